This design comes from an exercise in tuning for small area, a short achievable clock period and few clock cycles on the open sky130 flow, not from production work.
At most, simulation tests tie the RTL to the original design; equivalence was not proved.
The runs stand in the order in which they began. Some may have run side by side, so a run need not build on the results above it, and the first need not be the original design.
Some runs may be left out. An edit can pass the tests and still lose a function that they never use.
Function not checked in runs 7 and 8: the RTL went through the layout flow alone.
Power and IR drop assume default switching activity.

### flow/run.sh
#!/bin/bash
# synth_recipe.tcl (not shown) runs the flow's synth.tcl, then flattens the netlist and writes it again
# the make line also repeats each setting of config.mk as NAME=value (left out here)
make -C /OpenROAD-flow-scripts/flow DESIGN_CONFIG=/design/flow/config.mk WORK_HOME=/design/flow/orfs CLKGATE_MAP_FILE= SYNTH_SCRIPT=/design/flow/synth_recipe.tcl finish
### flow/config.mk
export PLATFORM = sky130hd
export DESIGN_NAME = mips_cpu
export DESIGN_NICKNAME = mips_cpu
export VERILOG_FILES = /design/flow/design.v
export SDC_FILE = /design/flow/constraint.sdc
export NUM_CORES = 4
export LEC_CHECK = 0
export CAP_MARGIN = 20
export CORE_MARGIN = 2
export CORE_UTILIZATION = 40
export SLEW_MARGIN = 20
### flow/constraint.sdc
create_clock -name core_clock -period 11.0 [get_ports {clk}]
set_input_delay 2.2000 -clock core_clock [delete_from_list [all_inputs] [get_ports {clk}]]
set_output_delay 2.2000 -clock core_clock [all_outputs]
set_load 0.01 [all_outputs]
### flow/design.v
localparam
	EXE_B_RT   = 0,
	EXE_B_IMM  = 1,
	EXE_B_LINK = 2;
localparam
	EXE_A_RS   = 0,
	EXE_A_PC  = 1;
localparam
	PC_NEXT = 0,
	PC_BRANCH = 2,
	PC_JUMP = 1,
	PC_JR = 3,
	PC_NOT_BRANCH = 4;
localparam
	EXE_ALU_ADD    = 0,
	EXE_ALU_SUB    = 1,
	EXE_ALU_SLT    = 2,
	EXE_ALU_LUI    = 3,
	EXE_ALU_AND    = 4,
	EXE_ALU_OR     = 5,
	EXE_ALU_XOR    = 6,
	EXE_ALU_NOR    = 7,
	EXE_ALU_SLL    = 8,
	EXE_ALU_SRL    = 9,   
	EXE_ALU_ROTR   = 10,
	EXE_ALU_SRA    = 11,
	EXE_ALU_SLLV   = 12,
	EXE_ALU_SRLV   = 13,   
	EXE_ALU_ROTRV  = 14,
	EXE_ALU_SRAV   = 15,
	EXE_ALU_SLTU   = 16,
	EXE_ALU_ADDU 	= 17,
	EXE_ALU_SUBU	= 18;
localparam
	WB_ADDR_RD    = 0,
	WB_ADDR_RT    = 1,
	WB_ADDR_LINK  = 2;
localparam
	WB_DATA_ALU   = 0,
	WB_DATA_MEM   = 1,
	WB_DATA_LINK  = 2,
	WB_DATA_REGA  = 3;
localparam
	PC_RESET  = 32'h0000_0000;
localparam   
	INST_R          = 6'b000000,   
	R_FUNC_SLL      = 6'b000000,
	R_FUNC_SRL      = 6'b000010,   
	R_FUNC_SRA      = 6'b000011,
	R_FUNC_SLLV     = 6'b000100,
	R_FUNC_SRLV     = 6'b000110,   
	R_FUNC_SRAV     = 6'b000111,
	R_FUNC_JR       = 6'b001000,
	R_FUNC_JALR     = 6'b001001,
	R_FUNC_MOVZ     = 6'b001010,
	R_FUNC_MOVN     = 6'b001011,
	R_FUNC_SYSCALL  = 6'b001100,
	R_FUNC_ADD      = 6'b100000,
	R_FUNC_ADDU     = 6'b100001,
	R_FUNC_SUB      = 6'b100010,
	R_FUNC_SUBU     = 6'b100011,
	R_FUNC_AND      = 6'b100100,
	R_FUNC_OR       = 6'b100101,
	R_FUNC_XOR      = 6'b100110,
	R_FUNC_NOR      = 6'b100111,
	R_FUNC_SLT      = 6'b101010,
	R_FUNC_SLTU     = 6'b101011,
	R_FUNC_TGE      = 6'b110000,
	R_FUNC_TGEU     = 6'b110001,
	R_FUNC_TLT      = 6'b110010,
	R_FUNC_TLTU     = 6'b110011,
	R_FUNC_TEQ      = 6'b110100,
	R_FUNC_TNE      = 6'b110110,
	INST_I          = 6'b000001,   
	I_FUNC_BLTZ     = 5'b00000,
	I_FUNC_BGEZ     = 5'b00001,
	I_FUNC_TGEI     = 5'b01000,
	I_FUNC_TGEIU    = 5'b01001,
	I_FUNC_TLTI     = 5'b01010,
	I_FUNC_TLTIU    = 5'b01011,
	I_FUNC_TEQI     = 5'b01100,
	I_FUNC_TNEI     = 5'b01110,
	I_FUNC_BLTZAL   = 5'b10000,
	I_FUNC_BGEZAL   = 5'b10001,
	INST_J          = 6'b000010,
	INST_JAL        = 6'b000011,
	INST_BEQ        = 6'b000100,
	INST_BNE        = 6'b000101,
	INST_BLEZ       = 6'b000110,
	INST_BGTZ       = 6'b000111,
	INST_ADDI       = 6'b001000,
	INST_ADDIU      = 6'b001001,
	INST_SLTI       = 6'b001010,
	INST_SLTIU      = 6'b001011,
	INST_ANDI       = 6'b001100,
	INST_ORI        = 6'b001101,
	INST_XORI       = 6'b001110,
	INST_LUI        = 6'b001111,
	INST_CP0        = 6'b010000,   
	CP_FUNC_MF     = 4'b0000,
	CP_FUNC_MT     = 4'b0100,
	CP0_CO_ERET     = 6'b011000,
	INST_LB         = 6'b100000,
	INST_LH         = 6'b100001,
	INST_LW         = 6'b100011,
	INST_LBU        = 6'b100100,
	INST_LHU        = 6'b100101,
	INST_SB         = 6'b101000,
	INST_SH         = 6'b101001,
	INST_SW         = 6'b101011;
localparam
	GPR_ZERO = 0,
	GPR_AT = 1,
	GPR_V0 = 2,
	GPR_V1 = 3,
	GPR_A0 = 4,
	GPR_A1 = 5,
	GPR_A2 = 6,
	GPR_A3 = 7,
	GPR_T0 = 8,
	GPR_T1 = 9,
	GPR_T2 = 10,
	GPR_T3 = 11,
	GPR_T4 = 12,
	GPR_T5 = 13,
	GPR_T6 = 14,
	GPR_T7 = 15,
	GPR_S0 = 16,
	GPR_S1 = 17,
	GPR_S2 = 18,
	GPR_S3 = 19,
	GPR_S4 = 20,
	GPR_S5 = 21,
	GPR_S6 = 22,
	GPR_S7 = 23,
	GPR_T8 = 24,
	GPR_T9 = 25,
	GPR_K0 = 26,
	GPR_K1 = 27,
	GPR_GP = 28,
	GPR_SP = 29,
	GPR_FP = 30,
	GPR_RA = 31;
`timescale 1ns / 1ps
module alu (
input wire[31:0] a, b,
input wire[4:0]sa,
input wire[4:0] oper,
output reg [31:0]result
);
localparam
	EXE_B_RT   = 0,
	EXE_B_IMM  = 1,
	EXE_B_LINK = 2;
localparam
	EXE_A_RS   = 0,
	EXE_A_PC  = 1;
localparam
	PC_NEXT = 0,
	PC_BRANCH = 2,
	PC_JUMP = 1,
	PC_JR = 3,
	PC_NOT_BRANCH = 4;
localparam
	EXE_ALU_ADD    = 0,
	EXE_ALU_SUB    = 1,
	EXE_ALU_SLT    = 2,
	EXE_ALU_LUI    = 3,
	EXE_ALU_AND    = 4,
	EXE_ALU_OR     = 5,
	EXE_ALU_XOR    = 6,
	EXE_ALU_NOR    = 7,
	EXE_ALU_SLL    = 8,
	EXE_ALU_SRL    = 9,   
	EXE_ALU_ROTR   = 10,
	EXE_ALU_SRA    = 11,
	EXE_ALU_SLLV   = 12,
	EXE_ALU_SRLV   = 13,   
	EXE_ALU_ROTRV  = 14,
	EXE_ALU_SRAV   = 15,
	EXE_ALU_SLTU   = 16,
	EXE_ALU_ADDU 	= 17,
	EXE_ALU_SUBU	= 18;
localparam
	WB_ADDR_RD    = 0,
	WB_ADDR_RT    = 1,
	WB_ADDR_LINK  = 2;
localparam
	WB_DATA_ALU   = 0,
	WB_DATA_MEM   = 1,
	WB_DATA_LINK  = 2,
	WB_DATA_REGA  = 3;
localparam
	PC_RESET  = 32'h0000_0000;
localparam   
	INST_R          = 6'b000000,   
	R_FUNC_SLL      = 6'b000000,
	R_FUNC_SRL      = 6'b000010,   
	R_FUNC_SRA      = 6'b000011,
	R_FUNC_SLLV     = 6'b000100,
	R_FUNC_SRLV     = 6'b000110,   
	R_FUNC_SRAV     = 6'b000111,
	R_FUNC_JR       = 6'b001000,
	R_FUNC_JALR     = 6'b001001,
	R_FUNC_MOVZ     = 6'b001010,
	R_FUNC_MOVN     = 6'b001011,
	R_FUNC_SYSCALL  = 6'b001100,
	R_FUNC_ADD      = 6'b100000,
	R_FUNC_ADDU     = 6'b100001,
	R_FUNC_SUB      = 6'b100010,
	R_FUNC_SUBU     = 6'b100011,
	R_FUNC_AND      = 6'b100100,
	R_FUNC_OR       = 6'b100101,
	R_FUNC_XOR      = 6'b100110,
	R_FUNC_NOR      = 6'b100111,
	R_FUNC_SLT      = 6'b101010,
	R_FUNC_SLTU     = 6'b101011,
	R_FUNC_TGE      = 6'b110000,
	R_FUNC_TGEU     = 6'b110001,
	R_FUNC_TLT      = 6'b110010,
	R_FUNC_TLTU     = 6'b110011,
	R_FUNC_TEQ      = 6'b110100,
	R_FUNC_TNE      = 6'b110110,
	INST_I          = 6'b000001,   
	I_FUNC_BLTZ     = 5'b00000,
	I_FUNC_BGEZ     = 5'b00001,
	I_FUNC_TGEI     = 5'b01000,
	I_FUNC_TGEIU    = 5'b01001,
	I_FUNC_TLTI     = 5'b01010,
	I_FUNC_TLTIU    = 5'b01011,
	I_FUNC_TEQI     = 5'b01100,
	I_FUNC_TNEI     = 5'b01110,
	I_FUNC_BLTZAL   = 5'b10000,
	I_FUNC_BGEZAL   = 5'b10001,
	INST_J          = 6'b000010,
	INST_JAL        = 6'b000011,
	INST_BEQ        = 6'b000100,
	INST_BNE        = 6'b000101,
	INST_BLEZ       = 6'b000110,
	INST_BGTZ       = 6'b000111,
	INST_ADDI       = 6'b001000,
	INST_ADDIU      = 6'b001001,
	INST_SLTI       = 6'b001010,
	INST_SLTIU      = 6'b001011,
	INST_ANDI       = 6'b001100,
	INST_ORI        = 6'b001101,
	INST_XORI       = 6'b001110,
	INST_LUI        = 6'b001111,
	INST_CP0        = 6'b010000,   
	CP_FUNC_MF     = 4'b0000,
	CP_FUNC_MT     = 4'b0100,
	CP0_CO_ERET     = 6'b011000,
	INST_LB         = 6'b100000,
	INST_LH         = 6'b100001,
	INST_LW         = 6'b100011,
	INST_LBU        = 6'b100100,
	INST_LHU        = 6'b100101,
	INST_SB         = 6'b101000,
	INST_SH         = 6'b101001,
	INST_SW         = 6'b101011;
localparam
	GPR_ZERO = 0,
	GPR_AT = 1,
	GPR_V0 = 2,
	GPR_V1 = 3,
	GPR_A0 = 4,
	GPR_A1 = 5,
	GPR_A2 = 6,
	GPR_A3 = 7,
	GPR_T0 = 8,
	GPR_T1 = 9,
	GPR_T2 = 10,
	GPR_T3 = 11,
	GPR_T4 = 12,
	GPR_T5 = 13,
	GPR_T6 = 14,
	GPR_T7 = 15,
	GPR_S0 = 16,
	GPR_S1 = 17,
	GPR_S2 = 18,
	GPR_S3 = 19,
	GPR_S4 = 20,
	GPR_S5 = 21,
	GPR_S6 = 22,
	GPR_S7 = 23,
	GPR_T8 = 24,
	GPR_T9 = 25,
	GPR_K0 = 26,
	GPR_K1 = 27,
	GPR_GP = 28,
	GPR_SP = 29,
	GPR_FP = 30,
	GPR_RA = 31;
	always @(*) begin
		result = 0;
		case (oper)
			EXE_ALU_ADD: begin
				result = a + b;
			end
			EXE_ALU_ADDU: begin
				result = a + b;
			end
			EXE_ALU_SUB: begin
				result = a - b;
			end
			EXE_ALU_SUBU: begin
				result = a - b;
			end
			EXE_ALU_AND: begin
				result = a & b;
			end
			EXE_ALU_OR: begin
				result = a | b;
			end
			EXE_ALU_XOR: begin
				result = a ^ b;
			end
			EXE_ALU_NOR: begin
				result = ~(a | b);
			end
			EXE_ALU_SLT: begin
				result = $signed(a) < $signed(b) ? 1 : 0;
			end
			EXE_ALU_SLTU: begin
				result = $unsigned(a) < $unsigned(b) ? 1 : 0;
			end
			EXE_ALU_SLL: begin
				result = $unsigned(b) << sa;				
			end
			EXE_ALU_SRL: begin
				result = $unsigned(b) >> sa;
			end
			EXE_ALU_SRA: begin
				result = $signed(b) >> sa;
			end
			EXE_ALU_SLLV: begin
				result = $unsigned(b) << a;
			end
			EXE_ALU_SRLV: begin
				result = $unsigned(b) >> a;
			end
			EXE_ALU_SRAV: begin
				result = $signed(b) >> a;
			end
			EXE_ALU_LUI: begin
				result = {b[15:0], 16'b0};
			end
		endcase
	end
endmodule
`timescale 1ns / 1ps
module regFile(
input wire clk,
input wire wreg,
input wire[4:0] n1,n2,
input wire[4:0] writeReg,
input wire[31:0] regData,
output wire[31:0] op1,op2
    );
reg[31:0] mem[31:1];
always @(posedge clk)
if(wreg & writeReg!=0) begin
   mem[writeReg] <= regData;
	end
assign op1 = (n1 == 0) ? 32'd0 : mem[n1];
assign op2 = (n2 == 0) ? 32'd0 : mem[n2];
endmodule
`timescale 1ns / 1ps
module pipeController (
	input wire clk,  
	input wire rst, 
	input wire [1:0] pc_src_id,
	input wire [1:0] pc_src_exe,
	input wire [31:0] instr,   
	input wire rs_rt_equal, 
	input wire is_load_exe, 
	input wire is_store_exe, 
	input wire [4:0] regw_addr_exe,  
	input wire wb_wen_exe,  
	input wire is_load_mem,  
	input wire is_store_mem,  
	input wire is_jump_exe,
	input wire is_branch_exe,
	input wire is_jump_mem,
	input wire is_branch_mem,
	input wire [4:0] addr_rt_mem,  
	input wire [4:0] regw_addr_mem,  
	input wire wb_wen_mem,  
	input wire [4:0] regw_addr_wb,  
	input wire wb_wen_wb,  
	output reg imm_ext,   
	output reg [1:0] exe_b_src,   
	output reg exe_a_src,
	output reg [4:0] exe_alu_oper,   
	output reg mem_ren,   
	output reg mem_wen,   
	output reg [1:0] wb_addr_src,   
	output reg wb_data_src,   
	output reg wb_wen,   
	output reg [1:0] pc_src,  
	output reg is_load,  
	output reg is_store,  
	output reg is_branch,
	output reg is_jump,
	output reg unrecognized,   
	output reg [2:0] fwd_a,
	output reg [2:0] fwd_b,
	output reg fwd_m,
	output reg if_rst, 
	output reg if_en,  
	input wire if_valid,  
	output reg id_rst,
	output reg id_en,
	input wire id_valid,
	output reg exe_rst,
	output reg exe_en,
	input wire exe_valid,
	output reg mem_rst,
	output reg mem_en,
	input wire mem_valid,
	output reg wb_rst,
	output reg wb_en,
	input wire wb_valid
	);
    reg reg_stall, control_stall;
    wire [4:0] addr_rs, addr_rt;
localparam
	EXE_B_RT   = 0,
	EXE_B_IMM  = 1,
	EXE_B_LINK = 2;
localparam
	EXE_A_RS   = 0,
	EXE_A_PC  = 1;
localparam
	PC_NEXT = 0,
	PC_BRANCH = 2,
	PC_JUMP = 1,
	PC_JR = 3,
	PC_NOT_BRANCH = 4;
localparam
	EXE_ALU_ADD    = 0,
	EXE_ALU_SUB    = 1,
	EXE_ALU_SLT    = 2,
	EXE_ALU_LUI    = 3,
	EXE_ALU_AND    = 4,
	EXE_ALU_OR     = 5,
	EXE_ALU_XOR    = 6,
	EXE_ALU_NOR    = 7,
	EXE_ALU_SLL    = 8,
	EXE_ALU_SRL    = 9,   
	EXE_ALU_ROTR   = 10,
	EXE_ALU_SRA    = 11,
	EXE_ALU_SLLV   = 12,
	EXE_ALU_SRLV   = 13,   
	EXE_ALU_ROTRV  = 14,
	EXE_ALU_SRAV   = 15,
	EXE_ALU_SLTU   = 16,
	EXE_ALU_ADDU 	= 17,
	EXE_ALU_SUBU	= 18;
localparam
	WB_ADDR_RD    = 0,
	WB_ADDR_RT    = 1,
	WB_ADDR_LINK  = 2;
localparam
	WB_DATA_ALU   = 0,
	WB_DATA_MEM   = 1,
	WB_DATA_LINK  = 2,
	WB_DATA_REGA  = 3;
localparam
	PC_RESET  = 32'h0000_0000;
localparam   
	INST_R          = 6'b000000,   
	R_FUNC_SLL      = 6'b000000,
	R_FUNC_SRL      = 6'b000010,   
	R_FUNC_SRA      = 6'b000011,
	R_FUNC_SLLV     = 6'b000100,
	R_FUNC_SRLV     = 6'b000110,   
	R_FUNC_SRAV     = 6'b000111,
	R_FUNC_JR       = 6'b001000,
	R_FUNC_JALR     = 6'b001001,
	R_FUNC_MOVZ     = 6'b001010,
	R_FUNC_MOVN     = 6'b001011,
	R_FUNC_SYSCALL  = 6'b001100,
	R_FUNC_ADD      = 6'b100000,
	R_FUNC_ADDU     = 6'b100001,
	R_FUNC_SUB      = 6'b100010,
	R_FUNC_SUBU     = 6'b100011,
	R_FUNC_AND      = 6'b100100,
	R_FUNC_OR       = 6'b100101,
	R_FUNC_XOR      = 6'b100110,
	R_FUNC_NOR      = 6'b100111,
	R_FUNC_SLT      = 6'b101010,
	R_FUNC_SLTU     = 6'b101011,
	R_FUNC_TGE      = 6'b110000,
	R_FUNC_TGEU     = 6'b110001,
	R_FUNC_TLT      = 6'b110010,
	R_FUNC_TLTU     = 6'b110011,
	R_FUNC_TEQ      = 6'b110100,
	R_FUNC_TNE      = 6'b110110,
	INST_I          = 6'b000001,   
	I_FUNC_BLTZ     = 5'b00000,
	I_FUNC_BGEZ     = 5'b00001,
	I_FUNC_TGEI     = 5'b01000,
	I_FUNC_TGEIU    = 5'b01001,
	I_FUNC_TLTI     = 5'b01010,
	I_FUNC_TLTIU    = 5'b01011,
	I_FUNC_TEQI     = 5'b01100,
	I_FUNC_TNEI     = 5'b01110,
	I_FUNC_BLTZAL   = 5'b10000,
	I_FUNC_BGEZAL   = 5'b10001,
	INST_J          = 6'b000010,
	INST_JAL        = 6'b000011,
	INST_BEQ        = 6'b000100,
	INST_BNE        = 6'b000101,
	INST_BLEZ       = 6'b000110,
	INST_BGTZ       = 6'b000111,
	INST_ADDI       = 6'b001000,
	INST_ADDIU      = 6'b001001,
	INST_SLTI       = 6'b001010,
	INST_SLTIU      = 6'b001011,
	INST_ANDI       = 6'b001100,
	INST_ORI        = 6'b001101,
	INST_XORI       = 6'b001110,
	INST_LUI        = 6'b001111,
	INST_CP0        = 6'b010000,   
	CP_FUNC_MF     = 4'b0000,
	CP_FUNC_MT     = 4'b0100,
	CP0_CO_ERET     = 6'b011000,
	INST_LB         = 6'b100000,
	INST_LH         = 6'b100001,
	INST_LW         = 6'b100011,
	INST_LBU        = 6'b100100,
	INST_LHU        = 6'b100101,
	INST_SB         = 6'b101000,
	INST_SH         = 6'b101001,
	INST_SW         = 6'b101011;
localparam
	GPR_ZERO = 0,
	GPR_AT = 1,
	GPR_V0 = 2,
	GPR_V1 = 3,
	GPR_A0 = 4,
	GPR_A1 = 5,
	GPR_A2 = 6,
	GPR_A3 = 7,
	GPR_T0 = 8,
	GPR_T1 = 9,
	GPR_T2 = 10,
	GPR_T3 = 11,
	GPR_T4 = 12,
	GPR_T5 = 13,
	GPR_T6 = 14,
	GPR_T7 = 15,
	GPR_S0 = 16,
	GPR_S1 = 17,
	GPR_S2 = 18,
	GPR_S3 = 19,
	GPR_S4 = 20,
	GPR_S5 = 21,
	GPR_S6 = 22,
	GPR_S7 = 23,
	GPR_T8 = 24,
	GPR_T9 = 25,
	GPR_K0 = 26,
	GPR_K1 = 27,
	GPR_GP = 28,
	GPR_SP = 29,
	GPR_FP = 30,
	GPR_RA = 31;
	reg rs_used,rt_used;
	always @(*) begin
		imm_ext = 0;
		exe_b_src = EXE_B_RT;
		exe_a_src = EXE_A_RS;
		exe_alu_oper = EXE_ALU_ADD;
		mem_ren = 0;
		mem_wen = 0;
		wb_addr_src = WB_ADDR_RD;
		wb_data_src = WB_DATA_ALU;
		wb_wen = 0;
		pc_src = 2'b00;
		rs_used = 0;
		rt_used = 0;
        is_load = 0;
        is_store = 0;
        is_branch = 0;
        is_jump = 0;
		unrecognized = 0;
		case (instr[31:26])
			INST_R: begin
				case (instr[5:0])
					R_FUNC_ADD: begin
						exe_alu_oper = EXE_ALU_ADD;
						wb_addr_src = WB_ADDR_RD;
						wb_data_src = WB_DATA_ALU;
						wb_wen = 1;
						rs_used = 1;
						rt_used = 1;
					end
					R_FUNC_ADDU: begin
						exe_alu_oper = EXE_ALU_ADDU;
						wb_addr_src = WB_ADDR_RD;
						wb_data_src = WB_DATA_ALU;
						wb_wen = 1;
						rs_used = 1;
						rt_used = 1;
					end
					R_FUNC_SUB: begin
						exe_alu_oper = EXE_ALU_SUB;
						wb_addr_src = WB_ADDR_RD;
						wb_data_src = WB_DATA_ALU;
						wb_wen = 1;
						rs_used = 1;
						rt_used = 1;
					end
					R_FUNC_SUBU: begin
						exe_alu_oper = EXE_ALU_SUBU;
						wb_addr_src = WB_ADDR_RD;
						wb_data_src = WB_DATA_ALU;
						wb_wen = 1;
						rs_used = 1;
						rt_used = 1;
					end
					R_FUNC_AND: begin
						exe_alu_oper = EXE_ALU_AND;
						wb_addr_src = WB_ADDR_RD;
						wb_data_src = WB_DATA_ALU;
						wb_wen = 1;
						rs_used = 1;
						rt_used = 1;
					end
					R_FUNC_OR: begin
						exe_alu_oper = EXE_ALU_OR;
						wb_addr_src = WB_ADDR_RD;
						wb_data_src = WB_DATA_ALU;
						wb_wen = 1;
						rs_used = 1;
						rt_used = 1;
					end
					R_FUNC_XOR: begin
						exe_alu_oper = EXE_ALU_XOR;
						wb_addr_src = WB_ADDR_RD;
						wb_data_src = WB_DATA_ALU;
						wb_wen = 1;
						rs_used = 1;
						rt_used = 1;
					end
					R_FUNC_NOR: begin
						exe_alu_oper = EXE_ALU_NOR;
						wb_addr_src = WB_ADDR_RD;
						wb_data_src = WB_DATA_ALU;
						wb_wen = 1;
						rs_used = 1;
						rt_used = 1;
					end
					R_FUNC_SLT: begin
						exe_alu_oper = EXE_ALU_SLT;
						wb_addr_src = WB_ADDR_RD;
						wb_data_src = WB_DATA_ALU;
						wb_wen = 1;
						rs_used = 1;
						rt_used = 1;
					end
					R_FUNC_SLTU: begin
						exe_alu_oper = EXE_ALU_SLTU;
						wb_addr_src = WB_ADDR_RD;
						wb_data_src = WB_DATA_ALU;
						wb_wen = 1;
						rs_used = 1;
						rt_used = 1;
					end
					R_FUNC_SLL: begin
						exe_alu_oper = EXE_ALU_SLL;
						wb_addr_src = WB_ADDR_RD;
						wb_data_src = WB_DATA_ALU;
						wb_wen = 1;
						rt_used = 1;
					end
					R_FUNC_SRL: begin
						exe_alu_oper = EXE_ALU_SRL;
						wb_addr_src = WB_ADDR_RD;
						wb_data_src = WB_DATA_ALU;
						wb_wen = 1;
						rt_used = 1;
					end
					R_FUNC_SRA: begin
						exe_alu_oper = EXE_ALU_SRA;
						wb_addr_src = WB_ADDR_RD;
						wb_data_src = WB_DATA_ALU;
						wb_wen = 1;
						rt_used = 1;
					end
					R_FUNC_SLLV: begin
						exe_alu_oper = EXE_ALU_SLLV;
						wb_addr_src = WB_ADDR_RD;
						wb_data_src = WB_DATA_ALU;
						wb_wen = 1;
						rs_used = 1;
						rt_used = 1;
					end
					R_FUNC_SRLV: begin
						exe_alu_oper = EXE_ALU_SRLV;
						wb_addr_src = WB_ADDR_RD;
						wb_data_src = WB_DATA_ALU;
						wb_wen = 1;
						rs_used = 1;
						rt_used = 1;
					end
					R_FUNC_SRAV: begin
						exe_alu_oper = EXE_ALU_SRAV;
						wb_addr_src = WB_ADDR_RD;
						wb_data_src = WB_DATA_ALU;
						wb_wen = 1;
						rs_used = 1;
						rt_used = 1;
					end
					R_FUNC_JR: begin
						rs_used = 1;
						pc_src = PC_JR;
						is_jump = 1;
					end
					default: begin
						unrecognized = 1;
					end
				endcase
			end
			INST_ADDI:begin
				imm_ext = 1;
				rs_used = 1;
				exe_b_src = EXE_B_IMM;
				exe_alu_oper = EXE_ALU_ADD;
				wb_addr_src = WB_ADDR_RT;
				wb_data_src = WB_DATA_ALU;
				wb_wen = 1;
			end
			INST_ADDIU:begin
				exe_alu_oper = EXE_ALU_ADDU;
				exe_b_src = EXE_B_IMM;
				imm_ext = 1;
				rs_used = 1;
				wb_addr_src = WB_ADDR_RT;
				wb_data_src = WB_DATA_ALU;
				wb_wen = 1;
			end
			INST_ANDI:begin
				exe_alu_oper = EXE_ALU_AND;
				exe_b_src = EXE_B_IMM;
				rs_used = 1;
				wb_addr_src = WB_ADDR_RT;
				wb_data_src = WB_DATA_ALU;
				wb_wen = 1;
			end
			INST_ORI:begin
				exe_alu_oper = EXE_ALU_OR;
				exe_b_src = EXE_B_IMM;
				rs_used = 1;
				wb_addr_src = WB_ADDR_RT;
				wb_data_src = WB_DATA_ALU;
				wb_wen = 1;
			end
			INST_XORI:begin
				exe_alu_oper = EXE_ALU_XOR;
				exe_b_src = EXE_B_IMM;
				rs_used = 1;
				wb_addr_src = WB_ADDR_RT;
				wb_data_src = WB_DATA_ALU;
				wb_wen = 1;
			end
			INST_LUI:begin
				exe_alu_oper = EXE_ALU_LUI;
				exe_b_src = EXE_B_IMM;
				wb_addr_src = WB_ADDR_RT;
				wb_data_src = WB_DATA_ALU;
				wb_wen = 1;
			end
			INST_SLTI:begin
				exe_alu_oper = EXE_ALU_SLT;
				exe_b_src = EXE_B_IMM;
				imm_ext = 1;
				wb_addr_src = WB_ADDR_RT;
				wb_data_src = WB_DATA_ALU;
				wb_wen = 1;
				rs_used = 1;
			end
			INST_SLTIU:begin
				exe_alu_oper = EXE_ALU_SLT;
				exe_b_src = EXE_B_IMM;
				wb_addr_src = WB_ADDR_RT;
				wb_data_src = WB_DATA_ALU;
				wb_wen = 1;
				rs_used = 1;
			end
			INST_BEQ: begin
				if (rs_rt_equal) begin
					pc_src = PC_BRANCH;
				end
				else begin
					pc_src = PC_NOT_BRANCH;
				end
				exe_b_src = EXE_B_IMM;
				imm_ext = 1;
				rs_used = 1;
				rt_used = 1;
				is_branch = 1;
			end
			INST_BNE: begin
				if (!rs_rt_equal) begin
					pc_src = PC_BRANCH;
				end
				else begin
					pc_src = PC_NOT_BRANCH;
				end
				exe_b_src = EXE_B_IMM;
				imm_ext = 1;
				rs_used = 1;
				rt_used = 1;
				is_branch = 1;
			end
			INST_J: begin
				pc_src = PC_JUMP;
				is_jump = 1;
			end
			INST_JAL: begin
				pc_src = PC_JUMP;
				wb_addr_src = WB_ADDR_LINK;
				wb_data_src = WB_DATA_ALU;
				exe_b_src = EXE_B_LINK;
				exe_a_src = EXE_A_PC;
				wb_wen = 1;
				is_jump = 1;
			end
			INST_LW: begin
				imm_ext = 1;
				exe_b_src = EXE_B_IMM;
				exe_alu_oper = EXE_ALU_ADD;
				mem_ren = 1;
				wb_addr_src = WB_ADDR_RT;
				wb_data_src = WB_DATA_MEM;
				wb_wen = 1;
				rs_used = 1;
				is_load = 1;
			end
			INST_SW: begin
				imm_ext = 1;
				exe_b_src = EXE_B_IMM;
				exe_alu_oper = EXE_ALU_ADD;
				mem_wen = 1;
				rs_used = 1;
				rt_used = 1;
				is_store = 1;
			end
			default: begin
				unrecognized = 1;
			end
		endcase
	end
	assign
        addr_rs = instr[25:21],
        addr_rt = instr[20:16];
	always @(*) begin
		reg_stall = 0;
		control_stall = 0;
		fwd_a = 0;
		fwd_b = 0;
		fwd_m = 0;
		if (rs_used && addr_rs!=0) begin
			if (regw_addr_exe == addr_rs && wb_wen_exe) begin
                if (is_load_exe) begin  
					reg_stall = 1;
                end 
				else begin
					fwd_a = 1;  
				end
			end
			else if (regw_addr_mem == addr_rs && wb_wen_mem) begin
                if (is_load_mem) begin
					fwd_a =3;
                end
				else begin
					fwd_a =2;			
				end
			end
            else if (regw_addr_wb == addr_rs && wb_wen_wb) begin
                fwd_a = 4;
            end
		end
		if (rt_used && addr_rt!=0) begin
			if (regw_addr_exe == addr_rt && wb_wen_exe) begin
                if (is_load_exe) begin
					reg_stall = 1;
                end
				else begin
					fwd_b = 1;
				end
			end
			else if (regw_addr_mem == addr_rt && wb_wen_mem) begin
				if (is_load_mem)
					fwd_b =3;
				else begin
					fwd_b =2;			
				end
			end
            else if (regw_addr_wb == addr_rt && wb_wen_wb) begin
                fwd_b = 4;
            end
		end
		if (is_branch_exe | is_jump_exe ) begin
			control_stall = 1;
		end
	end
	always @(*) begin
		if_rst = 0;
		if_en = 1;
		id_rst = 0;
		id_en = 1;
		exe_rst = 0;
		exe_en = 1;
		mem_rst = 0;
		mem_en = 1;
		wb_rst = 0;
		wb_en = 1;
		if (rst) begin
			if_rst = 1;
			id_rst = 1;
			exe_rst = 1;
			mem_rst = 1;
			wb_rst = 1;
		end
		else if (reg_stall) begin
			if_en = 0;
			id_en = 0;
			exe_rst = 1;
		end
		else if (control_stall) begin
			if_en = 0;
			id_en = 0;
			exe_rst = 1;
			if( pc_src_id == PC_BRANCH )begin
				id_rst = 1;
			end
		end
	end
endmodule
`timescale 1ns / 1ps
module stages(
	input wire clk,
	output reg [31:0] instr_data_ctrl,   
    output reg rs_rt_equal,
    output reg is_load_exe,
    output reg is_store_exe,
    output reg [4:0] regw_addr_exe,
    output reg wb_wen_exe,
    output reg is_load_mem,
    output reg is_store_mem,
    output reg is_jump_exe,
	output reg is_branch_exe,
	output reg is_jump_mem,
	output reg is_branch_mem,
    output reg [4:0] addr_rt_mem,
    output reg [4:0] regw_addr_mem,
    output reg wb_wen_mem,
    output reg [4:0] regw_addr_wb,
    output reg wb_wen_wb,
    input wire [1:0] pc_src_ctrl,
    output reg [1:0] pc_src_id,
    output reg [1:0] pc_src_exe,
	input wire imm_ext_ctrl,   
	input wire exe_a_src_ctrl,
	input wire [1:0] exe_b_src_ctrl,   
	input wire [4:0] exe_alu_oper_ctrl,   
	input wire mem_ren_ctrl,   
	input wire mem_wen_ctrl,   
	input wire [1:0] wb_addr_src_ctrl,   
	input wire wb_data_src_ctrl,   
	input wire wb_wen_ctrl,   
	input wire [2:0] fwd_a_ctrl,
	input wire [2:0] fwd_b_ctrl,
	input wire fwd_m_ctrl,
	input wire is_load_ctrl,
	input wire is_store_ctrl,
	input wire is_branch_ctrl,
	input wire is_jump_ctrl,
	input wire if_rst,   
	input wire if_en,   
	output reg if_valid,   
	output reg instr_ren,   
	output reg [31:0] instr_addr,   
	input wire [31:0] instr_data,   
	input wire id_rst,
	input wire id_en,
	output reg id_valid,
	input wire exe_rst,
	input wire exe_en,
	output reg exe_valid,
	output reg [31:0] instr_data_exe,
	input wire mem_rst,
	input wire mem_en,
	output reg mem_valid,
	output wire mem_ren,   
	output wire mem_wen,   
	output wire [31:0] mem_addr,   
	output wire [31:0] mem_dout,   
	input wire [31:0] mem_din,   
	output reg [31:0] instr_data_mem,
	input wire wb_rst,
	input wire wb_en,
	output reg [31:0] instr_data_wb,
	output reg wb_valid
    );
	reg [4:0] exe_alu_oper_exe;
	reg mem_ren_exe, mem_ren_mem;
	reg mem_wen_exe, mem_wen_mem;
	reg wb_data_src_exe, wb_data_src_mem;
	wire [31:0] instr_addr_next;
	reg [31:0] instr_addr_id;
	reg [31:0] instr_addr_next_id;
	reg [4:0] regw_addr_id;
	wire [4:0] addr_rs, addr_rt;
	wire [31:0] data_rs, data_rt, data_imm;
	reg AFromEXLW,BFromEXLW;	
	reg [31:0] instr_addr_exe;
	reg [31:0] instr_addr_next_exe;
	reg [31:0] data_rt_exe;
	wire [31:0] alu_a_exe, alu_b_exe;
	wire [31:0] alu_out_exe;
    reg [31:0] data_rs_fwd, data_rt_fwd;
    reg [4:0] addr_rs_exe, addr_rt_exe;
    reg [31:0] data_rs_exe, data_imm_exe;
    reg [1:0]exe_b_src_exe;
	reg exe_a_src_exe;
	reg [31:0] instr_addr_mem;
	reg [31:0] data_rt_mem;
	reg [31:0] alu_out_mem;
	reg [31:0] regw_data_mem;
	reg [31:0] regw_data_wb;
    reg [4:0] regw_addr_final;
    reg [31:0] regw_data_final;
    reg wb_wen_final;
localparam
	EXE_B_RT   = 0,
	EXE_B_IMM  = 1,
	EXE_B_LINK = 2;
localparam
	EXE_A_RS   = 0,
	EXE_A_PC  = 1;
localparam
	PC_NEXT = 0,
	PC_BRANCH = 2,
	PC_JUMP = 1,
	PC_JR = 3,
	PC_NOT_BRANCH = 4;
localparam
	EXE_ALU_ADD    = 0,
	EXE_ALU_SUB    = 1,
	EXE_ALU_SLT    = 2,
	EXE_ALU_LUI    = 3,
	EXE_ALU_AND    = 4,
	EXE_ALU_OR     = 5,
	EXE_ALU_XOR    = 6,
	EXE_ALU_NOR    = 7,
	EXE_ALU_SLL    = 8,
	EXE_ALU_SRL    = 9,   
	EXE_ALU_ROTR   = 10,
	EXE_ALU_SRA    = 11,
	EXE_ALU_SLLV   = 12,
	EXE_ALU_SRLV   = 13,   
	EXE_ALU_ROTRV  = 14,
	EXE_ALU_SRAV   = 15,
	EXE_ALU_SLTU   = 16,
	EXE_ALU_ADDU 	= 17,
	EXE_ALU_SUBU	= 18;
localparam
	WB_ADDR_RD    = 0,
	WB_ADDR_RT    = 1,
	WB_ADDR_LINK  = 2;
localparam
	WB_DATA_ALU   = 0,
	WB_DATA_MEM   = 1,
	WB_DATA_LINK  = 2,
	WB_DATA_REGA  = 3;
localparam
	PC_RESET  = 32'h0000_0000;
localparam   
	INST_R          = 6'b000000,   
	R_FUNC_SLL      = 6'b000000,
	R_FUNC_SRL      = 6'b000010,   
	R_FUNC_SRA      = 6'b000011,
	R_FUNC_SLLV     = 6'b000100,
	R_FUNC_SRLV     = 6'b000110,   
	R_FUNC_SRAV     = 6'b000111,
	R_FUNC_JR       = 6'b001000,
	R_FUNC_JALR     = 6'b001001,
	R_FUNC_MOVZ     = 6'b001010,
	R_FUNC_MOVN     = 6'b001011,
	R_FUNC_SYSCALL  = 6'b001100,
	R_FUNC_ADD      = 6'b100000,
	R_FUNC_ADDU     = 6'b100001,
	R_FUNC_SUB      = 6'b100010,
	R_FUNC_SUBU     = 6'b100011,
	R_FUNC_AND      = 6'b100100,
	R_FUNC_OR       = 6'b100101,
	R_FUNC_XOR      = 6'b100110,
	R_FUNC_NOR      = 6'b100111,
	R_FUNC_SLT      = 6'b101010,
	R_FUNC_SLTU     = 6'b101011,
	R_FUNC_TGE      = 6'b110000,
	R_FUNC_TGEU     = 6'b110001,
	R_FUNC_TLT      = 6'b110010,
	R_FUNC_TLTU     = 6'b110011,
	R_FUNC_TEQ      = 6'b110100,
	R_FUNC_TNE      = 6'b110110,
	INST_I          = 6'b000001,   
	I_FUNC_BLTZ     = 5'b00000,
	I_FUNC_BGEZ     = 5'b00001,
	I_FUNC_TGEI     = 5'b01000,
	I_FUNC_TGEIU    = 5'b01001,
	I_FUNC_TLTI     = 5'b01010,
	I_FUNC_TLTIU    = 5'b01011,
	I_FUNC_TEQI     = 5'b01100,
	I_FUNC_TNEI     = 5'b01110,
	I_FUNC_BLTZAL   = 5'b10000,
	I_FUNC_BGEZAL   = 5'b10001,
	INST_J          = 6'b000010,
	INST_JAL        = 6'b000011,
	INST_BEQ        = 6'b000100,
	INST_BNE        = 6'b000101,
	INST_BLEZ       = 6'b000110,
	INST_BGTZ       = 6'b000111,
	INST_ADDI       = 6'b001000,
	INST_ADDIU      = 6'b001001,
	INST_SLTI       = 6'b001010,
	INST_SLTIU      = 6'b001011,
	INST_ANDI       = 6'b001100,
	INST_ORI        = 6'b001101,
	INST_XORI       = 6'b001110,
	INST_LUI        = 6'b001111,
	INST_CP0        = 6'b010000,   
	CP_FUNC_MF     = 4'b0000,
	CP_FUNC_MT     = 4'b0100,
	CP0_CO_ERET     = 6'b011000,
	INST_LB         = 6'b100000,
	INST_LH         = 6'b100001,
	INST_LW         = 6'b100011,
	INST_LBU        = 6'b100100,
	INST_LHU        = 6'b100101,
	INST_SB         = 6'b101000,
	INST_SH         = 6'b101001,
	INST_SW         = 6'b101011;
localparam
	GPR_ZERO = 0,
	GPR_AT = 1,
	GPR_V0 = 2,
	GPR_V1 = 3,
	GPR_A0 = 4,
	GPR_A1 = 5,
	GPR_A2 = 6,
	GPR_A3 = 7,
	GPR_T0 = 8,
	GPR_T1 = 9,
	GPR_T2 = 10,
	GPR_T3 = 11,
	GPR_T4 = 12,
	GPR_T5 = 13,
	GPR_T6 = 14,
	GPR_T7 = 15,
	GPR_S0 = 16,
	GPR_S1 = 17,
	GPR_S2 = 18,
	GPR_S3 = 19,
	GPR_S4 = 20,
	GPR_S5 = 21,
	GPR_S6 = 22,
	GPR_S7 = 23,
	GPR_T8 = 24,
	GPR_T9 = 25,
	GPR_K0 = 26,
	GPR_K1 = 27,
	GPR_GP = 28,
	GPR_SP = 29,
	GPR_FP = 30,
	GPR_RA = 31;
	assign
		instr_addr_next = instr_addr + 1;
	always @(posedge clk) begin
		if (if_rst) begin
			if_valid <= 0;
			instr_ren <= 0;
			instr_addr <= 0;
		end
		else if (if_en) begin
			if_valid <= 1;
			instr_ren <= 1;
			case (pc_src_ctrl)
				PC_NEXT: instr_addr <= instr_addr_next;
				PC_JUMP: instr_addr <= instr_addr_id[31:26] + instr_data_ctrl[25:0];
				PC_BRANCH: instr_addr <= instr_addr_next_id + data_imm[31:0];
				PC_JR:instr_addr <= data_rs_fwd;
			endcase
		end
	end
	always @(posedge clk) begin
		if (id_rst) begin
			id_valid <= 0;
			instr_addr_id <= 0;
			instr_data_ctrl <= 0;
			instr_addr_next_id <= 0;
			pc_src_id <= 0;
		end
		else if (id_en) begin
			id_valid <= if_valid;
			instr_addr_id <= instr_addr;
			instr_data_ctrl <= instr_data;
			instr_addr_next_id <= instr_addr_next;
			pc_src_id <= pc_src_ctrl;
		end
	end
   assign
        addr_rs = instr_data_ctrl[25:21],
        addr_rt = instr_data_ctrl[20:16],
        data_imm = imm_ext_ctrl ? (instr_data_ctrl[15] == 1 ? {16'hffff, instr_data_ctrl[15:0]} : {16'h0, instr_data_ctrl[15:0]}) : {16'h0, instr_data_ctrl[15:0]};
	always @(*) begin
		regw_addr_id = instr_data_ctrl[15:11];
		case (wb_addr_src_ctrl)
			WB_ADDR_RD: regw_addr_id = instr_data_ctrl[15:11];
			WB_ADDR_RT: regw_addr_id = instr_data_ctrl[20:16];
			WB_ADDR_LINK: regw_addr_id = 5'd31;
		endcase
	end
	regFile REGFILE (
		.clk(clk),
		.n1(addr_rs),
		.op1(data_rs),
		.n2(addr_rt),
		.op2(data_rt),
		.wreg(wb_wen_wb),
		.writeReg(regw_addr_wb),
		.regData(regw_data_wb)
		);
	always @(*) begin 
		data_rs_fwd = data_rs;
		data_rt_fwd = data_rt;
		case (fwd_a_ctrl)
            0: data_rs_fwd = data_rs;
            1: data_rs_fwd = alu_out_exe;
            2: data_rs_fwd = alu_out_mem;
            3: data_rs_fwd = mem_din;
            4: data_rs_fwd = regw_data_wb;
		endcase
        case (fwd_b_ctrl)
            0: data_rt_fwd = data_rt;
            1: data_rt_fwd = alu_out_exe;
            2: data_rt_fwd = alu_out_mem;
            3: data_rt_fwd = mem_din;
            4: data_rt_fwd = regw_data_wb;
        endcase
        rs_rt_equal = (data_rs_fwd == data_rt_fwd);
	end
	always @(posedge clk) begin
		if (exe_rst) begin
			exe_valid <= 0;
			instr_addr_exe <= 0;
			instr_data_exe <= 0;
			regw_addr_exe <= 0;
			exe_a_src_exe <= 0;
			exe_b_src_exe <= 0;
			addr_rs_exe <= 0;
			addr_rt_exe <= 0;
			data_rs_exe <= 0;
			data_rt_exe <= 0;
			data_imm_exe <= 0;
			exe_alu_oper_exe <= 0;
			mem_ren_exe <= 0;
			mem_wen_exe <= 0;
			wb_data_src_exe <= 0;
			wb_wen_exe <= 0;
			is_load_exe <= 0;
			is_store_exe <= 0;
			is_jump_exe <= 0;
			is_branch_exe <= 0;
			instr_addr_next_exe <= 0;
			pc_src_exe <= 0;
		end
		else if (exe_en) begin
			exe_valid <= id_valid;
			instr_addr_exe <= instr_addr_id;
			instr_addr_next_exe <= instr_addr_next_id;
			instr_data_exe <= instr_data_ctrl;
			regw_addr_exe <= regw_addr_id;
			exe_a_src_exe <= exe_a_src_ctrl;
			exe_b_src_exe <= exe_b_src_ctrl;
			addr_rs_exe <= addr_rs;
			addr_rt_exe <= addr_rt;
			data_rs_exe <= data_rs_fwd;
			data_rt_exe <= data_rt_fwd;
			data_imm_exe <= data_imm;
			exe_alu_oper_exe <= exe_alu_oper_ctrl;
			mem_ren_exe <= mem_ren_ctrl;
			mem_wen_exe <= mem_wen_ctrl;
			wb_data_src_exe <= wb_data_src_ctrl;
			wb_wen_exe <= wb_wen_ctrl;
			is_load_exe <= is_load_ctrl;
			is_store_exe <= is_store_ctrl;
			is_jump_exe <= is_jump_ctrl;
			is_branch_exe <= is_branch_ctrl;
			pc_src_exe <= pc_src_id;
		end
	end
	assign alu_a_exe = exe_a_src_exe ? instr_addr_next_exe:data_rs_exe;
    assign alu_b_exe = exe_b_src_exe[1] ? 1 :(exe_b_src_exe[0] ? data_imm_exe : data_rt_exe);
	alu ALU (
		.sa(instr_data_exe[10:6]),
		.a(alu_a_exe),
		.b(alu_b_exe),
		.oper(exe_alu_oper_exe),
		.result(alu_out_exe)
		);
	always @(posedge clk) begin
		if (mem_rst) begin
			mem_valid <= 0;
			instr_addr_mem <= 0;
			instr_data_mem <= 0;
			regw_addr_mem <= 0;
			data_rt_mem <= 0;
			alu_out_mem <= 0;
			mem_ren_mem <= 0;
			mem_wen_mem <= 0;
			wb_data_src_mem <= 0;
			wb_wen_mem <= 0;
            is_load_mem <= 0;
            is_store_mem <= 0;
            is_jump_mem <= 0;
			is_branch_mem <= 0;
		end
		else if (mem_en) begin
			mem_valid <= exe_valid;
			instr_addr_mem <= instr_addr_exe;
			instr_data_mem <= instr_data_exe;
			regw_addr_mem <= regw_addr_exe;
			data_rt_mem <= data_rt_exe;
			alu_out_mem <= alu_out_exe;
			mem_ren_mem <= mem_ren_exe;
			mem_wen_mem <= mem_wen_exe;
			wb_data_src_mem <= wb_data_src_exe;
			wb_wen_mem <= wb_wen_exe;
            is_load_mem <= is_load_exe;
            is_store_mem <= is_store_exe;
            is_jump_mem <= is_jump_exe;
			is_branch_mem <= is_branch_exe;
		end
	end
	always @(*) begin
		regw_data_mem = alu_out_mem;
		case (wb_data_src_mem)
			WB_DATA_ALU: regw_data_mem = alu_out_mem;
			WB_DATA_MEM: regw_data_mem = mem_din;
		endcase
	end
	assign
		mem_ren = mem_ren_mem,
		mem_wen = mem_wen_mem,
		mem_addr = alu_out_mem,
		mem_dout = fwd_m_ctrl ? regw_data_wb : data_rt_mem; 
    always @(posedge clk) begin
        if (wb_rst) begin
            wb_valid <= 0;
            wb_wen_wb <= 0;
            regw_addr_wb <= 0;
            regw_data_wb <= 0;
            instr_data_wb <= 0;
        end
        else if (wb_en) begin
            wb_valid <= mem_valid;
            wb_wen_wb <= wb_wen_mem;
            regw_addr_wb <= regw_addr_mem;
            regw_data_wb <= regw_data_mem;
            instr_data_wb <= instr_data_mem;
        end
    end
endmodule
`timescale 1ns / 1ps
module mips_cpu (
	input  wire        clk,
	input  wire        rst,
	output wire [31:0] imem_addr,
	input  wire [31:0] imem_data,
	output wire        dmem_ren,
	output wire        dmem_wen,
	output wire [31:0] dmem_addr,
	output wire [31:0] dmem_wdata,
	input  wire [31:0] dmem_rdata
);
	wire instr_ren;
	wire [31:0] instr_data_ctrl, instr_data_exe, instr_data_mem, instr_data_wb;
	wire imm_ext_ctrl;
	wire [1:0] exe_b_src_ctrl;
	wire exe_a_src_ctrl;
	wire [4:0] exe_alu_oper_ctrl;
	wire mem_ren_ctrl;
	wire mem_wen_ctrl;
	wire [1:0] wb_addr_src_ctrl;
	wire wb_data_src_ctrl;
	wire wb_wen_ctrl;
	wire [1:0] pc_src_ctrl;
	wire if_rst, if_en, if_valid;
	wire id_rst, id_en, id_valid;
	wire exe_rst, exe_en, exe_valid;
	wire mem_rst, mem_en, mem_valid;
	wire wb_rst, wb_en, wb_valid;
	wire [2:0] fwd_a, fwd_b;
	wire fwd_m;
	wire is_load_ctrl, is_load_exe, is_load_mem;
	wire is_store_ctrl, is_store_exe, is_store_mem;
	wire rs_rt_equal;
	wire wb_wen_exe, wb_wen_mem, wb_wen_wb;
	wire [4:0] addr_rt_mem, regw_addr_exe, regw_addr_mem, regw_addr_wb;
	wire [1:0] pc_src_exe, pc_src_id;
	wire is_branch_exe, is_jump_exe, is_branch_ctrl, is_jump_ctrl, is_branch_mem, is_jump_mem;
	stages STAGES (
		.clk(clk),
		.instr_data_ctrl(instr_data_ctrl),
		.rs_rt_equal(rs_rt_equal),
		.is_load_exe(is_load_exe),
		.is_store_exe(is_store_exe),
		.regw_addr_exe(regw_addr_exe),
		.wb_wen_exe(wb_wen_exe),
		.is_load_mem(is_load_mem),
		.is_store_mem(is_store_mem),
		.is_jump_exe(is_jump_exe),
		.is_branch_exe(is_branch_exe),
		.is_jump_mem(is_jump_mem),
		.is_branch_mem(is_branch_mem),
		.addr_rt_mem(addr_rt_mem),
		.regw_addr_mem(regw_addr_mem),
		.wb_wen_mem(wb_wen_mem),
		.regw_addr_wb(regw_addr_wb),
		.wb_wen_wb(wb_wen_wb),
		.pc_src_ctrl(pc_src_ctrl),
		.imm_ext_ctrl(imm_ext_ctrl),
		.exe_a_src_ctrl(exe_a_src_ctrl),
		.exe_b_src_ctrl(exe_b_src_ctrl),
		.exe_alu_oper_ctrl(exe_alu_oper_ctrl),
		.mem_ren_ctrl(mem_ren_ctrl),
		.mem_wen_ctrl(mem_wen_ctrl),
		.wb_addr_src_ctrl(wb_addr_src_ctrl),
		.wb_data_src_ctrl(wb_data_src_ctrl),
		.wb_wen_ctrl(wb_wen_ctrl),
		.fwd_a_ctrl(fwd_a),
		.fwd_b_ctrl(fwd_b),
		.fwd_m_ctrl(fwd_m),
		.is_load_ctrl(is_load_ctrl),
		.is_store_ctrl(is_store_ctrl),
		.is_branch_ctrl(is_branch_ctrl),
		.is_jump_ctrl(is_jump_ctrl),
		.if_rst(if_rst),
		.if_en(if_en),
		.if_valid(if_valid),
		.instr_ren(instr_ren),
		.instr_addr(imem_addr),
		.instr_data(imem_data),
		.id_rst(id_rst),
		.id_en(id_en),
		.id_valid(id_valid),
		.pc_src_id(pc_src_id),
		.exe_rst(exe_rst),
		.exe_en(exe_en),
		.exe_valid(exe_valid),
		.instr_data_exe(instr_data_exe),
		.pc_src_exe(pc_src_exe),
		.mem_rst(mem_rst),
		.mem_en(mem_en),
		.mem_valid(mem_valid),
		.mem_ren(dmem_ren),
		.mem_wen(dmem_wen),
		.mem_addr(dmem_addr),
		.mem_dout(dmem_wdata),
		.mem_din(dmem_rdata),
		.instr_data_mem(instr_data_mem),
		.wb_rst(wb_rst),
		.wb_en(wb_en),
		.wb_valid(wb_valid),
		.instr_data_wb(instr_data_wb)
	);
	pipeController CONTROLLER (
		.clk(clk),
		.rst(rst),
		.pc_src_exe(pc_src_exe),
		.pc_src_id(pc_src_id),
		.instr(instr_data_ctrl),
		.rs_rt_equal(rs_rt_equal),
		.is_load_exe(is_load_exe),
		.is_store_exe(is_store_exe),
		.is_jump_exe(is_jump_exe),
		.is_branch_exe(is_branch_exe),
		.is_jump_mem(is_jump_mem),
		.is_branch_mem(is_branch_mem),
		.regw_addr_exe(regw_addr_exe),
		.wb_wen_exe(wb_wen_exe),
		.is_load_mem(is_load_mem),
		.is_store_mem(is_store_mem),
		.addr_rt_mem(addr_rt_mem),
		.regw_addr_mem(regw_addr_mem),
		.wb_wen_mem(wb_wen_mem),
		.regw_addr_wb(regw_addr_wb),
		.wb_wen_wb(wb_wen_wb),
		.imm_ext(imm_ext_ctrl),
		.exe_b_src(exe_b_src_ctrl),
		.exe_a_src(exe_a_src_ctrl),
		.exe_alu_oper(exe_alu_oper_ctrl),
		.mem_ren(mem_ren_ctrl),
		.mem_wen(mem_wen_ctrl),
		.wb_addr_src(wb_addr_src_ctrl),
		.wb_data_src(wb_data_src_ctrl),
		.wb_wen(wb_wen_ctrl),
		.pc_src(pc_src_ctrl),
		.unrecognized(),
		.is_load(is_load_ctrl),
		.is_store(is_store_ctrl),
		.is_branch(is_branch_ctrl),
		.is_jump(is_jump_ctrl),
		.fwd_a(fwd_a),
		.fwd_b(fwd_b),
		.fwd_m(fwd_m),
		.if_rst(if_rst),
		.if_en(if_en),
		.if_valid(if_valid),
		.id_rst(id_rst),
		.id_en(id_en),
		.id_valid(id_valid),
		.exe_rst(exe_rst),
		.exe_en(exe_en),
		.exe_valid(exe_valid),
		.mem_rst(mem_rst),
		.mem_en(mem_en),
		.mem_valid(mem_valid),
		.wb_rst(wb_rst),
		.wb_en(wb_en),
		.wb_valid(wb_valid)
	);
endmodule
==> impl_metrics.py, run 1 <==
metrics = {
    "sta": {
        "drv_slew": 0,
        "slew-limit-headroom_pct": 9.60,
        "setup_violations": 0,
        "grt_setup_unrepaired": "false",
        "period_share_pct": 87.7,
        "tightest_slew_ns": 1.34,
        "fin_setup_tns_ns": 0,
        "fmax_mhz": 104,
        "finalCriticalPeriod_ns": 9.65,
        "fin_worst_skew_ns": 0.0618,
        "hold_violations": 0,
    },
    "setup_path": {
        "startpoint": "STAGES.exe_alu_oper_exe[4]",
        "path_class": "reg -> reg",
        "cp_max_fo": 18,
        "r2r_start": "STAGES.exe_alu_oper_exe[4]",
        "cp_data_required_time_ns": 11.65,
        "cp-start-kind": "flop",
        "cp.arrival_ns": 10.30,
        "endpoint_kind": "flop",
    },
    "yosys": {
        "yosys_register_bits": 1355,
        "netlist.area_leader.share_pct": 38.4,
        "syn_inst": 6404,
        "ys_seq_area_share_pct": 47.8,
        "syn_area_per_cell_um2": 12.1,
        "yosys_warnings": 4,
        "synth_edf_count": 992,
        "async_flop_share_pct": 0,
        "synthesis.nets": 6614,
        "yosysTopAreaCell": "edfxtp_1",
        "synth_cell_types": 115,
        "synth_top_cells_by_area": "edfxtp_1 (38%), mux4_2 (17%), dfxtp_1 (9.4%)",
        "synthesis.area_mm2": 0.0775,
        "synth_ff_type": "edfxtp_1",
    },
    "cts": {
        "cts_root_buffer": "clkbuf_16",
        "cts_tree": "built",
        "ctsHoldBuffers": 0,
        "cts.htree.levels": 4,
        "cts_buffer_depth": 3,
        "cts.reportedPaths.clkPinSlew_ns": 0.07,
        "clkSinkCount": 1355,
        "post_cts_buffers": 0,
        "cts_resized": 0,
        "cts-buffers-inserted": 149,
        "clock_latency_ns": 0.85,
    },
    "global_route": {
        "track_usage_pct": 36.1,
        "grt_max_degree": 137,
        "grt_pass1_wl_um": 497000,
        "grt_antenna_before_repair": 25,
        "overflow": 0,
        "grt_pass1_vias": 60700,
    },
    "routing": {
        "dr.pass1.iters": 10,
        "avgViaCountPerCell": 6.89,
        "vias": 62800,
        "drc_errors": 0,
        "wl_per_cell_um": 39.8,
        "ant_nets": 0,
        "wirelength_um": 363000,
        "first_iter_violations": 9353,
    },
    "die": {
        "fp.dieH_um": 444,
        "start_util_pct": 40.2,
        "die_w_um": 444,
        "num_rows": 161,
        "io_pins": 164,
        "die_area_mm2": 0.197,
        "coreArea_mm2": 0.193,
    },
    "placed_design": {
        "gp_congestion": 1.06,
        "dp_hpwl_um": 252000,
        "dp.cells": 8837,
        "port_buffers": 163,
    },
    "status": {
        "outcome": "timing/DRC/antenna clean",
    },
    "pwr": {
        "vdd_drop_max_uv": 130,
        "power_density_mw_per_mm2": 163,
        "p_leak_nw": 29.1,
    },
    "cells_and_area": {
        "fin_nets": 6672,
        "fin_cells": 9118,
        "syn2layout_area_growth_pct": 12.8,
        "fillers": 17300,
        "drive_above_1_share_pct": 19.6,
    },
    "hold_path": {
        "hp-start": "STAGES.mem_wen_exe",
        "hold_class": "reg -> reg",
    },
    "run": {
        "max_cap_viol_count": 0,
    },
}
## final cells by class
class / count / area, um^2 / area share, %
flip-flops and latches: 1355 / 37100 / 42.5
clock buffers: 195 / 4150 / 4.75
clock inverters: 73 / 728 / 0.833
diodes: 13 / 32.5 / 0.0372
well taps: 2526 / 3160 / 3.62
multi-input cells: 4410 / 38200 / 43.7
inverters: 160 / 601 / 0.687
repair buffers: 386 / 3420 / 3.91
## cells by family after synthesis
logic type | after synthesis | share of synthesized area [%]
AOI/OAI and AO/OA | 1687 | 14.7
xor gates and xnor gates | 126 | 1.42
adders and majority gates | 144 | 2.36
buffers and inverters | 639 | 3.47
DFF | 1355 | 47.8
muxes | 826 | 20.1
and+or+nand+nor | 1627 | 10.2
## sequential cells by signal, indices dropped and copies added, names as in the netlist, 6 cells and up, named ones only
name	count
STAGES.instr_addr	32
STAGES.instr_addr_next_exe	32
STAGES.regw_data_wb	32
STAGES.alu_out_mem	32
STAGES.data_imm_exe	17
STAGES.instr_addr_next_id	32
STAGES.data_rt_mem	32
STAGES.data_rt_exe	32
STAGES.data_rs_exe	32
STAGES.REGFILE.mem	992
STAGES.instr_data_ctrl	32
STAGES.instr_addr_id	6
## per-stage QoR
step	cell area [um^2]	util (%)	power (mW)	hold WS (ns)	setup WS, ns
finish	87400	45.4	14.3	0.477	1.35
global placement	82400	42.8	9.20	0.483	1.72
floorplan	77500	-	7.71	0.414	4.77
CTS	87300	45.3	14.2	0.488	1.80
detailed placement	82400	42.8	9.18	0.481	1.85
global route	87300	45.4	14.6	0.495	1.34
## where the power goes
part           total (mW)  switching, mW  internal [mW]  leakage (nW)
Combinational        3.21           2.13           1.07          14.6
Clock                5.06           2.21           2.85          2.38
Sequential           6.02          0.350           5.67          12.1
## synthesized netlist by cell type, types with 48 or more instances
library cell and n:
edfxtp_1 992, mux4_2 575, nor2_1 489, o21ai_0 395, dfxtp_1 363, nand2_1 351, a21oi_1 350, clkbuf_1 281
mux2i_1 215, nand3_1 176, inv_1 150, ha_1 140, nor3_1 123, o211ai_1 110, buf_2 108, and3_1 99
a211oi_1 95, nor2b_1 82, xnor2_1 81, a21o_1 73, o22ai_1 69, a31oi_1 60, and2_1 56, buf_1 54
nand2b_1 52, a221oi_1 48, o221a_2 48
## layer usage
layer	up-vias	track usage (%)	part of all wire, %
met4	20	27.2	9.2
met2	3968	57.2	46
met3	1144	7.61	8.6
met1	32200	43.4	36
met5	-	0	0.038
li1	25500	-	-
## critical path, stage by stage (launching register included)
cell and delay (ns):
dfxtp_1 0.50, and3b_1 0.91, buf_4 0.32, a21o_1 0.53, nand2_1 0.79, o21ai_1 1.04, a211oi_1 0.21, a21oi_1 0.91
mux2_2 0.50, a2111oi_2 0.14, nor2_1 0.48, xnor2_1 0.19, nand4_1 0.25, or4_1 0.67, nor4_2 0.38, nand3_1 0.17
a21oi_4 0.37, nand2b_1 0.48, buf_4 0.27, mux2i_1 0.21, a221oi_1 0.10
## path summary, 6_finish.rpt
check                              end  slack, ns  depth (start not counted)
hold / removal      STAGES.mem_wen_mem       0.48                          1
setup / recovery  STAGES.instr_addr[5]       1.35                         20
setup reg to reg  STAGES.instr_addr[5]       1.35                         20
hold reg to reg     STAGES.mem_wen_mem       0.48                          1
## cells in the final DEF, fill, tap and decap left out, types with 29 or more instances in the layout
cell             instances
o211ai_1               110
mux2i_1                214
dfxtp_1                323
a221oi_1                48
and2_1                  55
edfxtp_1               992
a31oi_1                 60
o221a_2                 48
o22ai_1                 69
nor2_1                 451
mux4_2                 575
xnor2_1                 81
clkdlybuf4s50_1        162
and3_1                  99
nand2b_1                52
xor2_1                  45
nand3_1                176
nor4_1                  33
a21oi_1                348
o21a_1                  35
clkbuf_16              155
inv_1                  149
mux2_2                  29
dfxtp_2                 32
a211oi_1                95
nand2_1                350
o21ai_0                390
ha_1                   140
buf_4                  215
nor2_4                  32
o21ai_1                 30
nor2b_1                 82
a22oi_1                 30
nand4_1                 39
nor3_1                 117
a21o_1                  73
Testbench counts, summed over its fixed seeds: cycles 31,374.
==> inputs of run 2 (changes only) <==
==> flow/design.v (replaced) <==
localparam
	OP_R     = 6'b000000,
	OP_J     = 6'b000010,
	OP_JAL   = 6'b000011,
	OP_BEQ   = 6'b000100,
	OP_BNE   = 6'b000101,
	OP_ADDI  = 6'b001000,
	OP_ADDIU = 6'b001001,
	OP_SLTI  = 6'b001010,
	OP_SLTIU = 6'b001011,
	OP_ANDI  = 6'b001100,
	OP_ORI   = 6'b001101,
	OP_XORI  = 6'b001110,
	OP_LUI   = 6'b001111,
	OP_LW    = 6'b100011,
	OP_SW    = 6'b101011;
`timescale 1ns / 1ps
module alu (
	input  wire [31:0] a,
	input  wire [31:0] b,         
	input  wire        sub,       
	input  wire [4:0]  sa,
	input  wire        shv,       
	input  wire        sh16,      
	input  wire        shr,       
	input  wire [2:0]  sel,       
	output wire [31:0] sum,       
	output reg  [31:0] result
);
	localparam SEL_SUM = 3'd0, SEL_AND = 3'd1, SEL_OR = 3'd2, SEL_XOR = 3'd3,
	           SEL_NOR = 3'd4, SEL_SLT = 3'd5, SEL_SLTU = 3'd6, SEL_SH = 3'd7;
	wire [32:0] s33 = {1'b0, a} + {1'b0, sub ? ~b : b} + {32'd0, sub};
	assign sum = s33[31:0];
	wire ltu = ~s33[32];
	wire lts = (a[31] ^ b[31]) ? a[31] : s33[31];
	wire [31:0] amt = shv ? a : {27'd0, sh16 ? 5'd16 : sa};
	wire big = |amt[31:5];
	wire [31:0] brev;
	genvar i;
	generate for (i = 0; i < 32; i = i + 1) begin : rev
		assign brev[i] = b[31 - i];
	end endgenerate
	wire [31:0] sin = shr ? b : brev;
	wire [31:0] sr = sin >> amt[4:0];
	wire [31:0] srev;
	generate for (i = 0; i < 32; i = i + 1) begin : rev2
		assign srev[i] = sr[31 - i];
	end endgenerate
	wire [31:0] sh = big ? 32'd0 : (shr ? sr : srev);
	always @(*) begin
		case (sel)
			SEL_SUM:  result = sum;
			SEL_AND:  result = a & b;
			SEL_OR:   result = a | b;
			SEL_XOR:  result = a ^ b;
			SEL_NOR:  result = ~(a | b);
			SEL_SLT:  result = {31'd0, lts};
			SEL_SLTU: result = {31'd0, ltu};
			default:  result = sh;
		endcase
	end
endmodule
`timescale 1ns / 1ps
module regFile(
	input  wire        clk,
	input  wire        wreg,
	input  wire [4:0]  n1, n2,
	input  wire [4:0]  writeReg,
	input  wire [31:0] regData,
	output wire [31:0] op1, op2
);
	reg [31:0] mem [31:1];
	always @(posedge clk)
		if (wreg && writeReg != 0)
			mem[writeReg] <= regData;
	assign op1 = (n1 == 0) ? 32'd0 : mem[n1];
	assign op2 = (n2 == 0) ? 32'd0 : mem[n2];
endmodule
`timescale 1ns / 1ps
module mips_cpu (
	input  wire        clk,
	input  wire        rst,
	output wire [31:0] imem_addr,
	input  wire [31:0] imem_data,
	output wire        dmem_ren,
	output wire        dmem_wen,
	output wire [31:0] dmem_addr,
	output wire [31:0] dmem_wdata,
	input  wire [31:0] dmem_rdata
);
localparam
	OP_R     = 6'b000000,
	OP_J     = 6'b000010,
	OP_JAL   = 6'b000011,
	OP_BEQ   = 6'b000100,
	OP_BNE   = 6'b000101,
	OP_ADDI  = 6'b001000,
	OP_ADDIU = 6'b001001,
	OP_SLTI  = 6'b001010,
	OP_SLTIU = 6'b001011,
	OP_ANDI  = 6'b001100,
	OP_ORI   = 6'b001101,
	OP_XORI  = 6'b001110,
	OP_LUI   = 6'b001111,
	OP_LW    = 6'b100011,
	OP_SW    = 6'b101011;
	reg [31:0] ir;     
	reg [31:0] pcx;    
	reg        pend;   
	reg [31:0] ra;     
	reg [31:0] rb;     
	wire [5:0]  op   = ir[31:26];
	wire [5:0]  fn   = ir[5:0];
	wire [4:0]  rd   = ir[15:11];
	wire [4:0]  rt   = ir[20:16];
	wire [31:0] simm = {{16{ir[15]}}, ir[15:0]};
	wire [31:0] zimm = {16'd0, ir[15:0]};
	wire r_type  = op == OP_R;
	wire f_add   = r_type && (fn == 6'b100000 || fn == 6'b100001);
	wire f_sub   = r_type && (fn == 6'b100010 || fn == 6'b100011);
	wire f_and   = r_type && fn == 6'b100100;
	wire f_or    = r_type && fn == 6'b100101;
	wire f_xor   = r_type && fn == 6'b100110;
	wire f_nor   = r_type && fn == 6'b100111;
	wire f_slt   = r_type && fn == 6'b101010;
	wire f_sltu  = r_type && fn == 6'b101011;
	wire f_shift = r_type && fn[5:3] == 3'b000 && fn[1:0] != 2'b01 &&
	               !(fn[2:0] == 3'b101);
	wire f_jr    = r_type && fn == 6'b001000;
	wire i_addi  = op == OP_ADDI || op == OP_ADDIU;
	wire i_slti  = op == OP_SLTI;
	wire i_sltiu = op == OP_SLTIU;
	wire i_andi  = op == OP_ANDI;
	wire i_ori   = op == OP_ORI;
	wire i_xori  = op == OP_XORI;
	wire i_lui   = op == OP_LUI;
	wire i_lw    = op == OP_LW;
	wire i_sw    = op == OP_SW;
	wire i_beq   = op == OP_BEQ;
	wire i_bne   = op == OP_BNE;
	wire i_j     = op == OP_J;
	wire i_jal   = op == OP_JAL;
	wire r_write = f_add | f_sub | f_and | f_or | f_xor | f_nor | f_slt | f_sltu | f_shift;
	wire i_write = i_addi | i_slti | i_sltiu | i_andi | i_ori | i_xori | i_lui | i_lw;
	wire wen     = r_write | i_write | i_jal;
	wire [4:0] waddr = i_jal ? 5'd31 : (r_type ? rd : rt);
	wire wen_nz  = wen && waddr != 5'd0;
	wire [31:0] alu_b = r_type ? rb : ((i_andi | i_ori | i_xori | i_sltiu | i_lui) ? zimm : simm);
	wire [2:0] alu_sel =
		(f_and | i_andi) ? 3'd1 :
		(f_or  | i_ori)  ? 3'd2 :
		(f_xor | i_xori) ? 3'd3 :
		f_nor            ? 3'd4 :
		(f_slt | i_slti | i_sltiu) ? 3'd5 :
		f_sltu           ? 3'd6 :
		(f_shift | i_lui) ? 3'd7 : 3'd0;
	wire [31:0] sum, alu_out;
	alu ALU (
		.a(ra), .b(alu_b),
		.sub(f_sub | f_slt | f_sltu | i_slti | i_sltiu),
		.sa(ir[10:6]), .shv(r_type & fn[2]), .sh16(i_lui), .shr(r_type & fn[1]),
		.sel(alu_sel),
		.sum(sum), .result(alu_out)
	);
	wire [31:0] wdata = i_lw ? dmem_rdata : (i_jal ? pcx + 32'd2 : alu_out);
	assign dmem_ren   = i_lw;
	assign dmem_wen   = i_sw;
	assign dmem_addr  = sum;
	assign dmem_wdata = rb;
	wire [31:0] pc_seq = pcx + 32'd1;
	wire taken = (i_beq && ra == rb) || (i_bne && ra != rb);
	assign imem_addr = pend ? pcx : (taken ? pc_seq + simm : pc_seq);
	wire jump = i_j | i_jal | f_jr;
	wire [31:0] jtarget = f_jr ? ra : {26'd0, pcx[31:26]} + {6'd0, ir[25:0]};
	wire [4:0] frs = imem_data[25:21];
	wire [4:0] frt = imem_data[20:16];
	wire [31:0] rf_a, rf_b;
	regFile REGFILE (
		.clk(clk), .wreg(wen_nz), .n1(frs), .n2(frt),
		.writeReg(waddr), .regData(wdata), .op1(rf_a), .op2(rf_b)
	);
	always @(posedge clk) begin
		ra <= (wen_nz && waddr == frs) ? wdata : rf_a;
		rb <= (wen_nz && waddr == frt) ? wdata : rf_b;
		if (rst) begin
			ir   <= 32'd0;
			pcx  <= 32'hFFFF_FFFF;
			pend <= 1'b0;
		end else begin
			ir   <= imem_data;
			pcx  <= jump ? jtarget : imem_addr;
			pend <= jump;
		end
	end
endmodule
==> run 2 against run 1 <==
  * Largest power group unchanged
  * Synthesized area fell by 18%
  * Via count fell by 26%
  * Routed wire length fell by 31%
  * Power fell by 7.5%
  * Non-clock buffer count fell by 65
  * Maximum frequency rose by 7.1%
  * Sequential power fell by 9.1%
  * Register-to-register slack improved by 2.0 ns
  * Combinational power rose by 17%
  * Worst hold slack improved by 0.14 ns
  * Sequential cell count fell by 234
  * Worst setup slack improved by 0.64 ns
==> impl_metrics.py, run 2 <==
metrics = {
    "routing": {
        "first_iter_violations": 6269,
        "vias": 46600,
        "drc_errors": 0,
        "avgViaCountPerCell": 6.64,
        "ant_nets": 0,
        "dr.pass1.iters": 6,
        "wl_per_cell_um": 35.8,
        "wirelength_um": 251000,
    },
    "cells_and_area": {
        "fin_nets": 5056,
        "drive_above_1_share_pct": 19.2,
        "largest_reg_flops": 992,
        "regMostFlops": "REGFILE.mem",
        "syn2layout_area_growth_pct": 13.1,
        "design_area_mm2": 0.0716,
        "final_cell_mix": "edfxtp_1 (992), mux4_2 (455), mux2i_1 (317)",
        "layout_commonest_cell": "edfxtp_1",
        "fin_cells": 7012,
    },
    "status": {
        "outcome": "timing/DRC/antenna clean",
    },
    "cts": {
        "cts.reportedPaths.clkPinSlew_ns": 0.07,
        "cts.htree.levels": 3,
        "clock_latency_ns": 0.77,
        "cts_tree": "built",
        "ctsHoldBuffers": 0,
        "clkSinkCount": 1121,
        "cts_root_buffer": "clkbuf_16",
        "cts_buffer_depth": 3,
        "cts_resized": 0,
        "cts-buffers-inserted": 116,
        "post_cts_buffers": 0,
    },
    "global_route": {
        "grt_pass1_vias": 44800,
        "use_met2_pct": 46.4,
        "grt_max_degree": 141,
        "gr-usage-met3_pct": 7.20,
        "grt_antenna_before_repair": 10,
        "grt.met1_usage_pct": 40.2,
        "grt_pass1_wl_um": 349000,
        "overflow": 0,
        "track_usage_pct": 30.5,
        "gr-max-usage-layer": "met2",
    },
    "hold_path": {
        "hold_path_end": "pcx[25]",
        "hold_class": "reg -> reg",
        "hp-start": "ir[25]",
        "holdPathStages": 3,
    },
    "sta": {
        "tightest_slew_ns": 1.21,
        "finalCriticalPeriod_ns": 9.01,
        "setup_violations": 0,
        "drv_slew": 0,
        "period_share_pct": 81.9,
        "hold_violations": 0,
        "fmax_mhz": 111,
        "slew-limit-headroom_pct": 18.7,
        "fin_setup_tns_ns": 0,
        "fin_worst_skew_ns": 0.0687,
        "grt_setup_unrepaired": "false",
    },
    "setup_path": {
        "endpoint_kind": "output pin",
        "cp.arrival_ns": 6.81,
        "cp_slowest_cell": "nor4_4",
        "r2r_start": "ir[27]",
        "cp-start-kind": "flop",
        "rr_worst_depth": 18,
        "cp_data_required_time_ns": 8.80,
        "slowest_delay_ns": 0.75,
        "rr_endpoint": "REGFILE.mem[8][12]",
        "path_class": "reg -> out",
        "reg2reg_slack_ns": 3.34,
        "cp_max_fo": 33,
        "crit_chain": "nor4_4 -> nand2_1 -> o21ai_4 -> buf_4 -> xnor2_1 -> ha_1 -> a21oi_1 -> o21ai_1 -> o21ba_2 -> o211ai_1 -> o2111ai_1 -> o21ai_1 -> a21boi_1 -> o21ai_0 -> xnor2_1 -> clkdlybuf4s50_1",
    },
    "yosys": {
        "syn_area_per_cell_um2": 13.3,
        "yosys_warnings": 3,
        "syn_inst": 4763,
        "synthesis.area_mm2": 0.0633,
        "synth_cell_types": 105,
        "synthMostInstantiatedCell": "edfxtp_1",
        "async_flop_share_pct": 0,
        "ys_seq_area_share_pct": 51.2,
        "yosys_register_bits": 1121,
        "yosysTopAreaCell": "edfxtp_1",
        "synth.top_cells.by_count": "edfxtp_1 (992), mux4_2 (455), mux2i_1 (317), nor2_1 (301), a21oi_1 (291)",
        "synth_edf_count": 992,
        "synth_top_cells_by_area": "edfxtp_1 (47%), mux4_2 (16%), mux2i_1 (5.0%)",
        "netlist.area_leader.share_pct": 47.1,
        "synth_ff_type": "edfxtp_1",
        "synthesis.nets": 4966,
    },
    "pwr": {
        "power_density_mw_per_mm2": 185,
        "p_leak_nw": 24.6,
        "vdd_drop_max_uv": 119,
        "total_power_mw": 13.2,
    },
    "placed_design": {
        "dp_hpwl_um": 158000,
        "placed_area_mm2": 0.0677,
        "gp_congestion": 1.01,
        "dp.cells": 6792,
        "port_buffers": 163,
    },
    "die": {
        "io_pins": 164,
        "die_w_um": 402,
        "coreArea_mm2": 0.157,
        "start_util_pct": 40.4,
        "die_area_mm2": 0.161,
        "fp.dieH_um": 402,
        "num_rows": 145,
    },
    "run": {
        "max_cap_viol_count": 0,
    },
}
==> run 2: cell types whose count changed after synthesis, sizes merged, moves of 79 or more <==
cell / previous run / this run
mux4: 575 / 455
nor2: 494 / 303
dfxtp: 363 / 129
mux2i: 220 / 317
nor3: 127 / 48
nand2: 353 / 262
nand3: 176 / 94
o21ai: 429 / 213
==> run 2: kinds of logic (layout without fill, tap and decap cells) <==
| logic type | count (synthesis) | count (layout) | synth area share (%) |
|---|---|---|---|
| adders and majority gates | 137 | 137 | 2.74 |
| AOI/OAI and AO/OA | 1080 | 1080 | 11.4 |
| and+or+nand+nor | 931 | 931 | 6.93 |
| xor gates and xnor gates | 205 | 205 | 2.84 |
| buffers and inverters | 479 | 668 | 3.07 |
| muxes | 810 | 810 | 21.9 |
| DFF | 1121 | 1121 | 51.2 |
| other | 0 | 2 | 0 |
==> run 2: worst max-delay path by stage <==
stage                 from            end  slack [ns]  cells after the start
floorplan           ir[26]  dmem_addr[29]        4.33                     21
global placement    ir[27]  dmem_addr[30]        2.96                     15
detailed placement  ir[27]  dmem_addr[29]        2.91                     16
CTS                 ir[27]  dmem_addr[29]        2.06                     16
global route        ir[27]  dmem_addr[29]        1.60                     16
finish              ir[27]  dmem_addr[29]        1.99                     16
==> run 2: critical path, delay by kind of cell, from the launching register on <==
kind                     cells  cell delay (ns)
adder cells (fa/ha/maj)      1             0.46
buffers and inverters        2             1.06
AO/OA/AOI/OAI                9             2.28
XOR/XNOR                     2             0.31
AND/OR/NAND/NOR              2             1.43
flip-flops                   1             0.44
==> run 2: final cells by class <==
class                           instances  area, um^2
Multi-Input combinational cell       3163       29400
Clock inverter                         75         768
Timing Repair Buffer                  321        2880
Sequential cell                      1121       32400
Clock buffer                          142        3080
Inverter                              130         490
Tap cell                             2058        2570
Fill cell                           13900       85000
Antenna cell                            2        5.00
==> run 2: per-layer routing <==
metal | vias to the layer above | wire length (um)
li1 | 19200 | -
met1 | 23900 | 96300
met2 | 2836 | 112000
met3 | 628 | 26800
met4 | 6 | 15800
met5 | - | 44
==> run 2: where the power goes <==
| part | switching [mW] | internal, mW | total [mW] |
|---|---|---|---|
| Clock | 1.72 | 2.28 | 4.00 |
| Sequential | 0.203 | 5.26 | 5.47 |
| Combinational | 2.50 | 1.24 | 3.74 |
==> run 2: per-stage QoR <==
step / hold WS (ns) / util [%] / setup slack, ns
final: 0.616 / 45.7 / 1.99
after global routing: 0.667 / 45.7 / 1.60
after CTS: 0.622 / 45.7 / 2.06
after detailed placement: 0.616 / 43.2 / 2.91
after global placement: 0.610 / 43.2 / 2.96
after floorplan: 0.556 / - / 4.33
Testbench counts for the RTL of run 2, summed over its fixed seeds: cycles 23,866.
==> inputs of run 3 (changes only) <==
--- a/flow/design.v
+++ b/flow/design.v
@@ -106,45 +106,36 @@
 	OP_SW    = 6'b101011;
-	reg [31:0] ir;     
-	reg [31:0] pcx;    
-	reg        pend;   
-	reg [31:0] ra;     
-	reg [31:0] rb;     
-	wire [5:0]  op   = ir[31:26];
-	wire [5:0]  fn   = ir[5:0];
-	wire [4:0]  rd   = ir[15:11];
-	wire [4:0]  rt   = ir[20:16];
-	wire [31:0] simm = {{16{ir[15]}}, ir[15:0]};
-	wire [31:0] zimm = {16'd0, ir[15:0]};
-	wire r_type  = op == OP_R;
-	wire f_add   = r_type && (fn == 6'b100000 || fn == 6'b100001);
-	wire f_sub   = r_type && (fn == 6'b100010 || fn == 6'b100011);
-	wire f_and   = r_type && fn == 6'b100100;
-	wire f_or    = r_type && fn == 6'b100101;
-	wire f_xor   = r_type && fn == 6'b100110;
-	wire f_nor   = r_type && fn == 6'b100111;
-	wire f_slt   = r_type && fn == 6'b101010;
-	wire f_sltu  = r_type && fn == 6'b101011;
-	wire f_shift = r_type && fn[5:3] == 3'b000 && fn[1:0] != 2'b01 &&
-	               !(fn[2:0] == 3'b101);
-	wire f_jr    = r_type && fn == 6'b001000;
-	wire i_addi  = op == OP_ADDI || op == OP_ADDIU;
-	wire i_slti  = op == OP_SLTI;
-	wire i_sltiu = op == OP_SLTIU;
-	wire i_andi  = op == OP_ANDI;
-	wire i_ori   = op == OP_ORI;
-	wire i_xori  = op == OP_XORI;
-	wire i_lui   = op == OP_LUI;
-	wire i_lw    = op == OP_LW;
-	wire i_sw    = op == OP_SW;
-	wire i_beq   = op == OP_BEQ;
-	wire i_bne   = op == OP_BNE;
-	wire i_j     = op == OP_J;
-	wire i_jal   = op == OP_JAL;
+	wire [5:0] fop = imem_data[31:26];
+	wire [5:0] ffn = imem_data[5:0];
+	wire [4:0] frs = imem_data[25:21];
+	wire [4:0] frt = imem_data[20:16];
+	wire [4:0] frd = imem_data[15:11];
+	wire r_type  = fop == OP_R;
+	wire f_add   = r_type && (ffn == 6'b100000 || ffn == 6'b100001);
+	wire f_sub   = r_type && (ffn == 6'b100010 || ffn == 6'b100011);
+	wire f_and   = r_type && ffn == 6'b100100;
+	wire f_or    = r_type && ffn == 6'b100101;
+	wire f_xor   = r_type && ffn == 6'b100110;
+	wire f_nor   = r_type && ffn == 6'b100111;
+	wire f_slt   = r_type && ffn == 6'b101010;
+	wire f_sltu  = r_type && ffn == 6'b101011;
+	wire f_shift = r_type && ffn[5:3] == 3'b000 && ffn[1:0] != 2'b01;
+	wire f_jr    = r_type && ffn == 6'b001000;
+	wire i_addi  = fop == OP_ADDI || fop == OP_ADDIU;
+	wire i_slti  = fop == OP_SLTI;
+	wire i_sltiu = fop == OP_SLTIU;
+	wire i_andi  = fop == OP_ANDI;
+	wire i_ori   = fop == OP_ORI;
+	wire i_xori  = fop == OP_XORI;
+	wire i_lui   = fop == OP_LUI;
+	wire i_lw    = fop == OP_LW;
+	wire i_sw    = fop == OP_SW;
+	wire i_beq   = fop == OP_BEQ;
+	wire i_bne   = fop == OP_BNE;
+	wire i_j     = fop == OP_J;
+	wire i_jal   = fop == OP_JAL;
 	wire r_write = f_add | f_sub | f_and | f_or | f_xor | f_nor | f_slt | f_sltu | f_shift;
 	wire i_write = i_addi | i_slti | i_sltiu | i_andi | i_ori | i_xori | i_lui | i_lw;
-	wire wen     = r_write | i_write | i_jal;
-	wire [4:0] waddr = i_jal ? 5'd31 : (r_type ? rd : rt);
-	wire wen_nz  = wen && waddr != 5'd0;
-	wire [31:0] alu_b = r_type ? rb : ((i_andi | i_ori | i_xori | i_sltiu | i_lui) ? zimm : simm);
-	wire [2:0] alu_sel =
+	wire [4:0] f_waddr = i_jal ? 5'd31 : (r_type ? frd : frt);
+	wire f_wen = (r_write | i_write | i_jal) && f_waddr != 5'd0;
+	wire [2:0] f_sel =
 		(f_and | i_andi) ? 3'd1 :
@@ -156,38 +147,67 @@
 		(f_shift | i_lui) ? 3'd7 : 3'd0;
+	reg [25:0] ir;       
+	reg [31:0] pc1;      
+	reg [31:0] ra;       
+	reg [31:0] rb;       
+	reg        x_rb;     
+	reg        x_zimm;   
+	reg        x_sub;
+	reg [2:0]  x_sel;
+	reg        x_shv, x_shr, x_lui;
+	reg        x_wen;
+	reg [4:0]  x_waddr;
+	reg        x_lw, x_sw, x_beq, x_bne, x_jump, x_jr, x_jal;
+	wire [31:0] simm = {{16{ir[15]}}, ir[15:0]};
+	wire [31:0] bimm = {{16{ir[15] & ~x_zimm}}, ir[15:0]};
+	wire [31:0] alu_b = x_rb ? rb : bimm;
 	wire [31:0] sum, alu_out;
 	alu ALU (
-		.a(ra), .b(alu_b),
-		.sub(f_sub | f_slt | f_sltu | i_slti | i_sltiu),
-		.sa(ir[10:6]), .shv(r_type & fn[2]), .sh16(i_lui), .shr(r_type & fn[1]),
-		.sel(alu_sel),
+		.a(ra), .b(alu_b), .sub(x_sub),
+		.sa(ir[10:6]), .shv(x_shv), .sh16(x_lui), .shr(x_shr),
+		.sel(x_sel),
 		.sum(sum), .result(alu_out)
 	);
-	wire [31:0] wdata = i_lw ? dmem_rdata : (i_jal ? pcx + 32'd2 : alu_out);
-	assign dmem_ren   = i_lw;
-	assign dmem_wen   = i_sw;
-	assign dmem_addr  = sum;
+	wire [31:0] wdata = x_lw ? dmem_rdata : (x_jal ? pc1 + 32'd1 : alu_out);
+	assign dmem_ren   = x_lw;
+	assign dmem_wen   = x_sw;
+	assign dmem_addr  = ra + simm;
 	assign dmem_wdata = rb;
-	wire [31:0] pc_seq = pcx + 32'd1;
-	wire taken = (i_beq && ra == rb) || (i_bne && ra != rb);
-	assign imem_addr = pend ? pcx : (taken ? pc_seq + simm : pc_seq);
-	wire jump = i_j | i_jal | f_jr;
-	wire [31:0] jtarget = f_jr ? ra : {26'd0, pcx[31:26]} + {6'd0, ir[25:0]};
-	wire [4:0] frs = imem_data[25:21];
-	wire [4:0] frt = imem_data[20:16];
+	wire taken = (x_beq && ra == rb) || (x_bne && ra != rb);
+	assign imem_addr = taken ? pc1 + simm : pc1;
+	wire [31:0] pcx = pc1 - 32'd1;
+	wire [31:0] jtarget = x_jr ? ra : {26'd0, pcx[31:26]} + {6'd0, ir[25:0]};
 	wire [31:0] rf_a, rf_b;
 	regFile REGFILE (
-		.clk(clk), .wreg(wen_nz), .n1(frs), .n2(frt),
-		.writeReg(waddr), .regData(wdata), .op1(rf_a), .op2(rf_b)
+		.clk(clk), .wreg(x_wen), .n1(frs), .n2(frt),
+		.writeReg(x_waddr), .regData(wdata), .op1(rf_a), .op2(rf_b)
 	);
 	always @(posedge clk) begin
-		ra <= (wen_nz && waddr == frs) ? wdata : rf_a;
-		rb <= (wen_nz && waddr == frt) ? wdata : rf_b;
+		ra      <= (x_wen && x_waddr == frs) ? wdata : rf_a;
+		rb      <= (x_wen && x_waddr == frt) ? wdata : rf_b;
+		ir      <= imem_data[25:0];
+		x_rb    <= r_type;
+		x_zimm  <= i_andi | i_ori | i_xori | i_sltiu | i_lui;
+		x_sub   <= f_sub | f_slt | f_sltu | i_slti | i_sltiu;
+		x_sel   <= f_sel;
+		x_shv   <= r_type & ffn[2];
+		x_shr   <= r_type & ffn[1];
+		x_lui   <= i_lui;
+		x_waddr <= f_waddr;
+		x_jr    <= f_jr;
+		x_jal   <= i_jal;
+		x_lw    <= i_lw;
 		if (rst) begin
-			ir   <= 32'd0;
-			pcx  <= 32'hFFFF_FFFF;
-			pend <= 1'b0;
+			pc1    <= 32'd0;
+			x_wen  <= 1'b0;
+			x_sw   <= 1'b0;
+			x_beq  <= 1'b0;
+			x_bne  <= 1'b0;
+			x_jump <= 1'b0;
 		end else begin
-			ir   <= imem_data;
-			pcx  <= jump ? jtarget : imem_addr;
-			pend <= jump;
+			pc1    <= x_jump ? jtarget : imem_addr + 32'd1;
+			x_wen  <= f_wen;
+			x_sw   <= i_sw;
+			x_beq  <= i_beq;
+			x_bne  <= i_bne;
+			x_jump <= i_j | i_jal | f_jr;
 		end
--- a/flow/config.mk
+++ b/flow/config.mk
@@ -7,2 +7,3 @@
 export LEC_CHECK = 0
+export ABC_CLOCK_PERIOD_IN_PS = 4000
 export CAP_MARGIN = 20
@@ -10,2 +11,3 @@
 export CORE_UTILIZATION = 40
+export SETUP_SLACK_MARGIN = 5
 export SLEW_MARGIN = 20
==> run 3 against run 2 <==
  * Clock power about the same
  * Critical path depth grew 1
  * Worst hold slack gained 0.091 ns
  * Power decreased by 11%
  * Via count is 2.2% higher
  * Still clean
  * Routed wire length grew 2.4%
  * Core utilization rose by 0.72 points
  * Register-to-register slack improved by 1.8 ns
  * Clock skew is 0.011 ns lower
==> impl_metrics.py, run 3 <==
metrics = {
    "status": {
        "outcome": "timing/DRC/antenna clean",
    },
    "global_route": {
        "grt_antenna_before_repair": 12,
        "grt_pass1_wl_um": 355000,
        "grt_max_degree": 107,
        "track_usage_pct": 30.7,
        "use_met2_pct": 47.3,
        "grt_pass1_vias": 46400,
        "overflow": 0,
        "gr-max-usage-layer": "met2",
        "grt.met1_usage_pct": 40.5,
        "gr-usage-met3_pct": 7.09,
    },
    "sta": {
        "period_share_pct": 55.2,
        "setup_violations": 0,
        "grt_setup_unrepaired": "true",
        "slew-limit-headroom_pct": 20.5,
        "fin_setup_tns_ns": 0,
        "drv_slew": 0,
        "finalCriticalPeriod_ns": 6.07,
        "tightest_slew_ns": 1.19,
        "fmax_mhz": 165,
        "fin_worst_skew_ns": 0.0573,
        "hold_violations": 0,
    },
    "cells_and_area": {
        "regMostFlops": "REGFILE.mem",
        "fin_nets": 5278,
        "largest_reg_flops": 992,
        "layout_commonest_cell": "edfxtp_1",
        "final_cell_mix": "edfxtp_1 (992), mux4_2 (450), mux2i_1 (351)",
        "utilization_pct": 46.4,
        "syn2layout_area_growth_pct": 15.3,
        "drive_above_1_share_pct": 22.8,
    },
    "routing": {
        "wirelength_um": 257000,
        "avgViaCountPerCell": 6.52,
        "vias": 47600,
        "first_iter_violations": 5881,
        "ant_nets": 0,
        "wl_per_cell_um": 35.2,
        "drc_errors": 0,
        "dr.pass1.iters": 6,
    },
    "cts": {
        "clock_latency_ns": 0.79,
        "cts_tree": "built",
        "cts.reportedPaths.clkPinSlew_ns": 0.06,
        "cts.htree.levels": 3,
        "clkSinkCount": 1136,
        "cts-buffers-inserted": 121,
        "cts_buffer_depth": 3,
        "cts_root_buffer": "clkbuf_16",
    },
    "placed_design": {
        "port_buffers": 163,
        "gp_congestion": 1.05,
        "dp_hpwl_um": 167000,
    },
    "pwr": {
        "power_density_mw_per_mm2": 159,
        "p_leak_nw": 26.1,
        "vdd_drop_max_uv": 138,
    },
    "yosys": {
        "yosys_register_bits": 1136,
        "synthesis.nets": 5122,
        "yosysTopAreaCell": "edfxtp_1",
        "async_flop_share_pct": 0,
        "synthMostInstantiatedCell": "edfxtp_1",
        "synth_cell_types": 96,
        "syn_area_per_cell_um2": 13.2,
        "synth_top_cells_by_area": "edfxtp_1 (46%), mux4_2 (16%), mux2i_1 (5.5%)",
        "synth.top_cells.by_count": "edfxtp_1 (992), mux4_2 (450), mux2i_1 (354), nand2_1 (314), nor2_1 (292)",
        "yosys_warnings": 3,
        "synth_ff_type": "edfxtp_1",
        "syn_inst": 4886,
        "synthesis.area_mm2": 0.0645,
        "synth_edf_count": 992,
        "ys_seq_area_share_pct": 50.6,
        "netlist.area_leader.share_pct": 46.2,
    },
    "die": {
        "num_rows": 147,
        "die_w_um": 406,
        "io_pins": 164,
        "fp.dieH_um": 406,
        "start_util_pct": 40.2,
        "coreArea_mm2": 0.160,
        "die_area_mm2": 0.165,
    },
    "setup_path": {
        "crit_chain": "buf_6 -> ha_4 -> inv_2 -> fa_2 -> nor2b_1 -> o21a_1 -> o21ai_4 -> a21oi_4 -> a221oi_4 -> o21ai_2 -> a31oi_4 -> o21ai_2 -> buf_4 -> a31oi_4 -> nor3b_1 -> or3_1 -> buf_2",
        "endpoint_kind": "output pin",
        "rr_worst_depth": 17,
        "cp_data_required_time_ns": 8.80,
        "cp.arrival_ns": 3.87,
        "r2r_start": "x_rb",
        "cp_max_fo": 5,
        "slowest_delay_ns": 0.34,
        "rr_endpoint": "ra[16]",
        "path_class": "reg -> out",
        "reg2reg_slack_ns": 5.13,
        "cp_slowest_cell": "or3_1",
        "cp-start-kind": "flop",
    },
    "hold_path": {
        "hold_path_end": "pc1[29]",
        "holdPathStages": 1,
        "hp-start": "ra[29]",
        "hold_class": "reg -> reg",
    },
    "run": {
        "max_cap_viol_count": 0,
    },
}
## run 3: cell count changes in the layout (fill, tap and decap cells not counted), moves of 34 or more
cell / delta
nand2_1: +55
o21ai_0: -37
clkdlybuf4s50_1: -46
dfxtp_1: -47
a21oi_1: -38
mux2i_1: +34
a22oi_1: +40
dfxtp_2: +45
buf_4: +41
## run 3: worst max-delay path, delay by kind of cell, from the launching register on
kind	cells	cell delay [ns]
fa+ha+maj	2	0.37
buf+inv	4	0.48
simple gates	3	0.46
compound gates	8	1.45
flops	1	0.32
## run 3: power by group
| group | internal [mW] | total (mW) | switching (mW) |
|---|---|---|---|
| Sequential | 5.14 | 5.27 | 0.128 |
| Combinational | 0.864 | 2.50 | 1.63 |
| Clock | 2.27 | 4.03 | 1.76 |
## run 3: how the worst max path moves through the flow
stage / startpoint / end / cells after the start
after CTS: ra[0] / dmem_addr[28] / 16
after floorplan: ir[15] / dmem_addr[31] / 10
after global routing: ra[0] / dmem_addr[30] / 17
final: ra[0] / dmem_addr[30] / 17
after detailed placement: ra[0] / dmem_addr[28] / 16
after global placement: ra[0] / dmem_addr[28] / 16
## run 3: metal layers
metal,vias up,share of wire [%]
li1,19800,-
met1,24500,39
met2,2711,45
met3,646,10
met4,8,6.0
met5,-,0.021
## run 3: per-stage QoR
step | hold WS (ns) | std cells | area, um^2 | total power [mW] | setup WS (ns)
2_1_floorplan | 0.582 | 4886 | 64500 | 6.65 | 5.41
3_3_place_gp | 0.729 | 7019 | 69200 | 7.70 | 4.13
3_5_place_dp | 0.756 | 7019 | 69200 | 7.72 | 4.14
4_1_cts | 0.738 | 7271 | 73700 | 11.7 | 4.78
5_1_grt | 0.718 | 7304 | 74400 | 12.1 | 4.78
6_report | 0.707 | 7304 | 74400 | 11.8 | 4.93
## run 3: logic make-up after synthesis
family | Yosys count | synth area share [%]
flops | 1136 | 50.6
compound gates | 1051 | 11.2
simple gates | 998 | 7.25
mux | 843 | 21.9
buf+inv | 478 | 2.88
xor+xnor | 210 | 2.85
fa+ha+maj | 170 | 3.34
## run 3: layout make-up
type | count | area [um^2]
Antenna cell | 1 | 2.50
Sequential cell | 1136 | 32800
Clock buffer | 188 | 3560
Timing Repair inverter | 2 | 15.0
Timing Repair Buffer | 377 | 3460
Inverter | 132 | 503
Multi-Input combinational cell | 3272 | 31100
Tap cell | 2160 | 2700
Fill cell | 14200 | 85900
Clock inverter | 36 | 329
## run 3: repair_timing
item | 4_1_cts | 5_1_grt
setup endpoints to repair | 150 | 239
setup buffers | 24 | 29
hold buffers | 0 | 0
pin swaps | 27 | 52
resized for setup | 197 | 134
gates cloned | 4 | 3
Testbench counts for the RTL of run 3, summed over its fixed seeds: cycles 23,866.
==> inputs of run 4 (changes only) <==
--- a/flow/config.mk
+++ b/flow/config.mk
@@ -7,3 +7,2 @@
 export LEC_CHECK = 0
-export ABC_CLOCK_PERIOD_IN_PS = 4000
 export CAP_MARGIN = 20
==> run 4 against run 3 <==
  * Still clean on timing, DRC and antenna
  * Global-route usage stayed put
  * Non-clock buffer count stayed put
  * Power stayed put
  * Die area stayed put
  * Worst hold slack stayed put
  * Register-to-register slack hardly changed
  * Critical path type unchanged
==> impl_metrics.py, run 4 <==
metrics = {
    "status": {
        "outcome": "timing/DRC/antenna clean",
    },
    "sta": {
        "fin_worst_skew_ns": 0.0573,
        "setup_violations": 0,
        "drv_slew": 0,
        "fin_setup_tns_ns": 0,
        "slew-limit-headroom_pct": 20.5,
        "hold_violations": 0,
        "fin_hold_ws_ns": 0.707,
        "period_share_pct": 55.2,
        "setup_ws_ns": 4.93,
        "tightest_slew_ns": 1.19,
        "fmax_mhz": 165,
        "finalCriticalPeriod_ns": 6.07,
        "grt_setup_unrepaired": "true",
    },
    "hold_path": {
        "hold_class": "reg -> reg",
    },
    "placed_design": {
        "dp_slack_ns": 4.14,
        "dp_hpwl_um": 167000,
        "gp_congestion": 1.05,
        "port_buffers": 163,
    },
    "cells_and_area": {
        "multi_input_area_mm2": 0.0311,
        "regMostFlops": "REGFILE.mem",
        "fillers": 14200,
        "final_cell_mix": "edfxtp_1 (992), mux4_2 (450), mux2i_1 (351)",
        "layout_commonest_cell": "edfxtp_1",
        "drive_above_1_share_pct": 22.8,
        "regArea_mm2": 0.0328,
        "largest_reg_flops": 992,
        "fin_nets": 5278,
        "syn2layout_area_growth_pct": 15.3,
    },
    "yosys": {
        "synthMostInstantiatedCell": "edfxtp_1",
        "synthesis.nets": 5122,
        "syn_inst": 4886,
        "synth_ff_type": "edfxtp_1",
        "netlist.area_leader.share_pct": 46.2,
        "yosysTopAreaCell": "edfxtp_1",
        "async_flop_share_pct": 0,
        "yosys_warnings": 3,
        "synth_edf_count": 992,
        "synth_cell_types": 96,
        "ys_seq_area_share_pct": 50.6,
        "synth_top_cells_by_area": "edfxtp_1 (46%), mux4_2 (16%), mux2i_1 (5.5%)",
        "syn_area_per_cell_um2": 13.2,
        "yosys_register_bits": 1136,
        "synthesis.area_mm2": 0.0645,
        "synth.top_cells.by_count": "edfxtp_1 (992), mux4_2 (450), mux2i_1 (354), nand2_1 (314), nor2_1 (292)",
    },
    "cts": {
        "cts.htree.levels": 3,
        "clock_latency_ns": 0.79,
        "cts.reportedPaths.clkPinSlew_ns": 0.06,
        "clkSinkCount": 1136,
        "ctsHoldBuffers": 0,
        "cts_root_buffer": "clkbuf_16",
        "cts_tree": "built",
        "cts-buffers-inserted": 121,
        "cts_buffer_depth": 3,
    },
    "pwr": {
        "internal-power_mw": 8.27,
        "p_leak_nw": 26.1,
        "combPwrFrac_pct": 21.2,
        "power_density_mw_per_mm2": 159,
        "vdd_drop_max_uv": 138,
        "switching_share_pct": 29.9,
        "p_clk_share_pct": 34.2,
        "p_sw_mw": 3.53,
        "seqPwrFrac_pct": 44.6,
    },
    "routing": {
        "first_iter_violations": 5881,
        "ant_nets": 0,
        "avgViaCountPerCell": 6.52,
        "wl_per_cell_um": 35.2,
        "dr.pass1.iters": 6,
        "drc_errors": 0,
        "vias": 47600,
        "wirelength_um": 257000,
    },
    "global_route": {
        "grt_antenna_before_repair": 12,
        "track_usage_pct": 30.7,
        "grt_pass1_wl_um": 355000,
        "grt_max_degree": 107,
        "grt_pass1_vias": 46400,
        "overflow": 0,
    },
    "setup_path": {
        "endpoint_kind": "output pin",
        "cp_slowest_cell": "or3_1",
        "cp-start-kind": "flop",
        "slowest_delay_ns": 0.34,
        "r2r_start": "x_rb",
        "cp_data_required_time_ns": 8.80,
        "reg2reg_slack_ns": 5.13,
        "path_class": "reg -> out",
        "cp.arrival_ns": 3.87,
        "cp_max_fo": 5,
        "startpoint": "ra[0]",
        "rr_worst_depth": 17,
        "crit_chain": "buf_6 -> ha_4 -> inv_2 -> fa_2 -> nor2b_1 -> o21a_1 -> o21ai_4 -> a21oi_4 -> a221oi_4 -> o21ai_2 -> a31oi_4 -> o21ai_2 -> buf_4 -> a31oi_4 -> nor3b_1 -> or3_1 -> buf_2",
        "rr_endpoint": "ra[16]",
        "endpoint": "dmem_addr[30]",
    },
    "die": {
        "num_rows": 147,
        "coreArea_mm2": 0.160,
        "die_w_um": 406,
        "start_util_pct": 40.2,
        "die_area_mm2": 0.165,
        "io_pins": 164,
        "fp.dieH_um": 406,
    },
    "run": {
        "max_cap_viol_count": 0,
    },
}
run 4: area by class of cell:
cell class / count / share of cell area, %
antenna: 1 / 0.00336
clock inverter: 36 / 0.442
inverter: 132 / 0.676
sequential: 1136 / 44.0
clock buffer: 188 / 4.79
multi-input combinational: 3272 / 41.7
tap: 2160 / 3.63
timing repair inverter: 2 / 0.0202
timing repair buffer: 377 / 4.65
run 4: cells by family (layout without fill, tap and decap cells):
group                      count (synthesis)  count (layout)  synth area share [%]
AOI/OAI and AO/OA                       1051            1051                  11.2
xor gates and xnor gates                 210             210                  2.85
adders and majority gates                170             170                  3.34
buffers and inverters                    478             735                  2.88
DFF                                     1136            1136                  50.6
muxes                                    843             843                  21.9
other                                      0               1                     0
and+or+nand+nor                          998             998                  7.25
run 4: per-layer routing:
metal,GRT usage [%],routed length (um)
met1,40.5,99700
met2,47.3,115000
met3,7.09,26400
met4,15.5,15500
met5,0,53
run 4: power groups by stage:
stage          sequential [mW]  combinational (mW)  clock, mW
6_report                  5.27                2.50       4.03
5_1_grt                   5.27                2.64       4.23
4_1_cts                   5.26                2.41       4.08
3_5_place_dp              5.36                2.36          0
3_3_place_gp              5.35                2.35          0
2_1_floorplan             5.29                1.35          0
run 4: what timing repair did:
| item | in CTS | in global routing |
|---|---|---|
| endpoints found under the hold margin | 0 | 0 |
| gates resized for setup | 197 | 134 |
| endpoints found under the setup margin | 150 | 239 |
| pin swaps | 27 | 52 |
| setup buffers | 24 | 29 |
| cloned | 4 | 3 |
run 4: worst min path at each step:
stage / start / to / cells after the start
2_1_floorplan: ra[30] / pc1[30] / 1
3_3_place_gp: ra[4] / pc1[4] / 3
3_5_place_dp: ra[3] / pc1[3] / 4
4_1_cts: ra[1] / pc1[1] / 4
5_1_grt: ra[29] / pc1[29] / 1
6_report: ra[29] / pc1[29] / 1
run 4: through the flow:
stage	utilization, %	power (mW)	std cells	instance area [um^2]
2_1_floorplan	-	6.65	4886	64500
3_3_place_gp	43.1	7.70	7019	69200
3_5_place_dp	43.1	7.72	7019	69200
4_1_cts	46.0	11.7	7271	73700
5_1_grt	46.4	12.1	7304	74400
6_report	46.4	11.8	7304	74400
run 4: critical path: cells and delay by family, from the launching register on:
kind	cells	cell delay, ns
buffers and inverters	4	0.48
AOI/OAI and AO/OA	8	1.45
and+or+nand+nor	3	0.46
adders and majority gates	2	0.37
DFF	1	0.32
==> inputs of run 5 (changes only) <==
==> flow/flow/run.sh (new file) <==
#!/bin/bash
# The standard layout, with timing repair aiming for 6 ns of setup slack.
set -euo pipefail
bash standard.sh SETUP_SLACK_MARGIN=6 finish > standard_make.log 2>&1
==> flow/standard.sh (new file) <==
#!/bin/bash
# synth_recipe.tcl (not shown) runs the flow's synth.tcl, then flattens the netlist and writes it again
# the make line also repeats each setting of config.mk as NAME=value (left out here)
make -C /OpenROAD-flow-scripts/flow DESIGN_CONFIG=/design/flow/config.mk WORK_HOME=/design/flow/orfs CLKGATE_MAP_FILE= SYNTH_SCRIPT=/design/flow/synth_recipe.tcl "${@:-finish}"
--- a/flow/config.mk
+++ b/flow/config.mk
@@ -10,3 +10,2 @@
 export CORE_UTILIZATION = 40
-export SETUP_SLACK_MARGIN = 5
 export SLEW_MARGIN = 20
removed: flow/run.sh
==> run 5 against run 4 <==
  * Highest routed layer unchanged
  * Critical endpoint is now imem_addr[30]
  * Synthesized cell count unchanged
  * Clock power increased by about 10%
  * Still clean
  * Clock-buffer cell count decreased by 21
  * Largest cell class unchanged
==> impl_metrics.py, run 5 <==
metrics = {
    "routing": {
        "met2WireLength_um": 118000,
        "avgViaCountPerCell": 6.54,
        "vias": 48700,
        "wl_per_cell_um": 35.5,
        "dr.pass1.iters": 9,
        "first_iter_violations": 6420,
        "drc_errors": 0,
        "dr_wl_met3_um": 29000,
        "top_layer_used": "met5",
        "wirelength_um": 264000,
        "drt-met1-wl_um": 103000,
        "ant_nets": 0,
    },
    "pwr": {
        "power_density_mw_per_mm2": 161,
        "total_power_mw": 12.5,
        "p_leak_nw": 27.0,
        "vdd_drop_max_uv": 158,
    },
    "cells_and_area": {
        "fin_cells": 7447,
        "largest_reg_flops": 992,
        "design_area_mm2": 0.0776,
        "fin_nets": 5419,
        "final_cell_mix": "edfxtp_1 (992), mux4_2 (450), mux2i_1 (348)",
        "syn2layout_area_growth_pct": 20.2,
        "drive_above_1_share_pct": 29.1,
        "regMostFlops": "REGFILE.mem",
        "layout_commonest_cell": "edfxtp_1",
    },
    "placed_design": {
        "gp_congestion": 1.02,
        "dp_hpwl_um": 168000,
        "dp.cells": 7004,
        "port_buffers": 163,
        "placed_area_mm2": 0.0691,
    },
    "global_route": {
        "grt_pass1_wl_um": 363000,
        "grt_pass1_vias": 46700,
        "overflow": 0,
        "track_usage_pct": 31.5,
        "grt_antenna_before_repair": 11,
        "grt_max_degree": 108,
    },
    "die": {
        "die_area_mm2": 0.165,
        "die_w_um": 406,
        "io_pins": 164,
        "fp.dieH_um": 406,
        "start_util_pct": 40.2,
        "coreArea_mm2": 0.160,
        "num_rows": 147,
    },
    "sta": {
        "finalCriticalPeriod_ns": 5.93,
        "drv_slew": 0,
        "tightest_slew_ns": 1.25,
        "fin_setup_tns_ns": 0,
        "setup_violations": 0,
        "slew-limit-headroom_pct": 16.1,
        "fmax_mhz": 169,
        "hold_violations": 0,
        "fin_hold_ws_ns": 0.660,
        "fin_worst_skew_ns": 0.0459,
        "period_share_pct": 53.9,
        "grt_setup_unrepaired": "true",
    },
    "setup_path": {
        "cp-start-kind": "flop",
        "cp.arrival_ns": 3.73,
        "cp_max_fo": 3,
        "endpoint_kind": "output pin",
        "cp_data_required_time_ns": 8.80,
        "path_class": "reg -> out",
    },
    "status": {
        "outcome": "timing/DRC/antenna clean",
    },
    "yosys": {
        "syn_area_per_cell_um2": 13.2,
        "synth.top_cells.by_count": "edfxtp_1 (992), mux4_2 (450), mux2i_1 (354), nand2_1 (314), nor2_1 (292)",
        "synth_top_cells_by_area": "edfxtp_1 (46%), mux4_2 (16%), mux2i_1 (5.5%)",
        "yosys_register_bits": 1136,
        "synthesis.area_mm2": 0.0645,
        "async_flop_share_pct": 0,
        "synth_cell_types": 96,
        "ys_seq_area_share_pct": 50.6,
        "yosys_warnings": 3,
        "synth_ff_type": "edfxtp_1",
        "yosysTopAreaCell": "edfxtp_1",
        "synth_edf_count": 992,
        "syn_inst": 4886,
        "synthesis.nets": 5122,
        "synthMostInstantiatedCell": "edfxtp_1",
        "netlist.area_leader.share_pct": 46.2,
    },
    "hold_path": {
        "hold_class": "reg -> reg",
    },
    "cts": {
        "cts.reportedPaths.clkPinSlew_ns": 0.06,
        "ctsHoldBuffers": 0,
        "clkSinkCount": 1136,
        "cts.htree.levels": 4,
        "cts_tree": "built",
        "cts_buffer_depth": 3,
        "cts-buffers-inserted": 130,
        "cts_root_buffer": "clkbuf_16",
        "clock_latency_ns": 0.79,
    },
    "run": {
        "max_cap_viol_count": 0,
    },
}
run 5: cell counts after synthesis:
Identical to the previous run, type by type.
run 5: worst paths after layout:
| path | to | depth (start not counted) | startpoint | slack (ns) |
|---|---|---|---|---|
| max | imem_addr[30] | 12 | pc1[0] | 5.07 |
| min | pc1[30] | 1 | ra[30] | 0.66 |
| max reg2reg | REGFILE.mem[19][17] | 17 | ir[15] | 5.87 |
| min reg2reg | pc1[30] | 1 | ra[30] | 0.66 |
run 5: repair_timing:
item	4_1_cts	5_1_grt
pin swaps	87	99
setup buffers	113	66
gates resized for setup	645	200
endpoints found under the setup margin	665	661
cloned	19	6
run 5: power by group:
| part | internal (mW) | total (mW) | leakage, nW | switching [mW] |
|---|---|---|---|---|
| Sequential | 5.14 | 5.27 | 10.2 | 0.138 |
| Combinational | 1.01 | 2.78 | 14.8 | 1.77 |
| Clock | 2.57 | 4.44 | 2.11 | 1.87 |
run 5: area by class of cell:
class	instances	area, um^2
fillers	13900	82800
flip-flops and latches	1136	32900
multi-input cells	3274	32200
repair buffers	500	4770
clock buffers	167	3510
well taps	2160	2700
clock inverters	68	821
inverters	132	533
repair inverters	9	67.6
diodes	1	2.50
run 5: per-layer routing:
metal  GRT usage (%)  vias to the layer above
met5               0                        -
met4            13.9                       10
met3            7.28                      614
met2            48.2                     2945
met1            42.7                    25100
li1                -                    20000
run 5: cells by family after synthesis:
logic type,share of synthesized area (%)
simple gates,7.25
buf+inv,2.88
compound gates,11.2
xor+xnor,2.85
mux,21.9
flops,50.6
fa+ha+maj,3.34
run 5: worst max-delay path: stages, from the launching register on:
cell and delay, ns:
dfxtp_4 0.36, ha_4 0.17, fa_2 0.39, a211oi_4 0.31
o21ai_2 0.08, nor3b_4 0.18, o311ai_4 0.27, a211o_1 0.22
a21oi_2 0.07, o21a_1 0.25, or4_4 0.44, nand3_4 0.10
buf_6 0.11
run 5: per-stage QoR:
stage	utilization [%]	setup WS, ns
floorplan	-	6.00
global placement	43.1	4.41
detailed placement	43.1	4.49
CTS	47.4	4.99
global route	48.4	4.96
finish	48.4	5.07
==> inputs of run 6 (changes only) <==
--- a/flow/design.v
+++ b/flow/design.v
@@ -71,8 +71,28 @@
 );
-	reg [31:0] mem [31:1];
-	always @(posedge clk)
-		if (wreg && writeReg != 0)
-			mem[writeReg] <= regData;
-	assign op1 = (n1 == 0) ? 32'd0 : mem[n1];
-	assign op2 = (n2 == 0) ? 32'd0 : mem[n2];
+	wire [31:0] q [0:32];
+	wire [32:0] s1, s2;
+	assign q[0] = 32'd0;
+	assign q[32] = 32'd0;
+	assign s1[0] = 1'b0;
+	assign s2[0] = 1'b0;
+	assign s1[32] = 1'b0;
+	assign s2[32] = 1'b0;
+	genvar i;
+	generate for (i = 1; i < 32; i = i + 1) begin : r
+		reg [31:0] d;
+		always @(posedge clk)
+			if (wreg && writeReg == i)
+				d <= regData;
+		assign q[i] = d;
+		assign s1[i] = n1 == i;
+		assign s2[i] = n2 == i;
+	end endgenerate
+	wire [31:0] g1 [0:10];
+	wire [31:0] g2 [0:10];
+	generate for (i = 0; i < 11; i = i + 1) begin : g
+		assign g1[i] = ({32{s1[3*i]}} & q[3*i]) | ({32{s1[3*i+1]}} & q[3*i+1]) | ({32{s1[3*i+2]}} & q[3*i+2]);
+		assign g2[i] = ({32{s2[3*i]}} & q[3*i]) | ({32{s2[3*i+1]}} & q[3*i+1]) | ({32{s2[3*i+2]}} & q[3*i+2]);
+	end endgenerate
+	assign op1 = (g1[0] | g1[1] | g1[2] | g1[3]) | (g1[4] | g1[5] | g1[6] | g1[7]) | (g1[8] | g1[9] | g1[10]);
+	assign op2 = (g2[0] | g2[1] | g2[2] | g2[3]) | (g2[4] | g2[5] | g2[6] | g2[7]) | (g2[8] | g2[9] | g2[10]);
 endmodule
@@ -106,2 +126,3 @@
 	OP_SW    = 6'b101011;
+	reg [31:0] pc;
 	wire [5:0] fop = imem_data[31:26];
@@ -135,3 +156,4 @@
 	wire i_jal   = fop == OP_JAL;
-	wire r_write = f_add | f_sub | f_and | f_or | f_xor | f_nor | f_slt | f_sltu | f_shift;
+	wire r_alu   = f_add | f_sub | f_and | f_or | f_xor | f_nor | f_slt | f_sltu;
+	wire r_write = r_alu | f_shift;
 	wire i_write = i_addi | i_slti | i_sltiu | i_andi | i_ori | i_xori | i_lui | i_lw;
@@ -147,4 +169,8 @@
 		(f_shift | i_lui) ? 3'd7 : 3'd0;
-	reg [25:0] ir;       
-	reg [31:0] pc1;      
+	wire f_br   = (i_beq | i_bne) & (imem_data[15:0] != 16'd0);
+	wire f_pred = f_br & imem_data[15];
+	wire rs_used = r_alu | (f_shift & ffn[2]) | f_jr | (i_write & ~i_lui) | i_sw | f_br;
+	wire rt_used = r_write | f_br;
+	reg [15:0] ir;       
+	reg [31:0] x_alt;    
 	reg [31:0] ra;       
@@ -158,4 +184,8 @@
 	reg [4:0]  x_waddr;
-	reg        x_lw, x_sw, x_beq, x_bne, x_jump, x_jr, x_jal;
-	wire [31:0] simm = {{16{ir[15]}}, ir[15:0]};
+	reg        x_lw, x_sw, x_beq, x_bne, x_pred, x_j, x_jr, x_jal;
+	reg        x_stfwd;  
+	reg [31:0] m_val;    
+	reg [31:0] m_st;     
+	reg        m_lw, m_sw, m_wen;
+	reg [4:0]  m_waddr;
 	wire [31:0] bimm = {{16{ir[15] & ~x_zimm}}, ir[15:0]};
@@ -169,20 +199,31 @@
 	);
-	wire [31:0] wdata = x_lw ? dmem_rdata : (x_jal ? pc1 + 32'd1 : alu_out);
-	assign dmem_ren   = x_lw;
-	assign dmem_wen   = x_sw;
-	assign dmem_addr  = ra + simm;
-	assign dmem_wdata = rb;
-	wire taken = (x_beq && ra == rb) || (x_bne && ra != rb);
-	assign imem_addr = taken ? pc1 + simm : pc1;
-	wire [31:0] pcx = pc1 - 32'd1;
-	wire [31:0] jtarget = x_jr ? ra : {26'd0, pcx[31:26]} + {6'd0, ir[25:0]};
+	wire [31:0] pc_seq = pc + 32'd1;
+	wire [31:0] x_res = x_jal ? pc_seq : alu_out;
+	wire eq = ra == rb;
+	wire taken = (x_beq & eq) | (x_bne & ~eq);
+	wire redirect = (x_beq | x_bne) & (taken ^ x_pred);
+	wire [31:0] m_wd = m_lw ? dmem_rdata : m_val;
+	assign dmem_ren   = m_lw;
+	assign dmem_wen   = m_sw;
+	assign dmem_addr  = m_val;
+	assign dmem_wdata = m_st;
+	wire stall = x_lw & x_wen &
+		((rs_used & (frs == x_waddr)) | (rt_used & (frt == x_waddr)));
+	wire [31:0] f_simm = {{16{imem_data[15]}}, imem_data[15:0]};
+	wire [31:0] f_btgt = pc_seq + f_simm;
+	assign imem_addr = pc;
 	wire [31:0] rf_a, rf_b;
 	regFile REGFILE (
-		.clk(clk), .wreg(x_wen), .n1(frs), .n2(frt),
-		.writeReg(x_waddr), .regData(wdata), .op1(rf_a), .op2(rf_b)
+		.clk(clk), .wreg(m_wen), .n1(frs), .n2(frt),
+		.writeReg(m_waddr), .regData(m_wd), .op1(rf_a), .op2(rf_b)
 	);
+	wire x_take = !(rst || redirect || stall);
 	always @(posedge clk) begin
-		ra      <= (x_wen && x_waddr == frs) ? wdata : rf_a;
-		rb      <= (x_wen && x_waddr == frt) ? wdata : rf_b;
-		ir      <= imem_data[25:0];
+		ra <= (x_wen && x_waddr == frs) ? x_res :
+		      (m_wen && m_waddr == frs) ? m_wd : rf_a;
+		rb <= (x_wen && x_waddr == frt) ? x_res :
+		      (m_wen && m_waddr == frt) ? m_wd : rf_b;
+		ir      <= imem_data[15:0];
+		x_alt   <= i_j | i_jal ? {26'd0, pc[31:26]} + {6'd0, imem_data[25:0]} :
+		           (f_pred ? pc_seq : f_btgt);
 		x_rb    <= r_type;
@@ -195,20 +236,36 @@
 		x_waddr <= f_waddr;
-		x_jr    <= f_jr;
-		x_jal   <= i_jal;
-		x_lw    <= i_lw;
+		x_pred  <= f_pred;
+		x_stfwd <= x_lw & x_wen & (frt == x_waddr);
+		x_wen   <= x_take & f_wen;
+		x_lw    <= x_take & i_lw;
+		x_sw    <= x_take & i_sw;
+		x_beq   <= x_take & f_br & i_beq;
+		x_bne   <= x_take & f_br & i_bne;
+		x_j     <= x_take & (i_j | i_jal);
+		x_jr    <= x_take & f_jr;
+		x_jal   <= x_take & i_jal;
+		m_val   <= x_res;
+		m_st    <= x_stfwd ? m_wd : rb;
+		m_waddr <= x_waddr;
 		if (rst) begin
-			pc1    <= 32'd0;
-			x_wen  <= 1'b0;
-			x_sw   <= 1'b0;
-			x_beq  <= 1'b0;
-			x_bne  <= 1'b0;
-			x_jump <= 1'b0;
+			m_lw  <= 1'b0;
+			m_sw  <= 1'b0;
+			m_wen <= 1'b0;
 		end else begin
-			pc1    <= x_jump ? jtarget : imem_addr + 32'd1;
-			x_wen  <= f_wen;
-			x_sw   <= i_sw;
-			x_beq  <= i_beq;
-			x_bne  <= i_bne;
-			x_jump <= i_j | i_jal | f_jr;
+			m_lw  <= x_lw;
+			m_sw  <= x_sw;
+			m_wen <= x_wen;
 		end
+		if (rst)
+			pc <= 32'd0;
+		else if (redirect || x_j)
+			pc <= x_alt;
+		else if (x_jr)
+			pc <= ra;
+		else if (stall)
+			pc <= pc;
+		else if (f_pred)
+			pc <= f_btgt;
+		else
+			pc <= pc_seq;
 	end
==> flow/run.sh (new file) <==
#!/bin/bash
# synth_recipe.tcl (not shown) runs the flow's synth.tcl, then flattens the netlist and writes it again
# the make line also repeats each setting of config.mk as NAME=value (left out here)
make -C /OpenROAD-flow-scripts/flow DESIGN_CONFIG=/design/flow/config.mk WORK_HOME=/design/flow/orfs CLKGATE_MAP_FILE= SYNTH_SCRIPT=/design/flow/synth_recipe.tcl finish
--- a/flow/config.mk
+++ b/flow/config.mk
@@ -10,2 +10,3 @@
 export CORE_UTILIZATION = 40
+export SETUP_SLACK_MARGIN = 5
 export SLEW_MARGIN = 20
removed: flow/flow/run.sh
removed: flow/standard.sh
==> run 6 against run 5 <==
  * Non-clock buffer count shrank 151
  * Worst hold slack got worse by 0.24 ns
  * Still clean
  * Synthesized cell count is 11% higher
  * Sequential share of layout area increased by 5.8 points
  * Largest power group unchanged
  * Largest cell class unchanged
  * Clock-buffer cell count down 8
  * Global-route usage grew 8.5 points
  * Critical endpoint is now rb[6]
  * Combinational power decreased by about 10%
  * Clock power grew 7.2%
==> impl_metrics.py, run 6 <==
metrics = {
    "cts": {
        "cts_tree": "built",
        "clock_latency_ns": 0.83,
        "cts.reportedPaths.clkPinSlew_ns": 0.06,
        "cts.htree.levels": 4,
        "cts-buffers-inserted": 133,
        "post_cts_buffers": 0,
        "cts_root_buffer": "clkbuf_16",
        "ctsHoldBuffers": 0,
        "cts_buffer_depth": 3,
        "clkSinkCount": 1232,
    },
    "sta": {
        "slew-limit-headroom_pct": 11.7,
        "tightest_slew_ns": 1.32,
        "finalCriticalPeriod_ns": 5.94,
        "fin_hold_ws_ns": 0.425,
        "hold_violations": 0,
        "drv_slew": 0,
        "fin_worst_skew_ns": 0.0606,
        "fin_setup_tns_ns": 0,
        "setup_violations": 0,
        "grt_setup_unrepaired": "false",
        "fmax_mhz": 168,
        "period_share_pct": 54.0,
    },
    "pwr": {
        "power_density_mw_per_mm2": 183,
        "p_sw_mw": 4.10,
        "switching_share_pct": 31.2,
        "seqPwrFrac_pct": 44.6,
        "p_clk_share_pct": 36.3,
        "internal-power_mw": 9.01,
        "p_leak_nw": 24.4,
        "vdd_drop_max_uv": 173,
        "combPwrFrac_pct": 19.1,
        "total_power_mw": 13.1,
    },
    "cells_and_area": {
        "drive_above_1_share_pct": 11.8,
        "fillers": 13900,
        "fin_cells": 7668,
        "largest_reg_flops": 992,
        "final_cell_mix": "edfxtp_1 (992), a22oi_1 (726), nand2_1 (356)",
        "utilization_pct": 46.5,
        "layout_commonest_cell": "edfxtp_1",
        "syn2layout_area_growth_pct": 15.2,
        "fin_nets": 5707,
        "regMostFlops": "REGFILE.r.d",
    },
    "setup_path": {
        "rr_endpoint": "ra[29]",
        "endpoint_kind": "flop",
        "cp_num_buf_inv": 2,
        "cp_data_required_time_ns": 11.63,
        "reg2reg_slack_ns": 5.26,
        "cp.arrival_ns": 6.58,
        "cp_max_fo": 23,
        "cp_slowest_cell": "nor4_1",
        "crit_chain": "clkdlybuf4s50_1 -> nand2b_1 -> nor2_4 -> buf_4 -> a222oi_1 -> nand4_1 -> nor4_1 -> nand2_1 -> o211ai_1 -> o21ai_0",
        "path_delay_family": "simple AND/OR/NAND/NOR gates",
        "crit_cells": 10,
        "cp-start-kind": "input port",
        "rr_worst_depth": 15,
        "r2r_start": "x_rb",
        "slowest_delay_ns": 0.80,
        "path_class": "in -> reg",
    },
    "hold_path": {
        "hp-start": "x_waddr[3]",
        "holdPathStages": 0,
        "hold_path_end": "m_waddr[3]",
        "hold_class": "reg -> reg",
    },
    "die": {
        "die_w_um": 399,
        "start_util_pct": 40.3,
        "die_area_mm2": 0.159,
        "coreArea_mm2": 0.154,
        "num_rows": 144,
        "fp.dieH_um": 399,
        "io_pins": 164,
    },
    "yosys": {
        "synth_cell_types": 104,
        "synth_top_family_by_area": "compound AO/OA/AOI/OAI gates",
        "synth_compound_area_share_pct": 21.4,
        "ys_seq_area_share_pct": 55.5,
        "synthMostInstantiatedCell": "edfxtp_1",
        "yosys_warnings": 3,
        "netlist.area_leader.share_pct": 47.8,
        "synth_xor_area_share_pct": 2.66,
        "synth_ff_type": "edfxtp_1",
        "synthSimpleGateAreaFrac_pct": 10.0,
        "synthesis.area_mm2": 0.0623,
        "yosysTopAreaCell": "edfxtp_1",
        "synth.top_cells.by_count": "edfxtp_1 (992), a22oi_1 (727), nand2_1 (357), nor2_1 (340), clkbuf_1 (307)",
        "synth_edf_count": 992,
        "syn_area_per_cell_um2": 11.5,
        "syn_inst": 5417,
        "yosys-mux-area-fraction_pct": 4.04,
        "synthesis.nets": 5619,
        "synth_fa_ha_area_share_pct": 2.77,
        "yosys_register_bits": 1232,
        "async_flop_share_pct": 0,
        "synth_top_cells_by_area": "edfxtp_1 (48%), a22oi_1 (8.8%), dfxtp_1 (7.7%)",
    },
    "routing": {
        "dr.pass1.iters": 12,
        "wirelength_um": 328000,
        "first_iter_violations": 12100,
        "drt-met1-wl_um": 111000,
        "avgViaCountPerCell": 7.44,
        "dr_wl_met3_um": 50400,
        "drc_errors": 0,
        "vias": 57000,
        "met2WireLength_um": 136000,
        "ant_nets": 0,
        "top_layer_used": "met5",
        "wl_per_cell_um": 42.8,
    },
    "global_route": {
        "grt_pass1_wl_um": 439000,
        "grt_antenna_before_repair": 16,
        "grt_pass1_vias": 53000,
        "grt_max_degree": 72,
        "overflow": 0,
        "track_usage_pct": 40.0,
    },
    "placed_design": {
        "gp_congestion": 0.999,
        "dp.cells": 7412,
        "dp_hpwl_um": 199000,
        "port_buffers": 163,
    },
    "status": {
        "outcome": "timing/DRC/antenna clean",
    },
    "run": {
        "max_cap_viol_count": 0,
    },
}
## run 6: worst max-delay path by stage
stage,endpoint,startpoint
2_1_floorplan,pc[29],imem_data[14]
5_1_grt,pc[2],imem_data[17]
3_3_place_gp,pc[2],imem_data[17]
6_report,rb[6],imem_data[20]
4_1_cts,pc[2],imem_data[17]
3_5_place_dp,pc[2],imem_data[17]
## run 6: power groups by stage
stage / clock network, mW / registers (mW) / logic [mW]
CTS: 4.74 / 5.85 / 2.36
floorplan: 0 / 5.87 / 1.17
global route: 4.92 / 5.85 / 2.57
global placement: 0 / 5.95 / 2.34
finish: 4.76 / 5.85 / 2.50
detailed placement: 0 / 5.95 / 2.35
## run 6: cell type report
class | count | area (um^2) | share of cell area [%]
sequential | 1232 | 34600 | 48.2
timing repair buffer | 349 | 3070 | 4.28
antenna | 14 | 35.0 | 0.0488
clock buffer | 159 | 3490 | 4.86
inverter | 160 | 601 | 0.837
clock inverter | 81 | 1080 | 1.51
tap | 2044 | 2560 | 3.57
multi-input combinational | 3629 | 26300 | 36.6
## run 6: stage by stage
stage	cell area, um^2	setup WS (ns)
after floorplan	62300	6.19
after global placement	67000	4.24
after detailed placement	67000	4.24
after CTS	71600	5.08
after global routing	71700	5.03
final	71700	5.06
## run 6: logic make-up (layout without fill, tap and decap cells)
group,count (synthesis),count (layout)
adders and majority gates,136,136
xor gates and xnor gates,189,189
buffers and inverters,556,749
AOI/OAI and AO/OA,1817,1817
muxes,196,196
DFF,1232,1232
and+or+nand+nor,1291,1291
other,0,14
## run 6: worst reg2reg max path, cell delays in order, from the launching register on
cell      delay, ns
dfxtp_2        0.69
buf_6          0.50
nand2_1        0.16
nand2_1        0.30
inv_1          0.26
xnor2_1        0.19
ha_1           0.46
nand4_1        0.23
or3_1          0.48
a211oi_2       0.42
o31ai_1        0.26
o311ai_0       0.59
xnor2_1        0.19
nor2_1         0.06
o32ai_1        0.61
o21ai_0        0.18
## run 6: timing repair
action | 4_1_cts | 5_1_grt
endpoints found under the hold margin | 0 | 0
cloned | 0 | 0
endpoints found under the setup margin | 4 | 12
gates resized for setup | 2 | 3
## run 6: layer usage
metal | vias up | track usage [%]
met5 | - | 0.938
met4 | 24 | 28.5
met3 | 1851 | 16.2
met2 | 5864 | 58.2
met1 | 27500 | 47.9
li1 | 21800 | -
Testbench counts for the RTL of run 6, summed over its fixed seeds: cycles 25,152.
==> inputs of run 7 (changes only) <==
--- a/flow/design.v
+++ b/flow/design.v
@@ -31,6 +31,6 @@
 	           SEL_NOR = 3'd4, SEL_SLT = 3'd5, SEL_SLTU = 3'd6, SEL_SH = 3'd7;
-	wire [32:0] s33 = {1'b0, a} + {1'b0, sub ? ~b : b} + {32'd0, sub};
-	assign sum = s33[31:0];
-	wire ltu = ~s33[32];
-	wire lts = (a[31] ^ b[31]) ? a[31] : s33[31];
+	wire [33:0] s34 = {1'b0, a, 1'b1} + {1'b0, sub ? ~b : b, sub};
+	assign sum = s34[32:1];
+	wire ltu = ~s34[33];
+	wire lts = (a[31] ^ b[31]) ? a[31] : s34[32];
 	wire [31:0] amt = shv ? a : {27'd0, sh16 ? 5'd16 : sa};
@@ -212,3 +212,4 @@
 	wire [31:0] f_simm = {{16{imem_data[15]}}, imem_data[15:0]};
-	wire [31:0] f_btgt = pc_seq + f_simm;
+	wire [32:0] f_btgt1 = {pc, 1'b1} + {f_simm, 1'b1};   
+	wire [31:0] f_btgt = f_btgt1[32:1];
 	assign imem_addr = pc;
==> flow/flow/run.sh (new file) <==
#!/bin/bash
# The standard layout, with timing repair aiming for 7 ns of setup slack.
set -euo pipefail
bash standard.sh SETUP_SLACK_MARGIN=7 finish > standard_make.log 2>&1
==> flow/standard.sh (new file) <==
#!/bin/bash
# synth_recipe.tcl (not shown) runs the flow's synth.tcl, then flattens the netlist and writes it again
# the make line also repeats each setting of config.mk as NAME=value (left out here)
make -C /OpenROAD-flow-scripts/flow DESIGN_CONFIG=/design/flow/config.mk WORK_HOME=/design/flow/orfs CLKGATE_MAP_FILE= SYNTH_SCRIPT=/design/flow/synth_recipe.tcl "${@:-finish}"
--- a/flow/config.mk
+++ b/flow/config.mk
@@ -10,3 +10,2 @@
 export CORE_UTILIZATION = 40
-export SETUP_SLACK_MARGIN = 5
 export SLEW_MARGIN = 20
removed: flow/run.sh
==> run 7 against run 6 <==
  * Still clean on timing, DRC and antenna
  * Global-route usage grew 2.2 points
  * Clock skew grew 0.0054 ns
  * Core utilization grew 4.0 points
  * Synthesized cell count shrank 0.33%
  * Cell count grew 3.6%
  * Highest routed layer unchanged
==> impl_metrics.py, run 7 <==
metrics = {
    "status": {
        "outcome": "timing/DRC/antenna clean",
    },
    "routing": {
        "ant_nets": 0,
        "first_iter_violations": 12200,
        "drc_errors": 0,
        "dr.pass1.iters": 13,
        "vias": 60700,
        "wl_per_cell_um": 44.4,
        "wirelength_um": 353000,
        "avgViaCountPerCell": 7.65,
    },
    "hold_path": {
        "hold_path_end": "m_waddr[3]",
        "hp-start": "x_waddr[3]",
        "hold_class": "reg -> reg",
        "holdPathStages": 0,
    },
    "pwr": {
        "combPwrFrac_pct": 21.5,
        "switching_share_pct": 31.8,
        "p_clk_share_pct": 34.9,
        "power_density_mw_per_mm2": 175,
        "p_sw_mw": 4.34,
        "seqPwrFrac_pct": 43.6,
        "vdd_drop_max_uv": 183,
        "total_power_mw": 13.6,
        "p_leak_nw": 26.9,
        "internal-power_mw": 9.30,
    },
    "cells_and_area": {
        "final_cell_mix": "edfxtp_1 (992), a221oi_1 (319), a22oi_1 (306)",
        "regMostFlops": "REGFILE.r.d",
        "fillers": 13300,
        "fin_nets": 5962,
        "largest_reg_flops": 992,
        "drive_above_1_share_pct": 22.2,
        "layout_commonest_cell": "edfxtp_1",
        "syn2layout_area_growth_pct": 24.8,
        "fin_cells": 7942,
    },
    "setup_path": {
        "slowest_delay_ns": 0.47,
        "crit_chain": "buf_12 -> inv_16 -> ha_4 -> inv_2 -> fa_2 -> a211oi_2 -> o21bai_2 -> a2111oi_4 -> o21bai_2 -> buf_4 -> a21boi_4 -> xnor2_2 -> a211oi_2 -> a21oi_2 -> a221oi_2 -> nor2_1",
        "endpoint_kind": "flop",
        "cp_slowest_cell": "a2111oi_4",
        "cp_num_buf_inv": 4,
        "path_delay_family": "compound AO/OA/AOI/OAI gates",
        "path_class": "in -> reg",
        "cp-start-kind": "input port",
        "cp.arrival_ns": 5.01,
        "cp_max_fo": 3,
        "cp_data_required_time_ns": 11.66,
        "r2r_start": "x_rb",
        "rr_worst_depth": 16,
        "reg2reg_slack_ns": 6.85,
        "rr_endpoint": "ra[0]",
    },
    "global_route": {
        "overflow": 0,
        "track_usage_pct": 42.2,
        "grt_pass1_wl_um": 461000,
        "grt_pass1_vias": 55400,
        "grt_max_degree": 75,
        "grt_antenna_before_repair": 19,
    },
    "yosys": {
        "syn_area_per_cell_um2": 11.5,
        "synthMostInstantiatedCell": "edfxtp_1",
        "synthesis.nets": 5601,
        "async_flop_share_pct": 0,
        "netlist.area_leader.share_pct": 47.8,
        "synthesis.area_mm2": 0.0624,
        "yosysTopAreaCell": "edfxtp_1",
        "synth_fa_ha_area_share_pct": 2.75,
        "ys_seq_area_share_pct": 55.5,
        "synth_top_cells_by_area": "edfxtp_1 (48%), dfxtp_1 (7.7%), a221oi_1 (4.9%)",
        "synth_xor_area_share_pct": 2.71,
        "synth_ff_type": "edfxtp_1",
        "synth_cell_types": 99,
        "synth_edf_count": 992,
        "yosys-mux-area-fraction_pct": 3.19,
        "yosys_warnings": 3,
        "syn_inst": 5399,
        "synth_compound_area_share_pct": 22.7,
        "yosys_register_bits": 1232,
        "synthSimpleGateAreaFrac_pct": 9.69,
        "synth.top_cells.by_count": "edfxtp_1 (992), nor2_1 (352), a221oi_1 (350), a21oi_1 (308), a22oi_1 (307)",
        "synth_top_family_by_area": "compound AO/OA/AOI/OAI gates",
    },
    "die": {
        "fp.dieH_um": 399,
        "coreArea_mm2": 0.154,
        "die_area_mm2": 0.159,
        "io_pins": 164,
        "num_rows": 144,
        "start_util_pct": 40.4,
        "die_w_um": 399,
    },
    "cts": {
        "ctsHoldBuffers": 0,
        "clock_latency_ns": 0.83,
        "cts_root_buffer": "clkbuf_16",
        "cts.htree.levels": 4,
        "clkSinkCount": 1232,
        "cts.reportedPaths.clkPinSlew_ns": 0.06,
        "cts-buffers-inserted": 133,
        "cts_tree": "built",
        "cts_buffer_depth": 3,
    },
    "sta": {
        "finalCriticalPeriod_ns": 4.35,
        "period_share_pct": 39.6,
        "grt_setup_unrepaired": "true",
        "fin_worst_skew_ns": 0.0660,
        "drv_slew": 0,
        "fmax_mhz": 230,
        "tightest_slew_ns": 1.37,
        "hold_violations": 0,
        "setup_violations": 0,
        "slew-limit-headroom_pct": 8.29,
        "fin_setup_tns_ns": 0,
    },
    "placed_design": {
        "gp_congestion": 1.05,
        "port_buffers": 163,
        "dp_hpwl_um": 199000,
        "dp.cells": 7406,
    },
    "run": {
        "max_cap_viol_count": 0,
    },
}
run 7: changes by cell type after synthesis, moves of 14 or more:
| cell | before | now |
|---|---|---|
| a22oi_1 | 727 | 307 |
| nor3_1 | 86 | 105 |
| mux4_2 | 32 | 14 |
| a21oi_1 | 198 | 308 |
| inv_1 | 153 | 139 |
| nand4_1 | 128 | 164 |
| nand2_1 | 357 | 256 |
| a221oi_1 | 64 | 350 |
| a22o_1 | 95 | 306 |
| a221o_1 | 51 | 21 |
| a222oi_1 | 57 | 29 |
| o22a_1 | 18 | 1 |
| nor4_1 | 57 | 27 |
| o211ai_1 | 69 | 55 |
run 7: area by class of cell:
type	count	area, um^2	area share (%)
sequential	1232	34700	44.6
antenna	27	67.6	0.0868
inverter	144	577	0.741
timing repair buffer	616	6580	8.45
clock inverter	76	995	1.28
clock buffer	170	3610	4.64
tap	2044	2560	3.29
multi-input combinational	3633	28700	36.9
run 7: power by group through the flow:
stage	sequential [mW]	clock (mW)	combinational (mW)
after floorplan	5.89	0	1.20
after global placement	6.02	0	2.42
after detailed placement	6.02	0	2.43
after CTS	5.92	4.71	2.60
after global routing	5.94	4.91	2.99
final	5.95	4.76	2.93
run 7: per-layer routing:
layer	global-route usage (%)	share of wire (%)	vias up
met2	59.9	40	6747
met4	33.8	12	30
met1	48.0	32	29000
li1	-	-	22500
met3	20.3	17	2467
met5	1.18	0.27	-
run 7: cell families (layout without fill, tap and decap cells):
group                      Yosys count  after routing
AOI/OAI and AO/OA                 1902           1902
DFF                               1232           1232
and+or+nand+nor                   1231           1232
buffers and inverters              535           1006
xor gates and xnor gates           193            193
muxes                              170            170
adders and majority gates          136            136
other                                0             27
run 7: repair_timing:
action	4_1_cts	5_1_grt
pin swaps	110	121
endpoints found under the setup margin	203	145
gates cloned	10	12
buffers inserted	133	108
resized for setup	581	276
run 7: worst max path at each step:
stage	end	start	cells past startpoint	slack, ns
CTS	pc[24]	imem_data[0]	15	6.72
global route	pc[14]	imem_data[0]	16	6.55
detailed placement	rb[28]	imem_data[20]	11	4.85
floorplan	pc[24]	imem_data[0]	14	6.39
finish	pc[14]	imem_data[0]	16	6.65
global placement	pc[28]	imem_data[2]	12	4.87
run 7: worst register-to-register path, delay by kind of cell (launching register included):
family	cells	cell delay [ns]
xor gates and xnor gates	1	0.20
adders and majority gates	1	0.42
buffers and inverters	3	0.63
and+or+nand+nor	4	1.02
AOI/OAI and AO/OA	7	1.36
DFF	1	0.40
run 7: metrics by stage:
step / util, % / setup slack [ns] / hold slack [ns] / area [um^2]
finish: 50.4 / 6.65 / 0.400 / 77800
global route: 50.4 / 6.55 / 0.409 / 77800
CTS: 48.8 / 6.72 / 0.401 / 75300
detailed placement: 43.6 / 4.85 / 0.391 / 67400
global placement: 43.6 / 4.87 / 0.385 / 67400
floorplan: - / 6.39 / 0.375 / 62900
==> inputs of run 8 (changes only) <==
==> flow/flow/run.sh (replaced) <==
#!/bin/bash
# The standard layout with two changes to how it is made:
# - synthesis maps logic with flow/abc_speed.script, an area-oriented ABC
#   script, in place of ORFS's abc_speed.script (a copy of ORFS's scripts
#   folder with only that file replaced);
# - timing repair aims for 7 ns of setup slack.
set -euo pipefail
here=$(pwd)
rm -rf "$here/orfs_scripts"
cp -r "$FLOW_HOME/scripts" "$here/orfs_scripts"
cp "$here/flow/abc_speed.script" "$here/orfs_scripts/abc_speed.script"
bash standard.sh SCRIPTS_DIR="$here/orfs_scripts" SETUP_SLACK_MARGIN=7 finish > standard_make.log 2>&1
==> flow/flow/abc_speed.script (new file) <==
&get -n
&st
&dch
&nf -a
&put
buffer -c
topo
stime -c
upsize -c
dnsize -c
==> run 8 against run 7 <==
  * Still clean on timing, DRC and antenna
  * Combinational power fell by 2%
  * Die area is 4.6% lower
  * Routed wire length fell by 23%
  * Clock power fell by 6.3%
  * Critical endpoint is now ra[14]
==> impl_metrics.py, run 8 <==
metrics = {
    "setup_path": {
        "cp_max_fo": 32,
        "cp-start-kind": "input port",
        "reg2reg_slack_ns": 6.95,
        "r2r_start": "x_rb",
        "crit_chain": "buf_16 -> nand2b_4 -> buf_12 -> nor3_4 -> buf_12 -> a22oi_1 -> nand4_1 -> a2111oi_4 -> a41oi_2 -> a21oi_1 -> mux2i_1",
        "rr_endpoint": "m_val[28]",
        "cp_num_buf_inv": 3,
        "cp.arrival_ns": 5.04,
        "path_common_cell": "buf_12",
        "cp_data_required_time_ns": 11.65,
        "path_delay_family": "compound AO/OA/AOI/OAI gates",
        "endpoint_kind": "flop",
        "slowest_delay_ns": 0.90,
        "rr_worst_depth": 14,
        "cp_slowest_cell": "a2111oi_4",
        "path_class": "in -> reg",
        "startpoint": "imem_data[21]",
    },
    "cts": {
        "cts_tree": "built",
        "cts_buffer_depth": 3,
        "clock_latency_ns": 0.80,
        "cts_root_buffer": "clkbuf_16",
        "cts.reportedPaths.clkPinSlew_ns": 0.06,
        "cts-buffers-inserted": 132,
        "clkSinkCount": 1232,
        "cts.htree.levels": 4,
    },
    "placed_design": {
        "dp_hpwl_um": 166000,
        "dp.cells": 6735,
        "port_buffers": 163,
        "gp_congestion": 0.982,
    },
    "cells_and_area": {
        "fin_nets": 5432,
        "syn2layout_area_growth_pct": 25.4,
        "drive_above_1_share_pct": 22.1,
        "utilization_pct": 50.5,
        "regMostFlops": "REGFILE.r.d",
        "layout_commonest_cell": "edfxtp_1",
        "fin_cells": 7268,
        "final_cell_mix": "edfxtp_1 (992), a222oi_1 (563), buf_4 (288)",
        "largest_reg_flops": 992,
    },
    "yosys": {
        "async_flop_share_pct": 0,
        "synth_xor_area_share_pct": 2.80,
        "ys_seq_area_share_pct": 58.2,
        "synthesis.nets": 5080,
        "synth_cell_types": 84,
        "synth_edf_count": 992,
        "synth.top_cells.by_count": "edfxtp_1 (992), a222oi_1 (563), clkbuf_1 (344), nand2_1 (290), o21ai_0 (264)",
        "synth_ff_type": "edfxtp_1",
        "synthSimpleGateAreaFrac_pct": 8.12,
        "yosys_warnings": 3,
        "synth_compound_area_share_pct": 20.5,
        "syn_inst": 4878,
        "yosys_register_bits": 1232,
        "yosys-mux-area-fraction_pct": 4.00,
        "netlist.area_leader.share_pct": 50.1,
        "synthMostInstantiatedCell": "edfxtp_1",
        "synth_top_family_by_area": "compound AO/OA/AOI/OAI gates",
        "synth_fa_ha_area_share_pct": 2.89,
        "synthesis.area_mm2": 0.0594,
        "yosysTopAreaCell": "edfxtp_1",
        "synth_top_cells_by_area": "edfxtp_1 (50%), a222oi_1 (9.5%), dfxtp_1 (8.1%)",
        "syn_area_per_cell_um2": 12.2,
    },
    "sta": {
        "setup_violations": 0,
        "finalCriticalPeriod_ns": 4.39,
        "period_share_pct": 39.9,
        "slew-limit-headroom_pct": 15.8,
        "drv_slew": 0,
        "fmax_mhz": 228,
        "tightest_slew_ns": 1.23,
        "hold_violations": 0,
        "fin_setup_tns_ns": 0,
        "grt_setup_unrepaired": "true",
        "fin_worst_skew_ns": 0.0704,
    },
    "die": {
        "num_rows": 141,
        "start_util_pct": 40.2,
        "io_pins": 164,
        "fp.dieH_um": 389,
        "die_w_um": 389,
        "die_area_mm2": 0.152,
        "coreArea_mm2": 0.148,
    },
    "hold_path": {
        "hold_class": "reg -> reg",
        "hold_path_end": "m_sw",
        "hp-start": "x_sw",
        "holdPathStages": 1,
    },
    "global_route": {
        "grt_pass1_wl_um": 366000,
        "grt_max_degree": 63,
        "overflow": 0,
        "grt_pass1_vias": 47300,
        "grt_antenna_before_repair": 11,
        "track_usage_pct": 33.9,
    },
    "routing": {
        "top_layer_used": "met5",
        "ant_nets": 0,
        "dr.pass1.iters": 11,
        "wirelength_um": 272000,
        "first_iter_violations": 11100,
        "dr_wl_met3_um": 40700,
        "avgViaCountPerCell": 7.12,
        "wl_per_cell_um": 37.4,
        "drc_errors": 0,
        "drt-met1-wl_um": 94800,
        "vias": 51700,
        "met2WireLength_um": 113000,
    },
    "run": {
        "max_cap_viol_count": 0,
    },
    "pwr": {
        "p_leak_nw": 25.3,
        "vdd_drop_max_uv": 188,
        "power_density_mw_per_mm2": 178,
    },
    "status": {
        "outcome": "timing/DRC/antenna clean",
    },
}
-- run 8: layout make-up --
class                      instances  area, um^2
fill                           12600       73100
sequential                      1232       34700
multi-input combinational       3122       25800
timing repair buffer             600        6710
clock buffer                     178        3610
tap                             1930        2410
clock inverter                    56         709
inverter                         139         571
timing repair inverter             3        20.0
antenna                            8        20.0
-- run 8: worst max path at each step --
stage	end	cells past startpoint
4_1_cts	ra[14]	10
6_report	ra[14]	11
3_5_place_dp	ra[0]	10
5_1_grt	ra[23]	14
2_1_floorplan	pc[24]	13
3_3_place_gp	ra[14]	10
-- run 8: metrics by stage --
stage                     hold WS (ns)  cell area, um^2  total power, mW  worst slack, ns
after floorplan                  0.373            60200             7.06             6.66
after global placement           0.417            64200             8.44             4.09
after detailed placement         0.430            64400             8.47             4.33
after CTS                        0.425            72400             13.0             6.83
after global routing             0.461            74500             13.5             6.77
final                            0.451            74500             13.3             6.61
-- run 8: worst reg2reg max path, cell delays in order (launching register included) --
cell and delay [ns]:
dfxtp_4 0.40, buf_12 0.18, buf_12 0.13, mux2i_4 0.32
xnor2_1 0.11, ha_1 0.39, a21oi_1 0.18, nor2b_1 0.42
o21bai_2 0.15, a21oi_1 0.31, o31ai_2 0.16, xnor2_1 0.14
o21ai_0 0.14, o31ai_4 0.53, inv_1 0.33
-- run 8: metal layers --
metal  track usage [%]  vias up
met5                 0        -
met2              49.3     4435
met1              43.0    25400
met3              11.7      879
met4              22.1        8
li1                  -    21000
-- run 8: power breakdown --
| part | total, mW | internal [mW] | switching, mW |
|---|---|---|---|
| Combinational | 2.88 | 0.843 | 2.04 |
| Clock | 4.46 | 2.50 | 1.96 |
| Sequential | 5.93 | 5.70 | 0.230 |
-- run 8: timing repair --
item                       CTS  global route
gates cloned                30            16
hold buffers                 0             0
gates resized for setup    572           274
setup endpoints to repair  194           219
setup buffers              161            79
pin swaps                  153           163
-- run 8: cell families (layout without fill, tap and decap cells) --
kind of cell | after synthesis | in the layout
buffers and inverters | 529 | 976
other | 0 | 8
muxes | 192 | 192
and+or+nand+nor | 1000 | 1005
AOI/OAI and AO/OA | 1599 | 1599
DFF | 1232 | 1232
xor gates and xnor gates | 190 | 190
adders and majority gates | 136 | 136
==> inputs of run 9 (changes only) <==
--- a/flow/design.v
+++ b/flow/design.v
@@ -170,3 +170,4 @@
 	wire f_br   = (i_beq | i_bne) & (imem_data[15:0] != 16'd0);
-	wire f_pred = f_br & imem_data[15];
+	wire f_same = frs == frt;
+	wire f_pred = f_br & (i_beq & f_same | ~(i_bne & f_same) & imem_data[15]);
 	wire rs_used = r_alu | (f_shift & ffn[2]) | f_jr | (i_write & ~i_lui) | i_sw | f_br;
==> run 9 against run 8 <==
  * Sequential power barely moved
  * Maximum frequency rose by 0.11%
  * Global-route usage decreased by 0.83 points
  * First-iteration DRC count grew 6.6%
  * Die area grew 0.31%
  * Routed wire length increased by 0.92%
  * Synthesized area up 0.32%
  * Clock skew is 0.021 ns higher
==> impl_metrics.py, run 9 <==
metrics = {
    "pwr": {
        "p_clk_share_pct": 31.8,
        "power_density_mw_per_mm2": 169,
        "seqPwrFrac_pct": 46.1,
        "switching_share_pct": 31.8,
        "internal-power_mw": 8.80,
        "p_sw_mw": 4.11,
        "combPwrFrac_pct": 22.2,
        "p_leak_nw": 26.2,
        "vdd_drop_max_uv": 167,
    },
    "yosys": {
        "yosys_register_bits": 1232,
        "synth_ff_type": "edfxtp_1",
        "syn_inst": 4901,
        "syn_area_per_cell_um2": 12.2,
        "synth.top_cells.by_count": "edfxtp_1 (992), a222oi_1 (562), clkbuf_1 (337), nand2_1 (298), o21ai_0 (257)",
        "async_flop_share_pct": 0,
        "synthesis.area_mm2": 0.0596,
        "synthMostInstantiatedCell": "edfxtp_1",
        "synth_top_cells_by_area": "edfxtp_1 (50%), a222oi_1 (9.4%), dfxtp_1 (8.1%)",
        "ys_seq_area_share_pct": 58.0,
        "netlist.area_leader.share_pct": 50.0,
        "synth_cell_types": 84,
        "yosysTopAreaCell": "edfxtp_1",
        "synthesis.nets": 5103,
        "yosys_warnings": 3,
        "synth_edf_count": 992,
    },
    "cts": {
        "cts-buffers-inserted": 121,
        "cts_tree": "built",
        "cts.reportedPaths.clkPinSlew_ns": 0.06,
        "cts_root_buffer": "clkbuf_16",
        "clock_latency_ns": 0.82,
        "cts.htree.levels": 3,
        "clkSinkCount": 1232,
        "cts_buffer_depth": 3,
    },
    "hold_path": {
        "hp-start": "x_sw",
        "hold_class": "reg -> reg",
    },
    "setup_path": {
        "reg2reg_slack_ns": 6.93,
        "cp_num_buf_inv": 6,
        "path_class": "in -> reg",
        "crit_chain": "buf_12 -> buf_16 -> buf_6 -> nand2b_4 -> nor3_4 -> buf_12 -> buf_4 -> buf_16 -> a222oi_1 -> nand4_1 -> or4_1 -> o211ai_1 -> o21ai_1",
        "endpoint": "rb[18]",
        "crit_cells": 13,
        "r2r_start": "x_shr",
        "path_delay_family": "simple AND/OR/NAND/NOR gates",
        "cp-start-kind": "input port",
        "cp_max_fo": 8,
        "rr_endpoint": "ra[8]",
        "slowest_delay_ns": 0.65,
        "startpoint": "imem_data[19]",
        "cp_slowest_cell": "or4_1",
        "cp_data_required_time_ns": 11.65,
        "endpoint_kind": "flop",
        "rr_worst_depth": 11,
        "cp.arrival_ns": 5.04,
    },
    "cells_and_area": {
        "layout_commonest_cell": "edfxtp_1",
        "regMostFlops": "REGFILE.r.d",
        "utilization_pct": 51.6,
        "fillers": 12400,
        "drive_above_1_share_pct": 25.3,
        "syn2layout_area_growth_pct": 28.0,
        "final_cell_mix": "edfxtp_1 (992), a222oi_1 (562), buf_4 (348)",
        "largest_reg_flops": 992,
        "fin_nets": 5551,
    },
    "status": {
        "outcome": "timing/DRC/antenna clean",
    },
    "die": {
        "die_area_mm2": 0.152,
        "start_util_pct": 40.3,
        "io_pins": 164,
        "die_w_um": 390,
        "num_rows": 141,
        "coreArea_mm2": 0.148,
        "fp.dieH_um": 390,
    },
    "global_route": {
        "grt_pass1_vias": 47700,
        "grt_pass1_wl_um": 360000,
        "overflow": 0,
        "grt_max_degree": 66,
        "grt_antenna_before_repair": 8,
        "track_usage_pct": 33.1,
    },
    "sta": {
        "fin_worst_skew_ns": 0.0916,
        "fin_setup_tns_ns": 0,
        "period_share_pct": 39.9,
        "tightest_slew_ns": 1.19,
        "hold_violations": 0,
        "drv_slew": 0,
        "setup_violations": 0,
        "fmax_mhz": 228,
        "grt_setup_unrepaired": "true",
        "finalCriticalPeriod_ns": 4.38,
        "slew-limit-headroom_pct": 20.5,
    },
    "routing": {
        "wl_per_cell_um": 37.1,
        "vias": 52700,
        "dr.pass1.iters": 13,
        "first_iter_violations": 11900,
        "wirelength_um": 274000,
        "avgViaCountPerCell": 7.13,
        "drc_errors": 0,
        "ant_nets": 0,
    },
    "placed_design": {
        "port_buffers": 163,
        "gp_congestion": 1.00,
        "dp_hpwl_um": 160000,
    },
    "run": {
        "max_cap_viol_count": 0,
    },
}
[run 9: cell types whose count changed after synthesis, moves of 8 or more]
cell | before | now
a21oi_1 | 260 | 226
a211oi_1 | 48 | 66
nand2_1 | 290 | 298
o211ai_1 | 47 | 20
nand3_1 | 85 | 103
buf_2 | 21 | 39
o21ai_1 | 32 | 46
and3_1 | 37 | 49
[run 9: how the worst min path moves through the flow]
stage	slack, ns	cells past startpoint	to
floorplan	0.37	0	m_waddr[0]
global placement	0.41	0	m_waddr[3]
detailed placement	0.41	0	m_waddr[0]
CTS	0.42	0	m_waddr[3]
global route	0.44	0	m_waddr[1]
finish	0.44	1	m_sw
[run 9: area by class of cell]
type	instances	area [um^2]	area share, %
flip-flops and latches	1232	34700	45.5
clock inverters	76	669	0.877
repair buffers	714	8190	10.7
inverters	136	598	0.784
repair inverters	4	40.0	0.0525
clock buffers	151	3200	4.20
well taps	1930	2410	3.17
multi-input cells	3140	26500	34.7
diodes	7	17.5	0.0230
[run 9: power groups by stage]
stage | Clock [mW] | Sequential [mW] | Combinational, mW
2_1_floorplan | 0 | 5.93 | 1.16
3_3_place_gp | 0 | 6.03 | 2.38
3_5_place_dp | 0 | 6.03 | 2.43
4_1_cts | 4.09 | 5.93 | 2.56
5_1_grt | 4.28 | 5.94 | 2.94
6_report | 4.10 | 5.95 | 2.86
[run 9: what timing repair did]
action                     in CTS  in global routing
setup buffers                 121                194
gates resized for setup       507                455
pin swaps                     139                266
hold buffers                    0                  0
setup endpoints to repair     191                181
cloned                         32                 38
[run 9: kinds of logic (layout without fill, tap and decap cells)]
| family | after synthesis | after routing | synth area share [%] |
|---|---|---|---|
| compound gates | 1560 | 1561 | 20.2 |
| flops | 1232 | 1232 | 58.0 |
| simple gates | 1054 | 1056 | 8.59 |
| buf+inv | 532 | 1081 | 3.49 |
| xor+xnor | 196 | 196 | 2.88 |
| mux | 191 | 191 | 3.96 |
| fa+ha+maj | 136 | 136 | 2.88 |
| other cells | 0 | 7 | 0 |
[run 9: routing by layer]
layer | vias up | share of wire (%) | GRT usage (%)
met4 | 6 | 8.5 | 22.5
met2 | 4843 | 42 | 48.0
met1 | 25600 | 35 | 42.6
met3 | 969 | 15 | 9.85
met5 | - | 0.027 | 0
li1 | 21200 | - | -
[run 9: metrics by stage]
| step | total power, mW | area [um^2] | hold slack [ns] | setup slack, ns | cells |
|---|---|---|---|---|---|
| after floorplan | 7.09 | 61000 | 0.375 | 6.73 | 4901 |
| after global placement | 8.40 | 64800 | 0.414 | 4.70 | 6767 |
| after detailed placement | 8.46 | 64900 | 0.406 | 4.76 | 6769 |
| after CTS | 12.6 | 72100 | 0.420 | 6.89 | 7149 |
| after global routing | 13.2 | 76300 | 0.444 | 6.65 | 7383 |
| final | 12.9 | 76300 | 0.438 | 6.62 | 7390 |
Testbench counts for the RTL of run 9, summed over its fixed seeds: cycles 24,917.
==> inputs of run 10 (changes only) <==
--- a/flow/config.mk
+++ b/flow/config.mk
@@ -10,2 +10,5 @@
 export CORE_UTILIZATION = 40
+export CTS_BUF_LIST = sky130_fd_sc_hd__clkbuf_8
+export CTS_CLUSTER_DIAMETER = 50
+export CTS_CLUSTER_SIZE = 14
 export SLEW_MARGIN = 20
==> run 10 against run 9 <==
  * Power shrank 10%
  * Sequential share of layout area grew 2.2 points
  * Synthesized area is the same
  * Sequential cell count is the same
  * Largest power group unchanged
  * Highest routed layer unchanged
  * Maximum frequency grew 2.3%
==> impl_metrics.py, run 10 <==
metrics = {
    "pwr": {
        "total_power_mw": 11.6,
        "vdd_drop_max_uv": 129,
        "power_density_mw_per_mm2": 159,
        "p_leak_nw": 25.0,
    },
    "cts": {
        "clock_latency_ns": 0.94,
        "cts_root_buffer": "clkbuf_8",
        "cts_buffer_depth": 3,
        "cts_tree": "built",
        "cts-buffers-inserted": 115,
        "clkSinkCount": 1232,
        "cts.htree.levels": 3,
        "cts.reportedPaths.clkPinSlew_ns": 0.10,
    },
    "cells_and_area": {
        "fillers": 12800,
        "syn2layout_area_growth_pct": 22.1,
        "final_cell_mix": "edfxtp_1 (992), a222oi_1 (562), buf_4 (299)",
        "layout_commonest_cell": "edfxtp_1",
        "design_area_mm2": 0.0728,
        "largest_reg_flops": 992,
        "regMostFlops": "REGFILE.r.d",
        "fin_cells": 7269,
        "fin_nets": 5446,
        "drive_above_1_share_pct": 21.8,
    },
    "sta": {
        "tightest_slew_ns": 1.14,
        "grt_setup_unrepaired": "true",
        "fin_hold_ws_ns": 0.442,
        "setup_violations": 0,
        "drv_slew": 0,
        "fin_worst_skew_ns": 0.0786,
        "period_share_pct": 39.0,
        "fmax_mhz": 233,
        "slew-limit-headroom_pct": 23.9,
        "hold_violations": 0,
        "fin_setup_tns_ns": 0,
        "finalCriticalPeriod_ns": 4.29,
    },
    "die": {
        "io_pins": 164,
        "fp.dieH_um": 390,
        "start_util_pct": 40.3,
        "num_rows": 141,
        "coreArea_mm2": 0.148,
        "die_w_um": 390,
        "die_area_mm2": 0.152,
    },
    "setup_path": {
        "path_class": "in -> reg",
        "cp_max_fo": 32,
        "crit_cells": 12,
        "cp_num_buf_inv": 5,
        "path_delay_family": "simple AND/OR/NAND/NOR gates",
        "endpoint_kind": "flop",
        "reg2reg_slack_ns": 6.99,
        "cp_data_required_time_ns": 11.78,
        "slowest_delay_ns": 0.73,
        "cp_slowest_cell": "nand4_1",
        "cp-start-kind": "input port",
        "crit_chain": "buf_12 -> buf_16 -> buf_6 -> nand2b_4 -> buf_4 -> nor4_4 -> buf_8 -> a222oi_1 -> nand4_1 -> or4_4 -> o211ai_1 -> o21ai_1",
        "rr_worst_depth": 11,
        "cp.arrival_ns": 5.07,
    },
    "placed_design": {
        "dp_hpwl_um": 160000,
        "dp.cells": 6769,
        "placed_area_mm2": 0.0649,
        "gp_congestion": 1.00,
        "port_buffers": 163,
    },
    "run": {
        "max_cap_viol_count": 0,
    },
    "hold_path": {
        "holdPathStages": 1,
        "hold_class": "reg -> reg",
    },
    "yosys": {
        "ys_seq_area_share_pct": 58.0,
        "synthMostInstantiatedCell": "edfxtp_1",
        "synthesis.nets": 5103,
        "yosysTopAreaCell": "edfxtp_1",
        "yosys_warnings": 3,
        "syn_inst": 4901,
        "netlist.area_leader.share_pct": 50.0,
        "synth.top_cells.by_count": "edfxtp_1 (992), a222oi_1 (562), clkbuf_1 (337), nand2_1 (298), o21ai_0 (257)",
        "synth_top_cells_by_area": "edfxtp_1 (50%), a222oi_1 (9.4%), dfxtp_1 (8.1%)",
        "synth_edf_count": 992,
        "yosys_register_bits": 1232,
        "synth_cell_types": 84,
        "async_flop_share_pct": 0,
        "synthesis.area_mm2": 0.0596,
        "syn_area_per_cell_um2": 12.2,
        "synth_ff_type": "edfxtp_1",
    },
    "routing": {
        "avgViaCountPerCell": 7.10,
        "drc_errors": 0,
        "wl_per_cell_um": 36.7,
        "first_iter_violations": 11400,
        "drt-met1-wl_um": 93200,
        "vias": 51600,
        "met2WireLength_um": 111000,
        "dr.pass1.iters": 11,
        "dr_wl_met3_um": 39600,
        "ant_nets": 0,
        "wirelength_um": 266000,
        "top_layer_used": "met5",
    },
    "global_route": {
        "track_usage_pct": 32.8,
        "overflow": 0,
        "grt_max_degree": 66,
        "grt_pass1_wl_um": 356000,
        "grt_pass1_vias": 47100,
        "grt_antenna_before_repair": 14,
    },
    "status": {
        "outcome": "timing/DRC/antenna clean",
    },
}
run 10: cell counts after synthesis:
Identical to the previous run, type by type.
run 10: final timing paths:
| check | startpoint | to |
|---|---|---|
| max | imem_data[19] | rb[27] |
| min | x_sw | m_sw |
| max reg2reg | x_shr | ra[10] |
| min reg2reg | x_sw | m_sw |
run 10: logic make-up (layout without fill, tap and decap cells):
kind of cell               count (synthesis)  in the layout  synth area share, %
buffers and inverters                    532            959                 3.49
AOI/OAI and AO/OA                       1560           1560                 20.2
and+or+nand+nor                         1054           1056                 8.59
adders and majority gates                136            136                 2.88
DFF                                     1232           1232                 58.0
muxes                                    191            191                 3.96
other                                      0              9                    0
xor gates and xnor gates                 196            196                 2.88
run 10: stage by stage:
stage	util (%)	setup slack (ns)
2_1_floorplan	-	6.73
4_1_cts	47.4	6.99
3_3_place_gp	43.8	4.70
5_1_grt	49.2	6.84
6_report	49.2	6.71
3_5_place_dp	43.9	4.76
run 10: where the power goes:
group          switching, mW  internal (mW)  total (mW)
logic                   1.95          0.811        2.76
registers              0.233           5.70        5.93
clock network           1.73           1.17        2.90
run 10: per-layer routing:
layer  vias up  GRT usage (%)
met4        20           21.3
met5         -          0.447
met2      4602           47.6
li1      21000              -
met3       903           10.6
met1     25200           42.0
run 10: what timing repair did:
action,in CTS,in global routing
pin swaps,99,176
resized for setup,510,282
gates cloned,27,21
setup endpoints to repair,229,166
buffers inserted,107,130
hold buffers,0,0
run 10: final cells by class:
type | count | area (um^2) | area share [%]
clock buffer | 123 | 1690 | 2.33
clock inverter | 80 | 627 | 0.861
sequential | 1232 | 34700 | 47.7
tap | 1930 | 2410 | 3.32
inverter | 136 | 579 | 0.796
timing repair buffer | 618 | 6980 | 9.58
timing repair inverter | 2 | 20.0 | 0.0275
antenna | 9 | 22.5 | 0.0309
multi-input combinational | 3139 | 25700 | 35.4
==> inputs of run 11 (changes only) <==
--- a/flow/config.mk
+++ b/flow/config.mk
@@ -12,3 +12,3 @@
 export CTS_CLUSTER_DIAMETER = 50
-export CTS_CLUSTER_SIZE = 14
+export CTS_CLUSTER_SIZE = 12
 export SLEW_MARGIN = 20
==> run 11 against run 10 <==
  * Worst hold slack worse by 0.0054 ns
  * Critical endpoint is now rb[20]
  * Still clean on timing, DRC and antenna
  * Largest cell class unchanged
  * Cell count increased by 0.78%
  * Critical path depth is 3 higher
  * Largest power group unchanged
==> impl_metrics.py, run 11 <==
metrics = {
    "status": {
        "outcome": "timing/DRC/antenna clean",
    },
    "yosys": {
        "synth_compound_area_share_pct": 20.2,
        "synthMostInstantiatedCell": "edfxtp_1",
        "synthSimpleGateAreaFrac_pct": 8.59,
        "synth_xor_area_share_pct": 2.88,
        "synthesis.nets": 5103,
        "syn_inst": 4901,
        "synth_fa_ha_area_share_pct": 2.88,
        "yosys_warnings": 3,
        "synth_edf_count": 992,
        "synth_cell_types": 84,
        "synth_ff_type": "edfxtp_1",
        "yosysTopAreaCell": "edfxtp_1",
        "synth.top_cells.by_count": "edfxtp_1 (992), a222oi_1 (562), clkbuf_1 (337), nand2_1 (298), o21ai_0 (257)",
        "syn_area_per_cell_um2": 12.2,
        "async_flop_share_pct": 0,
        "synth_top_cells_by_area": "edfxtp_1 (50%), a222oi_1 (9.4%), dfxtp_1 (8.1%)",
        "yosys-mux-area-fraction_pct": 3.96,
        "yosys_register_bits": 1232,
        "synthesis.area_mm2": 0.0596,
        "ys_seq_area_share_pct": 58.0,
        "netlist.area_leader.share_pct": 50.0,
        "synth_top_family_by_area": "compound AO/OA/AOI/OAI gates",
    },
    "cells_and_area": {
        "fin_nets": 5510,
        "syn2layout_area_growth_pct": 23.8,
        "final_cell_mix": "edfxtp_1 (992), a222oi_1 (562), buf_4 (329)",
        "utilization_pct": 49.9,
        "largest_reg_flops": 992,
        "fin_cells": 7326,
        "regMostFlops": "REGFILE.r.d",
        "drive_above_1_share_pct": 23.5,
        "layout_commonest_cell": "edfxtp_1",
    },
    "placed_design": {
        "gp_congestion": 1.00,
        "dp.cells": 6769,
        "port_buffers": 163,
        "dp_hpwl_um": 160000,
    },
    "cts": {
        "cts.reportedPaths.clkPinSlew_ns": 0.09,
        "cts_root_buffer": "clkbuf_8",
        "ctsHoldBuffers": 0,
        "clock_latency_ns": 0.93,
        "cts-buffers-inserted": 135,
        "cts_tree": "built",
        "cts_buffer_depth": 3,
        "cts.htree.levels": 4,
        "clkSinkCount": 1232,
    },
    "sta": {
        "tightest_slew_ns": 1.17,
        "drv_slew": 0,
        "hold_violations": 0,
        "slew-limit-headroom_pct": 21.7,
        "fin_setup_tns_ns": 0,
        "finalCriticalPeriod_ns": 4.25,
        "grt_setup_unrepaired": "true",
        "period_share_pct": 38.7,
        "fin_worst_skew_ns": 0.0794,
        "setup_violations": 0,
        "fmax_mhz": 235,
    },
    "global_route": {
        "grt_max_degree": 73,
        "grt_pass1_wl_um": 357000,
        "overflow": 0,
        "track_usage_pct": 33.0,
        "grt_pass1_vias": 47400,
        "grt_antenna_before_repair": 12,
    },
    "die": {
        "die_w_um": 390,
        "coreArea_mm2": 0.148,
        "start_util_pct": 40.3,
        "io_pins": 164,
        "die_area_mm2": 0.152,
        "num_rows": 141,
        "fp.dieH_um": 390,
    },
    "setup_path": {
        "path_class": "in -> reg",
        "endpoint_kind": "flop",
        "cp_max_fo": 6,
        "cp-start-kind": "input port",
        "rr_worst_depth": 18,
        "r2r_start": "x_rb",
        "rr_endpoint": "rb[0]",
        "reg2reg_slack_ns": 6.97,
        "cp_data_required_time_ns": 11.76,
        "cp.arrival_ns": 5.02,
    },
    "routing": {
        "wl_per_cell_um": 36.9,
        "dr.pass1.iters": 14,
        "avgViaCountPerCell": 7.10,
        "wirelength_um": 270000,
        "first_iter_violations": 11600,
        "ant_nets": 0,
        "drc_errors": 0,
        "vias": 52000,
    },
    "pwr": {
        "p_leak_nw": 25.4,
        "power_density_mw_per_mm2": 162,
        "vdd_drop_max_uv": 148,
    },
    "hold_path": {
        "hp-start": "x_waddr[3]",
        "hold_path_end": "m_waddr[3]",
        "holdPathStages": 0,
        "hold_class": "reg -> reg",
    },
    "run": {
        "max_cap_viol_count": 0,
    },
}
[run 11: area by class of cell]
class | instances | area [um^2]
Clock inverter | 71 | 704
Sequential cell | 1232 | 34700
Timing Repair Buffer | 662 | 7370
Clock buffer | 144 | 1980
Antenna cell | 10 | 25.0
Timing Repair inverter | 3 | 36.3
Fill cell | 12700 | 74000
Tap cell | 1930 | 2410
Multi-Input combinational cell | 3138 | 26000
Inverter | 136 | 578
[run 11: how the worst max path moves through the flow]
stage             startpoint   endpoint  slack [ns]  cells past startpoint
2_1_floorplan   imem_data[0]  x_alt[22]        6.73                     11
3_3_place_gp   imem_data[22]     ra[15]        4.70                     10
3_5_place_dp   imem_data[22]     ra[15]        4.76                     10
4_1_cts         imem_data[7]      pc[9]        6.94                     14
5_1_grt        imem_data[16]     rb[27]        6.84                     11
6_report       imem_data[19]     rb[20]        6.75                     15
[run 11: stage by stage]
step / hold slack [ns] / worst slack [ns] / total power [mW] / area, um^2
after detailed placement: 0.406 / 4.76 / 8.46 / 64900
after floorplan: 0.375 / 6.73 / 7.09 / 61000
after CTS: 0.437 / 6.94 / 11.6 / 70500
final: 0.436 / 6.75 / 11.9 / 73800
after global routing: 0.442 / 6.84 / 12.2 / 73800
after global placement: 0.414 / 4.70 / 8.40 / 64800
[run 11: power by group]
group / leakage, nW / internal (mW) / switching [mW]
sequential: 11.0 / 5.70 / 0.235
combinational: 13.0 / 0.820 / 1.97
clock: 1.47 / 1.47 / 1.75
total: 25.4 / 7.99 / 3.95
[run 11: logic make-up (layout without fill, tap and decap cells)]
family,count (synthesis),count (layout)
and+or+nand+nor,1054,1055
AOI/OAI and AO/OA,1560,1560
xor gates and xnor gates,196,196
adders and majority gates,136,136
muxes,191,191
other,0,10
buffers and inverters,532,1016
DFF,1232,1232
[run 11: worst max-delay path: stages]
cell and delay (ns):
buf_6 0.09, buf_12 0.14, buf_6 0.12, nand2b_4 0.11, buf_6 0.13, nor4_4 0.06
buf_12 0.14, buf_4 0.15, clkbuf_16 0.17, a222oi_1 0.24, nand4_1 0.58, nor3_4 0.57
o21ai_1 0.14, nand2_1 0.09, o21ai_1 0.07
[run 11: routing by layer]
| metal | part of all wire (%) | global-route usage (%) |
|---|---|---|
| met3 | 15 | 10.4 |
| met5 | 0.099 | 0.447 |
| met2 | 42 | 47.6 |
| met1 | 34 | 42.2 |
| met4 | 8.3 | 22.5 |
[run 11: what timing repair did]
| item | in CTS | in global routing |
|---|---|---|
| setup buffers | 115 | 165 |
| setup endpoints to repair | 244 | 126 |
| pin swaps | 105 | 184 |
| gates cloned | 26 | 24 |
| resized for setup | 519 | 337 |
==> inputs of run 12 (changes only) <==
--- a/flow/config.mk
+++ b/flow/config.mk
@@ -7,3 +7,3 @@
 export LEC_CHECK = 0
-export CAP_MARGIN = 20
+export CAP_MARGIN = 10
 export CORE_MARGIN = 2
@@ -12,3 +12,3 @@
 export CTS_CLUSTER_DIAMETER = 50
-export CTS_CLUSTER_SIZE = 12
-export SLEW_MARGIN = 20
+export CTS_CLUSTER_SIZE = 16
+export SLEW_MARGIN = 10
==> run 12 against run 11 <==
  * Cell count shrank 1.0%
  * Critical path type unchanged
  * Maximum frequency grew 0.50%
  * Register-to-register slack gained 0.03 ns
  * First-iteration DRC count shrank 4.9%
  * Clock-buffer cell count shrank 32
  * Sequential power is essentially flat
==> impl_metrics.py, run 12 <==
metrics = {
    "status": {
        "outcome": "timing/DRC/antenna clean",
    },
    "routing": {
        "ant_nets": 0,
        "vias": 51400,
        "first_iter_violations": 11000,
        "avgViaCountPerCell": 7.09,
        "wirelength_um": 265000,
        "wl_per_cell_um": 36.6,
        "dr.pass1.iters": 15,
        "drc_errors": 0,
    },
    "cts": {
        "cts.htree.levels": 3,
        "cts_tree": "built",
        "cts_buffer_depth": 3,
        "clkSinkCount": 1232,
        "ctsHoldBuffers": 0,
        "clock_latency_ns": 0.93,
        "cts.reportedPaths.clkPinSlew_ns": 0.10,
        "cts_root_buffer": "clkbuf_8",
        "cts-buffers-inserted": 109,
    },
    "placed_design": {
        "dp_hpwl_um": 160000,
        "gp_congestion": 1.00,
        "dp.cells": 6767,
        "port_buffers": 163,
        "dp_slack_ns": 4.72,
    },
    "pwr": {
        "p_leak_nw": 24.9,
        "internal-power_mw": 7.78,
        "p_sw_mw": 3.93,
        "vdd_drop_max_uv": 150,
        "seqPwrFrac_pct": 50.8,
        "p_clk_share_pct": 25.9,
        "switching_share_pct": 33.5,
        "combPwrFrac_pct": 23.3,
        "power_density_mw_per_mm2": 161,
    },
    "die": {
        "num_rows": 141,
        "die_w_um": 390,
        "coreArea_mm2": 0.148,
        "fp.dieH_um": 390,
        "die_area_mm2": 0.152,
        "io_pins": 164,
        "start_util_pct": 40.3,
    },
    "cells_and_area": {
        "largest_reg_flops": 992,
        "fin_cells": 7251,
        "final_cell_mix": "edfxtp_1 (992), a222oi_1 (562), buf_4 (298)",
        "layout_commonest_cell": "edfxtp_1",
        "regArea_mm2": 0.0347,
        "multi_input_area_mm2": 0.0259,
        "drive_above_1_share_pct": 22.2,
        "fin_nets": 5436,
        "syn2layout_area_growth_pct": 22.2,
        "regMostFlops": "REGFILE.r.d",
        "fillers": 12800,
    },
    "sta": {
        "grt_setup_unrepaired": "true",
        "setup_ws_ns": 6.77,
        "setup_violations": 0,
        "slew-limit-headroom_pct": 14.0,
        "drv_slew": 0,
        "tightest_slew_ns": 1.26,
        "period_share_pct": 38.5,
        "fmax_mhz": 236,
        "finalCriticalPeriod_ns": 4.23,
        "hold_violations": 0,
        "fin_setup_tns_ns": 0,
        "fin_hold_ws_ns": 0.414,
        "fin_worst_skew_ns": 0.0784,
    },
    "global_route": {
        "grt_antenna_before_repair": 9,
        "grt_pass1_vias": 47000,
        "grt_pass1_wl_um": 357000,
        "overflow": 0,
        "grt_max_degree": 66,
        "track_usage_pct": 32.8,
    },
    "setup_path": {
        "endpoint_kind": "flop",
        "cp_data_required_time_ns": 11.74,
        "rr_worst_depth": 10,
        "cp.arrival_ns": 4.97,
        "path_class": "in -> reg",
        "cp_max_fo": 32,
        "cp-start-kind": "input port",
    },
    "yosys": {
        "yosys_register_bits": 1232,
        "synthesis.area_mm2": 0.0596,
        "syn_inst": 4901,
        "synth_cell_types": 84,
        "syn_area_per_cell_um2": 12.2,
        "ys_seq_area_share_pct": 58.0,
        "yosys_warnings": 3,
        "async_flop_share_pct": 0,
        "synth_top_cells_by_area": "edfxtp_1 (50%), a222oi_1 (9.4%), dfxtp_1 (8.1%)",
        "synth.top_cells.by_count": "edfxtp_1 (992), a222oi_1 (562), clkbuf_1 (337), nand2_1 (298), o21ai_0 (257)",
        "synthesis.nets": 5103,
        "yosysTopAreaCell": "edfxtp_1",
        "synth_ff_type": "edfxtp_1",
        "synthMostInstantiatedCell": "edfxtp_1",
        "synth_edf_count": 992,
        "netlist.area_leader.share_pct": 50.0,
    },
    "hold_path": {
        "hold_class": "reg -> reg",
        "holdPathStages": 0,
    },
    "run": {
        "max_cap_viol_count": 0,
    },
}
==> run 12: cell counts after synthesis <==
Identical to the previous run, type by type.
==> run 12: worst max-delay path, cell delays in order <==
cell      delay [ns]
buf_12          0.12
buf_12          0.14
buf_12          0.13
nand2b_4        0.11
buf_4           0.14
nor4_4          0.04
buf_8           0.21
a22oi_1         0.24
nand4_1         0.58
or4_1           0.64
o211ai_1        0.24
o21ai_1         0.12
==> run 12: layer usage <==
layer	track usage, %	share of wire, %	vias to the layer above
met5	0	0.012	-
li1	-	-	20900
met4	21.0	8.0	6
met2	48.1	42	4424
met1	42.6	36	25300
met3	9.41	14	818
==> run 12: logic make-up (layout without fill, tap and decap cells) <==
| logic type | count (synthesis) | after routing | synth area share (%) |
|---|---|---|---|
| buffers and inverters | 532 | 943 | 3.49 |
| xor gates and xnor gates | 196 | 196 | 2.88 |
| and+or+nand+nor | 1054 | 1055 | 8.59 |
| muxes | 191 | 191 | 3.96 |
| adders and majority gates | 136 | 136 | 2.88 |
| DFF | 1232 | 1232 | 58.0 |
| AOI/OAI and AO/OA | 1560 | 1560 | 20.2 |
| other | 0 | 8 | 0 |
==> run 12: layout make-up <==
type / count / share of cell area, %
flip-flops and latches: 1232 / 47.7
clock buffers: 112 / 2.12
repair buffers: 614 / 9.34
multi-input cells: 3138 / 35.5
inverters: 136 / 0.799
well taps: 1930 / 3.31
repair inverters: 3 / 0.0343
diodes: 8 / 0.0275
clock inverters: 78 / 1.20
==> run 12: timing repair <==
action,in CTS,in global routing
gates resized for setup,525,295
setup buffers,118,124
pin swaps,103,183
cloned,28,16
setup endpoints to repair,233,169
==> run 12: through the flow <==
stage / power, mW / cell area (um^2) / util, %
detailed placement: 8.44 / 64800 / 43.8
floorplan: 7.09 / 61000 / -
finish: 11.7 / 72900 / 49.3
CTS: 11.4 / 70300 / 47.6
global placement: 8.40 / 64800 / 43.8
global route: 12.0 / 72800 / 49.3
==> run 12: power groups by stage <==
stage	Clock (mW)	Combinational [mW]	Sequential, mW
after floorplan	0	1.16	5.93
after global placement	0	2.38	6.03
after detailed placement	0	2.41	6.03
after CTS	3.04	2.48	5.92
after global routing	3.20	2.82	5.94
final	3.03	2.73	5.94
==> run 12: path summary, 6_finish.rpt <==
kind / startpoint / endpoint / slack, ns
worst max-delay path: imem_data[21] / ra[17] / 6.77
worst max register to register: ra[10] / pc[15] / 7.00
worst min register to register: x_waddr[3] / m_waddr[3] / 0.41
worst min-delay path: x_waddr[3] / m_waddr[3] / 0.41

static timing again, ports no longer ideal:
In the flow no input, the clock included, has a driving cell. The finished layouts below were timed again as built, in two steps. Step 1 assumes that a clkbuf_16 drives the clock port and a buf_2 every other input. Step 2 times the ports against the registers' clock, not the clock port: input delays grow and output delays shrink by t, the midpoint of the rising clock arrivals with the driver on. Slacks: no drivers / after step 1 / after step 2; pairs: no drivers / after step 1.
run	t (ns)	slack for setup (ns)	worst hold slack (ns)
run 1	0.896	1.348 / 1.348 / 1.348	0.477 / 0.477 / 0.477
run 2	0.808	1.988 / 1.914 / 2.722	0.616 / 0.616 / 0.616
run 3	0.839	4.931 / 4.849 / 4.875	0.707 / 0.707 / 0.707
run 4	0.839	4.931 / 4.849 / 4.875	0.707 / 0.707 / 0.707
run 5	0.837	5.073 / 4.998 / 5.059	0.660 / 0.660 / 0.660
run 6	0.874	5.056 / 5.085 / 4.211	0.425 / 0.425 / 0.425
run 7	0.885	6.645 / 6.677 / 5.793	0.400 / 0.400 / 0.400
run 8	0.847	6.611 / 6.464 / 5.618	0.451 / 0.451 / 0.451
run 9	0.857	6.615 / 6.648 / 5.791	0.438 / 0.438 / 0.438
run 10	0.966	6.714 / 6.734 / 5.768	0.442 / 0.442 / 0.442
run 11	0.969	6.746 / 6.725 / 5.756	0.436 / 0.436 / 0.436
run 12	0.968	6.767 / 6.741 / 5.774	0.414 / 0.414 / 0.414
After both steps every run listed still meets setup and hold.
